From an optimization exercise on the open Yosys and OpenROAD flow, aimed at small area; shortcuts taken in it are not production practice. At most, simulation tests tie the RTL to the original design; equivalence was not proved. Runs are listed by start time; runs that overlapped did not see each other's results, and the first one shown may already differ from the original design. Not every run is shown, and edits may drop behaviour that the tests do not exercise. For runs 3 and 4, only the layout was checked, not whether the RTL still works. In runs 19 to 21 the design's own scripts or RTL, not TritonCTS, make the clock network. The clock input has no modelled driver; a real chip could not lean on it and would need a root buffer or a full tree.

### run.sh
#!/bin/bash
# synth_recipe.tcl (not shown) runs the flow's synth.tcl, then flattens the netlist and writes it again
# the make line also repeats each setting of config.mk as NAME=value (left out here)
make -C /OpenROAD-flow-scripts/flow DESIGN_CONFIG=/design/flow/config.mk WORK_HOME=/design/flow/orfs CLKGATE_MAP_FILE= SYNTH_SCRIPT=/design/flow/synth_recipe.tcl finish
### config.mk
export PLATFORM = sky130hd
export DESIGN_NAME = Clock
export DESIGN_NICKNAME = Clock
export VERILOG_FILES = /design/flow/design.v
export SDC_FILE = /design/flow/constraint.sdc
export NUM_CORES = 4
export LEC_CHECK = 0
export CAP_MARGIN = 20
export CORE_MARGIN = 2
export CORE_UTILIZATION = 40
export SLEW_MARGIN = 20
### constraint.sdc
create_clock -name core_clock -period 10.0 [get_ports {CLK}]
set_input_delay 2.0000 -clock core_clock [delete_from_list [all_inputs] [get_ports {CLK}]]
set_output_delay 2.0000 -clock core_clock [all_outputs]
set_load 0.01 [all_outputs]
### design.v
`timescale 1ns / 1ps
module Adjust(CLK, RST, ButtonMode, ButtonDigit, ButtonValue, Editing, Digit, IncrementDigit);
	input CLK, RST;
	input ButtonMode; 
	input ButtonDigit;
	input ButtonValue;
	output reg Editing;
	output reg[2:0] Digit;
	output wire IncrementDigit;
	wire ButtonModePressed, ButtonDigitPressed, ButtonValuePressed;
	ButtonHandler B1(.CLK(CLK), .Button(ButtonMode), .Pulse(ButtonModePressed));
	ButtonHandler B2(.CLK(CLK), .Button(ButtonDigit), .Pulse(ButtonDigitPressed));																		   
	ButtonHandler B3(.CLK(CLK), .Button(ButtonValue), .Pulse(IncrementDigit));
	always @ (posedge CLK or posedge RST) begin
		if(RST) begin
			Editing <= 1'b0;
			Digit <= 3'b001;
		end else begin
			if(ButtonModePressed) begin
				Editing <= ~Editing;
				Digit <= 3'b001;
			end
			if(ButtonDigitPressed) begin
				Digit <= {Digit[1:0], Digit[2]};
			end
		end
	end
endmodule
module ButtonHandler(CLK, Button, Pulse);
	input CLK;
	input Button;
	output Pulse;
	reg SyncPress;
	reg Latch;
	reg[8:0] Count;
	wire Max;
	assign Max = &Count;
	always @ (posedge CLK) begin
		SyncPress <= Button;
	end
	always @ (posedge CLK) begin
		if(~SyncPress) begin
			Latch <= 1'b0;
		end else begin
			if(Pulse) begin
				Latch <= 1'b1;
			end else begin
				Latch <= Latch;
			end
		end
	end
	always @ (posedge CLK) begin
		if(~SyncPress) begin
			Count <= 0;
		end else begin
			Count <= Count + 1'b1;
		end
	end
	assign Pulse = ~Latch & SyncPress & Max;
endmodule
`timescale 1ns/1ps
module SecondTick(CLK, RST, Tick);
	input CLK;
	input RST;
	output reg Tick;
	parameter CLOCKSPEED = 32768;
	reg[15:0] Counter;
	always @ (posedge CLK or posedge RST) begin
		if(RST) begin
			Tick <= 1'b0;
			Counter <= 16'd0;
		end else begin
			Counter <= Counter + 1;
			if(Counter == CLOCKSPEED) begin
				Tick <= 1'b1;
				Counter <= 16'd0;
			end else begin
				Tick <= 1'b0;
			end
		end
	end
endmodule
`timescale 1ns/1ps
module SecondsMinutesDigits(CLK, RST, InTick, EditEnable, Increment, OutTick, MSD, LSD);
	input CLK;
	input RST;
	input InTick;
	input EditEnable;
	input Increment;
	output reg OutTick;
	output reg[3:0] MSD;
	output reg[3:0] LSD;
	always @ (posedge CLK or posedge RST) begin
		if(RST) begin
			OutTick <= 1'b0;
			MSD <= 4'b0000;
			LSD <= 4'b0000;
		end else if(InTick || (EditEnable && Increment)) begin
			LSD <= LSD + 1'b1;
			if(LSD == 4'b1001) begin
				LSD <= 4'b0000;
				MSD <= MSD + 1'b1;
				if(MSD == 4'b0101) begin
					LSD <= 4'b0000;
					MSD <= 4'b0000;
					OutTick <= 1'b1;
				end
			end
		end else begin
			OutTick <= 1'b0;
		end
	end
endmodule
`timescale 1ns/1ps
module HoursDigits(CLK, RST, InTick, EditEnable, Increment, MSD, LSD);
	input CLK;
	input RST;
	input InTick;
	input EditEnable;
	input Increment;
	output reg[3:0] MSD;
	output reg[3:0] LSD;
	always @ (posedge CLK or posedge RST) begin
		if(RST) begin
			MSD <= 4'b0000;
			LSD <= 4'b0000;
		end else if(InTick || (EditEnable && Increment)) begin
			LSD <= LSD + 1'b1;
			if(MSD == 4'b0010 && LSD == 4'b0011) begin
				MSD <= 4'b0000;
				LSD <= 4'b0000;
			end
			if(LSD == 4'b1001) begin
				LSD <= 4'b0000;
				MSD <= MSD + 1'b1;
			end
		end else begin
		end
	end
endmodule
`timescale 1ns/1ps
module SevenSegmentDriver(CLK, RST, HourMSD, HourLSD, MinMSD, MinLSD, SecMSD, SecLSD, DigitEnable, DigitValue);
	input CLK;
	input RST;
	input[3:0] HourMSD, HourLSD, MinMSD, MinLSD, SecMSD, SecLSD;
	output reg[5:0] DigitEnable;
	output[6:0] DigitValue;
	wire Pulse;
	reg[3:0] BCDValue;
	Pulse333Hz P1(.CLK(CLK), .RST(RST), .PulseOut(Pulse));
	SevenSegmentROM S1(.Address(BCDValue), .Data(DigitValue));
	reg[2:0] Count;
	always @ (posedge CLK or posedge RST) begin
		if(RST) begin
			Count <= 3'b000;
		end else begin
			if(Pulse) begin
				Count <= Count + 1'b1;
				if(Count == 3'b101) begin
					Count <= 3'b000;
				end
			end
		end
	end
	always @ (Count or SecLSD or SecMSD or MinLSD or MinMSD or HourLSD or HourMSD) begin
		case(Count)
			3'b000: begin DigitEnable = 6'b000001; BCDValue = SecLSD; end
			3'b001: begin DigitEnable = 6'b000010; BCDValue = SecMSD; end
			3'b010: begin DigitEnable = 6'b000100; BCDValue = MinLSD; end
			3'b011: begin DigitEnable = 6'b001000; BCDValue = MinMSD; end
			3'b100: begin DigitEnable = 6'b010000; BCDValue = HourLSD; end
			3'b101: begin DigitEnable = 6'b100000; BCDValue = HourMSD; end
			3'b110: begin DigitEnable = 6'b000000; BCDValue = SecLSD; end
			3'b111: begin DigitEnable = 6'b000000; BCDValue = SecLSD; end
		endcase
	end
endmodule
module Pulse333Hz(CLK, RST, PulseOut);
	input CLK;
	input RST;
	output reg PulseOut;
	reg[6:0] Count;
	always @ (posedge CLK or posedge RST) begin
		if(RST) begin
			Count <= 7'd0;
			PulseOut <= 1'b0;
		end else begin
			Count <= Count + 1'b1;
			if(Count == 98) begin
				Count <= 7'd0;
				PulseOut <= 1'b1;
			end else begin
				PulseOut <= 1'b0;
			end
		end
	end
endmodule
module SevenSegmentROM(Address, Data);
	input[3:0] Address;
	output reg [6:0] Data;
	always @ (Address) begin
		case(Address)
			4'b0000: Data = 7'b0000001;
			4'b0001: Data = 7'b1001111;
			4'b0010: Data = 7'b0010010;
			4'b0011: Data = 7'b0000110;
			4'b0100: Data = 7'b1001100;
			4'b0101: Data = 7'b0100100;
			4'b0110: Data = 7'b0100000;
			4'b0111: Data = 7'b0001111;
			4'b1000: Data = 7'b0000000;
			4'b1001: Data = 7'b0000100;
			default: Data = 7'b1111111;
		endcase
	end
endmodule
`timescale 1ns/1ps
module Clock(CLK, RST, ButtonMode, ButtonDigit, ButtonValue, DigitEnable, DigitValue);
	input CLK;
	input RST;
	input ButtonMode, ButtonDigit, ButtonValue;
	output[5:0] DigitEnable;
	output[6:0] DigitValue;
	wire SecondTick;
	wire MinuteTick;
	wire HourTick;
	wire[3:0] SecMSD, SecLSD, MinMSD, MinLSD, HourMSD, HourLSD;
	wire[2:0] ActiveDigit;
	wire IncrementDigit;
	wire GlobalPause;
	wire[2:0] EnableEdit;
	SecondTick T1(	.CLK(CLK),
					.RST(RST),
					.Tick(SecondTick));
	Adjust A1(	.CLK(CLK),
				.RST(RST),
				.ButtonMode(ButtonMode),
				.ButtonDigit(ButtonDigit),
				.ButtonValue(ButtonValue),
				.Editing(GlobalPause),
				.Digit(ActiveDigit),
				.IncrementDigit(IncrementDigit));
	SecondsMinutesDigits S1(	.CLK(CLK),
								.RST(RST),
								.InTick(SecondTick & ~GlobalPause),
								.EditEnable(ActiveDigit[0] & GlobalPause),
								.Increment(IncrementDigit),
								.OutTick(MinuteTick),
								.MSD(SecMSD),
								.LSD(SecLSD));
	SecondsMinutesDigits S2(	.CLK(CLK),
								.RST(RST),
								.InTick(MinuteTick & ~GlobalPause),
								.EditEnable(ActiveDigit[1] & GlobalPause),
								.Increment(IncrementDigit),
								.OutTick(HourTick),
								.MSD(MinMSD),
								.LSD(MinLSD));
	HoursDigits H1(	.CLK(CLK),
					.RST(RST),
					.InTick(HourTick & ~GlobalPause),
					.EditEnable(ActiveDigit[2] & GlobalPause),
					.Increment(IncrementDigit),
					.MSD(HourMSD),
					.LSD(HourLSD));
	SevenSegmentDriver S3(	.CLK(CLK),
							.RST(RST),
							.HourMSD(HourMSD),
							.HourLSD(HourLSD),
							.MinMSD(MinMSD),
							.MinLSD(MinLSD),
							.SecMSD(SecMSD),
							.SecLSD(SecLSD),
							.DigitEnable(DigitEnable),
							.DigitValue(DigitValue));
endmodule
==> notes.md, run 1 <==
# TYPE chip_impl_metric gauge
chip_impl_info{name="status",value="finished clean"} 1
chip_impl_metric{name="timing.slew.headroom",unit="%"} 51.0
chip_impl_info{name="ys_top_cells_by_area",value="dfrtp_1 (32%), dfxtp_1 (15%), xnor2_1 (6.1%)"} 1
chip_impl_metric{name="antenna_violations_before_repair",unit=""} 0
chip_impl_metric{name="die_area",unit="sq um"} 12000
chip_impl_metric{name="pin_count",unit=""} 18
chip_impl_metric{name="multi_input_comb_area",unit="sq um"} 2210
chip_impl_metric{name="cts.reportedPaths.clkPinSlew",unit="ns"} 0.09
chip_impl_metric{name="grt_pass1_wl",unit="um"} 13700
chip_impl_info{name="cp_cell_sequence",value="and2_1 -> ha_1 -> or3b_1 -> o31ai_1 -> a221o_1 -> and2_1 -> ha_1 -> o21ai_0 -> mux2_2 -> a22oi_1 -> clkdlybuf4s50_1"} 1
chip_impl_metric{name="grtUsageTotal",unit="%"} 14.2
chip_impl_metric{name="detailroute.wirelength.met3",unit="um"} 196
chip_impl_metric{name="grt.overflow.total",unit=""} 0
chip_impl_metric{name="worst_ep_required_time",unit="ns"} 8.00
chip_impl_metric{name="filler_cell_count",unit=""} 1053
chip_impl_metric{name="clkSinkCount",unit=""} 91
chip_impl_metric{name="synth_area",unit="sq um"} 4450
chip_impl_metric{name="fin_worst_skew",unit="ns"} 0.0122
chip_impl_metric{name="postCtsSetupBuffers",unit=""} 0
chip_impl_metric{name="drt_first_pass_iters",unit=""} 6
chip_impl_metric{name="synthCells",unit=""} 448
chip_impl_info{name="critical_path.startpoint_type",value="flip-flop"} 1
chip_impl_info{name="most_area_hungry_cell_type_in_the_yosys_netlist",value="dfrtp_1"} 1
chip_impl_metric{name="maxSlewViolCount",unit=""} 0
chip_impl_metric{name="seq_area",unit="sq um"} 2110
chip_impl_metric{name="max_slew.worst_pin.slew",unit="ns"} 0.734
chip_impl_metric{name="synth-edff-count",unit=""} 0
chip_impl_metric{name="yosysWarningCount",unit=""} 8
chip_impl_metric{name="clock_latency_of_the_later_clocked_register_in_the_worst_skew_pair",unit="ns"} 0.36
chip_impl_metric{name="ctsResizeCount",unit=""} 0
chip_impl_metric{name="placeableCoreArea",unit="sq um"} 10800
chip_impl_metric{name="place_congestion",unit=""} 0.791
chip_impl_metric{name="total_wirelength_of_the_detailed_routed_design",unit="um"} 7680
chip_impl_metric{name="via_count",unit=""} 3131
chip_impl_metric{name="max_freq",unit="MHz"} 175
chip_impl_metric{name="post_route_cells_drive_above_1_share",unit="%"} 6.55
chip_impl_info{name="worst_setup_path_end_kind",value="output port"} 1
chip_impl_metric{name="wire_per_inst",unit="um"} 12.5
chip_impl_metric{name="ctsLongestPathBuffers",unit=""} 2
chip_impl_metric{name="setup_total_negative_slack",unit="ns"} 0
chip_impl_metric{name="synth_sequential_area_ratio",unit="%"} 47.4
chip_impl_metric{name="cts-hold-fix-buffers",unit=""} 0
chip_impl_metric{name="hpwl_after_detailed_placement",unit="um"} 5400
chip_impl_metric{name="cts_htree_levels",unit=""} 3
chip_impl_metric{name="finish.net_count",unit=""} 494
chip_impl_metric{name="routed_via_density",unit=""} 5.11
chip_impl_metric{name="timing_hold_violations_final",unit=""} 0
chip_impl_metric{name="num_cts_buffers",unit=""} 9
chip_impl_info{name="cp_slowest_cell",value="dfrtp_1"} 1
chip_impl_metric{name="route.met2.wl",unit="um"} 3510
chip_impl_metric{name="period_share",unit="%"} 57.1
chip_impl_metric{name="area_growth",unit="%"} 10.8
chip_impl_metric{name="period_needed",unit="ns"} 5.71
chip_impl_metric{name="timing.critical_path.buf_inv",unit=""} 1
chip_impl_info{name="grt_setup_unrepaired",value="false"} 1
chip_impl_info{name="critical-path-top-delay-family",value="simple AND/OR/NAND/NOR gates"} 1
chip_impl_metric{name="final_antenna_diode_count",unit=""} 0
chip_impl_metric{name="chipWidth",unit="um"} 110
chip_impl_metric{name="path_max_fanout",unit=""} 14
chip_impl_info{name="dr.max_layer_used",value="met4"} 1
chip_impl_metric{name="port-buffer-count",unit=""} 17
chip_impl_metric{name="final_routed_drc_violation_total",unit=""} 0
chip_impl_metric{name="synth_top_area_share",unit="%"} 32.0
chip_impl_metric{name="largest_net_degree_at_the_start_of_global_routing",unit=""} 59
chip_impl_metric{name="count_of_max_cap_constraint_violations",unit=""} 0
chip_impl_metric{name="synth_async_sr_flop_share",unit="%"} 63.7
chip_impl_info{name="ys_dominant_reg_cell",value="dfrtp_1"} 1
chip_impl_metric{name="fp.dieH",unit="um"} 110
chip_impl_metric{name="synthesis.nets",unit=""} 474
chip_impl_metric{name="post_route_ant_nets",unit=""} 0
chip_impl_metric{name="drt_iter0_drc",unit=""} 128
chip_impl_metric{name="mean_post_synth_cell_area",unit="sq um"} 9.94
chip_impl_metric{name="synth_cell_types",unit=""} 52
chip_impl_metric{name="postSynthRegisterBits",unit=""} 91
chip_impl_info{name="hold_path_class",value="reg2reg"} 1
chip_impl_metric{name="ff2ff_setup_slack",unit="ns"} 7.43
chip_impl_info{name="root_buffer_master",value="clkbuf_8"} 1
chip_impl_metric{name="cp_data_arrival_time",unit="ns"} 3.71
chip_impl_metric{name="cpPeakStageDelay",unit="ns"} 0.56
chip_impl_info{name="criticalPathCategory",value="reg2out"} 1
chip_impl_metric{name="report.final.setup_viol",unit=""} 0
chip_impl_info{name="cts_tree",value="built"} 1
chip_impl_metric{name="route.layer.met1.wl",unit="um"} 3830
chip_impl_metric{name="first_global_vias",unit=""} 3034
chip_impl_metric{name="core.rowCount",unit=""} 38
chip_impl_metric{name="initial_core_util",unit="%"} 41.1
-- registers in the layout (all words and copies together) (netlist names), 3 cells and up --
signal       count
A1.B2.Count      9
H1.LSD           4
A1.B3.Count      9
S3.P1.Count      7
S1.LSD           4
S1.MSD           4
S3.Count         3
T1.Counter      16
A1.Digit         3
A1.B1.Count      9
S2.LSD           4
H1.MSD           4
S2.MSD           4
-- stage by stage --
step	instances	utilization, %	cell area (sq um)	setup WS (ns)	hold slack, ns
2_1_floorplan	448	-	4450	5.41	0.412
3_3_place_gp	597	44.0	4770	4.80	0.428
3_5_place_dp	597	44.0	4770	4.71	0.434
4_1_cts	613	45.5	4940	4.28	0.449
5_1_grt	613	45.5	4940	4.05	0.472
6_report	613	45.5	4940	4.29	0.445
-- worst reg2reg max path, cell delays in order, from the launching register on --
cell	delay (ns)
dfxtp_1	0.39
and3_1	0.18
and3_1	0.19
and3_1	0.17
ha_1	0.18
nand3b_1	0.17
o22ai_1	0.45
and4_1	0.37
mux2_2	0.36
-- per-layer routing --
layer,vias to the layer above,global-route usage [%]
li1,1590,-
met1,1501,19.0
met5,-,0
met4,0,6.24
met2,28,22.4
met3,12,2.85
-- worst paths after layout --
kind | from | endpoint | depth (start not counted)
worst min-delay path | A1.B3.Count[0]$_SDFF_PN0_ | A1.B3.Count[0]$_SDFF_PN0_ | 1
worst max-delay path | S3.Count[0]$_DFFE_PP0P_ | DigitValue[0] | 11
min in group asynchronous | RST | T1.Counter[7]$_DFF_PP0_ | 3
worst min register to register | A1.B3.Count[0]$_SDFF_PN0_ | A1.B3.Count[0]$_SDFF_PN0_ | 1
max in group asynchronous | RST | S3.P1.Count[3]$_DFF_PP0_ | 3
worst max register to register | A1.B3.Count[3]$_SDFF_PN0_ | S1.MSD[1]$_DFFE_PP0P_ | 8
-- synth_stat cells, drive strengths merged, types with 7 or more instances --
master  instances
a21oi           7
a22o            9
a22oi           8
and2           28
and3           13
dfrtp          57
dfxtp          33
ha             21
inv            24
nand2          34
nand3          28
nor2           27
nor2b           9
nor3            7
o21ai          18
xnor2          31
xor2           17
-- cells by family (layout without fill, tap and decap cells) --
kind of cell | after synthesis | count (layout) | synth area share, %
simple gates | 178 | 178 | 21.3
flops | 91 | 91 | 47.4
compound gates | 68 | 68 | 10.9
xor+xnor | 48 | 48 | 9.44
buf+inv | 33 | 58 | 2.87
fa+ha+maj | 21 | 21 | 5.90
mux | 9 | 9 | 2.19
-- layout make-up --
type	instances	share of cell area, %
well taps	140	3.55
clock inverters	6	0.811
repair buffers	18	3.60
inverters	24	1.82
clock buffers	10	2.58
flip-flops and latches	91	42.8
multi-input cells	324	44.8
-- cell usage in the layout, fill, tap and decap left out, drive strengths merged, types with 7 or more instances in the layout --
cell type      Yosys  final
a21oi              7      7
a22o               9      9
a22oi              8      8
and2              28     28
and3              13     13
clkbuf             6     10
clkdlybuf4s50      0     17
dfrtp             57     57
dfxtp             33     33
ha                21     21
inv               24     26
nand2             34     34
nand3             28     28
nor2              27     27
nor2b              9      9
nor3               7      7
o21ai             18     18
xnor2             31     31
xor2              17     17
Power of run 1 is not shown: the default activity estimate is doubtful for this run.
==> run 2, diff against run 1 <==
==> design.v (replaced) <==
`timescale 1ns / 1ps
module Adjust(CLK, RST, ButtonMode, ButtonDigit, ButtonValue, Editing, Digit, IncrementDigit);
	input CLK, RST;
	input ButtonMode; 
	input ButtonDigit;
	input ButtonValue;
	output reg Editing;
	output[2:0] Digit;
	output wire IncrementDigit;
	wire ButtonModePressed, ButtonDigitPressed;
	reg[1:0] Sel;
	ButtonHandler B1(.CLK(CLK), .Button(ButtonMode), .Pulse(ButtonModePressed));
	ButtonHandler B2(.CLK(CLK), .Button(ButtonDigit), .Pulse(ButtonDigitPressed));
	ButtonHandler B3(.CLK(CLK), .Button(ButtonValue), .Pulse(IncrementDigit));
	assign Digit = {Sel[1], Sel[0] & ~Sel[1], ~Sel[0]};
	always @ (posedge CLK or posedge RST) begin
		if(RST) begin
			Editing <= 1'b0;
			Sel <= 2'b00;
		end else begin
			if(ButtonModePressed) begin
				Editing <= ~Editing;
				Sel <= 2'b00;
			end
			if(ButtonDigitPressed) begin
				Sel <= {Sel[0] & ~Sel[1], ~Sel[1]};
			end
		end
	end
endmodule
module ButtonHandler(CLK, Button, Pulse);
	input CLK;
	input Button;
	output Pulse;
	reg[9:0] Run;
	assign Pulse = ~Run[9] & ~Run[8] & Run[6] & Run[5] & Run[4] & Run[3] & ~Run[0];
	always @ (posedge CLK) begin
		if(~Button) begin
			Run <= 10'd0;
		end else if(Pulse) begin
			Run <= 10'h3FF;
		end else begin
			Run <= {Run[8:0], ~(Run[9] ^ Run[2])};
		end
	end
endmodule
`timescale 1ns/1ps
module SecondTick(CLK, RST, Pulse, Tick);
	input CLK;
	input RST;
	output Pulse;
	output Tick;
	reg [6:0] A;
	reg [8:0] B;
	wire EndA = (A[5:0] == 6'b000100);
	wire EndB = ~B[7] & (B[5:0] == 6'b111000);
	assign Pulse = EndA;
	assign Tick = EndA & EndB;
	always @ (posedge CLK or posedge RST) begin
		if(RST) begin
			A <= 7'd64;
			B <= 9'd56;
		end else begin
			A <= {A[5:3], A[2] & ~EndA, A[1:0], A[6] ^ A[0]};
			B <= {B[7:0], (B[8] ^ B[3]) ^ EndB};
		end
	end
endmodule
`timescale 1ns/1ps
module SecondsMinutesDigits(CLK, RST, InTick, EditEnable, Increment, OutTick, MSD, LSD);
	input CLK;
	input RST;
	input InTick;
	input EditEnable;
	input Increment;
	output reg OutTick;
	output reg[2:0] MSD;
	output reg[3:0] LSD;
	wire Inc = InTick | (EditEnable & Increment);
	always @ (posedge CLK) begin
		if(Inc) begin
			if(LSD == 4'd9 && MSD == 3'd5)
				OutTick <= 1'b1;
		end else begin
			OutTick <= 1'b0;
		end
	end
	always @ (posedge CLK or posedge RST) begin
		if(RST) begin
			MSD <= 3'd0;
			LSD <= 4'd0;
		end else if(Inc) begin
			if(LSD == 4'd9) begin
				LSD <= 4'd0;
				MSD <= (MSD == 3'd5) ? 3'd0 : MSD + 1'b1;
			end else begin
				LSD <= LSD + 1'b1;
			end
		end
	end
endmodule
`timescale 1ns/1ps
module HoursDigits(CLK, RST, InTick, EditEnable, Increment, MSD, LSD);
	input CLK;
	input RST;
	input InTick;
	input EditEnable;
	input Increment;
	output reg[1:0] MSD;
	output reg[3:0] LSD;
	always @ (posedge CLK or posedge RST) begin
		if(RST) begin
			MSD <= 2'd0;
			LSD <= 4'd0;
		end else if(InTick || (EditEnable && Increment)) begin
			if(MSD == 2'd2 && LSD == 4'd3) begin
				MSD <= 2'd0;
				LSD <= 4'd0;
			end else if(LSD == 4'd9) begin
				LSD <= 4'd0;
				MSD <= MSD + 1'b1;
			end else begin
				LSD <= LSD + 1'b1;
			end
		end
	end
endmodule
`timescale 1ns/1ps
module SevenSegmentDriver(CLK, RST, Pulse, HourMSD, HourLSD, MinMSD, MinLSD, SecMSD, SecLSD, DigitEnable, DigitValue);
	input CLK;
	input RST;
	input Pulse;
	input[1:0] HourMSD;
	input[2:0] MinMSD, SecMSD;
	input[3:0] HourLSD, MinLSD, SecLSD;
	output[5:0] DigitEnable;
	output[6:0] DigitValue;
	reg[2:0] C;
	always @ (posedge CLK or posedge RST) begin
		if(RST) begin
			C <= 3'b000;
		end else if(Pulse) begin
			C <= {C[1:0], ~C[2]};
		end
	end
	assign DigitEnable[0] = ~C[2] & ~C[0];
	assign DigitEnable[1] =  C[0] & ~C[1];
	assign DigitEnable[2] =  C[1] & ~C[2];
	assign DigitEnable[3] =  C[2] &  C[0];
	assign DigitEnable[4] =  C[1] & ~C[0];
	assign DigitEnable[5] =  C[2] & ~C[1];
	wire[3:0] BCDValue =
		({4{DigitEnable[0]}} & SecLSD) |
		({4{DigitEnable[1]}} & {1'b0, SecMSD}) |
		({4{DigitEnable[2]}} & MinLSD) |
		({4{DigitEnable[3]}} & {1'b0, MinMSD}) |
		({4{DigitEnable[4]}} & HourLSD) |
		({4{DigitEnable[5]}} & {2'b00, HourMSD});
	SevenSegmentROM S1(.Address(BCDValue), .Data(DigitValue));
endmodule
module SevenSegmentROM(Address, Data);
	input[3:0] Address;
	output reg [6:0] Data;
	always @ (Address) begin
		case(Address)
			4'b0000: Data = 7'b0000001;
			4'b0001: Data = 7'b1001111;
			4'b0010: Data = 7'b0010010;
			4'b0011: Data = 7'b0000110;
			4'b0100: Data = 7'b1001100;
			4'b0101: Data = 7'b0100100;
			4'b0110: Data = 7'b0100000;
			4'b0111: Data = 7'b0001111;
			4'b1000: Data = 7'b0000000;
			4'b1001: Data = 7'b0000100;
			default: Data = 7'bxxxxxxx;
		endcase
	end
endmodule
`timescale 1ns/1ps
module Clock(CLK, RST, ButtonMode, ButtonDigit, ButtonValue, DigitEnable, DigitValue);
	input CLK;
	input RST;
	input ButtonMode, ButtonDigit, ButtonValue;
	output[5:0] DigitEnable;
	output[6:0] DigitValue;
	wire ScanPulse;
	wire SecondTick;
	wire MinuteTick;
	wire HourTick;
	wire[3:0] SecLSD, MinLSD, HourLSD;
	wire[2:0] SecMSD, MinMSD;
	wire[1:0] HourMSD;
	wire[2:0] ActiveDigit;
	wire IncrementDigit;
	wire GlobalPause;
	SecondTick T1(	.CLK(CLK),
					.RST(RST),
					.Pulse(ScanPulse),
					.Tick(SecondTick));
	Adjust A1(	.CLK(CLK),
				.RST(RST),
				.ButtonMode(ButtonMode),
				.ButtonDigit(ButtonDigit),
				.ButtonValue(ButtonValue),
				.Editing(GlobalPause),
				.Digit(ActiveDigit),
				.IncrementDigit(IncrementDigit));
	SecondsMinutesDigits S1(	.CLK(CLK),
								.RST(RST),
								.InTick(SecondTick & ~GlobalPause),
								.EditEnable(ActiveDigit[0] & GlobalPause),
								.Increment(IncrementDigit),
								.OutTick(MinuteTick),
								.MSD(SecMSD),
								.LSD(SecLSD));
	SecondsMinutesDigits S2(	.CLK(CLK),
								.RST(RST),
								.InTick(MinuteTick & ~GlobalPause),
								.EditEnable(ActiveDigit[1] & GlobalPause),
								.Increment(IncrementDigit),
								.OutTick(HourTick),
								.MSD(MinMSD),
								.LSD(MinLSD));
	HoursDigits H1(	.CLK(CLK),
					.RST(RST),
					.InTick(HourTick & ~GlobalPause),
					.EditEnable(ActiveDigit[2] & GlobalPause),
					.Increment(IncrementDigit),
					.MSD(HourMSD),
					.LSD(HourLSD));
	SevenSegmentDriver S3(	.CLK(CLK),
							.RST(RST),
							.Pulse(ScanPulse),
							.HourMSD(HourMSD),
							.HourLSD(HourLSD),
							.MinMSD(MinMSD),
							.MinLSD(MinLSD),
							.SecMSD(SecMSD),
							.SecLSD(SecLSD),
							.DigitEnable(DigitEnable),
							.DigitValue(DigitValue));
endmodule
==> run 2 against run 1 <==
Largest cell class is now sequential cells. Wire length down 32%. Setup slack improved by 0.76 ns. Register-to-register slack better by 0.81 ns. Clock skew hardly changed. Critical path depth fell by 4. Sequential share of layout area up 5.7 points.
==> notes.md, run 2 <==
# TYPE chip_impl_metric gauge
chip_impl_metric{name="fin_worst_skew",unit="ns"} 0.0121
chip_impl_metric{name="place_congestion",unit=""} 0.754
chip_impl_metric{name="antenna_violations_before_repair",unit=""} 0
chip_impl_metric{name="period_share",unit="%"} 49.5
chip_impl_metric{name="post_route_ant_nets",unit=""} 0
chip_impl_metric{name="finish.net_count",unit=""} 307
chip_impl_metric{name="postCtsSetupBuffers",unit=""} 0
chip_impl_metric{name="cts.reportedPaths.clkPinSlew",unit="ns"} 0.08
chip_impl_metric{name="synth_async_sr_flop_share",unit="%"} 56.8
chip_impl_metric{name="timing.slew.headroom",unit="%"} 51.4
chip_impl_info{name="cp_slowest_cell",value="clkdlybuf4s50_1"} 1
chip_impl_info{name="most_area_hungry_cell_type_in_the_yosys_netlist",value="dfrtp_1"} 1
chip_impl_info{name="criticalPathCategory",value="reg2out"} 1
chip_impl_info{name="final_cell_mix",value="dfrtp_1 (38), dfxtp_1 (32), nand2_1 (18), o21a_1 (18)"} 1
chip_impl_info{name="regToRegStartpoint",value="T1.A[0]$_DFF_PP0_"} 1
chip_impl_metric{name="total_wirelength_of_the_detailed_routed_design",unit="um"} 5260
chip_impl_info{name="worst_setup_path_end_kind",value="output port"} 1
chip_impl_metric{name="synth-edff-count",unit=""} 0
chip_impl_metric{name="post_route_core_utilization",unit="%"} 47.7
chip_impl_metric{name="hold_path_depth",unit=""} 0
chip_impl_metric{name="pin_count",unit=""} 18
chip_impl_info{name="hold_path_class",value="reg2reg"} 1
chip_impl_info{name="critical-path-top-delay-family",value="simple AND/OR/NAND/NOR gates"} 1
chip_impl_metric{name="count_of_max_cap_constraint_violations",unit=""} 0
chip_impl_metric{name="core.rowCount",unit=""} 31
chip_impl_metric{name="ctsResizeCount",unit=""} 0
chip_impl_metric{name="final_routed_drc_violation_total",unit=""} 0
chip_impl_metric{name="worst_ep_required_time",unit="ns"} 8.00
chip_impl_metric{name="clock_latency_of_the_later_clocked_register_in_the_worst_skew_pair",unit="ns"} 0.34
chip_impl_metric{name="drt_iter0_drc",unit=""} 81
chip_impl_info{name="root_buffer_master",value="clkbuf_8"} 1
chip_impl_info{name="grt_setup_unrepaired",value="false"} 1
chip_impl_metric{name="cts-hold-fix-buffers",unit=""} 0
chip_impl_metric{name="num_cts_buffers",unit=""} 9
chip_impl_metric{name="timing.critical_path.buf_inv",unit=""} 1
chip_impl_info{name="ys_top_cells_by_area",value="dfrtp_1 (31%), dfxtp_1 (21%), o21a_1 (4.4%)"} 1
chip_impl_info{name="most_used_standard_cells_in_the_synthesized_netlist",value="dfrtp_1 (38), dfxtp_1 (32), nand2_1 (18), o21a_1 (18), nor2_1 (17)"} 1
chip_impl_metric{name="via_count",unit=""} 1985
chip_impl_metric{name="period_needed",unit="ns"} 4.95
chip_impl_metric{name="synthCells",unit=""} 277
chip_impl_metric{name="timing.critical_path.depth",unit=""} 7
chip_impl_info{name="final_common_cell",value="dfrtp_1"} 1
chip_impl_metric{name="fp.dieH",unit="um"} 91.3
chip_impl_info{name="cts_tree",value="built"} 1
chip_impl_metric{name="synth_sequential_area_ratio",unit="%"} 55.7
chip_impl_metric{name="post_route_cells_drive_above_1_share",unit="%"} 10.2
chip_impl_metric{name="cp_data_arrival_time",unit="ns"} 2.95
chip_impl_metric{name="chipWidth",unit="um"} 91.3
chip_impl_metric{name="largest_net_degree_at_the_start_of_global_routing",unit=""} 43
chip_impl_metric{name="worstRegToRegCells",unit=""} 4
chip_impl_metric{name="synth_area",unit="sq um"} 3050
chip_impl_metric{name="area_growth",unit="%"} 14.8
chip_impl_metric{name="maxSlewViolCount",unit=""} 0
chip_impl_metric{name="hpwl_after_detailed_placement",unit="um"} 3580
chip_impl_metric{name="yosysWarningCount",unit=""} 7
chip_impl_info{name="largestRegisters",value="A1.B1.Run (10), A1.B2.Run (10), A1.B3.Run (10)"} 1
chip_impl_metric{name="grt_pass1_wl",unit="um"} 9230
chip_impl_info{name="critical_path.reg2reg.endpoint",value="S1.LSD[1]$_DFFE_PP0P_"} 1
chip_impl_metric{name="report.final.setup_viol",unit=""} 0
chip_impl_metric{name="first_global_vias",unit=""} 1913
chip_impl_info{name="worst_hold_path.endpoint",value="T1.B[7]$_DFF_PP0_"} 1
chip_impl_metric{name="port-buffer-count",unit=""} 17
chip_impl_metric{name="filler_cell_count",unit=""} 690
chip_impl_metric{name="die_area",unit="sq um"} 8330
chip_impl_info{name="hold_path_startpoint",value="T1.B[6]$_DFF_PP0_"} 1
chip_impl_info{name="ys_dominant_reg_cell",value="dfrtp_1"} 1
chip_impl_metric{name="grt.overflow.total",unit=""} 0
chip_impl_metric{name="timing_hold_violations_final",unit=""} 0
chip_impl_metric{name="clkSinkCount",unit=""} 74
chip_impl_info{name="critical_path.startpoint_type",value="flip-flop"} 1
chip_impl_metric{name="mean_post_synth_cell_area",unit="sq um"} 11.0
chip_impl_metric{name="placeableCoreArea",unit="sq um"} 7330
chip_impl_metric{name="max_freq",unit="MHz"} 202
chip_impl_metric{name="wire_per_inst",unit="um"} 13.0
chip_impl_info{name="status",value="finished clean"} 1
chip_impl_metric{name="cts_htree_levels",unit=""} 3
chip_impl_metric{name="placedCellCount",unit=""} 387
chip_impl_metric{name="ctsLongestPathBuffers",unit=""} 2
chip_impl_metric{name="synth_top_area_share",unit="%"} 31.2
chip_impl_info{name="cell_with_the_most_instances_after_synthesis",value="dfrtp_1"} 1
chip_impl_metric{name="initial_core_util",unit="%"} 41.6
chip_impl_metric{name="path_max_fanout",unit=""} 11
chip_impl_metric{name="grtUsageTotal",unit="%"} 14.0
chip_impl_metric{name="max_slew.worst_pin.slew",unit="ns"} 0.723
chip_impl_metric{name="cpPeakStageDelay",unit="ns"} 0.55
chip_impl_metric{name="synth_cell_types",unit=""} 53
chip_impl_metric{name="ff2ff_setup_slack",unit="ns"} 8.24
chip_impl_metric{name="routed_via_density",unit=""} 4.93
chip_impl_metric{name="postSynthRegisterBits",unit=""} 74
chip_impl_metric{name="setup_total_negative_slack",unit="ns"} 0
chip_impl_metric{name="synthesis.nets",unit=""} 285
chip_impl_info{name="cp_cell_sequence",value="and2_1 -> a22o_1 -> or3_1 -> ha_1 -> or2_2 -> a21oi_1 -> clkdlybuf4s50_1"} 1
chip_impl_metric{name="number_of_standard_cells_in_the_layout_taps_in_and_fillers_out",unit=""} 403
chip_impl_metric{name="drt_first_pass_iters",unit=""} 4
chip_impl_metric{name="final_antenna_diode_count",unit=""} 0
## run 2: changes by cell type after synthesis, sizes merged, moves of 6 or more
cell	previous run	this run
and3	13	1
a22oi	8	2
xor2	17	3
inv	24	13
o21a	5	18
and2	28	16
xnor2	31	13
dfrtp	57	38
nand2	34	18
o21ai	18	10
ha	21	3
nand3	28	3
nor2	27	17
## run 2: layout make-up
cell class | instances | area (sq um) | area share, %
multi-input combinational | 183 | 1270 | 36.3
clock inverter | 4 | 25.0 | 0.715
timing repair buffer | 18 | 178 | 5.08
clock buffer | 12 | 156 | 4.47
tap | 99 | 124 | 3.54
sequential | 74 | 1700 | 48.5
inverter | 13 | 48.8 | 1.39
## run 2: per-stage QoR
step,instance area [sq um],hold slack [ns],worst slack (ns)
finish,3500,0.362,5.05
global route,3500,0.369,4.82
CTS,3500,0.362,5.02
detailed placement,3320,0.343,5.42
global placement,3320,0.337,5.44
floorplan,3050,0.331,5.89
## run 2: cell families after synthesis
| logic type | Yosys count | share of synthesized area (%) |
|---|---|---|
| simple gates | 98 | 18.9 |
| flops | 74 | 55.7 |
| compound gates | 59 | 14.5 |
| buf+inv | 20 | 2.63 |
| xor+xnor | 16 | 4.60 |
| mux | 7 | 2.55 |
| fa+ha+maj | 3 | 1.23 |
## run 2: layer usage
layer,global-route usage [%],up-vias,part of all wire [%]
met2,19.6,28,43
li1,-,1011,-
met1,20.1,938,53
met5,0,-,0
met3,3.98,8,3.0
met4,5.68,0,1.2
## run 2: how the worst max path moves through the flow
stage	startpoint	endpoint
after detailed placement	S3.C[2]$_DFFE_PP0N_	DigitValue[3]
final	S3.C[2]$_DFFE_PP0N_	DigitValue[3]
after CTS	S3.C[2]$_DFFE_PP0N_	DigitValue[3]
after global routing	S3.C[2]$_DFFE_PP0N_	DigitValue[3]
after global placement	S3.C[2]$_DFFE_PP0N_	DigitValue[3]
after floorplan	S3.C[2]$_DFFE_PP0N_	DigitValue[3]
Power of run 2 is not shown: the default activity estimate is doubtful for this run.
==> run 3, diff against run 2 <==
--- a/design.v
+++ b/design.v
@@ -35,11 +35,8 @@
 	reg[9:0] Run;
-	assign Pulse = ~Run[9] & ~Run[8] & Run[6] & Run[5] & Run[4] & Run[3] & ~Run[0];
+	wire[9:0] S = Run ^ 10'd682;
+	assign Pulse = (S & 10'd255) == 10'd127;
+	wire[9:0] N = ~Button ? 10'd726 :
+		({S[8:0], ~(S[9] ^ S[2])} | ({10{Pulse}} & 10'd257));
 	always @ (posedge CLK) begin
-		if(~Button) begin
-			Run <= 10'd0;
-		end else if(Pulse) begin
-			Run <= 10'h3FF;
-		end else begin
-			Run <= {Run[8:0], ~(Run[9] ^ Run[2])};
-		end
+		Run <= N ^ 10'd682;
 	end
@@ -54,4 +51,4 @@
 	reg [8:0] B;
-	wire EndA = (A[5:0] == 6'b000100);
-	wire EndB = ~B[7] & (B[5:0] == 6'b111000);
+	wire EndA = (A & 7'd61) == (7'd64 & 7'd61);
+	wire EndB = (B & 9'd415) == (9'd28 & 9'd415);
 	assign Pulse = EndA;
@@ -60,7 +57,7 @@
 		if(RST) begin
-			A <= 7'd64;
-			B <= 9'd56;
-		end else begin
-			A <= {A[5:3], A[2] & ~EndA, A[1:0], A[6] ^ A[0]};
-			B <= {B[7:0], (B[8] ^ B[3]) ^ EndB};
+			A <= 7'd72;
+			B <= 9'd28;
+		end else begin
+			A <= {A[5:0], A[6] ^ A[5]} ^ ({7{EndA}} & 7'd16);
+			B <= {B[7:0], B[8] ^ B[4]} ^ ({9{EndB}} & 9'd1);
 		end
@@ -79,9 +76,6 @@
 	wire Inc = InTick | (EditEnable & Increment);
+	wire Carry = Inc & LSD[0] & LSD[3];
+	wire Roll = Carry & MSD[0] & MSD[2];
 	always @ (posedge CLK) begin
-		if(Inc) begin
-			if(LSD == 4'd9 && MSD == 3'd5)
-				OutTick <= 1'b1;
-		end else begin
-			OutTick <= 1'b0;
-		end
+		OutTick <= Inc & (Roll | OutTick);
 	end
@@ -91,9 +85,10 @@
 			LSD <= 4'd0;
-		end else if(Inc) begin
-			if(LSD == 4'd9) begin
-				LSD <= 4'd0;
-				MSD <= (MSD == 3'd5) ? 3'd0 : MSD + 1'b1;
-			end else begin
-				LSD <= LSD + 1'b1;
-			end
+		end else begin
+			LSD[0] <= LSD[0] ^ Inc;
+			LSD[1] <= LSD[1] ^ (Inc & LSD[0] & ~LSD[3]);
+			LSD[2] <= LSD[2] ^ (Inc & LSD[0] & LSD[1]);
+			LSD[3] <= LSD[3] ^ (Inc & LSD[0] & (LSD[3] | (LSD[1] & LSD[2])));
+			MSD[0] <= MSD[0] ^ Carry;
+			MSD[1] <= MSD[1] ^ (Carry & MSD[0] & ~MSD[2]);
+			MSD[2] <= MSD[2] ^ (Carry & MSD[0] & (MSD[1] | MSD[2]));
 		end
@@ -110,2 +105,4 @@
 	output reg[3:0] LSD;
+	wire Inc = InTick | (EditEnable & Increment);
+	wire Carry = Inc & LSD[0] & LSD[3];
 	always @ (posedge CLK or posedge RST) begin
@@ -114,12 +111,9 @@
 			LSD <= 4'd0;
-		end else if(InTick || (EditEnable && Increment)) begin
-			if(MSD == 2'd2 && LSD == 4'd3) begin
-				MSD <= 2'd0;
-				LSD <= 4'd0;
-			end else if(LSD == 4'd9) begin
-				LSD <= 4'd0;
-				MSD <= MSD + 1'b1;
-			end else begin
-				LSD <= LSD + 1'b1;
-			end
+		end else begin
+			LSD[0] <= LSD[0] ^ Inc;
+			LSD[1] <= LSD[1] ^ (Inc & LSD[0] & ~LSD[3]);
+			LSD[2] <= LSD[2] ^ (Inc & LSD[0] & LSD[1] & ~MSD[1]);
+			LSD[3] <= LSD[3] ^ (Inc & LSD[0] & (LSD[3] | (LSD[1] & LSD[2])));
+			MSD[0] <= MSD[0] ^ Carry;
+			MSD[1] <= MSD[1] ? ~(Inc & LSD[0] & LSD[1]) : (Carry & MSD[0]);
 		end
@@ -162,18 +156,11 @@
 	input[3:0] Address;
-	output reg [6:0] Data;
-	always @ (Address) begin
-		case(Address)
-			4'b0000: Data = 7'b0000001;
-			4'b0001: Data = 7'b1001111;
-			4'b0010: Data = 7'b0010010;
-			4'b0011: Data = 7'b0000110;
-			4'b0100: Data = 7'b1001100;
-			4'b0101: Data = 7'b0100100;
-			4'b0110: Data = 7'b0100000;
-			4'b0111: Data = 7'b0001111;
-			4'b1000: Data = 7'b0000000;
-			4'b1001: Data = 7'b0000100;
-			default: Data = 7'bxxxxxxx;
-		endcase
-	end
+	output[6:0] Data;
+	wire[3:0] a = Address;
+  assign Data[6] = ~((a[3]) | (a[2]&a[0]) | (~a[2]&~a[0]) | (a[1]));
+  assign Data[5] = ~((~a[2]) | (a[1]&a[0]) | (~a[1]&~a[0]));
+  assign Data[4] = ~((a[2]) | (a[0]) | (~a[1]));
+  assign Data[3] = ~((a[3]) | (~a[2]&a[1]) | (~a[2]&~a[0]) | (a[2]&~a[1]&a[0]) | (a[1]&~a[0]));
+  assign Data[2] = ~((~a[2]&~a[0]) | (a[1]&~a[0]));
+  assign Data[1] = ~((a[3]) | (a[2]&~a[0]) | (a[2]&~a[1]) | (~a[1]&~a[0]));
+  assign Data[0] = ~((a[3]) | (~a[2]&a[1]) | (a[1]&~a[0]) | (a[2]&~a[1]));
 endmodule
--- a/config.mk
+++ b/config.mk
@@ -9,3 +9,6 @@
 export CORE_MARGIN = 2
-export CORE_UTILIZATION = 40
+export CORE_UTILIZATION = 65
+export CTS_BUF_LIST = sky130_fd_sc_hd__clkbuf_4
+export CTS_CLUSTER_DIAMETER = 60
+export CTS_CLUSTER_SIZE = 30
 export SLEW_MARGIN = 20
==> run 3 against run 2 <==
Clock skew up 0.0010 ns. Setup slack improved by 0.25 ns. Wire length decreased by 15%. Sequential cell count stayed put. Critical path depth down 1. Utilization is 29 points higher. Count of clock-buffer cells in the layout down 1.
==> notes.md, run 3 <==
# TYPE chip_impl_metric gauge
chip_impl_info{name="status",value="finished clean"} 1
chip_impl_metric{name="setup_total_negative_slack",unit="ns"} 0
chip_impl_metric{name="area_growth",unit="%"} 11.7
chip_impl_info{name="final_common_cell",value="dfrtp_1"} 1
chip_impl_metric{name="grt_pass1_wl",unit="um"} 7620
chip_impl_metric{name="timing_hold_violations_final",unit=""} 0
chip_impl_metric{name="first_global_vias",unit=""} 1689
chip_impl_metric{name="fp.dieH",unit="um"} 69.9
chip_impl_metric{name="place_congestion",unit=""} 0.848
chip_impl_info{name="final_cell_mix",value="dfrtp_1 (37), dfxtp_1 (32), nand2_1 (30), clkdlybuf4s50_1 (17), nor2b_1 (13)"} 1
chip_impl_metric{name="synth-edff-count",unit=""} 0
chip_impl_info{name="ys_dominant_reg_cell",value="dfrtp_1"} 1
chip_impl_info{name="most_used_standard_cells_in_the_synthesized_netlist",value="dfrtp_1 (37), dfxtp_1 (32), nand2_1 (30)"} 1
chip_impl_metric{name="cts_htree_levels",unit=""} 3
chip_impl_metric{name="postSynthRegisterBits",unit=""} 74
chip_impl_metric{name="cts.reportedPaths.clkPinSlew",unit="ns"} 0.12
chip_impl_metric{name="synthCells",unit=""} 245
chip_impl_metric{name="wire_per_inst",unit="um"} 13.8
chip_impl_metric{name="period_share",unit="%"} 47.0
chip_impl_metric{name="grtUsageTotal",unit="%"} 20.4
chip_impl_metric{name="clkSinkCount",unit=""} 74
chip_impl_metric{name="max_freq",unit="MHz"} 213
chip_impl_info{name="critical_path.startpoint_type",value="flip-flop"} 1
chip_impl_metric{name="final_routed_drc_violation_total",unit=""} 0
chip_impl_metric{name="num_cts_buffers",unit=""} 9
chip_impl_info{name="worst_setup_path_end_kind",value="output port"} 1
chip_impl_metric{name="hpwl_after_detailed_placement",unit="um"} 3250
chip_impl_info{name="regToRegStartpoint",value="T1.A[0]$_DFF_PP0_"} 1
chip_impl_info{name="critical_path.reg2reg.endpoint",value="S1.MSD[2]$_DFF_PP0_"} 1
chip_impl_metric{name="maxSlewViolCount",unit=""} 0
chip_impl_info{name="largestRegisters",value="A1.B1.Run (10), A1.B2.Run (10), A1.B3.Run (10)"} 1
chip_impl_metric{name="final_antenna_diode_count",unit=""} 0
chip_impl_metric{name="synth_sequential_area_ratio",unit="%"} 60.1
chip_impl_metric{name="ctsResizeCount",unit=""} 0
chip_impl_metric{name="max_slew.worst_pin.slew",unit="ns"} 0.490
chip_impl_metric{name="clock_latency_of_the_later_clocked_register_in_the_worst_skew_pair",unit="ns"} 0.40
chip_impl_metric{name="die_area",unit="sq um"} 4890
chip_impl_metric{name="post_route_cells_drive_above_1_share",unit="%"} 13.6
chip_impl_metric{name="synth_area",unit="sq um"} 2820
chip_impl_metric{name="fin_worst_skew",unit="ns"} 0.0131
chip_impl_metric{name="total_wirelength_of_the_detailed_routed_design",unit="um"} 4450
chip_impl_metric{name="dp_worst_setup_slack",unit="ns"} 5.76
chip_impl_metric{name="ctsLongestPathBuffers",unit=""} 2
chip_impl_metric{name="placeableCoreArea",unit="sq um"} 4090
chip_impl_metric{name="cts-hold-fix-buffers",unit=""} 0
chip_impl_metric{name="synth_top_area_share",unit="%"} 32.8
chip_impl_info{name="root_buffer_master",value="clkbuf_4"} 1
chip_impl_metric{name="period_needed",unit="ns"} 4.70
chip_impl_metric{name="drt_iter0_drc",unit=""} 130
chip_impl_metric{name="report.final.setup_viol",unit=""} 0
chip_impl_metric{name="postCtsSetupBuffers",unit=""} 0
chip_impl_metric{name="yosysWarningCount",unit=""} 6
chip_impl_metric{name="synth_async_sr_flop_share",unit="%"} 56.8
chip_impl_metric{name="grt.overflow.total",unit=""} 0
chip_impl_metric{name="drt_first_pass_iters",unit=""} 4
chip_impl_metric{name="mean_post_synth_cell_area",unit="sq um"} 11.5
chip_impl_info{name="most_area_hungry_cell_type_in_the_yosys_netlist",value="dfrtp_1"} 1
chip_impl_metric{name="initial_core_util",unit="%"} 69.1
chip_impl_metric{name="finish.net_count",unit=""} 278
chip_impl_info{name="cell_with_the_most_instances_after_synthesis",value="dfrtp_1"} 1
chip_impl_info{name="hold_path_class",value="reg2reg"} 1
chip_impl_info{name="criticalPathCategory",value="reg2out"} 1
chip_impl_info{name="ys_top_cells_by_area",value="dfrtp_1 (33%), dfxtp_1 (23%), dfstp_2 (4.7%)"} 1
chip_impl_metric{name="cp_data_arrival_time",unit="ns"} 2.70
chip_impl_metric{name="routed_via_density",unit=""} 5.45
chip_impl_metric{name="count_of_max_cap_constraint_violations",unit=""} 0
chip_impl_metric{name="worstRegToRegCells",unit=""} 9
chip_impl_info{name="cts_tree",value="built"} 1
chip_impl_metric{name="pin_count",unit=""} 18
chip_impl_info{name="hold_path_startpoint",value="T1.B[2]$_DFF_PP1_"} 1
chip_impl_metric{name="path_max_fanout",unit=""} 9
chip_impl_metric{name="worst_ep_required_time",unit="ns"} 8.00
chip_impl_metric{name="chipWidth",unit="um"} 69.9
chip_impl_metric{name="ff2ff_setup_slack",unit="ns"} 7.45
chip_impl_metric{name="synth_cell_types",unit=""} 52
chip_impl_metric{name="via_count",unit=""} 1755
chip_impl_metric{name="antenna_violations_before_repair",unit=""} 0
chip_impl_metric{name="timing.slew.headroom",unit="%"} 67.0
chip_impl_metric{name="min_setup_slack_post_route",unit="ns"} 5.30
chip_impl_metric{name="post_route_ant_nets",unit=""} 0
chip_impl_metric{name="hold_path_depth",unit=""} 0
chip_impl_metric{name="synthesis.nets",unit=""} 256
chip_impl_info{name="worst_hold_path.endpoint",value="T1.B[3]$_DFF_PP1_"} 1
chip_impl_metric{name="largest_net_degree_at_the_start_of_global_routing",unit=""} 43
chip_impl_info{name="grt_setup_unrepaired",value="false"} 1
chip_impl_metric{name="core.rowCount",unit=""} 23
chip_impl_metric{name="port-buffer-count",unit=""} 17
==> run 3: changes by cell type in the layout (fill, tap and decap cells not counted), moves of 8 or more <==
cell      before  now
clkbuf_4       0   11
o21a_1        18    2
clkbuf_8       9    0
nand2b_1       3   11
nor2_1        17    8
nand2_1       18   30
and2_1        16    6
==> run 3: cells by family after synthesis <==
kind of cell             Yosys count  share of synthesized area (%)
adder cells (fa/ha/maj)            6                           2.66
flip-flops                        74                           60.1
XOR/XNOR                          17                           5.27
AND/OR/NAND/NOR                   93                           18.3
buffers and inverters             16                           2.92
AO/OA/AOI/OAI                     36                           9.66
multiplexers                       3                           1.06
==> run 3: final cells by class <==
| cell class | count | area [sq um] |
|---|---|---|
| Multi-Input combinational cell | 155 | 1040 |
| Sequential cell | 74 | 1700 |
| Fill cell | 278 | 933 |
| Timing Repair Buffer | 18 | 178 |
| Inverter | 9 | 36.3 |
| Tap cell | 50 | 62.6 |
| Clock inverter | 5 | 52.6 |
| Clock buffer | 11 | 82.6 |
==> run 3: critical path, stage by stage, from the launching register on <==
cell and delay (ns):
dfrtp_1 0.62, inv_4 0.08, a221oi_2 0.28, o21ai_2 0.17, or4b_1 0.53, o21ai_1 0.08
clkdlybuf4s50_1 0.54
==> run 3: worst max path at each step <==
stage / from / cells after the start / slack (ns) / endpoint
floorplan: S3.C[2]$_DFFE_PP0N_ / 6 / 6.39 / DigitValue[3]
global placement: S3.C[2]$_DFFE_PP0N_ / 6 / 5.79 / DigitValue[3]
detailed placement: S3.C[2]$_DFFE_PP0N_ / 6 / 5.76 / DigitValue[3]
CTS: S3.C[2]$_DFFE_PP0N_ / 6 / 5.28 / DigitValue[3]
global route: S3.C[2]$_DFFE_PP0N_ / 6 / 5.11 / DigitValue[3]
finish: S3.C[2]$_DFFE_PP0N_ / 6 / 5.30 / DigitValue[3]
==> run 3: stage by stage <==
stage | utilization, % | cells | hold WS [ns] | cell area, sq um
2_1_floorplan | - | 245 | 0.331 | 2820
3_3_place_gp | 73.9 | 306 | 0.333 | 3020
3_5_place_dp | 73.9 | 306 | 0.338 | 3020
4_1_cts | 77.2 | 322 | 0.366 | 3150
5_1_grt | 77.2 | 322 | 0.373 | 3150
6_report | 77.2 | 322 | 0.364 | 3150
==> run 3: routing by layer <==
| metal | vias to the layer above | global-route usage [%] | share of wire [%] |
|---|---|---|---|
| met5 | - | 0 | 0 |
| met4 | 0 | 9.19 | 1.3 |
| met3 | 8 | 8.66 | 6.3 |
| met2 | 46 | 31.6 | 48 |
| met1 | 833 | 24.7 | 45 |
| li1 | 868 | - | - |
Power of run 3 is not shown: the default activity estimate is doubtful for this run.
==> run 4, diff against run 3 <==
--- a/config.mk
+++ b/config.mk
@@ -9,6 +9,3 @@
 export CORE_MARGIN = 2
-export CORE_UTILIZATION = 65
-export CTS_BUF_LIST = sky130_fd_sc_hd__clkbuf_4
-export CTS_CLUSTER_DIAMETER = 60
-export CTS_CLUSTER_SIZE = 30
+export CORE_UTILIZATION = 40
 export SLEW_MARGIN = 20
==> run 4 against run 3 <==
Clock skew shrank 0.0035 ns. Hold slack got worse by 0.013 ns. Utilization decreased by 29 points. Critical endpoint unchanged.
==> notes.md, run 4 <==
# TYPE chip_impl_metric gauge
chip_impl_metric{name="post_route_core_utilization",unit="%"} 48.0
chip_impl_info{name="ys_top_cells_by_area",value="dfrtp_1 (33%), dfxtp_1 (23%), dfstp_2 (4.7%)"} 1
chip_impl_metric{name="grt_pass1_wl",unit="um"} 7760
chip_impl_metric{name="met2_usage",unit="%"} 19.5
chip_impl_metric{name="chipWidth",unit="um"} 88.0
chip_impl_metric{name="synthCells",unit=""} 245
chip_impl_metric{name="report.final.setup_viol",unit=""} 0
chip_impl_metric{name="core.rowCount",unit=""} 30
chip_impl_metric{name="synth-edff-count",unit=""} 0
chip_impl_metric{name="path_max_fanout",unit=""} 9
chip_impl_metric{name="post_route_ant_nets",unit=""} 0
chip_impl_metric{name="post_route_cells_drive_above_1_share",unit="%"} 14.3
chip_impl_metric{name="yosysWarningCount",unit=""} 6
chip_impl_metric{name="num_cts_buffers",unit=""} 9
chip_impl_metric{name="fp.dieH",unit="um"} 88.0
chip_impl_metric{name="synth_async_sr_flop_share",unit="%"} 56.8
chip_impl_info{name="root_buffer_master",value="clkbuf_8"} 1
chip_impl_metric{name="area_growth",unit="%"} 16.1
chip_impl_metric{name="drt_first_pass_iters",unit=""} 4
chip_impl_info{name="final_cell_mix",value="dfrtp_1 (37), dfxtp_1 (32), nand2_1 (30), clkdlybuf4s50_1 (17), nor2b_1 (13)"} 1
chip_impl_metric{name="synth_cell_types",unit=""} 52
chip_impl_metric{name="routed_via_density",unit=""} 4.56
chip_impl_info{name="grt.busiest_layer",value="met2"} 1
chip_impl_metric{name="mean_post_synth_cell_area",unit="sq um"} 11.5
chip_impl_metric{name="count_of_max_cap_constraint_violations",unit=""} 0
chip_impl_info{name="most_area_hungry_cell_type_in_the_yosys_netlist",value="dfrtp_1"} 1
chip_impl_metric{name="ctsLongestPathBuffers",unit=""} 2
chip_impl_metric{name="synth_top_area_share",unit="%"} 32.8
chip_impl_metric{name="synth_area",unit="sq um"} 2820
chip_impl_metric{name="finish.net_count",unit=""} 278
chip_impl_info{name="critical_path.startpoint_type",value="flip-flop"} 1
chip_impl_metric{name="globalRouteMet3Util",unit="%"} 6.03
chip_impl_metric{name="clock_latency_of_the_later_clocked_register_in_the_worst_skew_pair",unit="ns"} 0.34
chip_impl_info{name="final_common_cell",value="dfrtp_1"} 1
chip_impl_metric{name="synth_sequential_area_ratio",unit="%"} 60.1
chip_impl_metric{name="place_congestion",unit=""} 0.850
chip_impl_info{name="worst_setup_path_end_kind",value="output port"} 1
chip_impl_metric{name="placeableCoreArea",unit="sq um"} 6830
chip_impl_metric{name="grt_util_met1",unit="%"} 17.3
chip_impl_metric{name="final_routed_drc_violation_total",unit=""} 0
chip_impl_info{name="grt_setup_unrepaired",value="false"} 1
chip_impl_metric{name="postCtsSetupBuffers",unit=""} 0
chip_impl_info{name="status",value="finished clean"} 1
chip_impl_metric{name="maxSlewViolCount",unit=""} 0
chip_impl_metric{name="cts-hold-fix-buffers",unit=""} 0
chip_impl_metric{name="max_freq",unit="MHz"} 216
chip_impl_info{name="most_used_standard_cells_in_the_synthesized_netlist",value="dfrtp_1 (37), dfxtp_1 (32), nand2_1 (30)"} 1
chip_impl_metric{name="grt.overflow.total",unit=""} 0
chip_impl_metric{name="cp_data_arrival_time",unit="ns"} 2.64
chip_impl_metric{name="cts.reportedPaths.clkPinSlew",unit="ns"} 0.07
chip_impl_info{name="ys_dominant_reg_cell",value="dfrtp_1"} 1
chip_impl_metric{name="max_slew.worst_pin.slew",unit="ns"} 0.505
chip_impl_metric{name="hpwl_after_detailed_placement",unit="um"} 3150
chip_impl_info{name="cts_tree",value="built"} 1
chip_impl_info{name="hold_path_class",value="reg2reg"} 1
chip_impl_metric{name="initial_core_util",unit="%"} 41.3
chip_impl_metric{name="antenna_violations_before_repair",unit=""} 0
chip_impl_metric{name="final_antenna_diode_count",unit=""} 0
chip_impl_metric{name="setup_total_negative_slack",unit="ns"} 0
chip_impl_metric{name="pin_count",unit=""} 18
chip_impl_info{name="largestRegisters",value="A1.B1.Run (10), A1.B2.Run (10), A1.B3.Run (10)"} 1
chip_impl_info{name="criticalPathCategory",value="reg2out"} 1
chip_impl_metric{name="worst_ep_required_time",unit="ns"} 8.00
chip_impl_metric{name="period_needed",unit="ns"} 4.64
chip_impl_metric{name="port-buffer-count",unit=""} 17
chip_impl_metric{name="period_share",unit="%"} 46.4
chip_impl_metric{name="synthesis.nets",unit=""} 256
chip_impl_metric{name="clkSinkCount",unit=""} 74
chip_impl_metric{name="largest_net_degree_at_the_start_of_global_routing",unit=""} 43
chip_impl_metric{name="timing_hold_violations_final",unit=""} 0
chip_impl_metric{name="postSynthRegisterBits",unit=""} 74
chip_impl_metric{name="via_count",unit=""} 1679
chip_impl_metric{name="drt_iter0_drc",unit=""} 78
chip_impl_metric{name="grtUsageTotal",unit="%"} 13.3
chip_impl_metric{name="fin_worst_skew",unit="ns"} 0.00966
chip_impl_metric{name="die_area",unit="sq um"} 7750
chip_impl_metric{name="cts_htree_levels",unit=""} 3
chip_impl_metric{name="total_wirelength_of_the_detailed_routed_design",unit="um"} 4490
chip_impl_metric{name="first_global_vias",unit=""} 1666
chip_impl_metric{name="wire_per_inst",unit="um"} 12.2
chip_impl_info{name="cell_with_the_most_instances_after_synthesis",value="dfrtp_1"} 1
chip_impl_metric{name="timing.slew.headroom",unit="%"} 66.0
chip_impl_metric{name="ctsResizeCount",unit=""} 0
## run 4: per-stage QoR
| step | cell area (sq um) | setup slack, ns | hold slack (ns) | instances |
|---|---|---|---|---|
| after global placement | 3080 | 5.77 | 0.335 | 352 |
| after floorplan | 2820 | 6.39 | 0.331 | 245 |
| after global routing | 3280 | 5.15 | 0.354 | 368 |
| final | 3280 | 5.36 | 0.351 | 368 |
| after detailed placement | 3080 | 5.72 | 0.336 | 352 |
| after CTS | 3280 | 5.35 | 0.353 | 368 |
## run 4: cell families after synthesis
| logic type | count (synthesis) | share of synthesized area [%] |
|---|---|---|
| AND/OR/NAND/NOR | 93 | 18.3 |
| flip-flops | 74 | 60.1 |
| AO/OA/AOI/OAI | 36 | 9.66 |
| XOR/XNOR | 17 | 5.27 |
| buffers and inverters | 16 | 2.92 |
| adder cells (fa/ha/maj) | 6 | 2.66 |
| multiplexers | 3 | 1.06 |
## run 4: critical path: stages (launching register included)
cell	delay (ns)
dfrtp_1	0.59
inv_4	0.08
a221oi_2	0.28
o21ai_2	0.18
or4b_1	0.54
o21ai_1	0.09
clkdlybuf4s50_1	0.54
## run 4: worst paths after layout
kind | endpoint | cells after the start | startpoint | slack [ns]
max in group asynchronous | T1.B[4]$_DFF_PP1_ | 3 | RST | 7.54
max reg2reg | S1.MSD[1]$_DFF_PP0_ | 9 | T1.A[0]$_DFF_PP0_ | 7.62
min in group asynchronous | T1.A[4]$_DFF_PP0_ | 3 | RST | 2.09
min reg2reg | T1.B[7]$_DFF_PP0_ | 0 | T1.B[6]$_DFF_PP0_ | 0.35
min | T1.B[7]$_DFF_PP0_ | 0 | T1.B[6]$_DFF_PP0_ | 0.35
max | DigitValue[3] | 6 | S3.C[2]$_DFFE_PP0N_ | 5.36
## run 4: routing by layer
metal  share of wire [%]  routed length, um  vias to the layer above
li1                    -                  -                      869
met1                  51               2300                      776
met2                  42               1910                       26
met3                 4.0                181                        8
met4                 2.2                101                        0
met5                   0                  0                        -
## run 4: final cells by class
class / instances / area, sq um
clock buffer: 10 / 138
clock inverter: 6 / 65.1
fill: 644 / 3550
inverter: 9 / 36.3
multi-input combinational: 155 / 1040
sequential: 74 / 1700
tap: 96 / 120
timing repair buffer: 18 / 178
Power of run 4 is not shown: the default activity estimate is doubtful for this run.
==> run 5, diff against run 4 <==
--- a/design.v
+++ b/design.v
@@ -158,9 +158,9 @@
 	wire[3:0] a = Address;
-  assign Data[6] = ~((a[3]) | (a[2]&a[0]) | (~a[2]&~a[0]) | (a[1]));
-  assign Data[5] = ~((~a[2]) | (a[1]&a[0]) | (~a[1]&~a[0]));
-  assign Data[4] = ~((a[2]) | (a[0]) | (~a[1]));
-  assign Data[3] = ~((a[3]) | (~a[2]&a[1]) | (~a[2]&~a[0]) | (a[2]&~a[1]&a[0]) | (a[1]&~a[0]));
-  assign Data[2] = ~((~a[2]&~a[0]) | (a[1]&~a[0]));
-  assign Data[1] = ~((a[3]) | (a[2]&~a[0]) | (a[2]&~a[1]) | (~a[1]&~a[0]));
-  assign Data[0] = ~((a[3]) | (~a[2]&a[1]) | (a[1]&~a[0]) | (a[2]&~a[1]));
+  assign Data[6] = ((a[2]&~a[1]&~a[0]) | (~a[3]&~a[2]&~a[1]&a[0]));
+  assign Data[5] = ((a[2]&~a[1]&a[0]) | (a[2]&a[1]&~a[0]));
+  assign Data[4] = ((~a[2]&a[1]&~a[0]));
+  assign Data[3] = ((a[2]&~a[1]&~a[0]) | (a[2]&a[1]&a[0]) | (~a[3]&~a[2]&~a[1]&a[0]));
+  assign Data[2] = ((a[0]) | (a[2]&~a[1]));
+  assign Data[1] = ((~a[2]&a[1]) | (a[1]&a[0]) | (~a[3]&~a[2]&a[0]));
+  assign Data[0] = ((a[2]&a[1]&a[0]) | (~a[3]&~a[2]&~a[1]));
 endmodule
==> flow/run.sh (new file) <==
#!/bin/bash
# Own layout flow: the standard flow (standard.sh, unchanged synthesis) with three
# layout settings changed:
#  - port buffers are buf_1 (the standard flow picks a larger delay buffer);
#  - clock tree without dummy load cells, built from clkbuf_4;
#  - power recovery after global routing (downsizes gates with slack to spare).
set -euo pipefail
bash standard.sh \
  "BUFFER_PORTS_ARGS=-buffer_cell sky130_fd_sc_hd__buf_1" \
  "CTS_ARGS=-sink_clustering_enable -repair_clock_nets -dont_use_dummy_load -buf_list sky130_fd_sc_hd__clkbuf_4 -sink_clustering_size 30 -sink_clustering_max_diameter 60" \
  "RECOVER_POWER=100" \
  finish > standard_flow.log 2>&1
==> standard.sh (new file) <==
#!/bin/bash
# synth_recipe.tcl (not shown) runs the flow's synth.tcl, then flattens the netlist and writes it again
# the make line also repeats each setting of config.mk as NAME=value (left out here)
make -C /OpenROAD-flow-scripts/flow DESIGN_CONFIG=/design/flow/config.mk WORK_HOME=/design/flow/orfs CLKGATE_MAP_FILE= SYNTH_SCRIPT=/design/flow/synth_recipe.tcl "${@:-finish}"
--- a/config.mk
+++ b/config.mk
@@ -9,3 +9,6 @@
 export CORE_MARGIN = 2
-export CORE_UTILIZATION = 40
+export CORE_UTILIZATION = 65
+export CTS_BUF_LIST = sky130_fd_sc_hd__clkbuf_4
+export CTS_CLUSTER_DIAMETER = 60
+export CTS_CLUSTER_SIZE = 30
 export SLEW_MARGIN = 20
removed: run.sh
==> run 5 against run 4 <==
Now fails the layout checks on capacitance limit, slew limit. Die area fell by 38%. Global-route usage rose by 7.1 points. Register-to-register slack got worse by 0.40 ns. Wire length fell by 5.5%. Maximum frequency rose by 8.7%. Hold slack improved by 0.0021 ns. Non-clock buffer count did not move. Critical path depth did not move. Critical path type unchanged. Largest cell class unchanged. Highest routed layer unchanged.
==> notes.md, run 5 <==
# TYPE chip_impl_metric gauge
chip_impl_metric{name="antenna_violations_before_repair",unit=""} 0
chip_impl_metric{name="min_setup_slack_post_route",unit="ns"} 5.73
chip_impl_info{name="worst_hold_path.endpoint",value="T1.B[4]$_DFF_PP1_"} 1
chip_impl_metric{name="pin_count",unit=""} 18
chip_impl_info{name="check-failures",value="capacitance limit, slew limit"} 1
chip_impl_metric{name="placeableCoreArea",unit="sq um"} 4060
chip_impl_info{name="ys_top_cells_by_area",value="dfrtp_1 (33%), dfxtp_1 (23%), dfstp_2 (4.7%)"} 1
chip_impl_info{name="grt_setup_unrepaired",value="false"} 1
chip_impl_metric{name="yosysWarningCount",unit=""} 6
chip_impl_metric{name="postSynthRegisterBits",unit=""} 74
chip_impl_metric{name="total_wirelength_of_the_detailed_routed_design",unit="um"} 4250
chip_impl_metric{name="port-buffer-count",unit=""} 17
chip_impl_metric{name="post-route-cell-area",unit="sq um"} 2910
chip_impl_metric{name="post_route_cells_drive_above_1_share",unit="%"} 6.44
chip_impl_info{name="critical_path.reg2reg.endpoint",value="S1.MSD[1]$_DFF_PP0_"} 1
chip_impl_metric{name="post_route_core_utilization",unit="%"} 71.6
chip_impl_metric{name="detailed_place.area",unit="sq um"} 2880
chip_impl_metric{name="via_count",unit=""} 1698
chip_impl_metric{name="worstRegToRegCells",unit=""} 9
chip_impl_metric{name="hpwl_after_detailed_placement",unit="um"} 3040
chip_impl_metric{name="multi_input_comb_area",unit="sq um"} 973
chip_impl_metric{name="maxSlewViolCount",unit=""} 43
chip_impl_metric{name="seq_area",unit="sq um"} 1700
chip_impl_metric{name="period_share",unit="%"} 42.7
chip_impl_metric{name="grt.overflow.total",unit=""} 0
chip_impl_metric{name="max_slew.worst_pin.slew",unit="ns"} 2.15
chip_impl_metric{name="post_route_ant_nets",unit=""} 0
chip_impl_info{name="worst_setup_path_end_kind",value="output port"} 1
chip_impl_info{name="root_buffer_master",value="clkbuf_4"} 1
chip_impl_info{name="critical_path.startpoint_type",value="flip-flop"} 1
chip_impl_metric{name="cp_data_arrival_time",unit="ns"} 2.27
chip_impl_metric{name="drt_first_pass_iters",unit=""} 4
chip_impl_metric{name="synth-edff-count",unit=""} 0
chip_impl_info{name="final_common_cell",value="dfrtp_1"} 1
chip_impl_metric{name="timing_hold_violations_final",unit=""} 0
chip_impl_metric{name="timing.slew.headroom",unit="%"} -43.2
chip_impl_metric{name="cts_htree_levels",unit=""} 3
chip_impl_metric{name="fin_worst_skew",unit="ns"} 0.0374
chip_impl_info{name="ys_dominant_reg_cell",value="dfrtp_1"} 1
chip_impl_info{name="criticalPathCategory",value="reg2out"} 1
chip_impl_metric{name="die_area",unit="sq um"} 4810
chip_impl_info{name="status",value="complete, but fails checks"} 1
chip_impl_metric{name="finish.net_count",unit=""} 277
chip_impl_metric{name="fp.dieH",unit="um"} 69.4
chip_impl_metric{name="synth_async_sr_flop_share",unit="%"} 56.8
chip_impl_metric{name="place_congestion",unit=""} 0.800
chip_impl_metric{name="path_max_fanout",unit=""} 10
chip_impl_metric{name="mean_post_synth_cell_area",unit="sq um"} 11.4
chip_impl_metric{name="num_cts_buffers",unit=""} 9
chip_impl_info{name="largestRegisters",value="A1.B1.Run (10), A1.B2.Run (10), A1.B3.Run (10)"} 1
chip_impl_metric{name="filler_cell_count",unit=""} 302
chip_impl_metric{name="synth_top_area_share",unit="%"} 33.3
chip_impl_metric{name="area_growth",unit="%"} 4.69
chip_impl_metric{name="hold_path_depth",unit=""} 0
chip_impl_metric{name="synth_area",unit="sq um"} 2780
chip_impl_info{name="hold_path_startpoint",value="T1.B[3]$_DFF_PP1_"} 1
chip_impl_metric{name="routed_via_density",unit=""} 5.41
chip_impl_metric{name="chipWidth",unit="um"} 69.4
chip_impl_metric{name="synthCells",unit=""} 243
chip_impl_metric{name="synth_sequential_area_ratio",unit="%"} 61.2
chip_impl_metric{name="grt_pass1_wl",unit="um"} 7660
chip_impl_info{name="hold_path_class",value="reg2reg"} 1
chip_impl_metric{name="report.final.setup_viol",unit=""} 0
chip_impl_metric{name="wire_per_inst",unit="um"} 13.5
chip_impl_metric{name="grtUsageTotal",unit="%"} 20.5
chip_impl_metric{name="synth_cell_types",unit=""} 43
chip_impl_metric{name="max_freq",unit="MHz"} 234
chip_impl_metric{name="ctsResizeCount",unit=""} 0
chip_impl_metric{name="setup_total_negative_slack",unit="ns"} 0
chip_impl_metric{name="synthesis.nets",unit=""} 254
chip_impl_metric{name="worst_ep_required_time",unit="ns"} 8.00
chip_impl_metric{name="cts-hold-fix-buffers",unit=""} 0
chip_impl_metric{name="period_needed",unit="ns"} 4.27
chip_impl_metric{name="final_antenna_diode_count",unit=""} 0
chip_impl_metric{name="core.rowCount",unit=""} 23
chip_impl_info{name="cell_with_the_most_instances_after_synthesis",value="dfrtp_1"} 1
chip_impl_metric{name="clock_latency_of_the_later_clocked_register_in_the_worst_skew_pair",unit="ns"} 0.39
chip_impl_metric{name="first_global_vias",unit=""} 1736
chip_impl_metric{name="ff2ff_setup_slack",unit="ns"} 7.22
chip_impl_metric{name="dp_worst_setup_slack",unit="ns"} 6.31
chip_impl_metric{name="postCtsSetupBuffers",unit=""} 0
chip_impl_info{name="regToRegStartpoint",value="T1.A[0]$_DFF_PP0_"} 1
chip_impl_metric{name="final_routed_drc_violation_total",unit=""} 0
chip_impl_info{name="final_cell_mix",value="dfrtp_1 (37), nand2_1 (33), dfxtp_1 (32), buf_1 (14), nand2b_1 (13)"} 1
chip_impl_metric{name="cts.reportedPaths.clkPinSlew",unit="ns"} 0.10
chip_impl_metric{name="initial_core_util",unit="%"} 68.4
chip_impl_metric{name="count_of_max_cap_constraint_violations",unit=""} 1
chip_impl_info{name="cts_tree",value="built"} 1
chip_impl_info{name="most_used_standard_cells_in_the_synthesized_netlist",value="dfrtp_1 (37), nand2_1 (33), dfxtp_1 (32)"} 1
chip_impl_metric{name="ctsLongestPathBuffers",unit=""} 2
chip_impl_metric{name="clkSinkCount",unit=""} 74
chip_impl_metric{name="largest_net_degree_at_the_start_of_global_routing",unit=""} 43
chip_impl_info{name="most_area_hungry_cell_type_in_the_yosys_netlist",value="dfrtp_1"} 1
chip_impl_metric{name="drt_iter0_drc",unit=""} 105
[run 5: cell count changes in the layout (fill, tap and decap cells not counted), moves of 4 or more]
cell             previous run  this run
buf_1                       0        14
clkdlybuf4s50_1            17         0
clkbuf_1                    0         4
clkbuf_8                   10         0
and2_0                      0         6
nor2_1                      8        12
clkbuf_4                    0         9
and2_1                      6         0
[run 5: cells by family (layout without fill, tap and decap cells)]
family | count (synthesis) | after routing | share of synthesized area (%)
xor+xnor | 15 | 15 | 4.73
simple gates | 93 | 93 | 18.3
compound gates | 35 | 35 | 9.19
buf+inv | 16 | 37 | 2.48
fa+ha+maj | 6 | 6 | 2.70
mux | 4 | 4 | 1.44
flops | 74 | 74 | 61.2
[run 5: worst max-delay path, cell delays in order, from the launching register on]
cell and delay (ns):
dfrtp_1 0.48, inv_1 0.16, a221oi_1 0.10, o21ai_0 0.68, o21ai_0 0.20, nand2_1 0.12, buf_1 0.16
[run 5: how the worst max path moves through the flow]
stage | from | endpoint
floorplan | S3.C[1]$_DFFE_PP0N_ | DigitValue[1]
global placement | S3.C[1]$_DFFE_PP0N_ | DigitValue[1]
detailed placement | S3.C[1]$_DFFE_PP0N_ | DigitValue[1]
CTS | S3.C[1]$_DFFE_PP0N_ | DigitValue[1]
global route | S3.C[1]$_DFFE_PP0N_ | DigitValue[1]
finish | S3.C[1]$_DFFE_PP0N_ | DigitValue[1]
[run 5: through the flow]
stage,hold WS (ns),instances
after floorplan,0.331,243
after global placement,0.332,305
after detailed placement,0.336,305
after CTS,0.345,314
after global routing,0.362,314
final,0.353,314
[run 5: cell type report]
class,instances,share of cell area (%)
timing repair buffer,18,2.32
multi-input combinational,153,33.5
clock buffer,9,2.32
sequential,74,58.4
inverter,10,1.29
tap,50,2.15
[run 5: metal layers]
layer,vias to the layer above,track usage [%],wire length [um]
met5,-,0,0
met4,0,7.63,48
met3,6,8.72,182
met2,29,31.9,1990
met1,809,25.4,2020
li1,854,-,-
Power of run 5 is not shown: the default activity estimate is doubtful for this run.
==> run 6, diff against run 5 <==
==> run.sh (new file) <==
#!/bin/bash
# synth_recipe.tcl (not shown) runs the flow's synth.tcl, then flattens the netlist and writes it again
# the make line also repeats each setting of config.mk as NAME=value (left out here)
make -C /OpenROAD-flow-scripts/flow DESIGN_CONFIG=/design/flow/config.mk WORK_HOME=/design/flow/orfs CLKGATE_MAP_FILE= SYNTH_SCRIPT=/design/flow/synth_recipe.tcl finish
removed: flow/run.sh
removed: standard.sh
==> run 6 against run 5 <==
Now clean on timing, DRC and antenna. Synthesized cell count unchanged. Count of clock-buffer cells in the layout rose by 2. Highest routed layer unchanged. Sequential cell count unchanged. Largest cell class unchanged.
==> notes.md, run 6 <==
# TYPE chip_impl_metric gauge
chip_impl_metric{name="report.final.setup_viol",unit=""} 0
chip_impl_metric{name="final_routed_drc_violation_total",unit=""} 0
chip_impl_info{name="most_area_hungry_cell_type_in_the_yosys_netlist",value="dfrtp_1"} 1
chip_impl_metric{name="path_max_fanout",unit=""} 10
chip_impl_metric{name="post_route_cells_drive_above_1_share",unit="%"} 12.2
chip_impl_metric{name="fp.dieH",unit="um"} 69.4
chip_impl_metric{name="chipWidth",unit="um"} 69.4
chip_impl_metric{name="largest_net_degree_at_the_start_of_global_routing",unit=""} 43
chip_impl_info{name="largestRegisters",value="A1.B1.Run (10), A1.B2.Run (10), A1.B3.Run (10)"} 1
chip_impl_metric{name="placeableCoreArea",unit="sq um"} 4060
chip_impl_metric{name="fin_worst_skew",unit="ns"} 0.0115
chip_impl_metric{name="via_count",unit=""} 1748
chip_impl_info{name="grt_setup_unrepaired",value="false"} 1
chip_impl_metric{name="area_growth",unit="%"} 12.4
chip_impl_metric{name="setup_total_negative_slack",unit="ns"} 0
chip_impl_info{name="ys_top_cells_by_area",value="dfrtp_1 (33%), dfxtp_1 (23%), dfstp_2 (4.7%)"} 1
chip_impl_metric{name="grtUsageTotal",unit="%"} 20.7
chip_impl_metric{name="grt.overflow.total",unit=""} 0
chip_impl_metric{name="postSynthRegisterBits",unit=""} 74
chip_impl_metric{name="core.rowCount",unit=""} 23
chip_impl_metric{name="cts.reportedPaths.clkPinSlew",unit="ns"} 0.11
chip_impl_info{name="cp_cell_sequence",value="inv_2 -> a221o_1 -> a211oi_2 -> nand2_1 -> a31oi_1 -> clkdlybuf4s50_1"} 1
chip_impl_metric{name="drt_first_pass_iters",unit=""} 4
chip_impl_info{name="criticalPathCategory",value="reg2out"} 1
chip_impl_metric{name="clock_latency_of_the_later_clocked_register_in_the_worst_skew_pair",unit="ns"} 0.40
chip_impl_metric{name="synth_area",unit="sq um"} 2780
chip_impl_metric{name="cts-hold-fix-buffers",unit=""} 0
chip_impl_metric{name="synth_sequential_area_ratio",unit="%"} 61.2
chip_impl_metric{name="route.layer.met1.wl",unit="um"} 1940
chip_impl_metric{name="timing_hold_violations_final",unit=""} 0
chip_impl_info{name="hold_path_class",value="reg2reg"} 1
chip_impl_metric{name="worst_ep_required_time",unit="ns"} 8.00
chip_impl_metric{name="port-buffer-count",unit=""} 17
chip_impl_metric{name="max_slew.worst_pin.slew",unit="ns"} 0.528
chip_impl_metric{name="num_cts_buffers",unit=""} 9
chip_impl_metric{name="synth-edff-count",unit=""} 0
chip_impl_metric{name="synth_cell_types",unit=""} 43
chip_impl_metric{name="die_area",unit="sq um"} 4810
chip_impl_metric{name="postCtsSetupBuffers",unit=""} 0
chip_impl_metric{name="drt_iter0_drc",unit=""} 104
chip_impl_metric{name="route.met2.wl",unit="um"} 2230
chip_impl_info{name="critical_path.startpoint_type",value="flip-flop"} 1
chip_impl_info{name="critical-path-top-delay-family",value="compound AO/OA/AOI/OAI gates"} 1
chip_impl_metric{name="synth_async_sr_flop_share",unit="%"} 56.8
chip_impl_metric{name="clkSinkCount",unit=""} 74
chip_impl_metric{name="detailroute.wirelength.met3",unit="um"} 203
chip_impl_metric{name="antenna_violations_before_repair",unit=""} 0
chip_impl_metric{name="period_needed",unit="ns"} 4.57
chip_impl_metric{name="number_of_standard_cells_in_the_layout_taps_in_and_fillers_out",unit=""} 321
chip_impl_info{name="root_buffer_master",value="clkbuf_4"} 1
chip_impl_metric{name="synthCells",unit=""} 243
chip_impl_metric{name="maxSlewViolCount",unit=""} 0
chip_impl_metric{name="total_wirelength_of_the_detailed_routed_design",unit="um"} 4490
chip_impl_metric{name="mean_post_synth_cell_area",unit="sq um"} 11.4
chip_impl_metric{name="ctsLongestPathBuffers",unit=""} 2
chip_impl_metric{name="timing.slew.headroom",unit="%"} 64.6
chip_impl_metric{name="ctsResizeCount",unit=""} 0
chip_impl_metric{name="hpwl_after_detailed_placement",unit="um"} 3240
chip_impl_metric{name="pin_count",unit=""} 18
chip_impl_info{name="cts_tree",value="built"} 1
chip_impl_metric{name="filler_cell_count",unit=""} 282
chip_impl_metric{name="cp_data_arrival_time",unit="ns"} 2.57
chip_impl_metric{name="final_antenna_diode_count",unit=""} 0
chip_impl_metric{name="synthesis.nets",unit=""} 254
chip_impl_metric{name="initial_core_util",unit="%"} 68.4
chip_impl_info{name="most_used_standard_cells_in_the_synthesized_netlist",value="dfrtp_1 (37), nand2_1 (33), dfxtp_1 (32)"} 1
chip_impl_metric{name="timing.critical_path.buf_inv",unit=""} 2
chip_impl_metric{name="cpPeakStageDelay",unit="ns"} 0.55
chip_impl_metric{name="placedCellCount",unit=""} 305
chip_impl_metric{name="synth_top_area_share",unit="%"} 33.3
chip_impl_metric{name="cts_htree_levels",unit=""} 3
chip_impl_info{name="cell_with_the_most_instances_after_synthesis",value="dfrtp_1"} 1
chip_impl_info{name="worst_setup_path_end_kind",value="output port"} 1
chip_impl_metric{name="period_share",unit="%"} 45.7
chip_impl_info{name="dr.max_layer_used",value="met4"} 1
chip_impl_info{name="final_common_cell",value="dfrtp_1"} 1
chip_impl_info{name="cp_slowest_cell",value="dfrtp_1"} 1
chip_impl_metric{name="first_global_vias",unit=""} 1705
chip_impl_metric{name="count_of_max_cap_constraint_violations",unit=""} 0
chip_impl_metric{name="max_freq",unit="MHz"} 219
chip_impl_info{name="ys_dominant_reg_cell",value="dfrtp_1"} 1
chip_impl_metric{name="routed_via_density",unit=""} 5.45
chip_impl_metric{name="finish.net_count",unit=""} 277
chip_impl_info{name="final_cell_mix",value="dfrtp_1 (37), nand2_1 (33), dfxtp_1 (32), clkdlybuf4s50_1 (17), nand2b_1 (13)"} 1
chip_impl_metric{name="wire_per_inst",unit="um"} 14.0
chip_impl_metric{name="post_route_ant_nets",unit=""} 0
chip_impl_metric{name="grt_pass1_wl",unit="um"} 7710
chip_impl_metric{name="yosysWarningCount",unit=""} 6
chip_impl_metric{name="place_congestion",unit=""} 0.776
chip_impl_info{name="status",value="finished clean"} 1
## run 6: cell counts after synthesis
Identical to the previous run, type by type.
## run 6: kinds of logic after synthesis
family                   share of synthesized area [%]
flip-flops                                        61.2
XOR/XNOR                                          4.73
AND/OR/NAND/NOR                                   18.3
multiplexers                                      1.44
adder cells (fa/ha/maj)                           2.70
AO/OA/AOI/OAI                                     9.19
buffers and inverters                             2.48
## run 6: cell type report
cell class,count,area [sq um],share of cell area (%)
Clock buffer,11,82.6,2.65
Clock inverter,5,52.6,1.68
Inverter,10,37.5,1.20
Multi-Input combinational cell,153,1010,32.4
Sequential cell,74,1700,54.4
Tap cell,50,62.6,2.00
Timing Repair Buffer,18,178,5.69
## run 6: final timing paths
kind | endpoint | depth (start not counted) | slack, ns | start
setup / recovery | DigitValue[3] | 6 | 5.43 | S3.C[1]$_DFFE_PP0N_
hold / removal | T1.A[2]$_DFF_PP0_ | 0 | 0.37 | T1.A[1]$_DFF_PP0_
setup reg to reg | S1.MSD[2]$_DFF_PP0_ | 9 | 7.54 | T1.A[0]$_DFF_PP0_
hold reg to reg | T1.A[2]$_DFF_PP0_ | 0 | 0.37 | T1.A[1]$_DFF_PP0_
max in group asynchronous | T1.B[4]$_DFF_PP1_ | 3 | 7.60 | RST
min in group asynchronous | S1.MSD[1]$_DFF_PP0_ | 3 | 2.03 | RST
## run 6: metal layers
layer / vias up / GRT usage (%)
li1: 864 / -
met1: 829 / 25.4
met4: 0 / 11.5
met2: 41 / 32.6
met3: 14 / 6.25
met5: - / 0
## run 6: worst register-to-register path, cell delays in order (launching register included)
cell and delay, ns:
dfrtp_1 0.40, or4_4 0.57, nor2_8 0.16, inv_2 0.05, o32ai_2 0.28, ha_1 0.28, and2_1 0.16, ha_1 0.18
nand2b_1 0.10, o21ai_0 0.20
## run 6: stage by stage
stage / area (sq um) / setup slack (ns) / hold slack [ns] / util [%]
floorplan: 2780 / 6.44 / 0.331 / -
global placement: 2990 / 5.96 / 0.333 / 73.6
detailed placement: 2990 / 5.91 / 0.339 / 73.6
CTS: 3120 / 5.44 / 0.370 / 76.9
global route: 3120 / 5.27 / 0.381 / 76.9
finish: 3120 / 5.43 / 0.370 / 76.9
Power of run 6 is not shown: the default activity estimate is doubtful for this run.
==> run 7, diff against run 6 <==
==> flow/run.sh (new file) <==
#!/bin/bash
# Own layout flow: the standard flow (standard.sh, unchanged synthesis) with two
# layout settings changed:
#  - port buffers are buf_1 (the standard flow picks a larger delay buffer);
#  - clock tree without dummy load cells, built from clkbuf_4;
set -euo pipefail
bash standard.sh \
  "BUFFER_PORTS_ARGS=-buffer_cell sky130_fd_sc_hd__buf_1" \
  "CTS_ARGS=-sink_clustering_enable -repair_clock_nets -dont_use_dummy_load -buf_list sky130_fd_sc_hd__clkbuf_8 -sink_clustering_size 40 -sink_clustering_max_diameter 100" \
  finish > standard_flow.log 2>&1
==> standard.sh (new file) <==
#!/bin/bash
# synth_recipe.tcl (not shown) runs the flow's synth.tcl, then flattens the netlist and writes it again
# the make line also repeats each setting of config.mk as NAME=value (left out here)
make -C /OpenROAD-flow-scripts/flow DESIGN_CONFIG=/design/flow/config.mk WORK_HOME=/design/flow/orfs CLKGATE_MAP_FILE= SYNTH_SCRIPT=/design/flow/synth_recipe.tcl "${@:-finish}"
removed: run.sh
==> run 7 against run 6 <==
Global-route usage shrank 0.17 points. Cell area decreased by 3.8%. Critical path depth unchanged. First-iteration DRC count shrank 47%. Via count decreased by 3.3%. Setup slack improved by 0.52 ns. Die area unchanged. Final cell count fell by 2.2%. Count of clock-buffer cells in the layout is 2 lower. Wire length down 4.2%. Critical path type unchanged. Highest routed layer unchanged.
==> notes.md, run 7 <==
# TYPE chip_impl_metric gauge
chip_impl_metric{name="path_max_fanout",unit=""} 10
chip_impl_info{name="synth_top_family_by_area",value="simple AND/OR/NAND/NOR gates"} 1
chip_impl_info{name="cell_with_the_most_instances_after_synthesis",value="dfrtp_1"} 1
chip_impl_info{name="most_used_standard_cells_in_the_synthesized_netlist",value="dfrtp_1 (37), nand2_1 (33), dfxtp_1 (32)"} 1
chip_impl_metric{name="clock_latency_of_the_later_clocked_register_in_the_worst_skew_pair",unit="ns"} 0.33
chip_impl_metric{name="routed_via_density",unit=""} 5.38
chip_impl_metric{name="largest_net_degree_at_the_start_of_global_routing",unit=""} 43
chip_impl_metric{name="grt.overflow.total",unit=""} 0
chip_impl_info{name="grt_setup_unrepaired",value="false"} 1
chip_impl_metric{name="synth_async_sr_flop_share",unit="%"} 56.8
chip_impl_metric{name="yosys.area_share.xor_xnor",unit="%"} 4.73
chip_impl_metric{name="fp.dieH",unit="um"} 69.4
chip_impl_metric{name="total_wirelength_of_the_detailed_routed_design",unit="um"} 4300
chip_impl_info{name="cp_slowest_cell",value="dfrtp_1"} 1
chip_impl_metric{name="post_synth_fa_ha_maj_area_fraction",unit="%"} 2.70
chip_impl_metric{name="drt_first_pass_iters",unit=""} 4
chip_impl_metric{name="post_route_cells_drive_above_1_share",unit="%"} 10.6
chip_impl_metric{name="synthMuxAreaShare",unit="%"} 1.44
chip_impl_metric{name="first_global_vias",unit=""} 1750
chip_impl_metric{name="worst_ep_required_time",unit="ns"} 8.00
chip_impl_info{name="largestRegisters",value="A1.B1.Run (10), A1.B2.Run (10), A1.B3.Run (10)"} 1
chip_impl_metric{name="post_route_ant_nets",unit=""} 0
chip_impl_metric{name="finish.net_count",unit=""} 277
chip_impl_info{name="worst_setup_path_end_kind",value="output port"} 1
chip_impl_metric{name="cpPeakStageDelay",unit="ns"} 0.48
chip_impl_info{name="final_common_cell",value="dfrtp_1"} 1
chip_impl_info{name="critical_path.startpoint_type",value="flip-flop"} 1
chip_impl_metric{name="max_slew.worst_pin.slew",unit="ns"} 0.551
chip_impl_metric{name="synthesis.nets",unit=""} 254
chip_impl_metric{name="count_of_max_cap_constraint_violations",unit=""} 0
chip_impl_metric{name="grtUsageTotal",unit="%"} 20.5
chip_impl_metric{name="antenna_violations_before_repair",unit=""} 0
chip_impl_metric{name="final_routed_drc_violation_total",unit=""} 0
chip_impl_metric{name="synth_sequential_area_ratio",unit="%"} 61.2
chip_impl_metric{name="ctsResizeCount",unit=""} 0
chip_impl_metric{name="synth-compound-area-share",unit="%"} 9.19
chip_impl_metric{name="report.final.setup_viol",unit=""} 0
chip_impl_info{name="hold_path_class",value="reg2reg"} 1
chip_impl_metric{name="final_antenna_diode_count",unit=""} 0
chip_impl_metric{name="mean_post_synth_cell_area",unit="sq um"} 11.4
chip_impl_metric{name="synth_area",unit="sq um"} 2780
chip_impl_metric{name="num_cts_buffers",unit=""} 9
chip_impl_metric{name="clkSinkCount",unit=""} 74
chip_impl_metric{name="ctsLongestPathBuffers",unit=""} 2
chip_impl_metric{name="grt_pass1_wl",unit="um"} 7690
chip_impl_info{name="cp_cell_sequence",value="nor2b_2 -> a22o_1 -> or3_4 -> o21ai_1 -> nand2_1 -> buf_1"} 1
chip_impl_metric{name="hpwl_after_detailed_placement",unit="um"} 3040
chip_impl_metric{name="drt_iter0_drc",unit=""} 55
chip_impl_metric{name="die_area",unit="sq um"} 4810
chip_impl_metric{name="initial_core_util",unit="%"} 68.4
chip_impl_metric{name="timing_hold_violations_final",unit=""} 0
chip_impl_info{name="root_buffer_master",value="clkbuf_8"} 1
chip_impl_metric{name="fin_worst_skew",unit="ns"} 0.0251
chip_impl_metric{name="postCtsSetupBuffers",unit=""} 0
chip_impl_metric{name="max_freq",unit="MHz"} 247
chip_impl_info{name="status",value="finished clean"} 1
chip_impl_metric{name="timing.slew.headroom",unit="%"} 63.0
chip_impl_metric{name="synth_top_area_share",unit="%"} 33.3
chip_impl_info{name="ys_dominant_reg_cell",value="dfrtp_1"} 1
chip_impl_metric{name="postSynthRegisterBits",unit=""} 74
chip_impl_metric{name="via_count",unit=""} 1690
chip_impl_metric{name="period_needed",unit="ns"} 4.04
chip_impl_metric{name="wire_per_inst",unit="um"} 13.7
chip_impl_metric{name="period_share",unit="%"} 40.4
chip_impl_metric{name="cp_data_arrival_time",unit="ns"} 2.04
chip_impl_metric{name="port-buffer-count",unit=""} 17
chip_impl_metric{name="setup_total_negative_slack",unit="ns"} 0
chip_impl_metric{name="chipWidth",unit="um"} 69.4
chip_impl_metric{name="cts-hold-fix-buffers",unit=""} 0
chip_impl_metric{name="cts.reportedPaths.clkPinSlew",unit="ns"} 0.07
chip_impl_info{name="cts_tree",value="built"} 1
chip_impl_info{name="criticalPathCategory",value="reg2out"} 1
chip_impl_metric{name="core.rowCount",unit=""} 23
chip_impl_metric{name="placeableCoreArea",unit="sq um"} 4060
chip_impl_metric{name="cts_htree_levels",unit=""} 3
chip_impl_metric{name="area_growth",unit="%"} 8.16
chip_impl_metric{name="synthCells",unit=""} 243
chip_impl_metric{name="yosys.area_share.simple",unit="%"} 18.3
chip_impl_info{name="ys_top_cells_by_area",value="dfrtp_1 (33%), dfxtp_1 (23%), dfstp_2 (4.7%)"} 1
chip_impl_metric{name="synth_cell_types",unit=""} 43
chip_impl_metric{name="synth-edff-count",unit=""} 0
chip_impl_info{name="final_cell_mix",value="dfrtp_1 (37), nand2_1 (33), dfxtp_1 (32), buf_1 (17), nand2b_1 (13)"} 1
chip_impl_metric{name="maxSlewViolCount",unit=""} 0
chip_impl_info{name="most_area_hungry_cell_type_in_the_yosys_netlist",value="dfrtp_1"} 1
chip_impl_metric{name="yosysWarningCount",unit=""} 6
chip_impl_metric{name="place_congestion",unit=""} 0.800
chip_impl_metric{name="pin_count",unit=""} 18
==> run 7: path summary, 6_finish.rpt <==
check / start / to / slack [ns] / cells after the start
max reg2reg: T1.A[0]$_DFF_PP0_ / S1.MSD[1]$_DFF_PP0_ / 7.63 / 9
min in group asynchronous: RST / T1.B[6]$_DFF_PP0_ / 1.76 / 3
min: T1.B[5]$_DFF_PP0_ / T1.B[6]$_DFF_PP0_ / 0.35 / 0
min reg2reg: T1.B[5]$_DFF_PP0_ / T1.B[6]$_DFF_PP0_ / 0.35 / 0
max in group asynchronous: RST / T1.A[6]$_DFF_PP1_ / 7.86 / 3
max: S3.C[1]$_DFFE_PP0N_ / DigitValue[1] / 5.96 / 6
==> run 7: cells by family after synthesis <==
group	count (synthesis)
XOR/XNOR	15
flip-flops	74
AO/OA/AOI/OAI	35
adder cells (fa/ha/maj)	6
buffers and inverters	16
multiplexers	4
AND/OR/NAND/NOR	93
==> run 7: layout make-up <==
| class | instances | area [sq um] |
|---|---|---|
| multi-input combinational | 153 | 1010 |
| fill | 286 | 1050 |
| sequential | 74 | 1700 |
| timing repair buffer | 18 | 71.3 |
| inverter | 10 | 37.5 |
| tap | 50 | 62.6 |
| clock buffer | 9 | 124 |
==> run 7: per-stage QoR <==
step,area [sq um],hold WS (ns),std cells,setup WS (ns),util (%)
global placement,2880,0.332,305,6.34,71.0
finish,3000,0.350,314,5.96,74.0
global route,3000,0.352,314,5.78,74.0
detailed placement,2880,0.336,305,6.31,71.0
CTS,3000,0.351,314,5.94,74.0
floorplan,2780,0.331,243,6.44,-
==> run 7: worst max-delay path, delay by kind of cell (launching register included) <==
kind                   cells  cell delay, ns
AO/OA/AOI/OAI              2            0.41
AND/OR/NAND/NOR            3            0.71
buffers and inverters      1            0.12
flip-flops                 1            0.48
==> run 7: routing by layer <==
metal  vias up  wire [um]  GRT usage, %
met2        29       2080          32.7
met1       803       2000          24.8
met3         4        180          8.72
li1        854          -             -
met4         0         41          7.84
met5         -          0             0
Power of run 7 is not shown: the default activity estimate is doubtful for this run.
==> run 8, diff against run 7 <==
--- a/flow/run.sh
+++ b/flow/run.sh
@@ -8,3 +8,3 @@
   "BUFFER_PORTS_ARGS=-buffer_cell sky130_fd_sc_hd__buf_1" \
-  "CTS_ARGS=-sink_clustering_enable -repair_clock_nets -dont_use_dummy_load -buf_list sky130_fd_sc_hd__clkbuf_8 -sink_clustering_size 40 -sink_clustering_max_diameter 100" \
+  "CTS_ARGS=-sink_clustering_enable -repair_clock_nets -dont_use_dummy_load -buf_list sky130_fd_sc_hd__clkbuf_16 -sink_clustering_size 80 -sink_clustering_max_diameter 200" \
   finish > standard_flow.log 2>&1
==> run 8 against run 7 <==
Sequential share of layout area shrank 1.8 points. Area after synthesis is the same. Hold slack lost 0.0022 ns. Count of clock-buffer cells in the layout is the same. Final cell count is the same. Largest cell class unchanged. Utilization grew 2.5 points. Still clean on timing, DRC and antenna. Setup slack gained 0.0056 ns. Global-route usage grew 1.2 points. Die area is the same. Clock skew shrank 0.0072 ns. Wire length grew 4.7%. Critical endpoint unchanged. Critical path depth is the same.
==> notes.md, run 8 <==
# TYPE chip_impl_metric gauge
chip_impl_info{name="status",value="finished clean"} 1
chip_impl_metric{name="ff2ff_setup_slack",unit="ns"} 7.57
chip_impl_info{name="regToRegStartpoint",value="T1.A[0]$_DFF_PP0_"} 1
chip_impl_info{name="cell_with_the_most_instances_after_synthesis",value="dfrtp_1"} 1
chip_impl_metric{name="path_max_fanout",unit=""} 10
chip_impl_info{name="final_common_cell",value="dfrtp_1"} 1
chip_impl_metric{name="area_growth",unit="%"} 11.8
chip_impl_metric{name="largest_net_degree_at_the_start_of_global_routing",unit=""} 43
chip_impl_metric{name="chipWidth",unit="um"} 69.4
chip_impl_metric{name="clkSinkCount",unit=""} 74
chip_impl_metric{name="grt_pass1_wl",unit="um"} 8070
chip_impl_metric{name="first_global_vias",unit=""} 1803
chip_impl_metric{name="synth_async_sr_flop_share",unit="%"} 56.8
chip_impl_metric{name="antenna_violations_before_repair",unit=""} 0
chip_impl_info{name="largestRegisters",value="A1.B1.Run (10), A1.B2.Run (10), A1.B3.Run (10)"} 1
chip_impl_metric{name="synth-edff-count",unit=""} 0
chip_impl_metric{name="via_count",unit=""} 1709
chip_impl_info{name="root_buffer_master",value="clkbuf_16"} 1
chip_impl_metric{name="hpwl_after_detailed_placement",unit="um"} 3040
chip_impl_metric{name="pin_count",unit=""} 18
chip_impl_metric{name="postSynthRegisterBits",unit=""} 74
chip_impl_metric{name="worst_ep_required_time",unit="ns"} 8.00
chip_impl_metric{name="synth_cell_types",unit=""} 43
chip_impl_metric{name="place_congestion",unit=""} 0.800
chip_impl_metric{name="port-buffer-count",unit=""} 17
chip_impl_metric{name="initial_core_util",unit="%"} 68.4
chip_impl_metric{name="yosysWarningCount",unit=""} 6
chip_impl_metric{name="max_freq",unit="MHz"} 248
chip_impl_metric{name="synth_top_area_share",unit="%"} 33.3
chip_impl_metric{name="drt_iter0_drc",unit=""} 82
chip_impl_metric{name="ctsLongestPathBuffers",unit=""} 2
chip_impl_metric{name="routed_via_density",unit=""} 5.44
chip_impl_metric{name="postCtsSetupBuffers",unit=""} 0
chip_impl_metric{name="synthCells",unit=""} 243
chip_impl_metric{name="max_slew.worst_pin.slew",unit="ns"} 0.549
chip_impl_info{name="most_used_standard_cells_in_the_synthesized_netlist",value="dfrtp_1 (37), nand2_1 (33), dfxtp_1 (32)"} 1
chip_impl_info{name="critical_path.startpoint_type",value="flip-flop"} 1
chip_impl_metric{name="synth_sequential_area_ratio",unit="%"} 61.2
chip_impl_info{name="cp_slowest_cell",value="dfrtp_1"} 1
chip_impl_metric{name="worstRegToRegCells",unit=""} 9
chip_impl_info{name="worst_hold_path.endpoint",value="T1.B[6]$_DFF_PP0_"} 1
chip_impl_metric{name="drt_first_pass_iters",unit=""} 4
chip_impl_info{name="cts_tree",value="built"} 1
chip_impl_info{name="grt_setup_unrepaired",value="false"} 1
chip_impl_info{name="hold_path_startpoint",value="T1.B[5]$_DFF_PP0_"} 1
chip_impl_info{name="critical_path.reg2reg.endpoint",value="S1.MSD[1]$_DFF_PP0_"} 1
chip_impl_metric{name="synthesis.nets",unit=""} 254
chip_impl_info{name="most_area_hungry_cell_type_in_the_yosys_netlist",value="dfrtp_1"} 1
chip_impl_metric{name="post_route_ant_nets",unit=""} 0
chip_impl_info{name="criticalPathCategory",value="reg2out"} 1
chip_impl_metric{name="total_wirelength_of_the_detailed_routed_design",unit="um"} 4510
chip_impl_metric{name="final_routed_drc_violation_total",unit=""} 0
chip_impl_metric{name="ctsResizeCount",unit=""} 0
chip_impl_metric{name="hold_path_depth",unit=""} 0
chip_impl_metric{name="final_antenna_diode_count",unit=""} 0
chip_impl_metric{name="core.rowCount",unit=""} 23
chip_impl_info{name="hold_path_class",value="reg2reg"} 1
chip_impl_metric{name="setup_total_negative_slack",unit="ns"} 0
chip_impl_metric{name="mean_post_synth_cell_area",unit="sq um"} 11.4
chip_impl_metric{name="cts.reportedPaths.clkPinSlew",unit="ns"} 0.05
chip_impl_info{name="ys_top_cells_by_area",value="dfrtp_1 (33%), dfxtp_1 (23%), dfstp_2 (4.7%)"} 1
chip_impl_info{name="ys_dominant_reg_cell",value="dfrtp_1"} 1
chip_impl_metric{name="cp_data_arrival_time",unit="ns"} 2.04
chip_impl_metric{name="die_area",unit="sq um"} 4810
chip_impl_metric{name="wire_per_inst",unit="um"} 14.4
chip_impl_metric{name="period_needed",unit="ns"} 4.04
chip_impl_metric{name="maxSlewViolCount",unit=""} 0
chip_impl_metric{name="timing.slew.headroom",unit="%"} 63.1
chip_impl_metric{name="synth_area",unit="sq um"} 2780
chip_impl_metric{name="cts-hold-fix-buffers",unit=""} 0
chip_impl_metric{name="fp.dieH",unit="um"} 69.4
chip_impl_metric{name="grtUsageTotal",unit="%"} 21.7
chip_impl_metric{name="finish.net_count",unit=""} 277
chip_impl_info{name="final_cell_mix",value="dfrtp_1 (37), nand2_1 (33), dfxtp_1 (32), buf_1 (17), nand2b_1 (13)"} 1
chip_impl_metric{name="post_route_cells_drive_above_1_share",unit="%"} 10.6
chip_impl_info{name="worst_setup_path_end_kind",value="output port"} 1
chip_impl_metric{name="timing_hold_violations_final",unit=""} 0
chip_impl_metric{name="num_cts_buffers",unit=""} 9
chip_impl_metric{name="cts_htree_levels",unit=""} 3
chip_impl_metric{name="report.final.setup_viol",unit=""} 0
chip_impl_metric{name="clock_latency_of_the_later_clocked_register_in_the_worst_skew_pair",unit="ns"} 0.33
chip_impl_metric{name="cpPeakStageDelay",unit="ns"} 0.48
chip_impl_metric{name="period_share",unit="%"} 40.4
chip_impl_metric{name="grt.overflow.total",unit=""} 0
chip_impl_info{name="cp_cell_sequence",value="nor2b_2 -> a22o_1 -> or3_4 -> o21ai_1 -> nand2_1 -> buf_1"} 1
chip_impl_metric{name="fin_worst_skew",unit="ns"} 0.0179
chip_impl_metric{name="count_of_max_cap_constraint_violations",unit=""} 0
chip_impl_metric{name="placeableCoreArea",unit="sq um"} 4060
run 8: cell count changes in the layout (fill, tap and decap cells not counted):
cell | before | now
clkbuf_8 | 9 | 0
clkbuf_16 | 0 | 9
run 8: cell families (layout without fill, tap and decap cells):
group           Yosys count  in the layout  synth area share (%)
compound gates           35             35                  9.19
xor+xnor                 15             15                  4.73
fa+ha+maj                 6              6                  2.70
buf+inv                  16             37                  2.48
flops                    74             74                  61.2
mux                       4              4                  1.44
simple gates             93             93                  18.3
run 8: metrics by stage:
stage | area (sq um) | util, % | hold WS [ns] | instances | setup slack (ns)
2_1_floorplan | 2780 | - | 0.331 | 243 | 6.44
3_3_place_gp | 2880 | 71.0 | 0.332 | 305 | 6.34
3_5_place_dp | 2880 | 71.0 | 0.336 | 305 | 6.31
4_1_cts | 3100 | 76.5 | 0.347 | 314 | 5.96
5_1_grt | 3100 | 76.5 | 0.348 | 314 | 5.79
6_report | 3100 | 76.5 | 0.347 | 314 | 5.96
run 8: how the worst max path moves through the flow:
stage | start | end | slack, ns
final | S3.C[1]$_DFFE_PP0N_ | DigitValue[1] | 5.96
after global placement | S3.C[1]$_DFFE_PP0N_ | DigitValue[1] | 6.34
after global routing | S3.C[2]$_DFFE_PP0N_ | DigitValue[5] | 5.79
after floorplan | S3.C[1]$_DFFE_PP0N_ | DigitValue[1] | 6.44
after detailed placement | S3.C[1]$_DFFE_PP0N_ | DigitValue[1] | 6.31
after CTS | S3.C[1]$_DFFE_PP0N_ | DigitValue[1] | 5.96
run 8: cell type report:
type / count / area, sq um
inverter: 10 / 37.5
sequential: 74 / 1700
clock buffer: 9 / 225
fill: 277 / 953
tap: 50 / 62.6
timing repair buffer: 18 / 71.3
multi-input combinational: 153 / 1010
run 8: metal layers:
metal  share of wire [%]  wire length, um  GRT usage (%)  vias up
met5                   0                0              0        -
met4                 1.9               85           10.5        0
met3                 4.0              181           8.43       10
met2                  49             2220           34.2       25
met1                  45             2020           26.2      819
li1                    -                -              -      855
run 8: critical path: cells and delay by family, from the launching register on:
kind                   cells  cell delay, ns
buffers and inverters      1            0.12
flip-flops                 1            0.48
AND/OR/NAND/NOR            3            0.71
AO/OA/AOI/OAI              2            0.41
Power of run 8 is not shown: the default activity estimate is doubtful for this run.
==> run 9, diff against run 8 <==
--- a/flow/run.sh
+++ b/flow/run.sh
@@ -8,3 +8,3 @@
   "BUFFER_PORTS_ARGS=-buffer_cell sky130_fd_sc_hd__buf_1" \
-  "CTS_ARGS=-sink_clustering_enable -repair_clock_nets -dont_use_dummy_load -buf_list sky130_fd_sc_hd__clkbuf_16 -sink_clustering_size 80 -sink_clustering_max_diameter 200" \
+  "CTS_ARGS=-sink_clustering_enable -repair_clock_nets -dont_use_dummy_load -buf_list sky130_fd_sc_hd__clkbuf_4 -sink_clustering_size 30 -sink_clustering_max_diameter 60" \
   finish > standard_flow.log 2>&1
==> run 9 against run 8 <==
Non-clock buffer count unchanged. Global-route usage down 1.3 points. Maximum frequency down 1.6%. Sequential share of layout area up 2.9 points. First-iteration DRC count up 2.4%. Sequential cell count unchanged. Critical endpoint unchanged. Highest routed layer unchanged. Largest cell class unchanged.
==> notes.md, run 9 <==
# TYPE chip_impl_metric gauge
chip_impl_info{name="cell_with_the_most_instances_after_synthesis",value="dfrtp_1"} 1
chip_impl_metric{name="largest_net_degree_at_the_start_of_global_routing",unit=""} 43
chip_impl_metric{name="first_global_vias",unit=""} 1736
chip_impl_info{name="status",value="finished clean"} 1
chip_impl_metric{name="total_wirelength_of_the_detailed_routed_design",unit="um"} 4250
chip_impl_metric{name="via_count",unit=""} 1682
chip_impl_metric{name="fin_worst_skew",unit="ns"} 0.0377
chip_impl_info{name="cp_slowest_cell",value="dfrtp_1"} 1
chip_impl_metric{name="clkSinkCount",unit=""} 74
chip_impl_metric{name="drt_iter0_drc",unit=""} 84
chip_impl_metric{name="worst_ep_required_time",unit="ns"} 8.00
chip_impl_metric{name="drt_first_pass_iters",unit=""} 6
chip_impl_metric{name="routed_via_density",unit=""} 5.36
chip_impl_metric{name="count_of_max_cap_constraint_violations",unit=""} 0
chip_impl_metric{name="cts_htree_levels",unit=""} 3
chip_impl_metric{name="postCtsSetupBuffers",unit=""} 0
chip_impl_metric{name="place_congestion",unit=""} 0.800
chip_impl_metric{name="period_needed",unit="ns"} 4.10
chip_impl_info{name="cts_tree",value="built"} 1
chip_impl_metric{name="synth_async_sr_flop_share",unit="%"} 56.8
chip_impl_metric{name="timing.slew.headroom",unit="%"} 63.1
chip_impl_info{name="criticalPathCategory",value="reg2out"} 1
chip_impl_metric{name="hpwl_after_detailed_placement",unit="um"} 3040
chip_impl_metric{name="max_slew.worst_pin.slew",unit="ns"} 0.549
chip_impl_metric{name="cp_data_arrival_time",unit="ns"} 2.10
chip_impl_metric{name="synth-edff-count",unit=""} 0
chip_impl_info{name="most_area_hungry_cell_type_in_the_yosys_netlist",value="dfrtp_1"} 1
chip_impl_metric{name="antenna_violations_before_repair",unit=""} 0
chip_impl_metric{name="timing_hold_violations_final",unit=""} 0
chip_impl_metric{name="synthCells",unit=""} 243
chip_impl_metric{name="path_max_fanout",unit=""} 10
chip_impl_info{name="worst_setup_path_end_kind",value="output port"} 1
chip_impl_metric{name="cpPeakStageDelay",unit="ns"} 0.49
chip_impl_metric{name="period_share",unit="%"} 41.0
chip_impl_metric{name="placeableCoreArea",unit="sq um"} 4060
chip_impl_info{name="ys_dominant_reg_cell",value="dfrtp_1"} 1
chip_impl_metric{name="grt_pass1_wl",unit="um"} 7660
chip_impl_info{name="hold_path_class",value="reg2reg"} 1
chip_impl_metric{name="post_route_cells_drive_above_1_share",unit="%"} 10.6
chip_impl_metric{name="synth_area",unit="sq um"} 2780
chip_impl_metric{name="synthesis.nets",unit=""} 254
chip_impl_metric{name="maxSlewViolCount",unit=""} 0
chip_impl_metric{name="filler_cell_count",unit=""} 293
chip_impl_metric{name="max_freq",unit="MHz"} 244
chip_impl_info{name="final_common_cell",value="dfrtp_1"} 1
chip_impl_metric{name="seq_area",unit="sq um"} 1700
chip_impl_metric{name="wire_per_inst",unit="um"} 13.5
chip_impl_info{name="most_used_standard_cells_in_the_synthesized_netlist",value="dfrtp_1 (37), nand2_1 (33), dfxtp_1 (32)"} 1
chip_impl_metric{name="die_area",unit="sq um"} 4810
chip_impl_info{name="critical_path.startpoint_type",value="flip-flop"} 1
chip_impl_metric{name="final_routed_drc_violation_total",unit=""} 0
chip_impl_metric{name="num_cts_buffers",unit=""} 9
chip_impl_metric{name="fp.dieH",unit="um"} 69.4
chip_impl_metric{name="grt.overflow.total",unit=""} 0
chip_impl_info{name="root_buffer_master",value="clkbuf_4"} 1
chip_impl_metric{name="postSynthRegisterBits",unit=""} 74
chip_impl_metric{name="finish.net_count",unit=""} 277
chip_impl_metric{name="chipWidth",unit="um"} 69.4
chip_impl_metric{name="setup_total_negative_slack",unit="ns"} 0
chip_impl_metric{name="port-buffer-count",unit=""} 17
chip_impl_metric{name="cts-hold-fix-buffers",unit=""} 0
chip_impl_metric{name="core.rowCount",unit=""} 23
chip_impl_metric{name="synth_cell_types",unit=""} 43
chip_impl_info{name="cp_cell_sequence",value="nor2b_2 -> a22o_1 -> or3_4 -> o21ai_1 -> nand2_1 -> buf_1"} 1
chip_impl_metric{name="ctsLongestPathBuffers",unit=""} 2
chip_impl_metric{name="mean_post_synth_cell_area",unit="sq um"} 11.4
chip_impl_info{name="ys_top_cells_by_area",value="dfrtp_1 (33%), dfxtp_1 (23%), dfstp_2 (4.7%)"} 1
chip_impl_metric{name="cts.reportedPaths.clkPinSlew",unit="ns"} 0.10
chip_impl_metric{name="initial_core_util",unit="%"} 68.4
chip_impl_info{name="largestRegisters",value="A1.B1.Run (10), A1.B2.Run (10), A1.B3.Run (10)"} 1
chip_impl_metric{name="yosysWarningCount",unit=""} 6
chip_impl_metric{name="ctsResizeCount",unit=""} 0
chip_impl_metric{name="clock_latency_of_the_later_clocked_register_in_the_worst_skew_pair",unit="ns"} 0.39
chip_impl_metric{name="report.final.setup_viol",unit=""} 0
chip_impl_info{name="grt_setup_unrepaired",value="false"} 1
chip_impl_metric{name="final_antenna_diode_count",unit=""} 0
chip_impl_info{name="final_cell_mix",value="dfrtp_1 (37), nand2_1 (33), dfxtp_1 (32), buf_1 (17), nand2b_1 (13)"} 1
chip_impl_metric{name="grtUsageTotal",unit="%"} 20.5
chip_impl_metric{name="area_growth",unit="%"} 6.13
chip_impl_metric{name="synth_sequential_area_ratio",unit="%"} 61.2
chip_impl_metric{name="synth_top_area_share",unit="%"} 33.3
chip_impl_metric{name="multi_input_comb_area",unit="sq um"} 1010
chip_impl_metric{name="pin_count",unit=""} 18
chip_impl_metric{name="post_route_ant_nets",unit=""} 0
-- run 9: cell type report --
type / instances / share of cell area (%)
flip-flops and latches: 74 / 57.6
well taps: 50 / 2.12
repair buffers: 18 / 2.42
clock buffers: 9 / 2.29
inverters: 10 / 1.27
multi-input cells: 153 / 34.3
-- run 9: cells by family after synthesis --
family          count (synthesis)  share of synthesized area, %
xor+xnor                       15                          4.73
simple gates                   93                          18.3
mux                             4                          1.44
compound gates                 35                          9.19
buf+inv                        16                          2.48
flops                          74                          61.2
fa+ha+maj                       6                          2.70
-- run 9: critical path, delay by kind of cell, from the launching register on --
family | cells | cell delay [ns]
buffers and inverters | 1 | 0.12
and+or+nand+nor | 3 | 0.71
AOI/OAI and AO/OA | 2 | 0.41
DFF | 1 | 0.49
-- run 9: metrics by stage --
| stage | hold slack [ns] | setup WS [ns] | instances | utilization (%) | area, sq um |
|---|---|---|---|---|---|
| floorplan | 0.331 | 6.44 | 243 | - | 2780 |
| global placement | 0.332 | 6.34 | 305 | 71.0 | 2880 |
| detailed placement | 0.336 | 6.31 | 305 | 71.0 | 2880 |
| CTS | 0.345 | 5.87 | 314 | 72.6 | 2950 |
| global route | 0.356 | 5.69 | 314 | 72.6 | 2950 |
| finish | 0.350 | 5.90 | 314 | 72.6 | 2950 |
-- run 9: per-layer routing --
metal	share of wire [%]	vias to the layer above	GRT usage, %	routed length (um)
li1	-	856	-	-
met1	47	794	25.4	2010
met2	48	28	31.9	2030
met3	4.1	4	8.72	172
met4	0.89	0	7.63	38
met5	0	-	0	0
-- run 9: worst paths after layout --
kind / slack [ns] / startpoint / endpoint / depth (start not counted)
max reg2reg: 7.65 / T1.A[0]$_DFF_PP0_ / S1.MSD[1]$_DFF_PP0_ / 9
min: 0.35 / T1.B[3]$_DFF_PP1_ / T1.B[4]$_DFF_PP1_ / 0
max: 5.90 / S3.C[1]$_DFFE_PP0N_ / DigitValue[1] / 6
min in group asynchronous: 1.69 / RST / T1.B[5]$_DFF_PP0_ / 3
max in group asynchronous: 7.90 / RST / T1.A[6]$_DFF_PP1_ / 3
min reg2reg: 0.35 / T1.B[3]$_DFF_PP1_ / T1.B[4]$_DFF_PP1_ / 0
Power of run 9 is not shown: the default activity estimate is doubtful for this run.
==> run 10, diff against run 9 <==
--- a/config.mk
+++ b/config.mk
@@ -9,6 +9,3 @@
 export CORE_MARGIN = 2
-export CORE_UTILIZATION = 65
-export CTS_BUF_LIST = sky130_fd_sc_hd__clkbuf_4
-export CTS_CLUSTER_DIAMETER = 60
-export CTS_CLUSTER_SIZE = 30
+export CORE_UTILIZATION = 80
 export SLEW_MARGIN = 20
==> run 10 against run 9 <==
Still clean. Hold slack better by 0.011 ns. Global-route usage is 7.1 points higher. Cell area is 0.17% lower. First-iteration DRC count is 46% higher. Sequential share of layout area is 0.098 points higher.
==> notes.md, run 10 <==
# TYPE chip_impl_metric gauge
chip_impl_info{name="grt_setup_unrepaired",value="false"} 1
chip_impl_metric{name="synthesis.nets",unit=""} 254
chip_impl_metric{name="area_growth",unit="%"} 5.95
chip_impl_metric{name="synth_cell_types",unit=""} 43
chip_impl_info{name="grt.busiest_layer",value="met2"} 1
chip_impl_info{name="cell_with_the_most_instances_after_synthesis",value="dfrtp_1"} 1
chip_impl_metric{name="synth_top_area_share",unit="%"} 33.3
chip_impl_metric{name="cts.reportedPaths.clkPinSlew",unit="ns"} 0.10
chip_impl_info{name="cp_slowest_cell",value="dfrtp_1"} 1
chip_impl_metric{name="cts-hold-fix-buffers",unit=""} 0
chip_impl_metric{name="globalRouteMet3Util",unit="%"} 12.4
chip_impl_metric{name="post_route_cells_drive_above_1_share",unit="%"} 10.6
chip_impl_info{name="ys_top_cells_by_area",value="dfrtp_1 (33%), dfxtp_1 (23%), dfstp_2 (4.7%)"} 1
chip_impl_metric{name="period_share",unit="%"} 41.0
chip_impl_metric{name="hpwl_after_detailed_placement",unit="um"} 3300
chip_impl_metric{name="post_route_ant_nets",unit=""} 0
chip_impl_metric{name="cpPeakStageDelay",unit="ns"} 0.55
chip_impl_metric{name="antenna_violations_before_repair",unit=""} 0
chip_impl_info{name="most_area_hungry_cell_type_in_the_yosys_netlist",value="dfrtp_1"} 1
chip_impl_metric{name="cp_data_arrival_time",unit="ns"} 2.10
chip_impl_metric{name="total_wirelength_of_the_detailed_routed_design",unit="um"} 4590
chip_impl_metric{name="via_count",unit=""} 1785
chip_impl_metric{name="synth_async_sr_flop_share",unit="%"} 56.8
chip_impl_metric{name="postCtsSetupBuffers",unit=""} 0
chip_impl_metric{name="max_slew.worst_pin.slew",unit="ns"} 0.516
chip_impl_metric{name="synthCells",unit=""} 243
chip_impl_metric{name="grtUsageTotal",unit="%"} 27.5
chip_impl_metric{name="count_of_max_cap_constraint_violations",unit=""} 0
chip_impl_metric{name="postSynthRegisterBits",unit=""} 74
chip_impl_metric{name="grt_util_met1",unit="%"} 33.3
chip_impl_metric{name="ctsResizeCount",unit=""} 0
chip_impl_metric{name="chipWidth",unit="um"} 62.9
chip_impl_metric{name="cts_htree_levels",unit=""} 3
chip_impl_info{name="ys_dominant_reg_cell",value="dfrtp_1"} 1
chip_impl_info{name="root_buffer_master",value="clkbuf_4"} 1
chip_impl_metric{name="path_max_fanout",unit=""} 11
chip_impl_info{name="worst_setup_path_end_kind",value="output port"} 1
chip_impl_metric{name="place_congestion",unit=""} 0.825
chip_impl_metric{name="report.final.setup_viol",unit=""} 0
chip_impl_metric{name="timing_hold_violations_final",unit=""} 0
chip_impl_metric{name="final_antenna_diode_count",unit=""} 0
chip_impl_metric{name="max_freq",unit="MHz"} 244
chip_impl_metric{name="drt_first_pass_iters",unit=""} 4
chip_impl_metric{name="fp.dieH",unit="um"} 62.9
chip_impl_metric{name="pin_count",unit=""} 18
chip_impl_info{name="final_cell_mix",value="dfrtp_1 (37), nand2_1 (33), dfxtp_1 (32), buf_1 (17), nand2b_1 (13)"} 1
chip_impl_metric{name="mean_post_synth_cell_area",unit="sq um"} 11.4
chip_impl_metric{name="placeableCoreArea",unit="sq um"} 3340
chip_impl_metric{name="routed_via_density",unit=""} 5.76
chip_impl_metric{name="largest_net_degree_at_the_start_of_global_routing",unit=""} 43
chip_impl_metric{name="initial_core_util",unit="%"} 83.2
chip_impl_metric{name="worst_ep_required_time",unit="ns"} 8.00
chip_impl_metric{name="setup_total_negative_slack",unit="ns"} 0
chip_impl_metric{name="finish.net_count",unit=""} 277
chip_impl_metric{name="clkSinkCount",unit=""} 74
chip_impl_info{name="criticalPathCategory",value="reg2out"} 1
chip_impl_metric{name="grt_pass1_wl",unit="um"} 8240
chip_impl_metric{name="period_needed",unit="ns"} 4.10
chip_impl_metric{name="drt_iter0_drc",unit=""} 123
chip_impl_info{name="cts_tree",value="built"} 1
chip_impl_metric{name="met2_usage",unit="%"} 44.4
chip_impl_info{name="status",value="finished clean"} 1
chip_impl_metric{name="maxSlewViolCount",unit=""} 0
chip_impl_metric{name="die_area",unit="sq um"} 3960
chip_impl_metric{name="num_cts_buffers",unit=""} 9
chip_impl_info{name="hold_path_class",value="reg2reg"} 1
chip_impl_metric{name="timing.slew.headroom",unit="%"} 65.4
chip_impl_metric{name="wire_per_inst",unit="um"} 14.8
chip_impl_metric{name="fin_worst_skew",unit="ns"} 0.0383
chip_impl_metric{name="yosysWarningCount",unit=""} 6
chip_impl_metric{name="synth-edff-count",unit=""} 0
chip_impl_metric{name="first_global_vias",unit=""} 1827
chip_impl_metric{name="core.rowCount",unit=""} 21
chip_impl_metric{name="synth_area",unit="sq um"} 2780
chip_impl_metric{name="synth_sequential_area_ratio",unit="%"} 61.2
chip_impl_info{name="most_used_standard_cells_in_the_synthesized_netlist",value="dfrtp_1 (37), nand2_1 (33), dfxtp_1 (32)"} 1
chip_impl_metric{name="port-buffer-count",unit=""} 17
chip_impl_metric{name="grt.overflow.total",unit=""} 0
chip_impl_info{name="final_common_cell",value="dfrtp_1"} 1
chip_impl_info{name="cp_cell_sequence",value="inv_2 -> a221oi_1 -> o21ai_1 -> xnor2_1 -> and2_1 -> buf_1"} 1
chip_impl_metric{name="ctsLongestPathBuffers",unit=""} 2
chip_impl_info{name="largestRegisters",value="A1.B1.Run (10), A1.B2.Run (10), A1.B3.Run (10)"} 1
chip_impl_info{name="critical_path.startpoint_type",value="flip-flop"} 1
chip_impl_metric{name="clock_latency_of_the_later_clocked_register_in_the_worst_skew_pair",unit="ns"} 0.42
chip_impl_metric{name="final_routed_drc_violation_total",unit=""} 0
## run 10: area by class of cell
type                    count  area [sq um]
inverters                  10          37.5
flip-flops and latches     74          1700
repair buffers             18          71.3
clock buffers               9          67.6
well taps                  46          57.6
fillers                   158           395
multi-input cells         153          1010
## run 10: metrics by stage
stage	setup slack (ns)	instance area [sq um]	util, %	cells	hold WS [ns]
2_1_floorplan	6.44	2780	-	243	0.331
3_3_place_gp	6.35	2870	86.1	301	0.334
3_5_place_dp	6.32	2870	86.1	301	0.339
4_1_cts	5.90	2940	88.2	310	0.362
5_1_grt	5.65	2940	88.2	310	0.370
6_report	5.90	2940	88.2	310	0.361
## run 10: logic make-up after synthesis
kind of cell / synth area share (%)
XOR/XNOR: 4.73
multiplexers: 1.44
AND/OR/NAND/NOR: 18.3
adder cells (fa/ha/maj): 2.70
AO/OA/AOI/OAI: 9.19
buffers and inverters: 2.48
flip-flops: 61.2
## run 10: final timing paths
| check | start | to | slack, ns | depth (start not counted) |
|---|---|---|---|---|
| max | S3.C[2]$_DFFE_PP0N_ | DigitValue[5] | 5.90 | 6 |
| min | T1.B[5]$_DFF_PP0_ | T1.B[6]$_DFF_PP0_ | 0.36 | 0 |
| max reg2reg | T1.A[0]$_DFF_PP0_ | S1.MSD[1]$_DFF_PP0_ | 7.64 | 9 |
| min reg2reg | T1.B[5]$_DFF_PP0_ | T1.B[6]$_DFF_PP0_ | 0.36 | 0 |
| max in group asynchronous | RST | T1.A[6]$_DFF_PP1_ | 7.92 | 3 |
| min in group asynchronous | RST | A1.Editing$_DFFE_PP0P_ | 1.67 | 3 |
## run 10: critical path: cells and delay by family, from the launching register on
kind,cells,cell delay [ns]
AOI/OAI and AO/OA,2,0.59
xor gates and xnor gates,1,0.22
buffers and inverters,2,0.23
DFF,1,0.55
and+or+nand+nor,1,0.13
## run 10: per-layer routing
metal | share of wire, % | routed length [um]
met1 | 44 | 2030
met2 | 50 | 2280
met3 | 4.4 | 203
met4 | 1.7 | 78
met5 | 0 | 0
Power of run 10 is not shown: the default activity estimate is doubtful for this run.
==> run 11, diff against run 10 <==
==> flow/run.sh (replaced) <==
#!/bin/bash
# Own layout flow, built on the standard flow (standard.sh):
#  1. Synthesis: the standard synthesis script (synth_recipe.tcl, unchanged
#     registers and names) with the ABC mapping script replaced by an area-oriented
#     one (flow/abc_map.script: two rounds of dch + amap, no buffering/upsizing).
#     ORFS's scripts are copied to scripts_abc/ and only abc_area.script differs.
#  2. Layout: the standard flow from floorplan on, with port buffers of buf_1
#     (the standard flow picks a larger delay buffer) and a clock tree of clkbuf_4
#     without dummy load cells.
# Each step's full output goes to its own log file here (synth.log, layout.log),
# beside ORFS's own logs under orfs/logs.
set -euo pipefail
W=$PWD
rm -rf "$W/scripts_abc"
cp -r "$FLOW_HOME/scripts" "$W/scripts_abc"
cp "$W/flow/abc_map.script" "$W/scripts_abc/abc_area.script"
bash standard.sh "SCRIPTS_DIR=$W/scripts_abc" "ABC_AREA=1" synth > synth.log 2>&1
bash standard.sh \
  "BUFFER_PORTS_ARGS=-buffer_cell sky130_fd_sc_hd__buf_1" \
  "CTS_ARGS=-sink_clustering_enable -repair_clock_nets -dont_use_dummy_load -buf_list sky130_fd_sc_hd__clkbuf_4 -sink_clustering_size 30 -sink_clustering_max_diameter 60" \
  finish > layout.log 2>&1
==> flow/abc_map.script (new file) <==
strash
dch
amap
strash
dch
amap
topo
--- a/config.mk
+++ b/config.mk
@@ -9,3 +9,6 @@
 export CORE_MARGIN = 2
-export CORE_UTILIZATION = 80
+export CORE_UTILIZATION = 65
+export CTS_BUF_LIST = sky130_fd_sc_hd__clkbuf_4
+export CTS_CLUSTER_DIAMETER = 60
+export CTS_CLUSTER_SIZE = 30
 export SLEW_MARGIN = 20
==> run 11 against run 10 <==
Still clean on timing, DRC and antenna. Wire length shrank 6.9%. Non-clock buffer count is the same. Final cell count grew 6.5%. Maximum frequency shrank 14%. Cell area shrank 4.6%. Clock skew shrank 0.025 ns. Critical path depth grew 2. Die area grew 14%.
==> notes.md, run 11 <==
# TYPE chip_impl_metric gauge
chip_impl_info{name="ys_dominant_reg_cell",value="dfrtp_1"} 1
chip_impl_metric{name="period_share",unit="%"} 47.7
chip_impl_info{name="worst_setup_path_end_kind",value="output port"} 1
chip_impl_metric{name="clkSinkCount",unit=""} 74
chip_impl_metric{name="wire_per_inst",unit="um"} 13.0
chip_impl_metric{name="ff2ff_setup_slack",unit="ns"} 7.46
chip_impl_metric{name="largest_net_degree_at_the_start_of_global_routing",unit=""} 43
chip_impl_metric{name="pin_count",unit=""} 18
chip_impl_metric{name="num_cts_buffers",unit=""} 9
chip_impl_metric{name="fp.dieH",unit="um"} 67.3
chip_impl_info{name="critPathLaunch",value="S3.C[1]$_DFFE_PP0N_"} 1
chip_impl_metric{name="worst_ep_required_time",unit="ns"} 8.00
chip_impl_metric{name="mean_post_synth_cell_area",unit="sq um"} 10.3
chip_impl_metric{name="synth_sequential_area_ratio",unit="%"} 65.2
chip_impl_metric{name="dp_worst_setup_slack",unit="ns"} 5.69
chip_impl_metric{name="synthesis.nets",unit=""} 264
chip_impl_metric{name="cts_htree_levels",unit=""} 3
chip_impl_metric{name="fin_worst_skew",unit="ns"} 0.0132
chip_impl_info{name="cell_with_the_most_instances_after_synthesis",value="nor2_1"} 1
chip_impl_metric{name="grtUsageTotal",unit="%"} 22.5
chip_impl_metric{name="cts.reportedPaths.clkPinSlew",unit="ns"} 0.09
chip_impl_metric{name="max_freq",unit="MHz"} 210
chip_impl_metric{name="die_area",unit="sq um"} 4530
chip_impl_metric{name="total_wirelength_of_the_detailed_routed_design",unit="um"} 4280
chip_impl_metric{name="first_global_vias",unit=""} 1627
chip_impl_metric{name="placeableCoreArea",unit="sq um"} 3910
chip_impl_info{name="worst_hold_path.endpoint",value="T1.B[6]$_DFF_PP0_"} 1
chip_impl_metric{name="period_needed",unit="ns"} 4.77
chip_impl_metric{name="area_growth",unit="%"} 7.73
chip_impl_info{name="final_common_cell",value="nor2_1"} 1
chip_impl_info{name="most_area_hungry_cell_type_in_the_yosys_netlist",value="dfrtp_1"} 1
chip_impl_metric{name="path_max_fanout",unit=""} 5
chip_impl_metric{name="post_route_ant_nets",unit=""} 0
chip_impl_metric{name="grt_pass1_wl",unit="um"} 7160
chip_impl_info{name="final_cell_mix",value="nor2_1 (45), dfrtp_1 (37), nand2_1 (34), dfxtp_1 (32), clkinv_1 (31)"} 1
chip_impl_metric{name="maxSlewViolCount",unit=""} 0
chip_impl_metric{name="postCtsSetupBuffers",unit=""} 0
chip_impl_metric{name="cts-hold-fix-buffers",unit=""} 0
chip_impl_metric{name="yosysWarningCount",unit=""} 6
chip_impl_metric{name="max_slew.worst_pin.slew",unit="ns"} 0.831
chip_impl_metric{name="drt_first_pass_iters",unit=""} 7
chip_impl_info{name="criticalPathCategory",value="reg2out"} 1
chip_impl_info{name="critical_path.startpoint_type",value="flip-flop"} 1
chip_impl_metric{name="initial_core_util",unit="%"} 66.6
chip_impl_metric{name="port-buffer-count",unit=""} 17
chip_impl_metric{name="cp_data_arrival_time",unit="ns"} 2.77
chip_impl_info{name="most_used_standard_cells_in_the_synthesized_netlist",value="nor2_1 (45), dfrtp_1 (37), nand2_1 (34)"} 1
chip_impl_metric{name="final_antenna_diode_count",unit=""} 0
chip_impl_metric{name="hold_path_depth",unit=""} 0
chip_impl_metric{name="core.rowCount",unit=""} 23
chip_impl_metric{name="synth_area",unit="sq um"} 2600
chip_impl_metric{name="place_congestion",unit=""} 0.760
chip_impl_metric{name="clock_latency_of_the_later_clocked_register_in_the_worst_skew_pair",unit="ns"} 0.39
chip_impl_metric{name="min_setup_slack_post_route",unit="ns"} 5.23
chip_impl_metric{name="final_routed_drc_violation_total",unit=""} 0
chip_impl_info{name="hold_path_startpoint",value="T1.B[5]$_DFF_PP0_"} 1
chip_impl_metric{name="post_route_cells_drive_above_1_share",unit="%"} 5.36
chip_impl_metric{name="postSynthRegisterBits",unit=""} 74
chip_impl_info{name="status",value="finished clean"} 1
chip_impl_metric{name="synthCells",unit=""} 253
chip_impl_metric{name="synth_async_sr_flop_share",unit="%"} 56.8
chip_impl_metric{name="via_count",unit=""} 1764
chip_impl_metric{name="ctsLongestPathBuffers",unit=""} 2
chip_impl_info{name="root_buffer_master",value="clkbuf_4"} 1
chip_impl_info{name="largestRegisters",value="A1.B1.Run (10), A1.B2.Run (10), A1.B3.Run (10)"} 1
chip_impl_metric{name="setup_total_negative_slack",unit="ns"} 0
chip_impl_info{name="grt_setup_unrepaired",value="false"} 1
chip_impl_info{name="ys_top_cells_by_area",value="dfrtp_1 (36%), dfxtp_1 (25%), nor2_1 (6.5%)"} 1
chip_impl_info{name="regToRegStartpoint",value="T1.B[3]$_DFF_PP1_"} 1
chip_impl_info{name="critical_path.reg2reg.endpoint",value="S1.MSD[1]$_DFF_PP0_"} 1
chip_impl_metric{name="routed_via_density",unit=""} 5.35
chip_impl_info{name="hold_path_class",value="reg2reg"} 1
chip_impl_metric{name="synth-edff-count",unit=""} 0
chip_impl_metric{name="antenna_violations_before_repair",unit=""} 0
chip_impl_metric{name="synth_cell_types",unit=""} 27
chip_impl_metric{name="timing_hold_violations_final",unit=""} 0
chip_impl_metric{name="ctsResizeCount",unit=""} 0
chip_impl_metric{name="report.final.setup_viol",unit=""} 0
chip_impl_metric{name="drt_iter0_drc",unit=""} 211
chip_impl_metric{name="count_of_max_cap_constraint_violations",unit=""} 0
chip_impl_metric{name="worstRegToRegCells",unit=""} 11
chip_impl_metric{name="timing.slew.headroom",unit="%"} 43.2
chip_impl_info{name="cts_tree",value="built"} 1
chip_impl_metric{name="grt.overflow.total",unit=""} 0
chip_impl_metric{name="synth_top_area_share",unit="%"} 35.5
chip_impl_metric{name="chipWidth",unit="um"} 67.3
chip_impl_metric{name="finish.net_count",unit=""} 293
chip_impl_metric{name="hpwl_after_detailed_placement",unit="um"} 3160
run 11: cell types whose count changed after synthesis, moves of 10 or more:
cell and change:
nor2_1 +34, clkinv_1 +31, nand2b_1 -13, xnor2_1 -10
run 11: cells by family after synthesis:
family / after synthesis / share of synthesized area (%)
flip-flops: 74 / 65.2
adder cells (fa/ha/maj): 6 / 2.88
AND/OR/NAND/NOR: 98 / 15.8
buffers and inverters: 31 / 4.47
XOR/XNOR: 4 / 1.34
AO/OA/AOI/OAI: 40 / 10.4
run 11: how the worst max path moves through the flow:
stage	end	cells past startpoint
floorplan	DigitValue[3]	7
global placement	DigitValue[3]	8
detailed placement	DigitValue[3]	8
CTS	DigitValue[3]	8
global route	DigitValue[3]	8
finish	DigitValue[3]	8
run 11: through the flow:
| stage | std cells | util (%) | instance area (sq um) | hold WS [ns] |
|---|---|---|---|---|
| 6_report | 330 | 71.7 | 2810 | 0.357 |
| 5_1_grt | 330 | 71.7 | 2810 | 0.363 |
| 4_1_cts | 330 | 71.7 | 2810 | 0.363 |
| 3_5_place_dp | 321 | 70.0 | 2740 | 0.336 |
| 3_3_place_gp | 321 | 70.0 | 2740 | 0.334 |
| 2_1_floorplan | 253 | - | 2610 | 0.331 |
run 11: final cells by class:
cell class,instances,area [sq um]
Clock buffer,9,67.6
Fill cell,298,1110
Inverter,31,116
Multi-Input combinational cell,148,791
Sequential cell,74,1700
Tap cell,50,62.6
Timing Repair Buffer,18,71.3
run 11: worst max-delay path: stages (launching register included):
cell	delay (ns)
dfrtp_1	0.41
clkinv_1	0.11
nor2_1	0.10
a22o_1	0.24
a2111oi_0	0.66
nand2_1	0.20
o32ai_1	0.36
o21bai_1	0.15
buf_1	0.16
run 11: layer usage:
metal	track usage [%]	wire, um	vias to the layer above
li1	-	-	900
met1	26.4	1950	813
met2	36.5	2060	46
met3	10.3	219	5
met4	8.16	54	0
met5	0	0	-
Power of run 11 is not shown: the default activity estimate is doubtful for this run.
==> run 12, diff against run 11 <==
--- a/flow/run.sh
+++ b/flow/run.sh
@@ -4,3 +4,4 @@
 #     registers and names) with the ABC mapping script replaced by an area-oriented
-#     one (flow/abc_map.script: two rounds of dch + amap, no buffering/upsizing).
+#     one (flow/abc_map.script: two rounds of dch + amap, no buffering/upsizing),
+#     and without the adder-extraction step (ADDER_MAP_FILE empty).
 #     ORFS's scripts are copied to scripts_abc/ and only abc_area.script differs.
@@ -16,3 +17,3 @@
 cp "$W/flow/abc_map.script" "$W/scripts_abc/abc_area.script"
-bash standard.sh "SCRIPTS_DIR=$W/scripts_abc" "ABC_AREA=1" synth > synth.log 2>&1
+bash standard.sh "SCRIPTS_DIR=$W/scripts_abc" "ABC_AREA=1" "ADDER_MAP_FILE=" synth > synth.log 2>&1
 bash standard.sh \
==> run 12 against run 11 <==
Utilization rose by 2.3 points. Setup slack improved by 0.42 ns. Non-clock buffer count did not move. Sequential cell count did not move.
==> notes.md, run 12 <==
# TYPE chip_impl_metric gauge
chip_impl_info{name="status",value="finished clean"} 1
chip_impl_metric{name="first_global_vias",unit=""} 1682
chip_impl_info{name="cp_slowest_cell",value="dfrtp_1"} 1
chip_impl_metric{name="post_route_ant_nets",unit=""} 0
chip_impl_metric{name="max_freq",unit="MHz"} 230
chip_impl_metric{name="maxSlewViolCount",unit=""} 0
chip_impl_info{name="cell_with_the_most_instances_after_synthesis",value="nor2_1"} 1
chip_impl_metric{name="setup_total_negative_slack",unit="ns"} 0
chip_impl_metric{name="post_route_cells_drive_above_1_share",unit="%"} 5.32
chip_impl_metric{name="yosysWarningCount",unit=""} 6
chip_impl_info{name="cts_tree",value="built"} 1
chip_impl_metric{name="routed_via_density",unit=""} 5.46
chip_impl_metric{name="post-route-cell-area",unit="sq um"} 2770
chip_impl_metric{name="synth_sequential_area_ratio",unit="%"} 66.1
chip_impl_metric{name="count_of_max_cap_constraint_violations",unit=""} 0
chip_impl_metric{name="synth_cell_types",unit=""} 25
chip_impl_metric{name="area_growth",unit="%"} 7.74
chip_impl_info{name="root_buffer_master",value="clkbuf_4"} 1
chip_impl_metric{name="die_area",unit="sq um"} 4470
chip_impl_metric{name="synth_area",unit="sq um"} 2570
chip_impl_metric{name="core.rowCount",unit=""} 22
chip_impl_metric{name="place_congestion",unit=""} 0.757
chip_impl_metric{name="detailed_place.area",unit="sq um"} 2700
chip_impl_metric{name="postCtsSetupBuffers",unit=""} 0
chip_impl_metric{name="synthCells",unit=""} 255
chip_impl_metric{name="port-buffer-count",unit=""} 17
chip_impl_metric{name="timing.slew.headroom",unit="%"} 56.9
chip_impl_metric{name="timing_hold_violations_final",unit=""} 0
chip_impl_metric{name="cts.reportedPaths.clkPinSlew",unit="ns"} 0.07
chip_impl_metric{name="report.final.setup_viol",unit=""} 0
chip_impl_metric{name="fp.dieH",unit="um"} 66.9
chip_impl_metric{name="worst_ep_required_time",unit="ns"} 8.00
chip_impl_metric{name="drt_first_pass_iters",unit=""} 5
chip_impl_info{name="hold_path_class",value="reg2reg"} 1
chip_impl_metric{name="placeableCoreArea",unit="sq um"} 3740
chip_impl_info{name="cp_cell_sequence",value="clkinv_1 -> nor2_1 -> a222oi_1 -> nand2_1 -> a211oi_1 -> nor2b_1 -> o21a_1 -> or2_0 -> buf_1"} 1
chip_impl_info{name="most_used_standard_cells_in_the_synthesized_netlist",value="nor2_1 (44), nand2_1 (39), dfrtp_1 (37)"} 1
chip_impl_metric{name="final_antenna_diode_count",unit=""} 0
chip_impl_metric{name="met2_usage",unit="%"} 34.5
chip_impl_info{name="most_area_hungry_cell_type_in_the_yosys_netlist",value="dfrtp_1"} 1
chip_impl_metric{name="hpwl_after_detailed_placement",unit="um"} 3100
chip_impl_metric{name="cts-hold-fix-buffers",unit=""} 0
chip_impl_info{name="final_common_cell",value="nor2_1"} 1
chip_impl_metric{name="cpPeakStageDelay",unit="ns"} 0.40
chip_impl_info{name="critical_path.startpoint_type",value="flip-flop"} 1
chip_impl_metric{name="wire_per_inst",unit="um"} 12.7
chip_impl_metric{name="grt_util_met1",unit="%"} 27.2
chip_impl_metric{name="synth_top_area_share",unit="%"} 36.0
chip_impl_metric{name="period_needed",unit="ns"} 4.35
chip_impl_metric{name="synthesis.nets",unit=""} 260
chip_impl_info{name="worst_setup_path_end_kind",value="output port"} 1
chip_impl_info{name="hold_path_startpoint",value="T1.B[6]$_DFF_PP0_"} 1
chip_impl_metric{name="initial_core_util",unit="%"} 68.6
chip_impl_metric{name="via_count",unit=""} 1801
chip_impl_info{name="critical-path-top-delay-family",value="compound AO/OA/AOI/OAI gates"} 1
chip_impl_metric{name="filler_cell_count",unit=""} 288
chip_impl_metric{name="clock_latency_of_the_later_clocked_register_in_the_worst_skew_pair",unit="ns"} 0.39
chip_impl_metric{name="fin_worst_skew",unit="ns"} 0.0328
chip_impl_metric{name="total_wirelength_of_the_detailed_routed_design",unit="um"} 4180
chip_impl_metric{name="final_routed_drc_violation_total",unit=""} 0
chip_impl_metric{name="grtUsageTotal",unit="%"} 22.5
chip_impl_metric{name="grt_pass1_wl",unit="um"} 7180
chip_impl_info{name="critPathLaunch",value="S3.C[0]$_DFFE_PP0N_"} 1
chip_impl_metric{name="ctsLongestPathBuffers",unit=""} 2
chip_impl_metric{name="mean_post_synth_cell_area",unit="sq um"} 10.1
chip_impl_metric{name="chipWidth",unit="um"} 66.9
chip_impl_info{name="ys_top_cells_by_area",value="dfrtp_1 (36%), dfxtp_1 (25%), nor2_1 (6.4%)"} 1
chip_impl_metric{name="drt_iter0_drc",unit=""} 180
chip_impl_metric{name="cp_data_arrival_time",unit="ns"} 2.35
chip_impl_info{name="ys_dominant_reg_cell",value="dfrtp_1"} 1
chip_impl_info{name="regToRegStartpoint",value="T1.B[3]$_DFF_PP1_"} 1
chip_impl_metric{name="synth-edff-count",unit=""} 0
chip_impl_metric{name="synth_async_sr_flop_share",unit="%"} 56.8
chip_impl_metric{name="pin_count",unit=""} 18
chip_impl_info{name="criticalPathCategory",value="reg2out"} 1
chip_impl_info{name="final_cell_mix",value="nor2_1 (44), nand2_1 (39), dfrtp_1 (37), dfxtp_1 (32), clkinv_1 (27)"} 1
chip_impl_metric{name="postSynthRegisterBits",unit=""} 74
chip_impl_metric{name="globalRouteMet3Util",unit="%"} 10.5
chip_impl_info{name="grt.busiest_layer",value="met2"} 1
chip_impl_metric{name="timing.critical_path.buf_inv",unit=""} 2
chip_impl_metric{name="cts_htree_levels",unit=""} 3
chip_impl_metric{name="path_max_fanout",unit=""} 5
chip_impl_info{name="largestRegisters",value="A1.B1.Run (10), A1.B2.Run (10), A1.B3.Run (10)"} 1
chip_impl_metric{name="ctsResizeCount",unit=""} 0
chip_impl_info{name="grt_setup_unrepaired",value="false"} 1
chip_impl_metric{name="largest_net_degree_at_the_start_of_global_routing",unit=""} 43
chip_impl_metric{name="clkSinkCount",unit=""} 74
chip_impl_metric{name="antenna_violations_before_repair",unit=""} 0
chip_impl_metric{name="max_slew.worst_pin.slew",unit="ns"} 0.644
chip_impl_metric{name="period_share",unit="%"} 43.5
chip_impl_metric{name="num_cts_buffers",unit=""} 9
chip_impl_metric{name="finish.net_count",unit=""} 289
chip_impl_metric{name="grt.overflow.total",unit=""} 0
==> run 12: cell types whose count changed after synthesis, moves of 2 or more <==
cell | before | now
nand2_1 | 34 | 39
nor2b_1 | 5 | 3
clkinv_1 | 31 | 27
o21ai_0 | 9 | 7
a21oi_1 | 7 | 12
ha_1 | 6 | 0
nand3_1 | 3 | 5
o21a_1 | 2 | 7
==> run 12: final timing paths <==
path	end	cells past startpoint	slack, ns
setup / recovery	DigitValue[3]	9	5.65
hold / removal	T1.B[7]$_DFF_PP0_	0	0.35
setup reg to reg	S1.MSD[1]$_DFF_PP0_	9	7.70
hold reg to reg	T1.B[7]$_DFF_PP0_	0	0.35
max in group asynchronous	H1.MSD[0]$_DFF_PP0_	3	7.93
min in group asynchronous	A1.Sel[1]$_DFFE_PP0P_	3	1.69
==> run 12: area by class of cell <==
type	instances	area, sq um	share of cell area, %
flip-flops and latches	74	1700	61.3
clock buffers	9	67.6	2.44
inverters	27	101	3.66
well taps	48	60.1	2.17
multi-input cells	154	771	27.8
repair buffers	18	71.3	2.58
==> run 12: per-stage QoR <==
step                      setup slack, ns  hold slack [ns]  utilization [%]  instances
after floorplan                      6.19            0.331                -        255
after global placement               6.15            0.333             72.2        321
after detailed placement             6.04            0.335             72.2        321
after CTS                            5.62            0.357             74.0        330
after global routing                 5.35            0.353             74.0        330
final                                5.65            0.354             74.0        330
==> run 12: layer usage <==
| layer | wire, um | up-vias |
|---|---|---|
| met4 | 63 | 0 |
| met2 | 1910 | 52 |
| li1 | - | 914 |
| met5 | 0 | - |
| met1 | 1950 | 825 |
| met3 | 264 | 10 |
==> run 12: kinds of logic (layout without fill, tap and decap cells) <==
family	after synthesis	count (layout)	share of synthesized area (%)
buffers and inverters	27	54	3.94
XOR/XNOR	3	3	1.02
flip-flops	74	74	66.1
AND/OR/NAND/NOR	104	104	16.8
AO/OA/AOI/OAI	47	47	12.2
Power of run 12 is not shown: the default activity estimate is doubtful for this run.
==> run 13, diff against run 12 <==
--- a/design.v
+++ b/design.v
@@ -35,8 +35,8 @@
 	reg[9:0] Run;
-	wire[9:0] S = Run ^ 10'd682;
-	assign Pulse = (S & 10'd255) == 10'd127;
-	wire[9:0] N = ~Button ? 10'd726 :
-		({S[8:0], ~(S[9] ^ S[2])} | ({10{Pulse}} & 10'd257));
+	wire[9:0] S = Run ^ 10'd661;
+	assign Pulse = (S & 10'd759) == 10'd517;
+	wire[9:0] N = ~Button ? 10'd362 :
+		({S[8:0], S[9] ^ S[2]} & ~({10{Pulse}} & 10'd10));
 	always @ (posedge CLK) begin
-		Run <= N ^ 10'd682;
+		Run <= N ^ 10'd661;
 	end
@@ -52,3 +52,3 @@
 	wire EndA = (A & 7'd61) == (7'd64 & 7'd61);
-	wire EndB = (B & 9'd415) == (9'd28 & 9'd415);
+	wire EndB = (B[6:0] == 7'd7);
 	assign Pulse = EndA;
@@ -58,6 +58,6 @@
 			A <= 7'd72;
-			B <= 9'd28;
+			B <= 9'd7;
 		end else begin
 			A <= {A[5:0], A[6] ^ A[5]} ^ ({7{EndA}} & 7'd16);
-			B <= {B[7:0], B[8] ^ B[4]} ^ ({9{EndB}} & 9'd1);
+			B <= {B[7:0], B[8] ^ B[4]} ^ ({9{EndB}} & 9'd128);
 		end
--- a/flow/run.sh
+++ b/flow/run.sh
@@ -20,3 +20,3 @@
   "BUFFER_PORTS_ARGS=-buffer_cell sky130_fd_sc_hd__buf_1" \
-  "CTS_ARGS=-sink_clustering_enable -repair_clock_nets -dont_use_dummy_load -buf_list sky130_fd_sc_hd__clkbuf_4 -sink_clustering_size 30 -sink_clustering_max_diameter 60" \
+  "CTS_ARGS=-sink_clustering_enable -repair_clock_nets -dont_use_dummy_load -buf_list sky130_fd_sc_hd__clkbuf_8 -sink_clustering_size 40 -sink_clustering_max_diameter 100 -sink_buffer_max_cap_derate 1.0" \
   finish > layout.log 2>&1
==> run 13 against run 12 <==
Non-clock buffer count did not move. Setup slack worse by 0.25 ns. Synthesized cell count fell by 1.6%. Register-to-register slack better by 0.17 ns. Utilization increased by 1.8 points. Die area down 0.37%. Critical path depth did not move. Wire length rose by 4.0%. Sequential cell count unchanged. Final cell count is 1.2% lower. Count of clock-buffer cells in the layout is the same. Still clean on timing, DRC and antenna.
==> notes.md, run 13 <==
# TYPE chip_impl_metric gauge
chip_impl_info{name="status",value="finished clean"} 1
chip_impl_info{name="cp_slowest_cell",value="dfrtp_1"} 1
chip_impl_metric{name="synth_top_area_share",unit="%"} 36.2
chip_impl_info{name="hold_path_class",value="reg2reg"} 1
chip_impl_metric{name="place_congestion",unit=""} 0.778
chip_impl_metric{name="port-buffer-count",unit=""} 17
chip_impl_metric{name="clock_latency_of_the_later_clocked_register_in_the_worst_skew_pair",unit="ns"} 0.34
chip_impl_metric{name="worst_ep_required_time",unit="ns"} 8.00
chip_impl_metric{name="largest_net_degree_at_the_start_of_global_routing",unit=""} 43
chip_impl_metric{name="chipWidth",unit="um"} 66.8
chip_impl_info{name="worst_setup_path_end_kind",value="output port"} 1
chip_impl_metric{name="postSynthRegisterBits",unit=""} 74
chip_impl_metric{name="area_growth",unit="%"} 9.97
chip_impl_metric{name="synth_async_sr_flop_share",unit="%"} 56.8
chip_impl_info{name="critical-path-top-delay-family",value="compound AO/OA/AOI/OAI gates"} 1
chip_impl_metric{name="post_route_cells_drive_above_1_share",unit="%"} 5.40
chip_impl_metric{name="die_area",unit="sq um"} 4460
chip_impl_metric{name="cts-hold-fix-buffers",unit=""} 0
chip_impl_metric{name="report.final.setup_viol",unit=""} 0
chip_impl_metric{name="multi_input_comb_area",unit="sq um"} 757
chip_impl_metric{name="cts.reportedPaths.clkPinSlew",unit="ns"} 0.08
chip_impl_metric{name="cp_data_arrival_time",unit="ns"} 2.59
chip_impl_metric{name="route.met2.wl",unit="um"} 1960
chip_impl_info{name="final_common_cell",value="nand2_1"} 1
chip_impl_metric{name="drt_first_pass_iters",unit=""} 4
chip_impl_metric{name="synthesis.nets",unit=""} 256
chip_impl_info{name="critical_path.most_common_cell",value="clkinv_1"} 1
chip_impl_metric{name="postCtsSetupBuffers",unit=""} 0
chip_impl_metric{name="yosysWarningCount",unit=""} 6
chip_impl_metric{name="wire_per_inst",unit="um"} 13.3
chip_impl_metric{name="max_freq",unit="MHz"} 218
chip_impl_info{name="most_used_standard_cells_in_the_synthesized_netlist",value="nand2_1 (40), dfrtp_1 (37), dfxtp_1 (32)"} 1
chip_impl_metric{name="grt.overflow.total",unit=""} 0
chip_impl_metric{name="routed_via_density",unit=""} 5.48
chip_impl_info{name="critical_path.startpoint_type",value="flip-flop"} 1
chip_impl_info{name="cp_cell_sequence",value="clkinv_1 -> nor2_1 -> a222oi_1 -> o21ai_0 -> a221oi_1 -> clkinv_1 -> o32ai_1 -> o21bai_1 -> buf_1"} 1
chip_impl_metric{name="antenna_violations_before_repair",unit=""} 0
chip_impl_metric{name="cts_htree_levels",unit=""} 3
chip_impl_metric{name="synth_sequential_area_ratio",unit="%"} 66.3
chip_impl_info{name="cts_tree",value="built"} 1
chip_impl_info{name="criticalPathCategory",value="reg2out"} 1
chip_impl_info{name="final_cell_mix",value="nand2_1 (40), dfrtp_1 (37), dfxtp_1 (32), nor2_1 (31), clkinv_1 (28)"} 1
chip_impl_metric{name="fp.dieH",unit="um"} 66.8
chip_impl_metric{name="count_of_max_cap_constraint_violations",unit=""} 0
chip_impl_metric{name="max_slew.worst_pin.slew",unit="ns"} 0.502
chip_impl_metric{name="cpPeakStageDelay",unit="ns"} 0.40
chip_impl_metric{name="mean_post_synth_cell_area",unit="sq um"} 10.2
chip_impl_metric{name="num_cts_buffers",unit=""} 9
chip_impl_metric{name="ctsResizeCount",unit=""} 0
chip_impl_metric{name="timing_hold_violations_final",unit=""} 0
chip_impl_metric{name="seq_area",unit="sq um"} 1700
chip_impl_metric{name="via_count",unit=""} 1787
chip_impl_metric{name="timing.critical_path.buf_inv",unit=""} 3
chip_impl_metric{name="hpwl_after_detailed_placement",unit="um"} 3000
chip_impl_metric{name="setup_total_negative_slack",unit="ns"} 0
chip_impl_info{name="ys_top_cells_by_area",value="dfrtp_1 (36%), dfxtp_1 (25%), nand2_1 (5.9%)"} 1
chip_impl_metric{name="placeableCoreArea",unit="sq um"} 3720
chip_impl_info{name="dr.max_layer_used",value="met4"} 1
chip_impl_metric{name="clkSinkCount",unit=""} 74
chip_impl_info{name="most_area_hungry_cell_type_in_the_yosys_netlist",value="dfrtp_1"} 1
chip_impl_metric{name="total_wirelength_of_the_detailed_routed_design",unit="um"} 4350
chip_impl_metric{name="synthCells",unit=""} 251
chip_impl_metric{name="path_max_fanout",unit=""} 4
chip_impl_metric{name="detailroute.wirelength.met3",unit="um"} 189
chip_impl_metric{name="post_route_ant_nets",unit=""} 0
chip_impl_metric{name="core.rowCount",unit=""} 22
chip_impl_metric{name="ctsLongestPathBuffers",unit=""} 2
chip_impl_metric{name="maxSlewViolCount",unit=""} 0
chip_impl_metric{name="finish.net_count",unit=""} 285
chip_impl_metric{name="grt_pass1_wl",unit="um"} 7580
chip_impl_metric{name="drt_iter0_drc",unit=""} 159
chip_impl_metric{name="fin_worst_skew",unit="ns"} 0.0190
chip_impl_metric{name="synth_area",unit="sq um"} 2560
chip_impl_metric{name="timing.slew.headroom",unit="%"} 66.5
chip_impl_metric{name="pin_count",unit=""} 18
chip_impl_metric{name="period_needed",unit="ns"} 4.59
chip_impl_info{name="ys_dominant_reg_cell",value="dfrtp_1"} 1
chip_impl_metric{name="initial_core_util",unit="%"} 68.9
chip_impl_info{name="largestRegisters",value="A1.B1.Run (10), A1.B2.Run (10), A1.B3.Run (10)"} 1
chip_impl_info{name="root_buffer_master",value="clkbuf_8"} 1
chip_impl_metric{name="final_routed_drc_violation_total",unit=""} 0
chip_impl_metric{name="period_share",unit="%"} 45.9
chip_impl_metric{name="final_antenna_diode_count",unit=""} 0
chip_impl_info{name="grt_setup_unrepaired",value="false"} 1
chip_impl_metric{name="synth_cell_types",unit=""} 27
chip_impl_metric{name="synth-edff-count",unit=""} 0
chip_impl_metric{name="first_global_vias",unit=""} 1741
chip_impl_metric{name="grtUsageTotal",unit="%"} 23.1
chip_impl_metric{name="route.layer.met1.wl",unit="um"} 2120
chip_impl_metric{name="filler_cell_count",unit=""} 265
chip_impl_info{name="cell_with_the_most_instances_after_synthesis",value="nand2_1"} 1
==> run 13: cell count changes after synthesis, moves of 2 or more <==
cell      previous run  this run
a21oi_1             12        14
nand2b_1             0         2
nand3_1              5         3
nand4_1              3         1
nand4b_1             0         2
nor2_1              44        31
o21ai_0              7        16
o31ai_1              2         0
xor2_1               3         1
==> run 13: area by class of cell <==
| class | instances | share of cell area (%) |
|---|---|---|
| clock buffers | 9 | 4.40 |
| repair buffers | 18 | 2.53 |
| inverters | 28 | 3.73 |
| flip-flops and latches | 74 | 60.3 |
| well taps | 48 | 2.13 |
| multi-input cells | 149 | 26.9 |
==> run 13: path summary, 6_finish.rpt <==
check / from / end / slack, ns / depth (start not counted)
setup / recovery: S3.C[0]$_DFFE_PP0N_ / DigitValue[3] / 5.41 / 9
hold / removal: T1.B[0]$_DFF_PP1_ / T1.B[1]$_DFF_PP1_ / 0.35 / 0
setup reg to reg: A1.B3.Run[0]$_DFF_P_ / S1.MSD[2]$_DFF_PP0_ / 7.87 / 9
hold reg to reg: T1.B[0]$_DFF_PP1_ / T1.B[1]$_DFF_PP1_ / 0.35 / 0
max in group asynchronous: RST / T1.B[2]$_DFF_PP1_ / 7.87 / 3
min in group asynchronous: RST / T1.B[4]$_DFF_PP0_ / 1.75 / 3
==> run 13: worst reg2reg max path, cell delays in order, from the launching register on <==
cell and delay, ns:
dfxtp_1 0.31, nor4_1 0.25, and4_1 0.28, nand2_1 0.10, o21ai_0 0.29, nand2_1 0.18
nor2b_1 0.21, nand2_1 0.13, o21ai_0 0.16, nor2b_1 0.16
==> run 13: kinds of logic after synthesis <==
logic type             share of synthesized area (%)
buffers and inverters                           4.11
XOR/XNOR                                       0.342
flip-flops                                      66.3
AND/OR/NAND/NOR                                 15.7
AO/OA/AOI/OAI                                   13.5
==> run 13: per-stage QoR <==
stage / setup WS [ns] / hold WS [ns] / utilization, % / instances / cell area, sq um
2_1_floorplan: 5.89 / 0.331 / - / 251 / 2560
3_3_place_gp: 5.88 / 0.333 / 72.4 / 317 / 2690
3_5_place_dp: 5.75 / 0.335 / 72.4 / 317 / 2690
4_1_cts: 5.39 / 0.351 / 75.8 / 326 / 2820
5_1_grt: 5.15 / 0.353 / 75.8 / 326 / 2820
6_report: 5.41 / 0.350 / 75.8 / 326 / 2820
==> run 13: routing by layer <==
| layer | up-vias | track usage [%] |
|---|---|---|
| met3 | 9 | 5.07 |
| met5 | - | 0 |
| met4 | 0 | 11.5 |
| met1 | 826 | 29.9 |
| li1 | 908 | - |
| met2 | 44 | 36.9 |
Power of run 13 is not shown: the default activity estimate is doubtful for this run.
==> run 14, diff against run 13 <==
--- a/flow/run.sh
+++ b/flow/run.sh
@@ -20,3 +20,3 @@
   "BUFFER_PORTS_ARGS=-buffer_cell sky130_fd_sc_hd__buf_1" \
-  "CTS_ARGS=-sink_clustering_enable -repair_clock_nets -dont_use_dummy_load -buf_list sky130_fd_sc_hd__clkbuf_8 -sink_clustering_size 40 -sink_clustering_max_diameter 100 -sink_buffer_max_cap_derate 1.0" \
+  "CTS_ARGS=-repair_clock_nets -dont_use_dummy_load -buf_list sky130_fd_sc_hd__clkbuf_4" \
   finish > layout.log 2>&1
==> run 14 against run 13 <==
Critical path type unchanged. Final cell count unchanged. Sequential cell count unchanged. Register-to-register slack about the same. Hold slack worse by 0.0030 ns. Via count down 1.7%. Wire length down 3.7%. Cell area down 2.0%. Global-route usage down 0.77 points. Area after synthesis unchanged. First-iteration DRC count up 5.7%. Sequential share of layout area up 1.2 points. Die area unchanged.
==> notes.md, run 14 <==
# TYPE chip_impl_metric gauge
chip_impl_metric{name="maxSlewViolCount",unit=""} 0
chip_impl_info{name="critical_path.most_common_cell",value="clkinv_1"} 1
chip_impl_metric{name="worst_hold_slack",unit="ns"} 0.347
chip_impl_metric{name="final_antenna_diode_count",unit=""} 0
chip_impl_info{name="status",value="finished clean"} 1
chip_impl_metric{name="post_route_cells_drive_above_1_share",unit="%"} 5.40
chip_impl_metric{name="fp.dieH",unit="um"} 66.8
chip_impl_metric{name="filler_cell_count",unit=""} 281
chip_impl_metric{name="clkSinkCount",unit=""} 74
chip_impl_metric{name="final_routed_drc_violation_total",unit=""} 0
chip_impl_metric{name="total_wirelength_of_the_detailed_routed_design",unit="um"} 4190
chip_impl_metric{name="worst_ep_required_time",unit="ns"} 8.00
chip_impl_metric{name="largest_net_degree_at_the_start_of_global_routing",unit=""} 43
chip_impl_info{name="critical_path.endpoint",value="DigitValue[3]"} 1
chip_impl_metric{name="cts_htree_levels",unit=""} 3
chip_impl_metric{name="multi_input_comb_area",unit="sq um"} 757
chip_impl_info{name="final_common_cell",value="nand2_1"} 1
chip_impl_metric{name="placeableCoreArea",unit="sq um"} 3720
chip_impl_info{name="ys_dominant_reg_cell",value="dfrtp_1"} 1
chip_impl_metric{name="synth_area",unit="sq um"} 2560
chip_impl_metric{name="antenna_violations_before_repair",unit=""} 0
chip_impl_metric{name="yosys.area_share.xor_xnor",unit="%"} 0.342
chip_impl_metric{name="cpPeakStageDelay",unit="ns"} 0.41
chip_impl_metric{name="synthMuxAreaShare",unit="%"} 0
chip_impl_metric{name="report.final.setup_viol",unit=""} 0
chip_impl_info{name="root_buffer_master",value="clkbuf_4"} 1
chip_impl_info{name="regToRegStartpoint",value="A1.B3.Run[0]$_DFF_P_"} 1
chip_impl_metric{name="port-buffer-count",unit=""} 17
chip_impl_metric{name="fin_worst_skew",unit="ns"} 0.0264
chip_impl_metric{name="post_route_core_utilization",unit="%"} 74.2
chip_impl_metric{name="cts.reportedPaths.clkPinSlew",unit="ns"} 0.11
chip_impl_metric{name="chipWidth",unit="um"} 66.8
chip_impl_metric{name="timing.critical_path.depth",unit=""} 9
chip_impl_metric{name="period_needed",unit="ns"} 4.64
chip_impl_metric{name="clock_latency_of_the_later_clocked_register_in_the_worst_skew_pair",unit="ns"} 0.39
chip_impl_metric{name="synth_cell_types",unit=""} 27
chip_impl_metric{name="period_share",unit="%"} 46.4
chip_impl_metric{name="placedCellCount",unit=""} 317
chip_impl_info{name="most_area_hungry_cell_type_in_the_yosys_netlist",value="dfrtp_1"} 1
chip_impl_info{name="worst_setup_path_end_kind",value="output port"} 1
chip_impl_metric{name="max_freq",unit="MHz"} 216
chip_impl_metric{name="setup_total_negative_slack",unit="ns"} 0
chip_impl_info{name="synth_top_family_by_area",value="simple AND/OR/NAND/NOR gates"} 1
chip_impl_metric{name="synth_async_sr_flop_share",unit="%"} 56.8
chip_impl_metric{name="grt_pass1_wl",unit="um"} 7330
chip_impl_metric{name="drt_first_pass_iters",unit=""} 6
chip_impl_info{name="critPathLaunch",value="S3.C[0]$_DFFE_PP0N_"} 1
chip_impl_metric{name="post_synth_fa_ha_maj_area_fraction",unit="%"} 0
chip_impl_metric{name="cts-hold-fix-buffers",unit=""} 0
chip_impl_metric{name="post_route_ant_nets",unit=""} 0
chip_impl_metric{name="synth-edff-count",unit=""} 0
chip_impl_metric{name="max_slew.worst_pin.slew",unit="ns"} 0.502
chip_impl_info{name="ys_top_cells_by_area",value="dfrtp_1 (36%), dfxtp_1 (25%), nand2_1 (5.9%)"} 1
chip_impl_metric{name="worstRegToRegCells",unit=""} 9
chip_impl_info{name="hold_path_class",value="reg2reg"} 1
chip_impl_metric{name="postCtsSetupBuffers",unit=""} 0
chip_impl_metric{name="cp_data_arrival_time",unit="ns"} 2.64
chip_impl_metric{name="drt_iter0_drc",unit=""} 168
chip_impl_metric{name="yosys.area_share.simple",unit="%"} 15.7
chip_impl_metric{name="grtUsageTotal",unit="%"} 22.4
chip_impl_info{name="cp_slowest_cell",value="dfrtp_1"} 1
chip_impl_metric{name="synth-compound-area-share",unit="%"} 13.5
chip_impl_metric{name="die_area",unit="sq um"} 4460
chip_impl_metric{name="wire_per_inst",unit="um"} 12.8
chip_impl_metric{name="path_max_fanout",unit=""} 4
chip_impl_metric{name="ff2ff_setup_slack",unit="ns"} 7.86
chip_impl_info{name="final_cell_mix",value="nand2_1 (40), dfrtp_1 (37), dfxtp_1 (32), nor2_1 (31), clkinv_1 (28)"} 1
chip_impl_metric{name="hpwl_after_detailed_placement",unit="um"} 3000
chip_impl_info{name="cp_cell_sequence",value="clkinv_1 -> nor2_1 -> a222oi_1 -> o21ai_0 -> a221oi_1 -> clkinv_1 -> o32ai_1 -> o21bai_1 -> buf_1"} 1
chip_impl_info{name="most_used_standard_cells_in_the_synthesized_netlist",value="nand2_1 (40), dfrtp_1 (37), dfxtp_1 (32)"} 1
chip_impl_metric{name="routed_via_density",unit=""} 5.39
chip_impl_info{name="cell_with_the_most_instances_after_synthesis",value="nand2_1"} 1
chip_impl_metric{name="timing.critical_path.buf_inv",unit=""} 3
chip_impl_metric{name="synthesis.nets",unit=""} 256
chip_impl_metric{name="pin_count",unit=""} 18
chip_impl_metric{name="area_growth",unit="%"} 7.77
chip_impl_metric{name="synth_top_area_share",unit="%"} 36.2
chip_impl_metric{name="postSynthRegisterBits",unit=""} 74
chip_impl_metric{name="number_of_standard_cells_in_the_layout_taps_in_and_fillers_out",unit=""} 326
chip_impl_metric{name="yosysWarningCount",unit=""} 6
chip_impl_metric{name="place_congestion",unit=""} 0.778
chip_impl_metric{name="first_global_vias",unit=""} 1691
chip_impl_metric{name="mean_post_synth_cell_area",unit="sq um"} 10.2
chip_impl_info{name="largestRegisters",value="A1.B1.Run (10), A1.B2.Run (10), A1.B3.Run (10)"} 1
chip_impl_metric{name="finish.net_count",unit=""} 285
chip_impl_info{name="critical-path-top-delay-family",value="compound AO/OA/AOI/OAI gates"} 1
chip_impl_metric{name="count_of_max_cap_constraint_violations",unit=""} 0
chip_impl_metric{name="num_cts_buffers",unit=""} 9
chip_impl_info{name="critical_path.startpoint_type",value="flip-flop"} 1
chip_impl_metric{name="synthCells",unit=""} 251
chip_impl_metric{name="timing_hold_violations_final",unit=""} 0
chip_impl_metric{name="initial_core_util",unit="%"} 68.9
chip_impl_metric{name="timing.slew.headroom",unit="%"} 66.5
chip_impl_info{name="critical_path.reg2reg.endpoint",value="S1.MSD[2]$_DFF_PP0_"} 1
chip_impl_info{name="criticalPathCategory",value="reg2out"} 1
chip_impl_metric{name="grt.overflow.total",unit=""} 0
chip_impl_metric{name="ctsLongestPathBuffers",unit=""} 2
chip_impl_metric{name="via_count",unit=""} 1757
chip_impl_metric{name="core.rowCount",unit=""} 22
chip_impl_metric{name="synth_sequential_area_ratio",unit="%"} 66.3
chip_impl_info{name="cts_tree",value="built"} 1
chip_impl_metric{name="ctsResizeCount",unit=""} 0
chip_impl_metric{name="seq_area",unit="sq um"} 1700
chip_impl_info{name="grt_setup_unrepaired",value="false"} 1
## run 14: cell types whose count changed in the layout (fill, tap and decap cells not counted)
| cell | delta |
|---|---|
| clkbuf_4 | +9 |
| clkbuf_8 | -9 |
## run 14: worst min path at each step
stage,cells past startpoint,end,startpoint,slack [ns]
after floorplan,0,T1.A[2]$_DFF_PP0_,T1.A[1]$_DFF_PP0_,0.33
after global placement,0,T1.A[2]$_DFF_PP0_,T1.A[1]$_DFF_PP0_,0.33
after detailed placement,0,T1.A[2]$_DFF_PP0_,T1.A[1]$_DFF_PP0_,0.33
after CTS,0,T1.B[1]$_DFF_PP1_,T1.B[0]$_DFF_PP1_,0.35
after global routing,0,T1.B[1]$_DFF_PP1_,T1.B[0]$_DFF_PP1_,0.34
final,0,T1.B[1]$_DFF_PP1_,T1.B[0]$_DFF_PP1_,0.35
## run 14: area by class of cell
class                   instances  area share [%]
clock buffers                   9            2.45
flip-flops and latches         74            61.5
well taps                      48            2.18
inverters                      28            3.81
multi-input cells             149            27.4
repair buffers                 18            2.59
## run 14: kinds of logic (layout without fill, tap and decap cells)
| kind of cell | after synthesis | in the layout |
|---|---|---|
| and+or+nand+nor | 93 | 93 |
| AOI/OAI and AO/OA | 55 | 55 |
| buffers and inverters | 28 | 55 |
| xor gates and xnor gates | 1 | 1 |
| DFF | 74 | 74 |
## run 14: per-layer routing
metal	routed length [um]	GRT usage, %	part of all wire (%)
met1	2000	29.1	48
met5	0	0	0
met2	1950	35.4	47
met4	45	11.7	1.1
met3	186	4.56	4.4
## run 14: per-stage QoR
stage	setup slack, ns	area, sq um
global route	5.08	2760
floorplan	5.89	2560
finish	5.36	2760
global placement	5.88	2690
CTS	5.34	2760
detailed placement	5.75	2690
Power of run 14 is not shown: the default activity estimate is doubtful for this run.
==> run 15, diff against run 14 <==
--- a/flow/run.sh
+++ b/flow/run.sh
@@ -20,3 +20,3 @@
   "BUFFER_PORTS_ARGS=-buffer_cell sky130_fd_sc_hd__buf_1" \
-  "CTS_ARGS=-repair_clock_nets -dont_use_dummy_load -buf_list sky130_fd_sc_hd__clkbuf_4" \
+  "CTS_ARGS=-sink_clustering_enable -sink_clustering_levels 1 -sink_clustering_size 40 -sink_clustering_max_diameter 150 -repair_clock_nets -dont_use_dummy_load -buf_list sky130_fd_sc_hd__clkbuf_8" \
   finish > layout.log 2>&1
==> run 15 against run 14 <==
Die area unchanged. Sequential cell count unchanged. Register-to-register slack about the same. Critical endpoint unchanged. Highest routed layer unchanged. Count of clock-buffer cells in the layout unchanged. Setup slack improved by 0.046 ns. Critical path type unchanged. Final cell count unchanged. Non-clock buffer count unchanged.
==> notes.md, run 15 <==
# TYPE chip_impl_metric gauge
chip_impl_metric{name="cp_data_arrival_time",unit="ns"} 2.59
chip_impl_metric{name="placeableCoreArea",unit="sq um"} 3720
chip_impl_metric{name="cts.reportedPaths.clkPinSlew",unit="ns"} 0.08
chip_impl_metric{name="grt.overflow.total",unit=""} 0
chip_impl_metric{name="num_cts_buffers",unit=""} 9
chip_impl_metric{name="synthCells",unit=""} 251
chip_impl_info{name="root_buffer_master",value="clkbuf_8"} 1
chip_impl_metric{name="fin_worst_skew",unit="ns"} 0.0190
chip_impl_metric{name="min_setup_slack_post_route",unit="ns"} 5.41
chip_impl_metric{name="wire_per_inst",unit="um"} 13.3
chip_impl_metric{name="synth_area",unit="sq um"} 2560
chip_impl_metric{name="path_max_fanout",unit=""} 4
chip_impl_metric{name="setup_total_negative_slack",unit="ns"} 0
chip_impl_metric{name="postCtsSetupBuffers",unit=""} 0
chip_impl_info{name="hold_path_class",value="reg2reg"} 1
chip_impl_metric{name="yosysWarningCount",unit=""} 6
chip_impl_metric{name="cts_htree_levels",unit=""} 3
chip_impl_metric{name="via_count",unit=""} 1787
chip_impl_info{name="most_area_hungry_cell_type_in_the_yosys_netlist",value="dfrtp_1"} 1
chip_impl_info{name="largestRegisters",value="A1.B1.Run (10), A1.B2.Run (10), A1.B3.Run (10)"} 1
chip_impl_metric{name="cts-hold-fix-buffers",unit=""} 0
chip_impl_info{name="status",value="finished clean"} 1
chip_impl_metric{name="worst_ep_required_time",unit="ns"} 8.00
chip_impl_metric{name="ctsResizeCount",unit=""} 0
chip_impl_info{name="cp_cell_sequence",value="clkinv_1 -> nor2_1 -> a222oi_1 -> o21ai_0 -> a221oi_1 -> clkinv_1 -> o32ai_1 -> o21bai_1 -> buf_1"} 1
chip_impl_metric{name="synth_top_area_share",unit="%"} 36.2
chip_impl_metric{name="post_route_ant_nets",unit=""} 0
chip_impl_metric{name="synth_sequential_area_ratio",unit="%"} 66.3
chip_impl_metric{name="maxSlewViolCount",unit=""} 0
chip_impl_metric{name="post_route_cells_drive_above_1_share",unit="%"} 5.40
chip_impl_metric{name="mean_post_synth_cell_area",unit="sq um"} 10.2
chip_impl_metric{name="clkSinkCount",unit=""} 74
chip_impl_metric{name="detailed_place.area",unit="sq um"} 2690
chip_impl_metric{name="report.final.setup_viol",unit=""} 0
chip_impl_metric{name="filler_cell_count",unit=""} 265
chip_impl_info{name="ys_dominant_reg_cell",value="dfrtp_1"} 1
chip_impl_metric{name="timing.slew.headroom",unit="%"} 66.5
chip_impl_metric{name="cpPeakStageDelay",unit="ns"} 0.40
chip_impl_metric{name="final_routed_drc_violation_total",unit=""} 0
chip_impl_metric{name="first_global_vias",unit=""} 1741
chip_impl_info{name="critical_path.startpoint_type",value="flip-flop"} 1
chip_impl_metric{name="finish.net_count",unit=""} 285
chip_impl_metric{name="pin_count",unit=""} 18
chip_impl_metric{name="post-route-cell-area",unit="sq um"} 2820
chip_impl_metric{name="largest_net_degree_at_the_start_of_global_routing",unit=""} 43
chip_impl_metric{name="chipWidth",unit="um"} 66.8
chip_impl_metric{name="antenna_violations_before_repair",unit=""} 0
chip_impl_metric{name="clock_latency_of_the_later_clocked_register_in_the_worst_skew_pair",unit="ns"} 0.34
chip_impl_info{name="ys_top_cells_by_area",value="dfrtp_1 (36%), dfxtp_1 (25%), nand2_1 (5.9%)"} 1
chip_impl_metric{name="fp.dieH",unit="um"} 66.8
chip_impl_metric{name="hpwl_after_detailed_placement",unit="um"} 3000
chip_impl_info{name="cp_slowest_cell",value="dfrtp_1"} 1
chip_impl_metric{name="synthesis.nets",unit=""} 256
chip_impl_info{name="cts_tree",value="built"} 1
chip_impl_metric{name="routed_via_density",unit=""} 5.48
chip_impl_metric{name="synth_cell_types",unit=""} 27
chip_impl_metric{name="synth_async_sr_flop_share",unit="%"} 56.8
chip_impl_metric{name="grt_pass1_wl",unit="um"} 7580
chip_impl_metric{name="timing_hold_violations_final",unit=""} 0
chip_impl_metric{name="dp_worst_setup_slack",unit="ns"} 5.75
chip_impl_metric{name="die_area",unit="sq um"} 4460
chip_impl_info{name="criticalPathCategory",value="reg2out"} 1
chip_impl_info{name="worst_setup_path_end_kind",value="output port"} 1
chip_impl_metric{name="drt_first_pass_iters",unit=""} 4
chip_impl_metric{name="area_growth",unit="%"} 9.97
chip_impl_metric{name="period_needed",unit="ns"} 4.59
chip_impl_metric{name="grtUsageTotal",unit="%"} 23.1
chip_impl_info{name="cell_with_the_most_instances_after_synthesis",value="nand2_1"} 1
chip_impl_metric{name="port-buffer-count",unit=""} 17
chip_impl_metric{name="postSynthRegisterBits",unit=""} 74
chip_impl_metric{name="period_share",unit="%"} 45.9
chip_impl_info{name="final_cell_mix",value="nand2_1 (40), dfrtp_1 (37), dfxtp_1 (32), nor2_1 (31), clkinv_1 (28)"} 1
chip_impl_metric{name="count_of_max_cap_constraint_violations",unit=""} 0
chip_impl_metric{name="worst_hold_slack",unit="ns"} 0.350
chip_impl_info{name="grt_setup_unrepaired",value="false"} 1
chip_impl_metric{name="max_slew.worst_pin.slew",unit="ns"} 0.502
chip_impl_info{name="most_used_standard_cells_in_the_synthesized_netlist",value="nand2_1 (40), dfrtp_1 (37), dfxtp_1 (32)"} 1
chip_impl_metric{name="synth-edff-count",unit=""} 0
chip_impl_metric{name="total_wirelength_of_the_detailed_routed_design",unit="um"} 4350
chip_impl_metric{name="initial_core_util",unit="%"} 68.9
chip_impl_info{name="critical_path.most_common_cell",value="clkinv_1"} 1
chip_impl_metric{name="drt_iter0_drc",unit=""} 159
chip_impl_metric{name="core.rowCount",unit=""} 22
chip_impl_metric{name="max_freq",unit="MHz"} 218
chip_impl_metric{name="ctsLongestPathBuffers",unit=""} 2
chip_impl_metric{name="place_congestion",unit=""} 0.778
chip_impl_metric{name="final_antenna_diode_count",unit=""} 0
chip_impl_info{name="final_common_cell",value="nand2_1"} 1
[run 15: changes by cell type in the layout (fill, tap and decap cells not counted)]
cell      delta
clkbuf_4     -9
clkbuf_8     +9
[run 15: cell type report]
class | instances | area, sq um | area share, %
Sequential cell | 74 | 1700 | 60.3
Inverter | 28 | 105 | 3.73
Tap cell | 48 | 60.1 | 2.13
Timing Repair Buffer | 18 | 71.3 | 2.53
Multi-Input combinational cell | 149 | 757 | 26.9
Clock buffer | 9 | 124 | 4.40
[run 15: worst paths after layout]
path | startpoint | endpoint | slack (ns) | depth (start not counted)
setup / recovery | S3.C[0]$_DFFE_PP0N_ | DigitValue[3] | 5.41 | 9
hold / removal | T1.B[0]$_DFF_PP1_ | T1.B[1]$_DFF_PP1_ | 0.35 | 0
setup reg to reg | A1.B3.Run[0]$_DFF_P_ | S1.MSD[2]$_DFF_PP0_ | 7.87 | 9
hold reg to reg | T1.B[0]$_DFF_PP1_ | T1.B[1]$_DFF_PP1_ | 0.35 | 0
max in group asynchronous | RST | T1.B[2]$_DFF_PP1_ | 7.87 | 3
min in group asynchronous | RST | T1.B[4]$_DFF_PP0_ | 1.75 | 3
[run 15: cells by family (layout without fill, tap and decap cells)]
kind of cell / count (synthesis) / after routing / synth area share [%]
DFF: 74 / 74 / 66.3
AOI/OAI and AO/OA: 55 / 55 / 13.5
and+or+nand+nor: 93 / 93 / 15.7
buffers and inverters: 28 / 55 / 4.11
xor gates and xnor gates: 1 / 1 / 0.342
[run 15: metal layers]
| metal | vias to the layer above | wire (um) | global-route usage (%) |
|---|---|---|---|
| met1 | 826 | 2120 | 29.9 |
| met5 | - | 0 | 0 |
| li1 | 908 | - | - |
| met2 | 44 | 1960 | 36.9 |
| met4 | 0 | 80 | 11.5 |
| met3 | 9 | 189 | 5.07 |
[run 15: metrics by stage]
stage	utilization, %	cells
3_3_place_gp	72.4	317
2_1_floorplan	-	251
3_5_place_dp	72.4	317
6_report	75.8	326
4_1_cts	75.8	326
5_1_grt	75.8	326
[run 15: worst max-delay path: cells and delay by family, from the launching register on]
family | cells | cell delay, ns
simple gates | 1 | 0.09
flops | 1 | 0.40
compound gates | 5 | 1.32
buf+inv | 3 | 0.47
Power of run 15 is not shown: the default activity estimate is doubtful for this run.
==> run 16, diff against run 15 <==
--- a/design.v
+++ b/design.v
@@ -103,17 +103,18 @@
 	input Increment;
-	output reg[1:0] MSD;
-	output reg[3:0] LSD;
+	output[1:0] MSD;
+	output[3:0] LSD;
+	reg[3:0] Code;
+	reg Ten;
 	wire Inc = InTick | (EditEnable & Increment);
-	wire Carry = Inc & LSD[0] & LSD[3];
-	always @ (posedge CLK or posedge RST) begin
-		if(RST) begin
-			MSD <= 2'd0;
-			LSD <= 4'd0;
-		end else begin
-			LSD[0] <= LSD[0] ^ Inc;
-			LSD[1] <= LSD[1] ^ (Inc & LSD[0] & ~LSD[3]);
-			LSD[2] <= LSD[2] ^ (Inc & LSD[0] & LSD[1] & ~MSD[1]);
-			LSD[3] <= LSD[3] ^ (Inc & LSD[0] & (LSD[3] | (LSD[1] & LSD[2])));
-			MSD[0] <= MSD[0] ^ Carry;
-			MSD[1] <= MSD[1] ? ~(Inc & LSD[0] & LSD[1]) : (Carry & MSD[0]);
+	wire Nine = Code[3] & Code[0] & ~Code[1] & ~Code[2];
+	wire Wrap = (Code[3] & Code[2] & Code[0]) | (Nine & ~Ten);
+	assign LSD = Code;
+	assign MSD = {Code[3] & (Code[2] | Code[1]), Ten};
+	always @ (posedge CLK or posedge RST) begin
+		if(RST) begin
+			Code <= 4'd0;
+			Ten <= 1'b0;
+		end else if(Inc) begin
+			Code <= Wrap ? 4'd0 : Code + 1'b1;
+			if(Nine) Ten <= ~Ten;
 		end
@@ -158,9 +159,9 @@
 	wire[3:0] a = Address;
-  assign Data[6] = ((a[2]&~a[1]&~a[0]) | (~a[3]&~a[2]&~a[1]&a[0]));
-  assign Data[5] = ((a[2]&~a[1]&a[0]) | (a[2]&a[1]&~a[0]));
-  assign Data[4] = ((~a[2]&a[1]&~a[0]));
-  assign Data[3] = ((a[2]&~a[1]&~a[0]) | (a[2]&a[1]&a[0]) | (~a[3]&~a[2]&~a[1]&a[0]));
-  assign Data[2] = ((a[0]) | (a[2]&~a[1]));
-  assign Data[1] = ((~a[2]&a[1]) | (a[1]&a[0]) | (~a[3]&~a[2]&a[0]));
-  assign Data[0] = ((a[2]&a[1]&a[0]) | (~a[3]&~a[2]&~a[1]));
+  assign Data[6] = ((~a[3]&a[2]&~a[1]&~a[0]) | (~a[3]&~a[2]&~a[1]&a[0]) | (a[3]&a[1]&a[0]));
+  assign Data[5] = ((~a[3]&a[2]&~a[1]&a[0]) | (a[2]&a[1]&~a[0]));
+  assign Data[4] = ((~a[3]&~a[2]&a[1]&~a[0]) | (a[3]&a[2]&~a[0]));
+  assign Data[3] = ((a[2]&a[1]&a[0]) | (~a[3]&a[2]&~a[1]&~a[0]) | (~a[3]&~a[2]&~a[1]&a[0]) | (a[3]&a[1]&a[0]));
+  assign Data[2] = ((a[0]) | (~a[3]&a[2]&~a[1]));
+  assign Data[1] = ((~a[3]&~a[2]&a[1]) | (a[3]&a[2]) | (a[1]&a[0]) | (~a[3]&~a[2]&a[0]));
+  assign Data[0] = ((a[3]&a[1]) | (a[2]&a[1]&a[0]) | (~a[3]&~a[2]&~a[1]));
 endmodule
--- a/flow/run.sh
+++ b/flow/run.sh
@@ -20,3 +20,3 @@
   "BUFFER_PORTS_ARGS=-buffer_cell sky130_fd_sc_hd__buf_1" \
-  "CTS_ARGS=-sink_clustering_enable -sink_clustering_levels 1 -sink_clustering_size 40 -sink_clustering_max_diameter 150 -repair_clock_nets -dont_use_dummy_load -buf_list sky130_fd_sc_hd__clkbuf_8" \
+  "CTS_ARGS=-repair_clock_nets -dont_use_dummy_load -buf_list sky130_fd_sc_hd__clkbuf_4" \
   finish > layout.log 2>&1
==> run 16 against run 15 <==
Largest cell class unchanged. Maximum frequency grew 3.2%. Utilization decreased by 2.0 points. Setup slack improved by 0.14 ns. Final cell count down 0.92%. Non-clock buffer count is the same. Still clean on timing, DRC and antenna. Die area fell by 0.69%.
==> notes.md, run 16 <==
# TYPE chip_impl_metric gauge
chip_impl_info{name="status",value="finished clean"} 1
chip_impl_metric{name="port-buffer-count",unit=""} 17
chip_impl_metric{name="cp_data_arrival_time",unit="ns"} 2.45
chip_impl_metric{name="drt_iter0_drc",unit=""} 183
chip_impl_info{name="hold_path_class",value="reg2reg"} 1
chip_impl_metric{name="hpwl_after_detailed_placement",unit="um"} 3070
chip_impl_metric{name="area_growth",unit="%"} 7.83
chip_impl_info{name="cts_tree",value="built"} 1
chip_impl_metric{name="synth-edff-count",unit=""} 0
chip_impl_metric{name="cts-hold-fix-buffers",unit=""} 0
chip_impl_metric{name="largest_net_degree_at_the_start_of_global_routing",unit=""} 42
chip_impl_metric{name="pin_count",unit=""} 18
chip_impl_metric{name="fp.dieH",unit="um"} 66.5
chip_impl_metric{name="timing_hold_violations_final",unit=""} 0
chip_impl_metric{name="hold_path_depth",unit=""} 0
chip_impl_metric{name="initial_core_util",unit="%"} 68.4
chip_impl_metric{name="cts.reportedPaths.clkPinSlew",unit="ns"} 0.11
chip_impl_metric{name="synth_cell_types",unit=""} 28
chip_impl_metric{name="setup_total_negative_slack",unit="ns"} 0
chip_impl_metric{name="grt_util_met1",unit="%"} 30.8
chip_impl_info{name="cell_with_the_most_instances_after_synthesis",value="nor2_1"} 1
chip_impl_info{name="grt.busiest_layer",value="met2"} 1
chip_impl_metric{name="path_max_fanout",unit=""} 5
chip_impl_info{name="ys_top_cells_by_area",value="dfrtp_1 (35%), dfxtp_1 (25%), nor2_1 (5.5%)"} 1
chip_impl_metric{name="period_share",unit="%"} 44.5
chip_impl_metric{name="antenna_violations_before_repair",unit=""} 0
chip_impl_info{name="worst_setup_path_end_kind",value="output port"} 1
chip_impl_metric{name="worst_ep_required_time",unit="ns"} 8.00
chip_impl_metric{name="mean_post_synth_cell_area",unit="sq um"} 10.2
chip_impl_info{name="cp_cell_sequence",value="clkinv_1 -> nor2_1 -> a222oi_1 -> clkinv_1 -> nor2_1 -> nor2_1 -> a21oi_1 -> o21a_1 -> or2_0 -> buf_1"} 1
chip_impl_metric{name="yosysWarningCount",unit=""} 6
chip_impl_info{name="cp_slowest_cell",value="a222oi_1"} 1
chip_impl_info{name="grt_setup_unrepaired",value="false"} 1
chip_impl_metric{name="synth_sequential_area_ratio",unit="%"} 65.8
chip_impl_metric{name="clock_latency_of_the_later_clocked_register_in_the_worst_skew_pair",unit="ns"} 0.41
chip_impl_metric{name="drt_first_pass_iters",unit=""} 4
chip_impl_metric{name="core.rowCount",unit=""} 22
chip_impl_info{name="final_cell_mix",value="nor2_1 (37), dfrtp_1 (36), nand2_1 (36), dfxtp_1 (32), clkinv_1 (22)"} 1
chip_impl_metric{name="max_slew.worst_pin.slew",unit="ns"} 0.518
chip_impl_metric{name="grt_pass1_wl",unit="um"} 7690
chip_impl_metric{name="synth_async_sr_flop_share",unit="%"} 56.2
chip_impl_metric{name="clkSinkCount",unit=""} 73
chip_impl_metric{name="maxSlewViolCount",unit=""} 0
chip_impl_metric{name="placeableCoreArea",unit="sq um"} 3720
chip_impl_metric{name="worstRegToRegCells",unit=""} 8
chip_impl_metric{name="ctsLongestPathBuffers",unit=""} 2
chip_impl_info{name="ys_dominant_reg_cell",value="dfrtp_1"} 1
chip_impl_info{name="final_common_cell",value="nor2_1"} 1
chip_impl_info{name="root_buffer_master",value="clkbuf_4"} 1
chip_impl_metric{name="total_wirelength_of_the_detailed_routed_design",unit="um"} 4410
chip_impl_metric{name="via_count",unit=""} 1796
chip_impl_info{name="critical_path.startpoint_type",value="flip-flop"} 1
chip_impl_metric{name="postSynthRegisterBits",unit=""} 73
chip_impl_metric{name="final_antenna_diode_count",unit=""} 0
chip_impl_info{name="criticalPathCategory",value="reg2out"} 1
chip_impl_metric{name="grt.overflow.total",unit=""} 0
chip_impl_metric{name="synth_area",unit="sq um"} 2540
chip_impl_metric{name="first_global_vias",unit=""} 1741
chip_impl_metric{name="die_area",unit="sq um"} 4430
chip_impl_metric{name="timing.slew.headroom",unit="%"} 65.5
chip_impl_metric{name="count_of_max_cap_constraint_violations",unit=""} 0
chip_impl_metric{name="post_route_ant_nets",unit=""} 0
chip_impl_info{name="critical_path.most_common_cell",value="nor2_1"} 1
chip_impl_metric{name="cts_htree_levels",unit=""} 3
chip_impl_metric{name="ff2ff_setup_slack",unit="ns"} 7.58
chip_impl_metric{name="seq_area",unit="sq um"} 1670
chip_impl_metric{name="synth_top_area_share",unit="%"} 35.5
chip_impl_metric{name="post_route_cells_drive_above_1_share",unit="%"} 5.45
chip_impl_metric{name="final_routed_drc_violation_total",unit=""} 0
chip_impl_metric{name="fin_worst_skew",unit="ns"} 0.0276
chip_impl_metric{name="cpPeakStageDelay",unit="ns"} 0.51
chip_impl_metric{name="met2_usage",unit="%"} 36.5
chip_impl_metric{name="chipWidth",unit="um"} 66.5
chip_impl_metric{name="wire_per_inst",unit="um"} 13.6
chip_impl_metric{name="number_of_standard_cells_in_the_layout_taps_in_and_fillers_out",unit=""} 323
chip_impl_metric{name="synthCells",unit=""} 248
chip_impl_metric{name="report.final.setup_viol",unit=""} 0
chip_impl_metric{name="globalRouteMet3Util",unit="%"} 8.28
chip_impl_metric{name="synthesis.nets",unit=""} 253
chip_impl_info{name="largestRegisters",value="A1.B1.Run (10), A1.B2.Run (10), A1.B3.Run (10)"} 1
chip_impl_info{name="most_used_standard_cells_in_the_synthesized_netlist",value="nor2_1 (37), dfrtp_1 (36), nand2_1 (36)"} 1
chip_impl_metric{name="dp_worst_setup_slack",unit="ns"} 5.97
chip_impl_metric{name="grtUsageTotal",unit="%"} 24.2
chip_impl_metric{name="place_congestion",unit=""} 0.883
chip_impl_metric{name="post_route_core_utilization",unit="%"} 73.7
chip_impl_metric{name="placedCellCount",unit=""} 314
chip_impl_metric{name="ctsResizeCount",unit=""} 0
chip_impl_metric{name="min_setup_slack_post_route",unit="ns"} 5.55
chip_impl_info{name="most_area_hungry_cell_type_in_the_yosys_netlist",value="dfrtp_1"} 1
chip_impl_metric{name="finish.net_count",unit=""} 282
chip_impl_metric{name="postCtsSetupBuffers",unit=""} 0
chip_impl_metric{name="routed_via_density",unit=""} 5.56
chip_impl_metric{name="num_cts_buffers",unit=""} 9
chip_impl_metric{name="multi_input_comb_area",unit="sq um"} 786
chip_impl_metric{name="period_needed",unit="ns"} 4.45
chip_impl_metric{name="filler_cell_count",unit=""} 270
chip_impl_metric{name="max_freq",unit="MHz"} 225
==> run 16: changes by cell type in the layout (fill, tap and decap cells not counted), sizes merged, moves of 2 or more <==
cell    change
a21oi       -4
a32oi       +2
and3        +2
clkinv      -6
nand2       -4
nor2        +6
o22ai       -3
or4         +2
==> run 16: stage by stage <==
stage	instance area [sq um]	hold slack, ns
3_3_place_gp	2670	0.332
6_report	2740	0.365
5_1_grt	2740	0.376
3_5_place_dp	2670	0.349
4_1_cts	2740	0.368
2_1_floorplan	2540	0.331
==> run 16: cells by family (layout without fill, tap and decap cells) <==
family                    count (synthesis)  after routing  share of synthesized area [%]
and+or+nand+nor                         102            102                           17.7
DFF                                      73             73                           65.8
AOI/OAI and AO/OA                        50             50                           12.9
buffers and inverters                    22             49                           3.25
xor gates and xnor gates                  1              1                          0.345
==> run 16: area by class of cell <==
type                       instances  area share, %
sequential                        73           61.1
multi-input combinational        153           28.7
inverter                          22           3.01
timing repair buffer              18           2.60
clock buffer                       9           2.47
tap                               48           2.19
==> run 16: path summary, 6_finish.rpt <==
kind                                     startpoint                  end
worst min-delay path              T1.B[7]$_DFF_PP0_    T1.B[8]$_DFF_PP0_
worst max register to register    T1.B[0]$_DFF_PP1_  S1.MSD[1]$_DFF_PP0_
worst max-delay path            S3.C[1]$_DFFE_PP0N_        DigitValue[3]
max in group asynchronous                       RST    T1.B[1]$_DFF_PP1_
min in group asynchronous                       RST    T1.B[8]$_DFF_PP0_
worst min register to register    T1.B[7]$_DFF_PP0_    T1.B[8]$_DFF_PP0_
==> run 16: critical path, delay by kind of cell (launching register included) <==
family | cells | cell delay, ns
and+or+nand+nor | 4 | 0.44
AOI/OAI and AO/OA | 3 | 0.80
buffers and inverters | 3 | 0.42
DFF | 1 | 0.41
==> run 16: layer usage <==
layer	share of wire, %	vias up	wire (um)
li1	-	905	-
met1	47	843	2090
met2	46	42	2040
met3	5.0	6	222
met4	1.2	0	54
met5	0	-	0
Power of run 16 is not shown: the default activity estimate is doubtful for this run.
==> run 17, diff against run 16 <==
--- a/design.v
+++ b/design.v
@@ -72,3 +72,3 @@
 	input Increment;
-	output reg OutTick;
+	output OutTick;
 	output reg[2:0] MSD;
@@ -76,7 +76,7 @@
 	wire Inc = InTick | (EditEnable & Increment);
-	wire Carry = Inc & LSD[0] & LSD[3];
-	wire Roll = Carry & MSD[0] & MSD[2];
-	always @ (posedge CLK) begin
-		OutTick <= Inc & (Roll | OutTick);
-	end
+	wire Pending = LSD[3] & LSD[1];
+	wire Nine = LSD[3] & LSD[0];
+	wire Five = MSD[2] & MSD[0];
+	wire Carry = Inc & Nine;
+	assign OutTick = Pending;
 	always @ (posedge CLK or posedge RST) begin
@@ -87,5 +87,5 @@
 			LSD[0] <= LSD[0] ^ Inc;
-			LSD[1] <= LSD[1] ^ (Inc & LSD[0] & ~LSD[3]);
+			LSD[1] <= LSD[1] ^ (Inc ? ((LSD[0] & ~LSD[3]) | (Nine & Five)) : Pending);
 			LSD[2] <= LSD[2] ^ (Inc & LSD[0] & LSD[1]);
-			LSD[3] <= LSD[3] ^ (Inc & LSD[0] & (LSD[3] | (LSD[1] & LSD[2])));
+			LSD[3] <= LSD[3] ^ (Inc ? ((LSD[0] & LSD[1] & LSD[2]) | (Nine & ~Five)) : Pending);
 			MSD[0] <= MSD[0] ^ Carry;
==> run 17 against run 16 <==
Still clean on timing, DRC and antenna. Non-clock buffer count unchanged. Final cell count increased by 1.2%. Wire length decreased by 1.0%. First-iteration DRC count increased by 14%. Utilization unchanged. Area after synthesis unchanged. Sequential share of layout area decreased by 1.5 points. Clock skew about the same. Hold slack got worse by 0.0073 ns. Setup slack improved by 0.0020 ns. Sequential cell count decreased by 2. Critical path type unchanged. Critical endpoint unchanged. Largest cell class unchanged.
==> notes.md, run 17 <==
# TYPE chip_impl_metric gauge
chip_impl_metric{name="ff2ff_setup_slack",unit="ns"} 7.57
chip_impl_metric{name="synth_async_sr_flop_share",unit="%"} 57.7
chip_impl_metric{name="filler_cell_count",unit=""} 281
chip_impl_metric{name="drt_iter0_drc",unit=""} 208
chip_impl_metric{name="cpPeakStageDelay",unit="ns"} 0.44
chip_impl_metric{name="max_slew.worst_pin.slew",unit="ns"} 0.572
chip_impl_metric{name="placeableCoreArea",unit="sq um"} 3720
chip_impl_metric{name="routed_via_density",unit=""} 5.56
chip_impl_metric{name="clkSinkCount",unit=""} 71
chip_impl_metric{name="dp_worst_setup_slack",unit="ns"} 6.03
chip_impl_info{name="critical_path.most_common_cell",value="nor2_1"} 1
chip_impl_metric{name="area_growth",unit="%"} 7.83
chip_impl_metric{name="port-buffer-count",unit=""} 17
chip_impl_metric{name="grt_pass1_wl",unit="um"} 7560
chip_impl_metric{name="mean_post_synth_cell_area",unit="sq um"} 10.1
chip_impl_metric{name="core.rowCount",unit=""} 22
chip_impl_metric{name="post_route_core_utilization",unit="%"} 73.7
chip_impl_metric{name="cts.reportedPaths.clkPinSlew",unit="ns"} 0.10
chip_impl_info{name="most_used_standard_cells_in_the_synthesized_netlist",value="nand2_1 (38), dfrtp_1 (36), nor2_1 (36)"} 1
chip_impl_metric{name="clock_latency_of_the_later_clocked_register_in_the_worst_skew_pair",unit="ns"} 0.39
chip_impl_metric{name="synth-edff-count",unit=""} 0
chip_impl_info{name="worst_setup_path_end_kind",value="output port"} 1
chip_impl_info{name="status",value="finished clean"} 1
chip_impl_metric{name="drt_first_pass_iters",unit=""} 5
chip_impl_metric{name="period_share",unit="%"} 44.5
chip_impl_metric{name="fp.dieH",unit="um"} 66.5
chip_impl_metric{name="timing_hold_violations_final",unit=""} 0
chip_impl_metric{name="first_global_vias",unit=""} 1675
chip_impl_metric{name="seq_area",unit="sq um"} 1630
chip_impl_metric{name="largest_net_degree_at_the_start_of_global_routing",unit=""} 42
chip_impl_metric{name="maxSlewViolCount",unit=""} 0
chip_impl_info{name="final_common_cell",value="nand2_1"} 1
chip_impl_info{name="hold_path_class",value="reg2reg"} 1
chip_impl_metric{name="postSynthRegisterBits",unit=""} 71
chip_impl_metric{name="path_max_fanout",unit=""} 5
chip_impl_metric{name="cts_htree_levels",unit=""} 3
chip_impl_metric{name="multi_input_comb_area",unit="sq um"} 830
chip_impl_metric{name="period_needed",unit="ns"} 4.45
chip_impl_metric{name="setup_total_negative_slack",unit="ns"} 0
chip_impl_info{name="ys_top_cells_by_area",value="dfrtp_1 (35%), dfxtp_1 (24%), nand2_1 (5.6%)"} 1
chip_impl_metric{name="timing.slew.headroom",unit="%"} 61.8
chip_impl_metric{name="pin_count",unit=""} 18
chip_impl_info{name="cp_slowest_cell",value="a222oi_1"} 1
chip_impl_metric{name="report.final.setup_viol",unit=""} 0
chip_impl_metric{name="count_of_max_cap_constraint_violations",unit=""} 0
chip_impl_info{name="final_cell_mix",value="nand2_1 (38), dfrtp_1 (36), nor2_1 (36), dfxtp_1 (30), clkinv_1 (21)"} 1
chip_impl_metric{name="cts-hold-fix-buffers",unit=""} 0
chip_impl_metric{name="worst_ep_required_time",unit="ns"} 8.00
chip_impl_metric{name="num_cts_buffers",unit=""} 9
chip_impl_metric{name="place_congestion",unit=""} 0.797
chip_impl_metric{name="final_antenna_diode_count",unit=""} 0
chip_impl_info{name="cell_with_the_most_instances_after_synthesis",value="nand2_1"} 1
chip_impl_metric{name="chipWidth",unit="um"} 66.5
chip_impl_info{name="largestRegisters",value="A1.B1.Run (10), A1.B2.Run (10), A1.B3.Run (10)"} 1
chip_impl_metric{name="antenna_violations_before_repair",unit=""} 0
chip_impl_metric{name="synthCells",unit=""} 252
chip_impl_metric{name="finish.net_count",unit=""} 286
chip_impl_metric{name="fin_worst_skew",unit="ns"} 0.0280
chip_impl_metric{name="post_route_cells_drive_above_1_share",unit="%"} 5.38
chip_impl_metric{name="post_route_ant_nets",unit=""} 0
chip_impl_metric{name="grt.overflow.total",unit=""} 0
chip_impl_metric{name="final_routed_drc_violation_total",unit=""} 0
chip_impl_metric{name="synth_top_area_share",unit="%"} 35.5
chip_impl_metric{name="wire_per_inst",unit="um"} 13.3
chip_impl_metric{name="max_freq",unit="MHz"} 225
chip_impl_metric{name="via_count",unit=""} 1819
chip_impl_metric{name="hpwl_after_detailed_placement",unit="um"} 3190
chip_impl_metric{name="initial_core_util",unit="%"} 68.4
chip_impl_info{name="root_buffer_master",value="clkbuf_4"} 1
chip_impl_metric{name="total_wirelength_of_the_detailed_routed_design",unit="um"} 4360
chip_impl_info{name="critical_path.startpoint_type",value="flip-flop"} 1
chip_impl_info{name="ys_dominant_reg_cell",value="dfrtp_1"} 1
chip_impl_metric{name="ctsLongestPathBuffers",unit=""} 2
chip_impl_metric{name="cp_data_arrival_time",unit="ns"} 2.45
chip_impl_metric{name="synth_sequential_area_ratio",unit="%"} 64.3
chip_impl_info{name="cp_cell_sequence",value="clkinv_1 -> nor2_1 -> a222oi_1 -> clkinv_1 -> nor2_1 -> nor2_1 -> a21oi_1 -> o21a_1 -> or2_0 -> buf_1"} 1
chip_impl_metric{name="grtUsageTotal",unit="%"} 23.9
chip_impl_metric{name="ctsResizeCount",unit=""} 0
chip_impl_metric{name="synth_area",unit="sq um"} 2540
chip_impl_info{name="cts_tree",value="built"} 1
chip_impl_metric{name="min_setup_slack_post_route",unit="ns"} 5.55
chip_impl_info{name="grt_setup_unrepaired",value="false"} 1
chip_impl_info{name="criticalPathCategory",value="reg2out"} 1
chip_impl_metric{name="postCtsSetupBuffers",unit=""} 0
chip_impl_metric{name="synth_cell_types",unit=""} 31
chip_impl_metric{name="synthesis.nets",unit=""} 257
chip_impl_metric{name="yosysWarningCount",unit=""} 6
chip_impl_metric{name="die_area",unit="sq um"} 4430
chip_impl_info{name="most_area_hungry_cell_type_in_the_yosys_netlist",value="dfrtp_1"} 1
run 17: cell count changes in the layout (fill, tap and decap cells not counted), moves of 2 or more:
cell     delta
nor2b_1     -3
and2_0      +2
or2_0       +2
nor3_1      -2
a32oi_1     -2
o22ai_1     +2
a21oi_1     +4
dfxtp_1     -2
nand2_1     +2
and3_1      -2
o21a_1      -2
run 17: per-layer routing:
metal  vias up  track usage, %  part of all wire [%]
met4         0            11.5                   1.3
met2        46            35.9                    46
met5         -               0                     0
met3         7            8.11                   4.8
met1       832            31.1                    48
li1        934               -                     -
run 17: per-stage QoR:
stage	area, sq um	hold WS, ns	cells
2_1_floorplan	2540	0.331	252
3_3_place_gp	2670	0.333	318
3_5_place_dp	2670	0.337	318
4_1_cts	2740	0.358	327
5_1_grt	2740	0.362	327
6_report	2740	0.358	327
run 17: final cells by class:
class,count,share of cell area [%]
Clock buffer,9,2.47
Sequential cell,71,59.6
Multi-Input combinational cell,160,30.3
Inverter,21,2.88
Timing Repair Buffer,18,2.60
Tap cell,48,2.19
run 17: cells by family after synthesis:
| family | Yosys count | share of synthesized area [%] |
|---|---|---|
| buffers and inverters | 21 | 3.10 |
| AOI/OAI and AO/OA | 58 | 14.8 |
| and+or+nand+nor | 102 | 17.8 |
| DFF | 71 | 64.3 |
run 17: final timing paths:
kind | cells past startpoint | endpoint | startpoint
max | 10 | DigitValue[3] | S3.C[1]$_DFFE_PP0N_
min | 0 | T1.A[2]$_DFF_PP0_ | T1.A[1]$_DFF_PP0_
max reg2reg | 8 | S1.MSD[1]$_DFF_PP0_ | T1.B[2]$_DFF_PP1_
min reg2reg | 0 | T1.A[2]$_DFF_PP0_ | T1.A[1]$_DFF_PP0_
max in group asynchronous | 3 | S3.C[2]$_DFFE_PP0N_ | RST
min in group asynchronous | 3 | S1.LSD[3]$_DFF_PP0_ | RST
run 17: worst max-delay path, delay by kind of cell, from the launching register on:
| family | cells | cell delay (ns) |
|---|---|---|
| AO/OA/AOI/OAI | 3 | 0.77 |
| buffers and inverters | 3 | 0.43 |
| flip-flops | 1 | 0.40 |
| AND/OR/NAND/NOR | 4 | 0.42 |
Power of run 17 is not shown: the default activity estimate is doubtful for this run.
==> run 18, diff against run 17 <==
--- a/design.v
+++ b/design.v
@@ -49,4 +49,6 @@
 	output Tick;
-	reg [6:0] A;
-	reg [8:0] B;
+	reg [6:0] RA;
+	reg [8:0] RB;
+	wire [6:0] A = RA ^ 7'b1010101;
+	wire [8:0] B = RB ^ 9'b101010101;
 	wire EndA = (A & 7'd61) == (7'd64 & 7'd61);
@@ -55,10 +57,7 @@
 	assign Tick = EndA & EndB;
-	always @ (posedge CLK or posedge RST) begin
-		if(RST) begin
-			A <= 7'd72;
-			B <= 9'd7;
-		end else begin
-			A <= {A[5:0], A[6] ^ A[5]} ^ ({7{EndA}} & 7'd16);
-			B <= {B[7:0], B[8] ^ B[4]} ^ ({9{EndB}} & 9'd128);
-		end
+	wire [6:0] NA = RST ? 7'd72 : ({A[5:0], A[6] ^ A[5]} ^ ({7{EndA}} & 7'd16));
+	wire [8:0] NB = RST ? 9'd7 : ({B[7:0], B[8] ^ B[4]} ^ ({9{EndB}} & 9'd128));
+	always @ (posedge CLK) begin
+		RA <= NA ^ 7'b1010101;
+		RB <= NB ^ 9'b101010101;
 	end
@@ -67,2 +66,3 @@
 module SecondsMinutesDigits(CLK, RST, InTick, EditEnable, Increment, OutTick, MSD, LSD);
+	parameter LSD_ASYNC = 1;
 	input CLK;
@@ -81,15 +81,23 @@
 	assign OutTick = Pending;
-	always @ (posedge CLK or posedge RST) begin
-		if(RST) begin
-			MSD <= 3'd0;
-			LSD <= 4'd0;
-		end else begin
-			LSD[0] <= LSD[0] ^ Inc;
-			LSD[1] <= LSD[1] ^ (Inc ? ((LSD[0] & ~LSD[3]) | (Nine & Five)) : Pending);
-			LSD[2] <= LSD[2] ^ (Inc & LSD[0] & LSD[1]);
-			LSD[3] <= LSD[3] ^ (Inc ? ((LSD[0] & LSD[1] & LSD[2]) | (Nine & ~Five)) : Pending);
-			MSD[0] <= MSD[0] ^ Carry;
-			MSD[1] <= MSD[1] ^ (Carry & MSD[0] & ~MSD[2]);
-			MSD[2] <= MSD[2] ^ (Carry & MSD[0] & (MSD[1] | MSD[2]));
-		end
+	wire[3:0] NextLSD = {LSD[3] ^ (Inc ? ((LSD[0] & LSD[1] & LSD[2]) | (Nine & ~Five)) : Pending),
+	                     LSD[2] ^ (Inc & LSD[0] & LSD[1]),
+	                     LSD[1] ^ (Inc ? ((LSD[0] & ~LSD[3]) | (Nine & Five)) : Pending),
+	                     LSD[0] ^ Inc};
+	wire[2:0] NextMSD = {MSD[2] ^ (Carry & MSD[0] & (MSD[1] | MSD[2])),
+	                     MSD[1] ^ (Carry & MSD[0] & ~MSD[2]),
+	                     MSD[0] ^ Carry};
+	generate
+		if(LSD_ASYNC) begin : lsd_async
+			always @ (posedge CLK or posedge RST) begin
+				if(RST) LSD <= 4'd0;
+				else LSD <= NextLSD;
+			end
+		end else begin : lsd_sync
+			always @ (posedge CLK) begin
+				LSD <= RST ? 4'd0 : NextLSD;
+			end
+		end
+	endgenerate
+	always @ (posedge CLK) begin
+		MSD <= RST ? 3'd0 : NextMSD;
 	end
@@ -112,3 +120,3 @@
 	assign MSD = {Code[3] & (Code[2] | Code[1]), Ten};
-	always @ (posedge CLK or posedge RST) begin
+	always @ (posedge CLK) begin
 		if(RST) begin
@@ -204,3 +212,3 @@
 								.LSD(SecLSD));
-	SecondsMinutesDigits S2(	.CLK(CLK),
+	SecondsMinutesDigits #(.LSD_ASYNC(0)) S2(	.CLK(CLK),
 								.RST(RST),
==> run 18 against run 17 <==
Critical path type unchanged. Cell area fell by 3.4%. Hold slack improved by 0.023 ns. Wire length fell by 3.9%. Setup slack worse by 0.0084 ns. Non-clock buffer count is 1 lower. Clock skew is 0.0023 ns lower.
==> notes.md, run 18 <==
# TYPE chip_impl_metric gauge
chip_impl_info{name="status",value="finished clean"} 1
chip_impl_metric{name="hpwl_after_detailed_placement",unit="um"} 3090
chip_impl_metric{name="min_setup_slack_post_route",unit="ns"} 5.54
chip_impl_metric{name="cp_data_arrival_time",unit="ns"} 2.46
chip_impl_metric{name="final_antenna_diode_count",unit=""} 0
chip_impl_info{name="grt_setup_unrepaired",value="false"} 1
chip_impl_info{name="critical-path-top-delay-family",value="compound AO/OA/AOI/OAI gates"} 1
chip_impl_metric{name="postCtsSetupBuffers",unit=""} 0
chip_impl_metric{name="chipWidth",unit="um"} 65.5
chip_impl_metric{name="placeableCoreArea",unit="sq um"} 3630
chip_impl_info{name="cell_with_the_most_instances_after_synthesis",value="dfxtp_1"} 1
chip_impl_info{name="most_used_standard_cells_in_the_synthesized_netlist",value="dfxtp_1 (61), nand2_1 (45), nor2_1 (44)"} 1
chip_impl_metric{name="largest_net_degree_at_the_start_of_global_routing",unit=""} 24
chip_impl_metric{name="fp.dieH",unit="um"} 65.5
chip_impl_metric{name="initial_core_util",unit="%"} 67.6
chip_impl_metric{name="antenna_violations_before_repair",unit=""} 0
chip_impl_metric{name="yosysWarningCount",unit=""} 7
chip_impl_info{name="criticalPathCategory",value="reg2out"} 1
chip_impl_metric{name="port-buffer-count",unit=""} 17
chip_impl_metric{name="max_slew.worst_pin.slew",unit="ns"} 0.708
chip_impl_metric{name="cts-hold-fix-buffers",unit=""} 0
chip_impl_metric{name="cts.reportedPaths.clkPinSlew",unit="ns"} 0.09
chip_impl_metric{name="num_cts_buffers",unit=""} 9
chip_impl_metric{name="via_count",unit=""} 1903
chip_impl_info{name="critical_path.startpoint_type",value="flip-flop"} 1
chip_impl_metric{name="period_needed",unit="ns"} 4.46
chip_impl_metric{name="synth_cell_types",unit=""} 29
chip_impl_metric{name="yosys.area_share.simple",unit="%"} 20.5
chip_impl_metric{name="synth_area",unit="sq um"} 2450
chip_impl_metric{name="worst_ep_required_time",unit="ns"} 8.00
chip_impl_info{name="critical_path.most_common_cell",value="nor2_1"} 1
chip_impl_metric{name="count_of_max_cap_constraint_violations",unit=""} 0
chip_impl_metric{name="post_synth_fa_ha_maj_area_fraction",unit="%"} 0
chip_impl_info{name="ys_top_cells_by_area",value="dfxtp_1 (50%), dfrtp_1 (10%), nand2_1 (6.9%)"} 1
chip_impl_metric{name="clkSinkCount",unit=""} 71
chip_impl_metric{name="met2_usage",unit="%"} 36.5
chip_impl_metric{name="finish.net_count",unit=""} 308
chip_impl_metric{name="grt.overflow.total",unit=""} 0
chip_impl_metric{name="grtUsageTotal",unit="%"} 23.7
chip_impl_info{name="synth_top_family_by_area",value="simple AND/OR/NAND/NOR gates"} 1
chip_impl_metric{name="synthMuxAreaShare",unit="%"} 0
chip_impl_metric{name="die_area",unit="sq um"} 4280
chip_impl_metric{name="synth_async_sr_flop_share",unit="%"} 14.1
chip_impl_metric{name="path_max_fanout",unit=""} 5
chip_impl_metric{name="dp_worst_setup_slack",unit="ns"} 5.99
chip_impl_metric{name="first_global_vias",unit=""} 1740
chip_impl_metric{name="grt_util_met1",unit="%"} 29.8
chip_impl_metric{name="timing_hold_violations_final",unit=""} 0
chip_impl_metric{name="timing.slew.headroom",unit="%"} 52.5
chip_impl_metric{name="post_route_cells_drive_above_1_share",unit="%"} 2.99
chip_impl_metric{name="pin_count",unit=""} 18
chip_impl_metric{name="ctsResizeCount",unit=""} 0
chip_impl_info{name="grt.busiest_layer",value="met2"} 1
chip_impl_metric{name="timing.critical_path.buf_inv",unit=""} 3
chip_impl_metric{name="fin_worst_skew",unit="ns"} 0.0258
chip_impl_metric{name="mean_post_synth_cell_area",unit="sq um"} 8.93
chip_impl_metric{name="maxSlewViolCount",unit=""} 0
chip_impl_metric{name="total_wirelength_of_the_detailed_routed_design",unit="um"} 4190
chip_impl_info{name="cts_tree",value="built"} 1
chip_impl_metric{name="report.final.setup_viol",unit=""} 0
chip_impl_metric{name="synthCells",unit=""} 275
chip_impl_metric{name="setup_total_negative_slack",unit="ns"} 0
chip_impl_info{name="most_area_hungry_cell_type_in_the_yosys_netlist",value="dfxtp_1"} 1
chip_impl_info{name="hold_path_class",value="reg2reg"} 1
chip_impl_metric{name="max_freq",unit="MHz"} 224
chip_impl_metric{name="postSynthRegisterBits",unit=""} 71
chip_impl_info{name="cp_slowest_cell",value="a222oi_1"} 1
chip_impl_metric{name="synth_top_area_share",unit="%"} 49.7
chip_impl_metric{name="grt_pass1_wl",unit="um"} 7510
chip_impl_info{name="worst_setup_path_end_kind",value="output port"} 1
chip_impl_info{name="root_buffer_master",value="clkbuf_4"} 1
chip_impl_metric{name="place_congestion",unit=""} 0.836
chip_impl_metric{name="cpPeakStageDelay",unit="ns"} 0.51
chip_impl_metric{name="ctsLongestPathBuffers",unit=""} 2
chip_impl_metric{name="core.rowCount",unit=""} 22
chip_impl_metric{name="routed_via_density",unit=""} 5.45
chip_impl_metric{name="post_route_ant_nets",unit=""} 0
chip_impl_info{name="ys_dominant_reg_cell",value="dfxtp_1"} 1
chip_impl_metric{name="clock_latency_of_the_later_clocked_register_in_the_worst_skew_pair",unit="ns"} 0.40
chip_impl_metric{name="synth-compound-area-share",unit="%"} 15.6
chip_impl_metric{name="synthesis.nets",unit=""} 280
chip_impl_metric{name="drt_first_pass_iters",unit=""} 4
chip_impl_info{name="final_common_cell",value="dfxtp_1"} 1
chip_impl_metric{name="wire_per_inst",unit="um"} 12.0
chip_impl_metric{name="globalRouteMet3Util",unit="%"} 8.22
chip_impl_metric{name="yosys.area_share.xor_xnor",unit="%"} 0
chip_impl_metric{name="final_routed_drc_violation_total",unit=""} 0
chip_impl_metric{name="drt_iter0_drc",unit=""} 187
chip_impl_info{name="cp_cell_sequence",value="clkinv_1 -> nor2_1 -> a222oi_1 -> clkinv_1 -> nor2_1 -> nor2_1 -> a21oi_1 -> o21a_1 -> or2_0 -> buf_1"} 1
chip_impl_metric{name="cts_htree_levels",unit=""} 3
chip_impl_info{name="final_cell_mix",value="dfxtp_1 (61), nand2_1 (45), nor2_1 (44), clkinv_1 (26)"} 1
chip_impl_metric{name="area_growth",unit="%"} 7.80
chip_impl_metric{name="synth_sequential_area_ratio",unit="%"} 59.9
chip_impl_metric{name="synth-edff-count",unit=""} 0
chip_impl_info{name="largestRegisters",value="A1.B1.Run (10), A1.B2.Run (10), A1.B3.Run (10)"} 1
chip_impl_metric{name="period_share",unit="%"} 44.6
-- run 18: cell count changes after synthesis, moves of 3 or more --
cell and delta:
o21a_1 -3, clkinv_1 +5, dfrtp_1 -26, a211oi_1 +3, a21oi_1 +3, nor3_1 +6, and3_1 +4, dfxtp_1 +31
dfstp_2 -5, nor2_1 +8, nand2_1 +7
-- run 18: final cells by class --
class / count / area [sq um]
flip-flops and latches: 71 / 1470
fillers: 300 / 987
multi-input cells: 178 / 886
inverters: 26 / 97.6
clock buffers: 9 / 67.6
repair buffers: 17 / 63.8
well taps: 48 / 60.1
-- run 18: worst paths after layout --
kind	startpoint	end	slack, ns	cells past startpoint
max in group asynchronous	RST	S3.C[2]$_DFFE_PP0N_	7.71	2
max reg2reg	A1.B3.Run[9]$_DFF_P_	S1.MSD[2]$_SDFF_PP0_	7.76	12
min in group asynchronous	RST	S1.LSD[3]$_DFF_PP0_	1.93	2
min reg2reg	A1.B1.Run[8]$_SDFF_PN1_	A1.B1.Run[9]$_DFF_P_	0.38	1
min	A1.B1.Run[8]$_SDFF_PN1_	A1.B1.Run[9]$_DFF_P_	0.38	1
max	S3.C[1]$_DFFE_PP0N_	DigitValue[3]	5.54	10
-- run 18: logic make-up (layout without fill, tap and decap cells) --
| group | Yosys count | after routing |
|---|---|---|
| and+or+nand+nor | 118 | 118 |
| AOI/OAI and AO/OA | 60 | 60 |
| DFF | 71 | 71 |
| buffers and inverters | 26 | 52 |
-- run 18: metrics by stage --
| stage | hold WS, ns | util, % | cell area [sq um] | std cells |
|---|---|---|---|---|
| 2_1_floorplan | 0.350 | - | 2450 | 275 |
| 3_3_place_gp | 0.354 | 71.0 | 2580 | 340 |
| 3_5_place_dp | 0.356 | 71.0 | 2580 | 340 |
| 4_1_cts | 0.386 | 72.8 | 2650 | 349 |
| 5_1_grt | 0.394 | 72.8 | 2650 | 349 |
| 6_report | 0.381 | 72.8 | 2650 | 349 |
-- run 18: routing by layer --
layer	part of all wire (%)	wire, um
met5	0	0
met4	0.95	40
met3	5.8	243
met2	44	1830
met1	50	2080
Power of run 18 is not shown: the default activity estimate is doubtful for this run.
==> run 19, diff against run 18 <==
==> flow/run.sh (replaced) <==
#!/bin/bash
# Own layout flow, built on the standard flow (standard.sh):
#  1. Synthesis: the standard synthesis script (synth_recipe.tcl, unchanged
#     registers and names) with the ABC mapping script replaced by an area-oriented
#     one (flow/abc_map.script: two rounds of dch + amap, no buffering/upsizing),
#     and without the adder-extraction step (ADDER_MAP_FILE empty).
#  2. Layout: the standard flow from floorplan on, with port buffers of buf_1
#     (the standard flow picks a larger delay buffer) and, in place of TritonCTS,
#     a balanced one-level clock tree (flow/manual_cts.tcl): the registers are
#     split by position into four equal groups, each driven by one clkbuf_8 that
#     the clock port drives. The rest of ORFS's CTS step (placement legalisation,
#     timing repair) runs unchanged.
# ORFS's scripts are copied to scripts_mod/; only abc_area.script and the
# clock_tree_synthesis line of cts.tcl differ. Each step's full output goes to
# its own log file here (synth.log, layout.log), beside ORFS's logs in orfs/logs.
set -euo pipefail
W=$PWD
S=$W/scripts_mod
rm -rf "$S"
cp -r "$FLOW_HOME/scripts" "$S"
cp "$W/flow/abc_map.script" "$S/abc_area.script"
cp "$W/flow/manual_cts.tcl" "$S/manual_cts.tcl"
grep -q '^log_cmd clock_tree_synthesis {\*}\$cts_args$' "$S/cts.tcl"
sed -i 's|^log_cmd clock_tree_synthesis {\*}\$cts_args$|source $::env(SCRIPTS_DIR)/manual_cts.tcl\nmanual_clock_tree CLK sky130_fd_sc_hd__clkbuf_8 4\nset_propagated_clock [all_clocks]|' "$S/cts.tcl"
bash standard.sh "SCRIPTS_DIR=$S" "ABC_AREA=1" "ADDER_MAP_FILE=" synth > synth.log 2>&1
bash standard.sh "SCRIPTS_DIR=$S" \
  "BUFFER_PORTS_ARGS=-buffer_cell sky130_fd_sc_hd__buf_1" \
  finish > layout.log 2>&1
==> flow/manual_cts.tcl (new file) <==
# Manual clock tree: the clock net's register sinks are split into N groups by
# position (halves by x, then by y), and each group is driven by one buffer that
# the clock port drives directly. Every register sees one buffer of the same
# type, with loads balanced across the groups.
proc mct_split { its axis } {
  set keyed {}
  foreach it $its {
    set loc [[$it getInst] getLocation]
    lappend keyed [list [lindex $loc $axis] $it]
  }
  set keyed [lsort -integer -index 0 $keyed]
  set n [llength $keyed]
  set h [expr {$n / 2}]
  set a {}; set b {}
  for {set i 0} {$i < $n} {incr i} {
    if {$i < $h} { lappend a [lindex $keyed $i 1] } else { lappend b [lindex $keyed $i 1] }
  }
  return [list $a $b]
}
proc manual_clock_tree { clk_port buf_cell ngroups } {
  set block [ord::get_db_block]
  set clk_net [[$block findBTerm $clk_port] getNet]
  set sinks {}
  foreach it [$clk_net getITerms] { lappend sinks $it }
  set groups [list $sinks]
  set axis 0
  while {[llength $groups] < $ngroups} {
    set ng {}
    foreach g $groups { foreach s [mct_split $g $axis] { lappend ng $s } }
    set groups $ng
    set axis [expr {1 - $axis}]
  }
  set master [[ord::get_db] findMaster $buf_cell]
  set k 0
  foreach g $groups {
    set inst [odb::dbInst_create $block $master "clkbuf_manual_$k"]
    set net [odb::dbNet_create $block "clknet_manual_$k"]
    $net setSigType CLOCK
    set sx 0; set sy 0
    foreach it $g {
      set loc [[$it getInst] getLocation]
      incr sx [lindex $loc 0]; incr sy [lindex $loc 1]
      $it disconnect
      $it connect $net
    }
    set n [llength $g]
    $inst setLocation [expr {$sx / $n}] [expr {$sy / $n}]
    $inst setPlacementStatus PLACED
    [$inst findITerm A] connect $clk_net
    [$inst findITerm X] connect $net
    puts "manual clock tree: $buf_cell clkbuf_manual_$k drives $n sinks"
    incr k
  }
}
==> run 19 against run 18 <==
Sequential share of layout area up 0.26 points. Die area unchanged. Setup slack better by 0.22 ns. Synthesized cell count unchanged. Maximum frequency up 5.2%. Hold slack better by 0.0015 ns. Still clean. Sequential cell count unchanged. Via count down 1.1%. Utilization down 0.34 points. Critical endpoint unchanged.
==> notes.md, run 19 <==
# TYPE chip_impl_metric gauge
chip_impl_metric{name="port-buffer-count",unit=""} 17
chip_impl_metric{name="drt_first_pass_iters",unit=""} 5
chip_impl_metric{name="fp.dieH",unit="um"} 65.5
chip_impl_metric{name="placeableCoreArea",unit="sq um"} 3630
chip_impl_metric{name="hpwl_after_detailed_placement",unit="um"} 3090
chip_impl_metric{name="worstRegToRegCells",unit=""} 12
chip_impl_info{name="final_cell_mix",value="dfxtp_1 (61), nand2_1 (45), nor2_1 (44), clkinv_1 (26)"} 1
chip_impl_metric{name="maxSlewViolCount",unit=""} 0
chip_impl_metric{name="fin_worst_skew",unit="ns"} 0.0137
chip_impl_metric{name="clock_latency_of_the_later_clocked_register_in_the_worst_skew_pair",unit="ns"} 0.16
chip_impl_metric{name="synthCells",unit=""} 275
chip_impl_metric{name="wire_per_inst",unit="um"} 11.9
chip_impl_metric{name="synth_area",unit="sq um"} 2450
chip_impl_metric{name="report.final.setup_viol",unit=""} 0
chip_impl_metric{name="via_count",unit=""} 1882
chip_impl_metric{name="mean_post_synth_cell_area",unit="sq um"} 8.93
chip_impl_info{name="hold_path_startpoint",value="A1.B2.Run[7]$_DFF_P_"} 1
chip_impl_metric{name="timing_hold_violations_final",unit=""} 0
chip_impl_metric{name="core.rowCount",unit=""} 22
chip_impl_info{name="ys_top_cells_by_area",value="dfxtp_1 (50%), dfrtp_1 (10%), nand2_1 (6.9%)"} 1
chip_impl_metric{name="cts.reportedPaths.clkPinSlew",unit="ns"} 0.10
chip_impl_metric{name="place_congestion",unit=""} 0.836
chip_impl_info{name="final_common_cell",value="dfxtp_1"} 1
chip_impl_metric{name="synth_async_sr_flop_share",unit="%"} 14.1
chip_impl_metric{name="die_area",unit="sq um"} 4280
chip_impl_metric{name="antenna_violations_before_repair",unit=""} 0
chip_impl_metric{name="synth_top_area_share",unit="%"} 49.7
chip_impl_metric{name="period_share",unit="%"} 42.4
chip_impl_metric{name="cts-hold-fix-buffers",unit=""} 0
chip_impl_info{name="regToRegStartpoint",value="A1.B3.Run[0]$_DFF_P_"} 1
chip_impl_metric{name="synthesis.nets",unit=""} 280
chip_impl_metric{name="synth_sequential_area_ratio",unit="%"} 59.9
chip_impl_info{name="worst_hold_path.endpoint",value="A1.B2.Run[8]$_SDFF_PN1_"} 1
chip_impl_metric{name="post_route_ant_nets",unit=""} 0
chip_impl_metric{name="routed_via_density",unit=""} 5.47
chip_impl_info{name="grt_setup_unrepaired",value="false"} 1
chip_impl_metric{name="worst_ep_required_time",unit="ns"} 8.00
chip_impl_metric{name="synth-edff-count",unit=""} 0
chip_impl_metric{name="timing.slew.headroom",unit="%"} 52.1
chip_impl_metric{name="post-route-cell-area",unit="sq um"} 2630
chip_impl_info{name="worst_setup_path_end_kind",value="output port"} 1
chip_impl_metric{name="final_routed_drc_violation_total",unit=""} 0
chip_impl_info{name="most_area_hungry_cell_type_in_the_yosys_netlist",value="dfxtp_1"} 1
chip_impl_info{name="critical_path.most_common_cell",value="nor2_1"} 1
chip_impl_metric{name="post_route_core_utilization",unit="%"} 72.5
chip_impl_metric{name="finish.net_count",unit=""} 303
chip_impl_metric{name="area_growth",unit="%"} 7.29
chip_impl_metric{name="synth_cell_types",unit=""} 29
chip_impl_metric{name="postCtsSetupBuffers",unit=""} 0
chip_impl_metric{name="min_setup_slack_post_route",unit="ns"} 5.77
chip_impl_info{name="ys_dominant_reg_cell",value="dfxtp_1"} 1
chip_impl_metric{name="pin_count",unit=""} 18
chip_impl_metric{name="largest_net_degree_at_the_start_of_global_routing",unit=""} 24
chip_impl_metric{name="path_max_fanout",unit=""} 5
chip_impl_metric{name="post_route_cells_drive_above_1_share",unit="%"} 1.35
chip_impl_metric{name="max_freq",unit="MHz"} 236
chip_impl_info{name="most_used_standard_cells_in_the_synthesized_netlist",value="dfxtp_1 (61), nand2_1 (45), nor2_1 (44)"} 1
chip_impl_info{name="critical_path.startpoint_type",value="flip-flop"} 1
chip_impl_metric{name="timing.critical_path.buf_inv",unit=""} 3
chip_impl_metric{name="grt.overflow.total",unit=""} 0
chip_impl_metric{name="drt_iter0_drc",unit=""} 128
chip_impl_info{name="critical_path.reg2reg.endpoint",value="S1.MSD[2]$_SDFF_PP0_"} 1
chip_impl_metric{name="postSynthRegisterBits",unit=""} 71
chip_impl_metric{name="cpPeakStageDelay",unit="ns"} 0.50
chip_impl_metric{name="count_of_max_cap_constraint_violations",unit=""} 0
chip_impl_info{name="cp_slowest_cell",value="a222oi_1"} 1
chip_impl_metric{name="grt_pass1_wl",unit="um"} 7270
chip_impl_metric{name="cp_data_arrival_time",unit="ns"} 2.23
chip_impl_metric{name="chipWidth",unit="um"} 65.5
chip_impl_metric{name="setup_total_negative_slack",unit="ns"} 0
chip_impl_info{name="hold_path_class",value="reg2reg"} 1
chip_impl_metric{name="grtUsageTotal",unit="%"} 20.7
chip_impl_metric{name="ctsResizeCount",unit=""} 0
chip_impl_metric{name="initial_core_util",unit="%"} 67.6
chip_impl_metric{name="first_global_vias",unit=""} 1709
chip_impl_info{name="cell_with_the_most_instances_after_synthesis",value="dfxtp_1"} 1
chip_impl_metric{name="period_needed",unit="ns"} 4.24
chip_impl_metric{name="max_slew.worst_pin.slew",unit="ns"} 0.714
chip_impl_info{name="status",value="finished clean"} 1
chip_impl_metric{name="hold_path_depth",unit=""} 1
chip_impl_metric{name="ff2ff_setup_slack",unit="ns"} 7.79
chip_impl_metric{name="yosysWarningCount",unit=""} 7
chip_impl_metric{name="dp_worst_setup_slack",unit="ns"} 5.99
chip_impl_metric{name="detailed_place.area",unit="sq um"} 2580
chip_impl_metric{name="final_antenna_diode_count",unit=""} 0
chip_impl_info{name="largestRegisters",value="A1.B1.Run (10), A1.B2.Run (10), A1.B3.Run (10)"} 1
chip_impl_info{name="criticalPathCategory",value="reg2out"} 1
chip_impl_info{name="critical-path-top-delay-family",value="compound AO/OA/AOI/OAI gates"} 1
chip_impl_info{name="cp_cell_sequence",value="clkinv_1 -> nor2_1 -> a222oi_1 -> clkinv_1 -> nor2_1 -> nor2_1 -> a21oi_1 -> o21a_1 -> or2_0 -> buf_1"} 1
chip_impl_metric{name="total_wirelength_of_the_detailed_routed_design",unit="um"} 4080
## run 19: cell counts after synthesis
No cell type changed its count.
## run 19: how the worst max path moves through the flow
stage	startpoint	cells after the start	to	slack [ns]
final	S3.C[1]$_DFFE_PP0N_	10	DigitValue[3]	5.77
after global routing	S3.C[1]$_DFFE_PP0N_	10	DigitValue[3]	5.55
after CTS	S3.C[1]$_DFFE_PP0N_	10	DigitValue[3]	5.78
after detailed placement	S3.C[1]$_DFFE_PP0N_	10	DigitValue[3]	5.99
after global placement	S3.C[1]$_DFFE_PP0N_	10	DigitValue[3]	6.07
after floorplan	S3.C[1]$_DFFE_PP0N_	9	DigitValue[3]	6.14
## run 19: cell families after synthesis
group	after synthesis	synth area share (%)
and+or+nand+nor	118	20.5
DFF	71	59.9
AOI/OAI and AO/OA	60	15.6
buffers and inverters	26	3.98
## run 19: layout make-up
cell class / count / area (sq um)
flip-flops and latches: 71 / 1470
well taps: 48 / 60.1
inverters: 26 / 97.6
fillers: 301 / 1000
repair buffers: 17 / 63.8
plain buffers: 4 / 55.1
multi-input cells: 178 / 886
## run 19: through the flow
step | std cells | hold slack (ns)
detailed placement | 340 | 0.356
CTS | 344 | 0.386
floorplan | 275 | 0.350
finish | 344 | 0.382
global placement | 340 | 0.354
global route | 344 | 0.397
## run 19: routing by layer
metal,vias to the layer above,GRT usage [%],part of all wire [%]
met3,4,0.856,4.0
met4,0,2.34,0.91
met2,43,37.0,47
met5,-,0,0
li1,984,-,-
met1,851,28.9,48
Power of run 19 is not shown: the default activity estimate is doubtful for this run.
==> run 20, diff against run 19 <==
--- a/design.v
+++ b/design.v
@@ -35,8 +35,8 @@
 	reg[9:0] Run;
-	wire[9:0] S = Run ^ 10'd661;
-	assign Pulse = (S & 10'd759) == 10'd517;
-	wire[9:0] N = ~Button ? 10'd362 :
-		({S[8:0], S[9] ^ S[2]} & ~({10{Pulse}} & 10'd10));
-	always @ (posedge CLK) begin
-		Run <= N ^ 10'd661;
+	wire[9:0] S = Run ^ 10'd341;
+	assign Pulse = (S & 10'd319) == 10'd5;
+	wire[9:0] N = ~Button ? 10'd297 :
+		({S[8:0], S[9] ^ S[6]} & ~({10{Pulse}} & 10'd10));
+	always @ (posedge CLK) begin
+		Run <= N ^ 10'd341;
 	end
==> run 20 against run 19 <==
Sequential cell count did not move. Global-route usage increased by 1.5 points. Clock skew down 0.0012 ns. Die area is 0.29% lower. Sequential share of layout area is 0.16 points higher. Cell area decreased by 0.29%. Wire length increased by 14%. First-iteration DRC count rose by 7.0%.
==> notes.md, run 20 <==
# TYPE chip_impl_metric gauge
chip_impl_metric{name="number_of_standard_cells_in_the_layout_taps_in_and_fillers_out",unit=""} 340
chip_impl_info{name="ys_dominant_reg_cell",value="dfxtp_1"} 1
chip_impl_metric{name="drt_first_pass_iters",unit=""} 6
chip_impl_info{name="critical_path.startpoint_type",value="flip-flop"} 1
chip_impl_metric{name="worst_ep_required_time",unit="ns"} 8.00
chip_impl_metric{name="post_route_cells_drive_above_1_share",unit="%"} 1.37
chip_impl_metric{name="chipWidth",unit="um"} 65.4
chip_impl_metric{name="post_route_core_utilization",unit="%"} 72.3
chip_impl_info{name="ys_top_cells_by_area",value="dfxtp_1 (50%), dfrtp_1 (10%), nor2_1 (8.3%)"} 1
chip_impl_metric{name="synth_area",unit="sq um"} 2450
chip_impl_metric{name="maxSlewViolCount",unit=""} 0
chip_impl_metric{name="synthCells",unit=""} 271
chip_impl_metric{name="ff2ff_setup_slack",unit="ns"} 7.19
chip_impl_metric{name="timing_hold_violations_final",unit=""} 0
chip_impl_metric{name="mean_post_synth_cell_area",unit="sq um"} 9.03
chip_impl_info{name="final_cell_mix",value="dfxtp_1 (61), nor2_1 (54), nand2_1 (32), clkinv_1 (28), buf_1 (17)"} 1
chip_impl_metric{name="filler_cell_count",unit=""} 298
chip_impl_info{name="hold_path_startpoint",value="T1.RB[7]$_SDFF_PP0_"} 1
chip_impl_metric{name="fp.dieH",unit="um"} 65.4
chip_impl_metric{name="placeableCoreArea",unit="sq um"} 3630
chip_impl_metric{name="synth_sequential_area_ratio",unit="%"} 60.1
chip_impl_metric{name="max_freq",unit="MHz"} 238
chip_impl_metric{name="yosysWarningCount",unit=""} 7
chip_impl_metric{name="max_slew.worst_pin.slew",unit="ns"} 0.819
chip_impl_metric{name="multi_input_comb_area",unit="sq um"} 871
chip_impl_metric{name="cts.reportedPaths.clkPinSlew",unit="ns"} 0.11
chip_impl_metric{name="die_area",unit="sq um"} 4270
chip_impl_metric{name="synth_async_sr_flop_share",unit="%"} 14.1
chip_impl_info{name="hold_path_class",value="reg2reg"} 1
chip_impl_info{name="most_used_standard_cells_in_the_synthesized_netlist",value="dfxtp_1 (61), nor2_1 (54), nand2_1 (32)"} 1
chip_impl_metric{name="via_count",unit=""} 1916
chip_impl_metric{name="hpwl_after_detailed_placement",unit="um"} 3350
chip_impl_metric{name="cts-hold-fix-buffers",unit=""} 0
chip_impl_metric{name="pin_count",unit=""} 18
chip_impl_metric{name="area_growth",unit="%"} 7.31
chip_impl_info{name="final_common_cell",value="dfxtp_1"} 1
chip_impl_metric{name="final_routed_drc_violation_total",unit=""} 0
chip_impl_metric{name="largest_net_degree_at_the_start_of_global_routing",unit=""} 21
chip_impl_metric{name="hold_path_depth",unit=""} 1
chip_impl_info{name="worst_setup_path_end_kind",value="output port"} 1
chip_impl_metric{name="setup_total_negative_slack",unit="ns"} 0
chip_impl_metric{name="routed_via_density",unit=""} 5.64
chip_impl_info{name="worst_hold_path.endpoint",value="T1.RB[8]$_DFF_P_"} 1
chip_impl_metric{name="first_global_vias",unit=""} 1790
chip_impl_metric{name="synth-edff-count",unit=""} 0
chip_impl_metric{name="ctsResizeCount",unit=""} 0
chip_impl_info{name="grt_setup_unrepaired",value="false"} 1
chip_impl_metric{name="wire_per_inst",unit="um"} 13.7
chip_impl_metric{name="grt_pass1_wl",unit="um"} 7730
chip_impl_info{name="most_area_hungry_cell_type_in_the_yosys_netlist",value="dfxtp_1"} 1
chip_impl_metric{name="period_share",unit="%"} 42.0
chip_impl_metric{name="clock_latency_of_the_later_clocked_register_in_the_worst_skew_pair",unit="ns"} 0.16
chip_impl_metric{name="postCtsSetupBuffers",unit=""} 0
chip_impl_metric{name="min_setup_slack_post_route",unit="ns"} 5.80
chip_impl_info{name="regToRegStartpoint",value="A1.B3.Run[1]$_SDFF_PN0_"} 1
chip_impl_metric{name="initial_core_util",unit="%"} 67.4
chip_impl_metric{name="seq_area",unit="sq um"} 1470
chip_impl_metric{name="port-buffer-count",unit=""} 17
chip_impl_info{name="critical_path.reg2reg.endpoint",value="S1.MSD[1]$_SDFF_PP0_"} 1
chip_impl_metric{name="synth_top_area_share",unit="%"} 49.9
chip_impl_metric{name="dp_worst_setup_slack",unit="ns"} 6.01
chip_impl_info{name="largestRegisters",value="A1.B1.Run (10), A1.B2.Run (10), A1.B3.Run (10)"} 1
chip_impl_metric{name="synthesis.nets",unit=""} 276
chip_impl_info{name="status",value="finished clean"} 1
chip_impl_metric{name="synth_cell_types",unit=""} 26
chip_impl_metric{name="path_max_fanout",unit=""} 5
chip_impl_metric{name="place_congestion",unit=""} 0.805
chip_impl_metric{name="finish.net_count",unit=""} 299
chip_impl_metric{name="worstRegToRegCells",unit=""} 8
chip_impl_info{name="criticalPathCategory",value="reg2out"} 1
chip_impl_metric{name="report.final.setup_viol",unit=""} 0
chip_impl_metric{name="fin_worst_skew",unit="ns"} 0.0125
chip_impl_metric{name="period_needed",unit="ns"} 4.20
chip_impl_metric{name="post_route_ant_nets",unit=""} 0
chip_impl_metric{name="count_of_max_cap_constraint_violations",unit=""} 0
chip_impl_info{name="cell_with_the_most_instances_after_synthesis",value="dfxtp_1"} 1
chip_impl_metric{name="cp_data_arrival_time",unit="ns"} 2.20
chip_impl_metric{name="total_wirelength_of_the_detailed_routed_design",unit="um"} 4650
chip_impl_metric{name="timing.slew.headroom",unit="%"} 45.4
chip_impl_metric{name="grt.overflow.total",unit=""} 0
chip_impl_metric{name="drt_iter0_drc",unit=""} 137
chip_impl_metric{name="final_antenna_diode_count",unit=""} 0
chip_impl_metric{name="antenna_violations_before_repair",unit=""} 0
chip_impl_metric{name="core.rowCount",unit=""} 22
chip_impl_metric{name="placedCellCount",unit=""} 336
chip_impl_metric{name="grtUsageTotal",unit="%"} 22.2
chip_impl_metric{name="postSynthRegisterBits",unit=""} 71
==> run 20: cell count changes after synthesis, sizes merged, moves of 2 or more <==
| cell | delta |
|---|---|
| a211oi | +3 |
| or2 | -3 |
| o22ai | -2 |
| a21oi | -2 |
| nand4b | +2 |
| nand2 | -13 |
| o21ai | -3 |
| nor2 | +10 |
| nand4 | +2 |
| clkinv | +2 |
==> run 20: cells by family after synthesis <==
family | count (synthesis) | synth area share (%)
AO/OA/AOI/OAI | 56 | 15.0
buffers and inverters | 28 | 4.29
flip-flops | 71 | 60.1
AND/OR/NAND/NOR | 116 | 20.6
==> run 20: layout make-up <==
cell class	instances	area share [%]
plain buffers	4	2.10
inverters	28	4.00
multi-input cells	172	33.2
flip-flops and latches	71	56.0
well taps	48	2.29
repair buffers	17	2.43
==> run 20: metal layers <==
layer	up-vias	global-route usage, %	share of wire (%)
li1	980	-	-
met1	901	29.7	47
met2	30	40.3	49
met3	5	1.03	2.3
met4	0	4.17	1.4
met5	-	0	0
==> run 20: worst max-delay path by stage <==
stage | startpoint | to | depth (start not counted)
2_1_floorplan | S3.C[1]$_DFFE_PP0N_ | DigitValue[3] | 9
3_3_place_gp | S3.C[1]$_DFFE_PP0N_ | DigitValue[3] | 10
3_5_place_dp | S3.C[1]$_DFFE_PP0N_ | DigitValue[3] | 10
4_1_cts | S3.C[1]$_DFFE_PP0N_ | DigitValue[3] | 10
5_1_grt | S3.C[1]$_DFFE_PP0N_ | DigitValue[3] | 10
6_report | S3.C[1]$_DFFE_PP0N_ | DigitValue[3] | 10
==> run 20: stage by stage <==
| stage | hold WS [ns] | area (sq um) |
|---|---|---|
| after global placement | 0.355 | 2570 |
| after CTS | 0.378 | 2630 |
| after detailed placement | 0.363 | 2570 |
| final | 0.380 | 2630 |
| after global routing | 0.394 | 2630 |
| after floorplan | 0.352 | 2450 |
==> run 20: worst max-delay path, stage by stage, from the launching register on <==
cell	delay, ns
dfrtp_1	0.41
clkinv_1	0.09
nor2_1	0.10
a222oi_1	0.50
clkinv_1	0.16
nor2_1	0.15
nor2_1	0.07
a21oi_1	0.15
o21a_1	0.15
or2_0	0.11
buf_1	0.15
Power of run 20 is not shown: the default activity estimate is doubtful for this run.
==> run 21, diff against run 20 <==
--- a/design.v
+++ b/design.v
@@ -53,8 +53,8 @@
 	wire [8:0] B = RB ^ 9'b101010101;
-	wire EndA = (A & 7'd61) == (7'd64 & 7'd61);
-	wire EndB = (B[6:0] == 7'd7);
+	wire EndA = (A & 7'd111) == (7'd116 & 7'd111);
+	wire EndB = (B & 9'd493) == (9'd433 & 9'd493);
 	assign Pulse = EndA;
 	assign Tick = EndA & EndB;
-	wire [6:0] NA = RST ? 7'd72 : ({A[5:0], A[6] ^ A[5]} ^ ({7{EndA}} & 7'd16));
-	wire [8:0] NB = RST ? 9'd7 : ({B[7:0], B[8] ^ B[4]} ^ ({9{EndB}} & 9'd128));
+	wire [6:0] NA = RST ? 7'd52 : ({A[5:0], A[6] ^ A[2]} ^ ({7{EndA}} & 7'd1));
+	wire [8:0] NB = RST ? 9'd433 : ({B[7:0], B[8] ^ B[3]} ^ ({9{EndB}} & 9'd16));
 	always @ (posedge CLK) begin
==> run 21 against run 20 <==
Still clean. Final cell count decreased by 1.2%. Wire length down 9.9%. Setup slack improved by 0.0063 ns. Sequential cell count unchanged. Critical path depth stayed put. Critical path type unchanged. Critical endpoint unchanged. Largest cell class unchanged. Highest routed layer unchanged.
==> notes.md, run 21 <==
# TYPE chip_impl_metric gauge
chip_impl_info{name="status",value="finished clean"} 1
chip_impl_metric{name="synth_sequential_area_ratio",unit="%"} 60.8
chip_impl_metric{name="cts.reportedPaths.clkPinSlew",unit="ns"} 0.10
chip_impl_metric{name="worst_ep_required_time",unit="ns"} 8.00
chip_impl_metric{name="hold_path_depth",unit=""} 1
chip_impl_metric{name="cp_data_arrival_time",unit="ns"} 2.19
chip_impl_metric{name="port-buffer-count",unit=""} 17
chip_impl_metric{name="clock_latency_of_the_later_clocked_register_in_the_worst_skew_pair",unit="ns"} 0.16
chip_impl_info{name="criticalPathCategory",value="reg2out"} 1
chip_impl_info{name="cp_slowest_cell",value="a222oi_1"} 1
chip_impl_metric{name="setup_total_negative_slack",unit="ns"} 0
chip_impl_metric{name="finish.net_count",unit=""} 295
chip_impl_info{name="critical_path.startpoint_type",value="flip-flop"} 1
chip_impl_info{name="ys_top_cells_by_area",value="dfxtp_1 (50%), dfrtp_1 (10%), nor2_1 (8.2%)"} 1
chip_impl_metric{name="ff2ff_setup_slack",unit="ns"} 7.62
chip_impl_info{name="most_area_hungry_cell_type_in_the_yosys_netlist",value="dfxtp_1"} 1
chip_impl_info{name="final_common_cell",value="dfxtp_1"} 1
chip_impl_metric{name="wire_per_inst",unit="um"} 12.5
chip_impl_metric{name="grt_pass1_wl",unit="um"} 7060
chip_impl_metric{name="worstRegToRegCells",unit=""} 11
chip_impl_metric{name="max_slew.worst_pin.slew",unit="ns"} 0.746
chip_impl_metric{name="largest_net_degree_at_the_start_of_global_routing",unit=""} 22
chip_impl_metric{name="chipWidth",unit="um"} 65.0
chip_impl_metric{name="final_antenna_diode_count",unit=""} 0
chip_impl_metric{name="period_share",unit="%"} 41.9
chip_impl_metric{name="ctsResizeCount",unit=""} 0
chip_impl_info{name="critical_path.most_common_cell",value="nor2_1"} 1
chip_impl_metric{name="initial_core_util",unit="%"} 66.6
chip_impl_metric{name="period_needed",unit="ns"} 4.19
chip_impl_metric{name="routed_via_density",unit=""} 5.41
chip_impl_metric{name="antenna_violations_before_repair",unit=""} 0
chip_impl_info{name="cell_with_the_most_instances_after_synthesis",value="dfxtp_1"} 1
chip_impl_info{name="final_cell_mix",value="dfxtp_1 (61), nor2_1 (53), nand2_1 (37), clkinv_1 (21), buf_1 (17)"} 1
chip_impl_metric{name="first_global_vias",unit=""} 1642
chip_impl_metric{name="timing.slew.headroom",unit="%"} 50.2
chip_impl_metric{name="drt_iter0_drc",unit=""} 116
chip_impl_metric{name="timing.critical_path.buf_inv",unit=""} 3
chip_impl_info{name="worst_hold_path.endpoint",value="A1.B1.Run[8]$_DFF_P_"} 1
chip_impl_info{name="critical_path.reg2reg.endpoint",value="S1.MSD[2]$_SDFF_PP0_"} 1
chip_impl_metric{name="synth_cell_types",unit=""} 27
chip_impl_metric{name="synth-edff-count",unit=""} 0
chip_impl_metric{name="yosysWarningCount",unit=""} 7
chip_impl_metric{name="post_route_cells_drive_above_1_share",unit="%"} 1.74
chip_impl_metric{name="fin_worst_skew",unit="ns"} 0.0120
chip_impl_metric{name="count_of_max_cap_constraint_violations",unit=""} 0
chip_impl_metric{name="report.final.setup_viol",unit=""} 0
chip_impl_metric{name="die_area",unit="sq um"} 4230
chip_impl_metric{name="pin_count",unit=""} 18
chip_impl_metric{name="via_count",unit=""} 1817
chip_impl_metric{name="timing_hold_violations_final",unit=""} 0
chip_impl_info{name="most_used_standard_cells_in_the_synthesized_netlist",value="dfxtp_1 (61), nor2_1 (53), nand2_1 (37)"} 1
chip_impl_metric{name="worst_hold_slack",unit="ns"} 0.385
chip_impl_metric{name="final_routed_drc_violation_total",unit=""} 0
chip_impl_metric{name="synth_async_sr_flop_share",unit="%"} 14.1
chip_impl_metric{name="total_wirelength_of_the_detailed_routed_design",unit="um"} 4190
chip_impl_metric{name="grtUsageTotal",unit="%"} 20.3
chip_impl_metric{name="synth_top_area_share",unit="%"} 50.4
chip_impl_info{name="worst_setup_path_end_kind",value="output port"} 1
chip_impl_metric{name="area_growth",unit="%"} 7.70
chip_impl_metric{name="max_freq",unit="MHz"} 239
chip_impl_metric{name="synthCells",unit=""} 266
chip_impl_metric{name="synthesis.nets",unit=""} 271
chip_impl_metric{name="hpwl_after_detailed_placement",unit="um"} 3160
chip_impl_metric{name="path_max_fanout",unit=""} 5
chip_impl_info{name="critical-path-top-delay-family",value="compound AO/OA/AOI/OAI gates"} 1
chip_impl_metric{name="place_congestion",unit=""} 0.757
chip_impl_metric{name="post_route_ant_nets",unit=""} 0
chip_impl_metric{name="placeableCoreArea",unit="sq um"} 3630
chip_impl_info{name="largestRegisters",value="A1.B1.Run (10), A1.B2.Run (10), A1.B3.Run (10)"} 1
chip_impl_info{name="hold_path_startpoint",value="A1.B1.Run[7]$_SDFF_PN0_"} 1
chip_impl_metric{name="grt.overflow.total",unit=""} 0
chip_impl_metric{name="synth_area",unit="sq um"} 2420
chip_impl_metric{name="maxSlewViolCount",unit=""} 0
chip_impl_info{name="cp_cell_sequence",value="clkinv_1 -> nor2_1 -> a222oi_1 -> clkinv_1 -> nor2_1 -> nor2_1 -> a21oi_1 -> o21a_1 -> or2_0 -> buf_1"} 1
chip_impl_metric{name="mean_post_synth_cell_area",unit="sq um"} 9.10
chip_impl_info{name="ys_dominant_reg_cell",value="dfxtp_1"} 1
chip_impl_metric{name="drt_first_pass_iters",unit=""} 4
chip_impl_metric{name="cpPeakStageDelay",unit="ns"} 0.50
chip_impl_metric{name="postSynthRegisterBits",unit=""} 71
chip_impl_info{name="grt_setup_unrepaired",value="false"} 1
chip_impl_metric{name="cts-hold-fix-buffers",unit=""} 0
chip_impl_info{name="hold_path_class",value="reg2reg"} 1
chip_impl_metric{name="core.rowCount",unit=""} 22
chip_impl_info{name="regToRegStartpoint",value="A1.B3.Run[3]$_SDFF_PN1_"} 1
chip_impl_metric{name="postCtsSetupBuffers",unit=""} 0
chip_impl_metric{name="fp.dieH",unit="um"} 65.0
run 21: cell count changes in the layout (fill, tap and decap cells not counted), sizes merged, moves of 2 or more:
| cell | delta |
|---|---|
| a21oi | -7 |
| clkinv | -7 |
| nand2 | +5 |
| and3 | -3 |
| o21ai | +3 |
| o22ai | +3 |
| nand3 | +2 |
| nand4 | -2 |
| nand4b | -2 |
| o211a | +2 |
| o32ai | -2 |
run 21: per-layer routing:
metal	vias up	global-route usage [%]	wire length, um
met3	6	1.22	102
met4	0	3.39	68
met1	822	28.6	2090
met2	25	35.4	1930
met5	-	0	0
li1	964	-	-
run 21: how the worst max path moves through the flow:
| stage | start | endpoint | slack [ns] | cells past startpoint |
|---|---|---|---|---|
| final | S3.C[1]$_DFFE_PP0N_ | DigitValue[3] | 5.81 | 10 |
| after global routing | S3.C[1]$_DFFE_PP0N_ | DigitValue[3] | 5.57 | 10 |
| after CTS | S3.C[0]$_DFFE_PP0N_ | DigitValue[3] | 5.82 | 10 |
| after detailed placement | S3.C[0]$_DFFE_PP0N_ | DigitValue[3] | 6.02 | 10 |
| after global placement | S3.C[1]$_DFFE_PP0N_ | DigitValue[3] | 6.06 | 10 |
| after floorplan | S3.C[1]$_DFFE_PP0N_ | DigitValue[3] | 6.15 | 9 |
run 21: worst reg2reg max path, stage by stage (launching register included):
cell     delay (ns)
dfxtp_1        0.32
nor4_1         0.26
and4b_1        0.28
nand2_1        0.11
o21ai_0        0.42
nand2_1        0.23
nor2_1         0.17
nand2_1        0.11
nor2_1         0.12
and2_0         0.17
a21oi_1        0.05
nor2_1         0.08
run 21: area by class of cell:
type	instances	area, sq um
Inverter	21	78.8
Tap cell	48	60.1
Fill cell	288	1030
Buffer	4	55.1
Multi-Input combinational cell	174	871
Timing Repair Buffer	18	71.3
Sequential cell	71	1470
run 21: logic make-up (layout without fill, tap and decap cells):
logic type,count (synthesis),in the layout,synth area share (%)
compound gates,55,55,15.1
buf+inv,21,43,3.26
flops,71,71,60.8
simple gates,119,119,20.8
run 21: stage by stage:
stage,std cells,cell area (sq um),worst slack (ns),utilization [%]
floorplan,266,2420,6.15,-
CTS,336,2610,5.82,71.8
global placement,332,2550,6.06,70.2
detailed placement,332,2550,6.02,70.2
global route,336,2610,5.57,71.8
finish,336,2610,5.81,71.8
Power of run 21 is not shown: the default activity estimate is doubtful for this run.

[what the ideal ports hide]
How much do the figures lean on ideal ports? The routed layouts below were timed once more, with nothing changed but the port constraints. Step 1: set_driving_cell puts a clkbuf_16 on CLK and a buf_2 on each other input, an assumption about the parent block. Step 2 times the ports against the registers' clock, not the clock port: input delays grow and output delays shrink by t, the midpoint of the rising clock arrivals with the driver on. Slacks: no drivers / after step 1 / after step 2; pairs: no drivers / after step 1.
run | shift t [ns] | setup slack, ns | hold slack, ns | worst setup path after step 2
run 1 | 0.386 | 4.291 / 4.261 / 4.646 | 0.445 / 0.445 / 0.445 | register to output
run 2 | 0.365 | 5.046 / 5.018 / 5.384 | 0.362 / 0.362 / 0.362 | register to output
run 3 | 0.420 | 5.296 / 5.272 / 5.692 | 0.364 / 0.364 / 0.364 | register to output
run 4 | 0.363 | 5.363 / 5.334 / 5.697 | 0.351 / 0.351 / 0.351 | register to output
run 5 | 0.403 | 5.733 / 5.709 / 5.984 | 0.353 / 0.353 / 0.353 | input, reset recovery
run 6 | 0.420 | 5.433 / 5.409 / 5.830 | 0.370 / 0.370 / 0.370 | register to output
run 7 | 0.348 | 5.956 / 5.930 / 6.278 | 0.350 / 0.350 / 0.350 | register to output
run 8 | 0.349 | 5.962 / 5.930 / 6.279 | 0.347 / 0.347 / 0.347 | register to output
run 9 | 0.400 | 5.897 / 5.872 / 6.272 | 0.350 / 0.350 / 0.350 | register to output
run 10 | 0.419 | 5.899 / 5.876 / 6.295 | 0.361 / 0.361 / 0.361 | register to output
run 11 | 0.411 | 5.233 / 5.208 / 5.620 | 0.357 / 0.357 / 0.357 | register to output
run 12 | 0.402 | 5.654 / 5.629 / 6.032 | 0.354 / 0.354 / 0.354 | register to output
run 13 | 0.355 | 5.407 / 5.381 / 5.736 | 0.350 / 0.350 / 0.350 | register to output
run 14 | 0.401 | 5.360 / 5.336 / 5.737 | 0.347 / 0.347 / 0.347 | register to output
run 15 | 0.355 | 5.407 / 5.381 / 5.736 | 0.350 / 0.350 / 0.350 | register to output
run 16 | 0.423 | 5.551 / 5.527 / 5.950 | 0.365 / 0.365 / 0.365 | register to output
run 17 | 0.405 | 5.553 / 5.528 / 5.933 | 0.358 / 0.358 / 0.358 | register to output
run 18 | 0.410 | 5.545 / 5.521 / 5.931 | 0.381 / 0.381 / 0.381 | register to output
run 19 | 0.201 | 5.765 / 5.716 / 5.917 | 0.382 / 0.382 / 0.382 | register to output
run 20 | 0.210 | 5.801 / 5.748 / 5.958 | 0.380 / 0.380 / 0.380 | register to output
run 21 | 0.208 | 5.808 / 5.753 / 5.961 | 0.385 / 0.385 / 0.385 | register to output
The worst setup slack also covers recovery checks on asynchronous resets.
